Source: an optimization exercise on an open RTL-to-GDS flow (aim: small area). Production flows keep margins and buffers that such runs may drop. The RTL was checked by simulation tests, not by an equivalence proof against the original design. The runs stand in the order in which they began. Some may have run side by side, so a run need not build on the results above it, and the first need not be the original design. The series may have gaps, and a smaller design here may also do less where the tests do not look. In runs 8 to 16 the design's own scripts or RTL, not TritonCTS, make the clock network. The flow treats the clock pin as an ideal source. Dropping or thinning the clock tree relies on that and would not hold on a real chip.

--- flow/config.mk ---
export PLATFORM = sky130hd
export DESIGN_NAME = top
export DESIGN_NICKNAME = top
export VERILOG_FILES = /design/flow/design.v
export SDC_FILE = /design/flow/constraint.sdc
export NUM_CORES = 4
export LEC_CHECK = 0
export CAP_MARGIN = 20
export CORE_MARGIN = 2
export CORE_UTILIZATION = 40
export SLEW_MARGIN = 20
--- flow/constraint.sdc ---
create_clock -name core_clock -period 10.0 [get_ports {clk}]
set_input_delay 2.0000 -clock core_clock [delete_from_list [all_inputs] [get_ports {clk}]]
set_output_delay 2.0000 -clock core_clock [all_outputs]
set_load 0.01 [all_outputs]
--- flow/design.v ---
`timescale 1ns / 1ps
module top(input clk, rst_raw, up, left, right, down, 
           input [15:0]switches, output dp,a,b,c,d,e,f,g, output [3:0]anode,
           output load_done, output reg fsm_done);
    wire [7:0] A, B;     
    wire [3:0] init_ram_addr, fsm_ram_addr, ram_addr;    
    wire [1:0] rf_w_addr;
    wire rf_w_en;
    wire ram_w_en, init_ram_w_en, fsm_ram_w_en;    
    wire [1:0] reg_r_addr1, reg_r_addr2, reg_r_addr3, reg_r_addr4;
    wire [7:0] init_w_ram_data, fsm_w_ram_data, 
               w_ram_data, r_ram_data;   
    wire acc_en, acc_clear;
    wire done;
    wire [3:0] pp0, pp1;  
    wire [1:0] A1, A2, B1, B2;   
    wire [4:0] acc;  
    wire [4:0] C11, C12, C21, C22;   
    wire up_clean, left_clean, rst, right_clean, down_clean;    
    reg load_en;
    reg load_button;     
    reg start_button;    
    reg C11_button, C12_button, C21_button, C22_button;  
    reg display;     
    debouncer udb(.clk(clk), .raw(up), .clean(up_clean)); 
    debouncer ldb(.clk(clk), .raw(left), .clean(left_clean)); 
    debouncer cdb(.clk(clk), .raw(rst_raw), .clean(rst));  
    debouncer rdb(.clk(clk), .raw(right), .clean(right_clean)); 
    debouncer ddb(.clk(clk), .raw(down), .clean(down_clean)); 
    load_RAM init(.clk(clk), 
                  .rst(rst), 
                  .en(load_en), 
                  .button(load_button), 
                  .matrices(switches), 
                  .write_en(init_ram_w_en), 
                  .done(load_done), 
                  .ram_addr(init_ram_addr),
                  .w_ram_data(init_w_ram_data));   
    controller fsm(.clk(clk),
                   .rst(rst),
                   .start(start_button),
                   .acc(acc),
                   .ram_addr(fsm_ram_addr),
                   .rf_w_addr(rf_w_addr),
                   .ram_w_en(fsm_ram_w_en), 
                   .rf_w_en(rf_w_en), 
                   .w_ram_data(fsm_w_ram_data), 
                   .reg_r_addr1(reg_r_addr1), 
                   .reg_r_addr2(reg_r_addr2), 
                   .reg_r_addr3(reg_r_addr3), 
                   .reg_r_addr4(reg_r_addr4),
                   .acc_en(acc_en),
                   .acc_clear(acc_clear),
                   .done(done),
                   .C11(C11), 
                   .C12(C12), 
                   .C21(C21), 
                   .C22(C22));
    register_file rf(.clk(clk), 
                     .rst(rst), 
                     .write_en(rf_w_en), 
                     .w_addr(rf_w_addr), 
                     .r_addr1(reg_r_addr1), 
                     .r_addr2(reg_r_addr2), 
                     .r_addr3(reg_r_addr3), 
                     .r_addr4(reg_r_addr4), 
                     .w_data(r_ram_data[1:0]),  
                     .data1(A1), 
                     .data2(A2), 
                     .data3(B1), 
                     .data4(B2));               
    RAM8bit ram(.clk(clk), .rst(rst), .write_en(ram_w_en), .address(ram_addr), 
                .w_data(w_ram_data), .r_data(r_ram_data));       
    multiplier multi0(.A(A1), .B(B1), .product(pp0));
    multiplier multi1(.A(A2), .B(B2), .product(pp1));
    accumulator accum(.clk(clk), .rst(rst), .acc_en(acc_en), .clear(acc_clear), 
                      .pp0(pp0), .pp1(pp1), .acc(acc));
    display seg(.clk(clk), 
                .rst(rst),
                .display(display), 
                .C11(C11), 
                .C12(C12), 
                .C21(C21), 
                .C22(C22),
                .C11_button(C11_button), 
                .C12_button(C12_button),
                .C21_button(C21_button),
                .C22_button(C22_button),
                .dp(dp),.a(a),.b(b),.c(c),.d(d),.e(e),.f(f),.g(g), 
                .anode(anode));   
    assign ram_addr = load_en ? init_ram_addr : fsm_ram_addr;
    assign w_ram_data = load_en ? init_w_ram_data : fsm_w_ram_data;
    assign ram_w_en = load_en ? init_ram_w_en : fsm_ram_w_en;    
    always @(posedge clk) begin
        if(rst)
            fsm_done <= 0;
        else if(done)
            fsm_done <= done;
        else
            fsm_done <= fsm_done;
    end
    always @(posedge clk) begin
        if(rst) begin
            load_en <= 1;    
            load_button <= 0;    
            start_button <= 0;   
            C11_button <= 0;     
            C12_button <= 0;
            C21_button <= 0;
            C22_button <= 0;
            display <= 0;    
        end else if(load_en) begin
            if(load_done) begin  
                load_en <= 0;    
                load_button <= 0;    
            end else begin
                load_en <= 1;
                load_button <= left_clean;    
            end
        end else if(!fsm_done) begin
            load_en <= 0;   
            load_button <= 0;   
            start_button <= right_clean & load_done;   
        end else if(fsm_done) begin  
            load_en <= 0;
            load_button <= 0;
            start_button <= 0;   
            C11_button <= up_clean;  
            C12_button <= left_clean;
            C21_button <= right_clean;
            C22_button <= down_clean;
            display <= 1;    
        end
    end
endmodule
module debouncer(input raw, input clk, output reg clean);
    reg [9:0]counter;    
    always @(posedge clk) begin
        if(raw) begin
            if(!(&counter))  
                counter <= counter + 1;  
        end else begin
            if(counter != 0) 
                counter <= counter - 1;  
        end
        if(&counter)
            clean <= 1;
        else if(counter == 0)
            clean <= 0;
    end
endmodule
module load_RAM(input clk, rst, en, button, input [15:0]matrices,
                output reg write_en, done, output reg [3:0]ram_addr,
                output reg [7:0]w_ram_data);
    reg [2:0]count;  
    reg [1:0]current;
    always @(*) begin
        case(count)
            0: current = matrices[15:14];    
            1: current = matrices[13:12];
            2: current = matrices[11:10];
            3: current = matrices[9:8];
            4: current = matrices[7:6];
            5: current = matrices[5:4];
            6: current = matrices[3:2];
            7: current = matrices[1:0];  
        endcase
    end    
    always @(posedge clk) begin
        if(rst) begin
            count <= 0;
            write_en <= 0;
            done <= 0;
            ram_addr <= 0;
            w_ram_data <= 0;
        end else if(en && button) begin    
            write_en <= done ? 0 : 1;    
            if(!done) begin     
                ram_addr <= count;
                w_ram_data <= {6'b000000,current};   
                count <= count + 1;
                if(&count)
                    done <= 1;   
            end 
        end else if(done) begin   
            count <= 0;
            write_en <= 0;
            done <= 1;   
            ram_addr <= 0;
            w_ram_data <= 0;
        end 
    end
endmodule
module controller(input clk,
                  input rst,
                  input start,
                  input [4:0] acc,
                  output reg [3:0] ram_addr,
                  output reg [1:0] rf_w_addr,
                  output reg ram_w_en, rf_w_en, 
                  output reg [7:0] w_ram_data, 
                  output reg [1:0] reg_r_addr1, reg_r_addr2, reg_r_addr3, reg_r_addr4,
                  output reg acc_en,
                  output reg acc_clear,
                  output reg done,
                  output reg [4:0] C11, C12, C21, C22);
    parameter IDLE = 0; 
    parameter READ_A1 = 1;
    parameter LOAD_A1_READ_A2 = 2;
    parameter LOAD_A2_READ_B1 = 3;
    parameter LOAD_B1_READ_B2 = 4;
    parameter LOAD_B2 = 5;
    parameter MULTIPLY = 6;
    parameter ADD = 7;
    parameter WRITE = 8;
    parameter UPDATE = 9;
    parameter DONE = 10;
    reg [3:0] PS, NS;
    reg [2:0] iteration, next_it;     
    reg [2:0] A1_addr, A2_addr, B1_addr, B2_addr; 
    always @(posedge clk) begin
        if(rst) begin
            PS <= IDLE;
            iteration <= 0;
        end else begin
            PS <= NS;
            iteration <= next_it;
        end
    end
    always @(posedge clk) begin
        if(rst)
            {C11,C12,C21,C22} <= 0;
        else if(PS == WRITE) begin
            case(iteration)
                0: C11 <= acc;
                1: C12 <= acc;
                2: C21 <= acc;
                3: C22 <= acc;
            endcase
        end 
    end
    always @(*) begin
        case(PS)
            IDLE: NS = start ? READ_A1 : IDLE;    
            READ_A1: NS = LOAD_A1_READ_A2;
            LOAD_A1_READ_A2: NS = LOAD_A2_READ_B1;
            LOAD_A2_READ_B1: NS = LOAD_B1_READ_B2;
            LOAD_B1_READ_B2: NS = LOAD_B2;
            LOAD_B2: NS = MULTIPLY;
            MULTIPLY: NS = ADD;
            ADD: NS = WRITE;
            WRITE: NS = UPDATE;  
            UPDATE: NS = (iteration == 4) ? DONE : READ_A1;   
            DONE: NS = IDLE;     
            default: NS = IDLE; 
        endcase     
    end
    always @(*) begin
        case(iteration)
            0: {A1_addr,A2_addr,B1_addr,B2_addr} = {3'd0,3'd1,3'd4,3'd6};
            1: {A1_addr,A2_addr,B1_addr,B2_addr} = {3'd0,3'd1,3'd5,3'd7};
            2: {A1_addr,A2_addr,B1_addr,B2_addr} = {3'd2,3'd3,3'd4,3'd6};
            3: {A1_addr,A2_addr,B1_addr,B2_addr} = {3'd2,3'd3,3'd5,3'd7};
            default: {A1_addr,A2_addr,B1_addr,B2_addr} = {3'd2,3'd3,3'd5,3'd7};
        endcase
    end
    always @(*) begin
        case(iteration)
            0: next_it = (PS == WRITE) ? 1 : 0;
            1: next_it = (PS == WRITE) ? 2 : 1;
            2: next_it = (PS == WRITE) ? 3 : 2;
            3: next_it = (PS == WRITE) ? 4 : 3;
            default: next_it = iteration;    
        endcase
    end
    always @(*) begin
        ram_addr = 0;
        rf_w_addr = 0;
        ram_w_en = 0;
        rf_w_en = 0;
        w_ram_data = 0;
        reg_r_addr1 = 0;
        reg_r_addr2 = 1;
        reg_r_addr3 = 2;
        reg_r_addr4 = 3;
        acc_en = 0;
        acc_clear = 0;
        done = 0;
        case(PS)
            READ_A1: begin  
                rf_w_en = 1;
                ram_addr = A1_addr;
            end
            LOAD_A1_READ_A2: begin    
                rf_w_en = 1;
                rf_w_addr = 0;
                ram_addr = A2_addr;
            end
            LOAD_A2_READ_B1: begin
                rf_w_en = 1;
                rf_w_addr = 1;   
                ram_addr = B1_addr;
            end
            LOAD_B1_READ_B2: begin
                rf_w_en = 1;
                rf_w_addr = 2;
                ram_addr = B2_addr;
            end
            LOAD_B2: begin
                rf_w_en = 1;
                rf_w_addr = 3;
                ram_addr = B2_addr;
            end
            MULTIPLY: begin
                rf_w_addr = 3;
                ram_addr = B2_addr;
            end
            ADD: begin
                acc_en = 1;
                rf_w_addr = 3;
                ram_addr = B2_addr;
            end
            WRITE: begin
                rf_w_addr = 3;
                ram_w_en = 1;
                w_ram_data = {3'b000, acc};    
                ram_addr = {2'b10, iteration[1:0]};    
            end   
            UPDATE: begin
                rf_w_addr = 3;
                done = (iteration == 4) ? 1 : 0;     
                acc_clear = 1;   
            end
            DONE: begin
                rf_w_addr = 3;
                acc_clear = 1;
                done = 1;
            end
            default: ;
        endcase
    end
endmodule
module register_file(clk, rst, write_en, w_addr, r_addr1, r_addr2, r_addr3, 
                     r_addr4, w_data, data1, data2, data3, data4);
    parameter DATA_W = 2;     
    parameter ADDR_CNT = 4;     
    parameter ADDR_W = $clog2(ADDR_CNT);    
    input clk, rst, write_en;
    input [ADDR_W-1:0]r_addr1, r_addr2, r_addr3, r_addr4, w_addr;
    input [DATA_W-1:0]w_data;
    output reg [DATA_W-1:0]data1, data2, data3, data4;
    reg[DATA_W-1:0] mem[0:ADDR_CNT-1];  
    integer i;
    always @(posedge clk) begin
        if(rst) begin
            for(i=0; i<ADDR_CNT; i=i+1) begin
                mem[i] <= 0; 
            end
        end else begin
            if(write_en)
                mem[w_addr] <= w_data;
        end
    end
    always @(*) begin
        data1 = mem[r_addr1];
        data2 = mem[r_addr2];
        data3 = mem[r_addr3];
        data4 = mem[r_addr4];
    end
endmodule
module RAM8bit(clk, rst, write_en, address, w_data, r_data);
    parameter DATA_W = 8;    
    parameter ADDR_CNT = 12;    
    parameter ADDR_W = $clog2(ADDR_CNT);  
    input clk,rst,write_en;
    input [ADDR_W-1:0]address;
    input [DATA_W-1:0]w_data;
    output reg [DATA_W-1:0]r_data;
    reg[DATA_W-1:0] mem[0:ADDR_CNT-1];  
    integer i;
    always @(posedge clk) begin     
        if(rst) begin
            for(i=0; i<ADDR_CNT; i=i+1) 
                mem[i] <= 0;
        end else begin
            if(write_en)
                mem[address] <= w_data;
            else
                r_data <= mem[address];   
        end
    end
endmodule
module multiplier(input [1:0] A, B, output [3:0] product);
    assign product = A * B;
endmodule
module accumulator(input clk, rst, acc_en, clear, input [3:0] pp0, pp1, 
                   output reg [4:0] acc);
    always @(posedge clk) begin
        if(rst || clear)
            acc <= 0;    
        else if(acc_en)
            acc <= pp0 + pp1;  
        else
            acc <= acc;
    end
endmodule
module display(input clk, 
               input rst, 
               input display,
               input [4:0]C11, 
               input [4:0]C12, 
               input [4:0]C21, 
               input [4:0]C22, 
               input C11_button,
               input C12_button,
               input C21_button,
               input C22_button,
               output dp,a,b,c,d,e,f,g, 
               output [3:0]anode);
    wire [4:0] Cij;  
    wire [7:0] bcd_Cij;  
    wire conv_en;   
    wire conv_done;
    wire [3:0] value;   
    display_controller ctrl(.clk(clk),
                            .rst(rst),
                            .display(display),
                            .conv_done(conv_done),
                            .C11(C11),
                            .C12(C12),
                            .C21(C21),
                            .C22(C22),
                            .C11_button(C11_button),
                            .C12_button(C12_button),
                            .C21_button(C21_button),
                            .C22_button(C22_button),
                            .Cij(Cij),
                            .conv_en(conv_en));
    BCDconv converter(.clk(clk), .rst(rst), .en(conv_en), .bin_in({7'b0000000,Cij}), 
                      .bcd_out(bcd_Cij), .done(conv_done));
    anodeGen gen(.clk(clk), .rst(rst), .bcd_in({11'd0, bcd_Cij}), 
                 .anode(anode), .val(value));
    segConv seg(.num(value), .dp(dp),.a(a),.b(b),.c(c),.d(d),.e(e),.f(f),.g(g));
endmodule
module display_controller(input clk,
                          input rst,
                          input display,
                          input conv_done,
                          input [4:0]C11,
                          input [4:0]C12,
                          input [4:0]C21,
                          input [4:0]C22,
                          input C11_button,
                          input C12_button,
                          input C21_button,
                          input C22_button,
                          output reg [4:0]Cij,
                          output reg conv_en);
    parameter IDLE = 0;
    parameter READ = 1;
    parameter CONVERT = 2;
    parameter DISPLAY = 3;
    parameter DONE = 4;
    reg [2:0]PS, NS;
    always @(posedge clk) begin
        if(rst)
            PS <= IDLE;
        else
            PS <= NS;
    end
    always @(*) begin
        case(PS)
            IDLE: NS = display ? READ : IDLE;    
            READ: NS = CONVERT;
            CONVERT: NS = conv_done ? DISPLAY : CONVERT;  
            DISPLAY: NS = (|{C11_button,C12_button,C21_button,C22_button}) 
                           ? READ : DISPLAY;    
            default: NS = IDLE;
        endcase
    end
    always @(*) conv_en = (PS == CONVERT) ? 1 : 0;   
    always @(posedge clk) begin
        if(rst)
            Cij <= 0;
        else begin
            if(PS == READ) begin
                if(C11_button)
                    Cij <= C11;
                else if(C12_button)
                    Cij <= C12;
                else if(C21_button)
                    Cij <= C21;
                else if(C22_button)
                    Cij <= C22;
            end
        end
    end
endmodule
module BCDconv(input clk, en, rst, input [11:0]bin_in, 
               output reg [15:0]bcd_out, output reg done);
    parameter IDLE = 2'b00;
    parameter ADD = 2'b01;
    parameter SHIFT = 2'b10;
    parameter DONE = 2'b11;
    reg [27:0]shift_reg;    
    reg [3:0]shift_idx;     
    reg [1:0]state;        
    always @(posedge clk) begin
        if(rst) begin   
            done <= 0;
            bcd_out <= 0;
            shift_reg <= 0;
            shift_idx <= 0;
            state <= IDLE;
        end else begin
            case(state)
                IDLE: begin
                    done <= 0;
                    if(en) begin
                        shift_idx <= 0;
                        shift_reg <= {16'b0, bin_in};    
                        state <= SHIFT;
                    end
                end
                ADD: begin
                    if(shift_reg[27:24] > 4)
                        shift_reg[27:24] <= shift_reg[27:24] + 3;
                    if(shift_reg[23:20] > 4)
                        shift_reg[23:20] <= shift_reg[23:20] + 3;
                    if(shift_reg[19:16] > 4)
                        shift_reg[19:16] <= shift_reg[19:16] + 3;
                    if(shift_reg[15:12] > 4)
                        shift_reg[15:12] <= shift_reg[15:12] + 3;
                    state <= SHIFT;
                end
                SHIFT: begin  
                    shift_reg <= shift_reg << 1;   
                    shift_idx <= shift_idx + 1;    
                    if(shift_idx == 11)
                        state <= DONE;
                    else
                        state <= ADD;
                end
                DONE: begin
                    bcd_out <= shift_reg[27:12];     
                    done <= 1;
                    state <= IDLE;    
                end
            endcase
        end
    end
endmodule
module anodeGen(input clk, rst, input [15:0]bcd_in, 
                output reg [3:0]anode, output reg [3:0] val);
    reg [9:0] count; 
    always @(posedge clk) begin
        if(rst) begin
            anode <= 4'b1110; 
            val <= 0;
            count <= 0;
        end else begin
            count <= count + 1;
            if(count == 1023) begin    
                anode <= {anode[0],anode[3:1]};	 
                count <= 0;   
            end
            case(anode)
                4'b1110: val <= bcd_in[3:0];
                4'b1101: val <= bcd_in[7:4];
                4'b1011: val <= bcd_in[11:8];
                4'b0111: val <= bcd_in[15:12];
            endcase
        end
    end
endmodule
module segConv(input [3:0]num, output reg dp,a,b,c,d,e,f,g);
    always @(*) begin
        dp = 1'b1;    
        case(num)    
            4'b0000: {a,b,c,d,e,f,g} = 7'b0000001;
            4'b0001: {a,b,c,d,e,f,g} = 7'b1001111;
            4'b0010: {a,b,c,d,e,f,g} = 7'b0010010;
            4'b0011: {a,b,c,d,e,f,g} = 7'b0000110;
            4'b0100: {a,b,c,d,e,f,g} = 7'b1001100;
            4'b0101: {a,b,c,d,e,f,g} = 7'b0100100;
            4'b0110: {a,b,c,d,e,f,g} = 7'b0100000;
            4'b0111: {a,b,c,d,e,f,g} = 7'b0001111;
            4'b1000: {a,b,c,d,e,f,g} = 7'b0000000;
            4'b1001: {a,b,c,d,e,f,g} = 7'b0001100;
            default: {a,b,c,d,e,f,g} = 7'b1111111;
        endcase
    end
endmodule
--- flow/run.sh ---
#!/bin/bash
# synth_recipe.tcl (not shown) runs the flow's synth.tcl, then flattens the netlist and writes it again
# the make line also repeats each setting of config.mk as NAME=value (left out here)
make -C /OpenROAD-flow-scripts/flow DESIGN_CONFIG=/design/flow/config.mk WORK_HOME=/design/flow/orfs CLKGATE_MAP_FILE= SYNTH_SCRIPT=/design/flow/synth_recipe.tcl finish
==> results.py, run 1 <==
metrics = {
    "worst_setup_path": {
        "critPathKind": "input pin to register",
        "slowest_stage": "a2111oi_0",
        "max_stage_delay_ns": 0.57,
        "arrival_ns": 4.46,
        "endpoint_kind": "register",
        "start_kind": "input pin",
        "path_cells": "clkdlybuf4s50_1 -> inv_1 -> ha_1 -> a21o_1 -> a21oi_1 -> o21bai_1 -> a2111oi_0 -> nor2_1 -> xor2_1",
        "cp.required_ns": 10.26,
        "crit_path_max_fanout": 9,
    },
    "cells_and_area": {
        "largest_reg_flops": 24,
        "n_antenna_cell": 0,
        "fillers": 2555,
        "fin_nets": 1265,
        "drive_above_1_share_pct": 4.738,
        "syn_to_final_growth_pct": 12.63,
        "final_cells": 1523,
    },
    "worst_hold_path": {
        "min_path_type": "register to register",
    },
    "sta": {
        "finalCriticalPeriod_ns": 4.200,
        "drv_slew": 0,
        "finalClockSkew_ns": 0.007204,
        "postLayoutSetupSlackWorst_ns": 5.800,
        "fmax_ghz": 0.2381,
        "tightest_slew_ns": 1.073,
        "hold_violations": 0,
        "rsz0062_at_grt": "no",
        "max-slew-margin-rel_pct": 28.49,
        "layout_worst_path_cycle_share_pct": 42.00,
        "setup_viol": 0,
        "setup_tns_ns": 0,
    },
    "yosys": {
        "synth-async-reset-ratio_pct": 0,
        "ys_seq_area_share_pct": 45.12,
        "yosysTopAreaCell": "edfxtp_1",
        "syn_inst": 1142,
        "yosysTopAreaCellShare_pct": 22.83,
        "yosys_warnings": 13,
        "synth_top_cells_by_area": "edfxtp_1 23%, dfxtp_1 22%, ha_1 8.0%, nor2_1 6.2%, mux2i_1 5.1%",
        "synth_nets": 1243,
        "syn-cell-area_um2": 11050,
        "synth.distinct_cells": 66,
        "synth_edf_count": 84,
        "syn_avg_cell_area_um2": 9.673,
        "ys.flop_type": "dfxtp_1",
        "synth.ff_latch_count": 207,
    },
    "floorplanning": {
        "io_pins": 36,
        "die_h_um": 170.2,
        "dieArea_um2": 28960,
        "initial_core_util_pct": 40.88,
        "row_count": 60,
        "fp.dieW_um": 170.2,
        "core_area_um2": 27030,
    },
    "global_routing": {
        "grt.total_usage_pct": 14.82,
        "grt_max_degree": 72,
        "grt_pass1_vias": 7598,
        "grt_first_pass_wirelength_um": 36330,
        "grt_overflow": 0,
        "antenna_found_initial": 0,
    },
    "placement": {
        "place_worst_setup_slack_ns": 5.265,
        "port_buffers": 34,
        "gp_congestion": 0.7896,
        "dp_cells": 1479,
        "dp_hpwl_um": 14730,
    },
    "routing": {
        "wl_per_cell_um": 13.78,
        "drc_errors": 0,
        "drt_iter0_drc": 437,
        "vias": 7930,
        "ant_nets": 0,
        "wirelength_um": 20990,
        "viasPerCell": 5.207,
        "wl_met2_um": 9571,
        "wl_met1_um": 10460,
        "met3WireLength_um": 524,
        "dr.max_layer_used": "met4",
        "drtPass1Iterations": 5,
    },
    "cts": {
        "ctsResizeCount": 0,
        "cts_made_buffers": 24,
        "clock_path_buffers": 3,
        "cts.sinks": 207,
        "clk_pin_slew_ns": 0.06,
        "insertion_delay_ns": 0.52,
        "postCtsSetupRepairBufs": 0,
        "cts_hold_buf": 0,
        "tritoncts": "built",
        "root_buffer": "clkbuf_16",
        "cts_max_level": 1,
    },
    "job": {
        "max_cap_viol_count": 0,
    },
    "outcome": {
        "status": "complete, no violations",
    },
}
synth_stat cells, types with 20 or more instances:
master	n
a21o_1	20
a21oi_1	78
clkbuf_1	29
dfxtp_1	123
edfxtp_1	84
ha_1	71
inv_1	53
mux2i_1	56
nand2_1	57
nand2b_1	21
nand3_1	35
nor2_1	181
nor3_1	21
o21ai_0	39
xnor2_1	28
xor2_1	27
cells by family after synthesis:
| kind of cell | after synthesis | share of synthesized area, % |
|---|---|---|
| compound gates | 238 | 14.23 |
| xor+xnor | 55 | 4.361 |
| fa+ha+maj | 79 | 9.491 |
| buf+inv | 93 | 3.375 |
| flops | 207 | 45.12 |
| mux | 64 | 6.094 |
| other cells | 1 | 0.03395 |
| simple gates | 405 | 17.30 |
metrics by stage:
stage	util [%]	hold slack, ns	instance area, um^2
floorplan	-	0.4258	11050
global placement	43.14	0.4413	11660
detailed placement	43.14	0.4477	11660
CTS	46.04	0.4554	12440
global route	46.04	0.4948	12440
finish	46.04	0.4483	12440
final timing paths:
kind	startpoint	end	slack, ns	cells past startpoint
max	right	rdb.counter[7]$_DFFE_PP_	5.80	9
min	display$_SDFFE_PP0P_	display$_SDFFE_PP0P_	0.45	2
max reg2reg	load_en$_SDFF_PP1_	ram.r_data[1]$_DFFE_PP_	6.99	6
min reg2reg	display$_SDFFE_PP0P_	display$_SDFFE_PP0P_	0.45	2
cell type report:
class / count / area (um^2) / share of cell area (%)
sequential: 207 / 4989 / 40.09
clock buffer: 41 / 768.2 / 6.175
tap: 341 / 426.7 / 3.429
timing repair buffer: 36 / 355.3 / 2.856
multi-input combinational: 842 / 5689 / 45.73
inverter: 53 / 198.9 / 1.599
clock inverter: 3 / 15.01 / 0.1207
layout by cell type, fill, tap and decap left out, types with 12 or more instances in the layout:
cell | synthesis | layout
a21o_1 | 20 | 20
a21oi_1 | 78 | 78
a22oi_1 | 16 | 16
and3_1 | 13 | 13
clkbuf_16 | 0 | 27
clkdlybuf4s50_1 | 0 | 34
dfxtp_1 | 123 | 122
edfxtp_1 | 84 | 84
ha_1 | 71 | 71
inv_1 | 53 | 53
mux2i_1 | 56 | 56
nand2_1 | 57 | 57
nand2b_1 | 21 | 21
nand3_1 | 35 | 35
nand4_1 | 12 | 12
nor2_1 | 181 | 181
nor2b_1 | 14 | 14
nor3_1 | 21 | 21
nor4_1 | 15 | 15
o211ai_1 | 13 | 13
o21ai_0 | 39 | 39
o21bai_1 | 16 | 16
xnor2_1 | 28 | 28
xor2_1 | 27 | 27
worst max-delay path, delay by kind of cell:
family                   cells  cell delay (ns)
AO/OA/AOI/OAI                4             1.06
buffers and inverters        2             0.74
XOR/XNOR                     1             0.17
AND/OR/NAND/NOR              1             0.15
adder cells (fa/ha/maj)      1             0.34
metal layers:
metal,up-vias,track usage (%)
li1,4157,-
met5,-,0
met4,0,4.051
met2,67,23.91
met3,33,2.047
met1,3673,20.85
Power of run 1 is not shown: the default activity estimate is doubtful for this run.
==> inputs of run 2 (changes only) <==
==> flow/design.v (replaced) <==
module top(input clk, rst_raw, up, left, right, down,
           input [15:0] switches, output dp, a, b, c, d, e, f, g,
           output [3:0] anode, output load_done, output reg fsm_done);
    wire up_clean, left_clean, rst, right_clean, down_clean;
    debouncer udb(.clk(clk), .raw(up),      .clean(up_clean));
    debouncer ldb(.clk(clk), .raw(left),    .clean(left_clean));
    debouncer cdb(.clk(clk), .raw(rst_raw), .clean(rst));
    debouncer rdb(.clk(clk), .raw(right),   .clean(right_clean));
    debouncer ddb(.clk(clk), .raw(down),    .clean(down_clean));
    reg b_up, b_left, b_right, b_down;
    always @(posedge clk) begin
        b_up    <= up_clean    & ~rst;
        b_left  <= left_clean  & ~rst;
        b_right <= right_clean & ~rst;
        b_down  <= down_clean  & ~rst;
    end
    wire any_btn = b_up | b_left | b_right | b_down;
    reg [5:0] cnt;
    wire ld = |cnt[5:3];
    assign load_done = ld;
    localparam IDLE = 2'd0, READ = 2'd1, CONV = 2'd3, DISP = 2'd2;
    reg [1:0] ps;
    wire conv = (ps == CONV);
    wire c4849 = (cnt[5:1] == 5'b11000);
    always @(posedge clk) begin
        if (rst)
            cnt <= 6'd0;
        else if (!ld)
            cnt <= cnt + {5'd0, b_left};
        else if (!fsm_done) begin
            if (!(cnt == 6'd10 && !b_right))
                cnt <= cnt + 6'd1;
        end else if (c4849)
            cnt <= conv ? 6'd24 : 6'd49;
        else
            cnt <= cnt + 6'd1;
    end
    always @(posedge clk) begin
        if (rst)
            fsm_done <= 1'b0;
        else if (cnt == 6'd46)
            fsm_done <= 1'b1;
    end
    reg [15:0] mat;
    integer k;
    always @(posedge clk) begin
        for (k = 0; k < 8; k = k + 1)
            if (cnt == k)
                mat[15-2*k -: 2] <= switches[15-2*k -: 2];
    end
    always @(posedge clk) begin
        if (rst)
            ps <= IDLE;
        else case (ps)
            IDLE: if (fsm_done && !cnt[0]) ps <= READ;
            READ: ps <= CONV;
            CONV: if (cnt == 6'd48) ps <= DISP;
            DISP: if (any_btn) ps <= READ;
        endcase
    end
    reg [2:0] sel, cap, shown;    
    always @(posedge clk) begin
        if (rst) begin
            sel <= 3'd0;
            cap <= 3'd0;
            shown <= 3'd0;
        end else begin
            if (ps == READ && any_btn)
                sel <= {1'b1, ~(b_up | b_left), ~b_up & (b_left | ~b_right)};
            if (conv && c4849)
                cap <= sel;
            if (cnt == 6'd48)
                shown <= cap;
        end
    end
    reg [11:0] acnt;
    always @(posedge clk) begin
        if (rst)
            acnt <= 12'd0;
        else
            acnt <= acnt + 12'd1;
    end
    assign anode = (acnt[11:10] == 2'd0) ? 4'b1110 :
                   (acnt[11:10] == 2'd1) ? 4'b0111 :
                   (acnt[11:10] == 2'd2) ? 4'b1011 : 4'b1101;
    wire [1:0] pidx = acnt[11:10] - {1'b0, (acnt[9:0] == 10'd0)};
    wire [1:0] a1 = shown[1] ? mat[11:10] : mat[15:14];
    wire [1:0] a2 = shown[1] ? mat[9:8]   : mat[13:12];
    wire [1:0] b1 = shown[0] ? mat[5:4]   : mat[7:6];
    wire [1:0] b2 = shown[0] ? mat[1:0]   : mat[3:2];
    wire [4:0] val = shown[2] ? (a1 * b1 + a2 * b2) : 5'd0;
    wire tens = (val >= 5'd10);
    wire [3:0] ones = tens ? val - 5'd10 : val[3:0];
    wire [3:0] num = (pidx == 2'd0) ? ones : (pidx == 2'd3) ? {3'b000, tens} : 4'd0;
    reg [6:0] seg;
    always @(*) begin
        case (num)
            4'd0: seg = 7'b0000001;
            4'd1: seg = 7'b1001111;
            4'd2: seg = 7'b0010010;
            4'd3: seg = 7'b0000110;
            4'd4: seg = 7'b1001100;
            4'd5: seg = 7'b0100100;
            4'd6: seg = 7'b0100000;
            4'd7: seg = 7'b0001111;
            4'd8: seg = 7'b0000000;
            4'd9: seg = 7'b0001100;
            default: seg = 7'b1111111;
        endcase
    end
    assign {a, b, c, d, e, f, g} = seg;
    assign dp = 1'b1;
endmodule
module debouncer(input raw, input clk, output reg clean);
    reg [9:0] q;
    wire z8 = ~|q[8:1];
    wire a9 = &q[9:1];                        
    wire fu = q[9] ^ q[6] ^ (z8 & ~q[0]);     
    wire fd = q[0] ^ q[7] ^ (z8 & ~q[9]);     
    wire hold0 = a9 & (q[0] ~^ raw);          
    always @(posedge clk) begin
        q[9:1] <= raw ? q[8:0] : {fd, q[9:2]};
        q[0] <= hold0 ? q[0] : (raw ? fu : q[1]);
        if (a9) clean <= q[0];
    end
endmodule
==> run 2 against run 1 <==
Compared with the run above: clock skew up 0.0036 ns; wire length down 57%; sequential share of layout area down 0.20 points; critical path depth up 9; maximum frequency down 40%; setup slack worse by 2.8 ns.
==> results.py, run 2 <==
metrics = {
    "outcome": {
        "status": "complete, no violations",
    },
    "worst_setup_path": {
        "r2r_slack_ns": 7.66,
        "critPathKind": "register to output pin",
        "max_stage_delay_ns": 0.53,
        "crit_path_max_fanout": 5,
        "r2r-start": "cnt[3]$_SDFFE_PP0P_",
        "reg2reg_to": "mat[10]$_DFFE_PN_",
        "arrival_ns": 5.02,
        "r2r_cells": 4,
        "start_kind": "register",
        "cp_common_cell": "ha_1",
        "endpoint_kind": "output pin",
        "cp.required_ns": 8.00,
        "path_cells": "mux2_2 -> nand2_1 -> fa_1 -> inv_1 -> ha_1 -> ha_1 -> fa_1 -> nand2_1 -> ha_1 -> inv_1 -> a221oi_1 -> o22ai_2 -> nand2_1 -> inv_1 -> ha_1 -> nor4_1 -> nor3_1 -> clkdlybuf4s50_1",
        "slowest_stage": "fa_1",
    },
    "cells_and_area": {
        "largest_register": "mat",
        "n_antenna_cell": 0,
        "final_cell_mix": "79 x dfxtp_1, 49 x mux2_2, 47 x nand2_1, 43 x nor2_1, 34 x clkdlybuf4s50_1",
        "largest_reg_flops": 16,
        "mostFrequentLayoutCell": "dfxtp_1",
        "fin_nets": 576,
        "drive_above_1_share_pct": 14.98,
        "syn_to_final_growth_pct": 15.69,
    },
    "yosys": {
        "syn_inst": 499,
        "yosysTopAreaCell": "dfxtp_1",
        "synth.distinct_cells": 61,
        "ys.flop_type": "dfxtp_1",
        "post-synth-top-count-cell": "dfxtp_1",
        "synth.top_cells.by_count": "79 x dfxtp_1, 49 x mux2_2, 47 x nand2_1",
        "synth.ff_latch_count": 105,
        "syn-cell-area_um2": 5119,
        "syn_avg_cell_area_um2": 10.26,
        "ys_seq_area_share_pct": 46.15,
        "synth_nets": 546,
        "synth_top_cells_by_area": "dfxtp_1 31%, edfxtp_1 15%, mux2_2 11%, ha_1 5.4%, nand2_1 3.4%",
        "yosys_warnings": 2,
        "synth-async-reset-ratio_pct": 0,
        "synth_edf_count": 26,
        "yosysTopAreaCellShare_pct": 30.90,
    },
    "sta": {
        "rsz0062_at_grt": "no",
        "setup_viol": 0,
        "hold_violations": 0,
        "tightest_slew_ns": 1.068,
        "fmax_ghz": 0.1424,
        "max-slew-margin-rel_pct": 28.22,
        "setup_tns_ns": 0,
        "finalClockSkew_ns": 0.01082,
        "drv_slew": 0,
        "finalCriticalPeriod_ns": 7.024,
        "layout_worst_path_cycle_share_pct": 70.24,
    },
    "cts": {
        "postCtsSetupRepairBufs": 0,
        "insertion_delay_ns": 0.35,
        "cts_made_buffers": 9,
        "cts.sinks": 105,
        "cts_hold_buf": 0,
        "ctsResizeCount": 0,
        "clk_pin_slew_ns": 0.07,
        "root_buffer": "clkbuf_16",
        "cts_max_level": 3,
        "clock_path_buffers": 2,
        "tritoncts": "built",
    },
    "global_routing": {
        "grt_pass1_vias": 3548,
        "grt_first_pass_wirelength_um": 15790,
        "grt.total_usage_pct": 14.44,
        "grt_max_degree": 33,
        "grt_overflow": 0,
        "antenna_found_initial": 0,
    },
    "placement": {
        "gp_congestion": 0.8614,
        "dp_hpwl_um": 6598,
        "port_buffers": 34,
    },
    "worst_hold_path": {
        "whs_endpoint": "b_right$_DFF_P_",
        "min_path_type": "register to register",
        "min_from": "rdb.clean$_DFFE_PP_",
        "holdPathStages": 1,
    },
    "routing": {
        "viasPerCell": 5.059,
        "drt_iter0_drc": 107,
        "vias": 3572,
        "wl_per_cell_um": 12.67,
        "wirelength_um": 8944,
        "drtPass1Iterations": 4,
        "ant_nets": 0,
        "drc_errors": 0,
    },
    "floorplanning": {
        "core_area_um2": 12570,
        "die_h_um": 117.1,
        "fp.dieW_um": 117.1,
        "initial_core_util_pct": 40.73,
        "io_pins": 36,
        "dieArea_um2": 13720,
        "row_count": 41,
    },
    "job": {
        "max_cap_viol_count": 0,
    },
}
==> run 2: changes by cell type in the layout (fill, tap and decap cells not counted), sizes merged, moves of 43 or more <==
cell    before  now
dfxtp      123   79
mux2         6   49
a21oi       78   14
mux2i       56   10
ha          71   22
edfxtp      84   26
nor2       182   43
==> run 2: cell type report <==
type / instances / area, um^2
sequential: 105 / 2362
clock inverter: 6 / 70.07
inverter: 19 / 71.32
tap: 172 / 215.2
clock buffer: 10 / 239.0
fill: 1216 / 6646
multi-input combinational: 359 / 2616
timing repair buffer: 35 / 347.8
==> run 2: worst max-delay path by stage <==
stage	slack (ns)	from	depth (start not counted)	endpoint
floorplan	4.03	shown[1]$_SDFFE_PP0N_	18	g
global placement	3.50	shown[1]$_SDFFE_PP0N_	18	g
detailed placement	3.37	shown[1]$_SDFFE_PP0N_	18	g
CTS	2.96	shown[1]$_SDFFE_PP0N_	18	g
global route	2.60	shown[1]$_SDFFE_PP0N_	18	f
finish	2.98	shown[1]$_SDFFE_PP0N_	18	g
==> run 2: critical path: cells and delay by family (launching register included) <==
| kind | cells | cell delay (ns) |
|---|---|---|
| adders and majority gates | 6 | 1.82 |
| DFF | 1 | 0.47 |
| muxes | 1 | 0.38 |
| AOI/OAI and AO/OA | 2 | 0.49 |
| buffers and inverters | 4 | 0.74 |
| and+or+nand+nor | 5 | 0.78 |
==> run 2: kinds of logic (layout without fill, tap and decap cells) <==
group                      Yosys count  after routing  share of synthesized area [%]
xor gates and xnor gates            33             33                          5.793
DFF                                105            105                          46.15
other                                1              1                        0.07326
AOI/OAI and AO/OA                   55             55                          7.480
adders and majority gates           25             25                          6.551
muxes                               59             59                          12.74
buffers and inverters               35             70                          2.738
and+or+nand+nor                    186            186                          18.48
==> run 2: per-layer routing <==
layer / GRT usage (%) / vias up / part of all wire (%)
li1: - / 1829 / -
met1: 17.23 / 1695 / 46
met2: 24.59 / 37 / 49
met3: 3.708 / 11 / 3.3
met4: 6.431 / 0 / 1.6
met5: 0 / - / 0
==> run 2: through the flow <==
| stage | std cells | utilization (%) | area (um^2) | setup WS [ns] | hold slack [ns] |
|---|---|---|---|---|---|
| final | 706 | 47.12 | 5922 | 2.976 | 0.4508 |
| after global routing | 706 | 47.12 | 5922 | 2.604 | 0.4726 |
| after CTS | 706 | 47.12 | 5922 | 2.963 | 0.4579 |
| after detailed placement | 690 | 44.66 | 5613 | 3.369 | 0.4423 |
| after global placement | 690 | 44.66 | 5613 | 3.500 | 0.4310 |
| after floorplan | 499 | - | 5119 | 4.034 | 0.4258 |
Power of run 2 is not shown: the default activity estimate is doubtful for this run.
==> inputs of run 3 (changes only) <==
--- a/flow/design.v
+++ b/flow/design.v
@@ -1,6 +1,6 @@
 module top(input clk, rst_raw, up, left, right, down,
            input [15:0] switches, output dp, a, b, c, d, e, f, g,
-           output [3:0] anode, output load_done, output reg fsm_done);
+           output [3:0] anode, output load_done, output fsm_done);
     wire up_clean, left_clean, rst, right_clean, down_clean;
     debouncer udb(.clk(clk), .raw(up),      .clean(up_clean));
     debouncer ldb(.clk(clk), .raw(left),    .clean(left_clean));
@@ -15,31 +15,28 @@
         b_down  <= down_clean  & ~rst;
     end
     wire any_btn = b_up | b_left | b_right | b_down;
-    reg [5:0] cnt;
-    wire ld = |cnt[5:3];
-    assign load_done = ld;
     localparam IDLE = 2'd0, READ = 2'd1, CONV = 2'd3, DISP = 2'd2;
     reg [1:0] ps;
     wire conv = (ps == CONV);
+    reg [5:0] cnt;
+    wire ld = |cnt[5:3];
+    wire c48 = (cnt == 6'd48);
     wire c4849 = (cnt[5:1] == 5'b11000);
+    wire fd = (ps != IDLE) | c48 | (cnt == 6'd47);
+    assign load_done = ld;
+    assign fsm_done = fd;
     always @(posedge clk) begin
         if (rst)
             cnt <= 6'd0;
         else if (!ld)
             cnt <= cnt + {5'd0, b_left};
-        else if (!fsm_done) begin
+        else if (!fd) begin
             if (!(cnt == 6'd10 && !b_right))
                 cnt <= cnt + 6'd1;
         end else if (c4849)
             cnt <= conv ? 6'd24 : 6'd49;
         else
             cnt <= cnt + 6'd1;
-    end
-    always @(posedge clk) begin
-        if (rst)
-            fsm_done <= 1'b0;
-        else if (cnt == 6'd46)
-            fsm_done <= 1'b1;
     end
     reg [15:0] mat;
     integer k;
@@ -52,9 +49,9 @@
         if (rst)
             ps <= IDLE;
         else case (ps)
-            IDLE: if (fsm_done && !cnt[0]) ps <= READ;
+            IDLE: if (c48) ps <= READ;
             READ: ps <= CONV;
-            CONV: if (cnt == 6'd48) ps <= DISP;
+            CONV: if (c48) ps <= DISP;
             DISP: if (any_btn) ps <= READ;
         endcase
     end
@@ -69,21 +66,26 @@
                 sel <= {1'b1, ~(b_up | b_left), ~b_up & (b_left | ~b_right)};
             if (conv && c4849)
                 cap <= sel;
-            if (cnt == 6'd48)
+            if (c48)
                 shown <= cap;
         end
     end
-    reg [11:0] acnt;
+    reg [9:0] lo;
+    reg [1:0] hi;
+    wire lz = ~|lo[8:0];
+    wire lo_first = lz & ~lo[9];
+    wire lo_last = lz & lo[9];
     always @(posedge clk) begin
+        lo <= {lo[8:0], (lo[9] ^ lo[6] ^ lz) & ~rst};
         if (rst)
-            acnt <= 12'd0;
+            hi <= 2'd0;
         else
-            acnt <= acnt + 12'd1;
+            hi <= hi + {1'b0, lo_last};
     end
-    assign anode = (acnt[11:10] == 2'd0) ? 4'b1110 :
-                   (acnt[11:10] == 2'd1) ? 4'b0111 :
-                   (acnt[11:10] == 2'd2) ? 4'b1011 : 4'b1101;
-    wire [1:0] pidx = acnt[11:10] - {1'b0, (acnt[9:0] == 10'd0)};
+    assign anode = (hi == 2'd0) ? 4'b1110 :
+                   (hi == 2'd1) ? 4'b0111 :
+                   (hi == 2'd2) ? 4'b1011 : 4'b1101;
+    wire [1:0] pidx = hi - {1'b0, lo_first};
     wire [1:0] a1 = shown[1] ? mat[11:10] : mat[15:14];
     wire [1:0] a2 = shown[1] ? mat[9:8]   : mat[13:12];
     wire [1:0] b1 = shown[0] ? mat[5:4]   : mat[7:6];
@@ -114,13 +116,13 @@
 module debouncer(input raw, input clk, output reg clean);
     reg [9:0] q;
     wire z8 = ~|q[8:1];
-    wire a9 = &q[9:1];                        
+    wire z9 = z8 & ~q[9];                     
     wire fu = q[9] ^ q[6] ^ (z8 & ~q[0]);     
-    wire fd = q[0] ^ q[7] ^ (z8 & ~q[9]);     
-    wire hold0 = a9 & (q[0] ~^ raw);          
+    wire fd = q[0] ^ q[7] ^ z9;               
+    wire hold0 = z9 & (q[0] ^ raw);           
     always @(posedge clk) begin
         q[9:1] <= raw ? q[8:0] : {fd, q[9:2]};
         q[0] <= hold0 ? q[0] : (raw ? fu : q[1]);
-        if (a9) clean <= q[0];
+        if (z9) clean <= ~q[0];
     end
 endmodule
==> run 3 against run 2 <==
Compared with the run above: still clean; clock skew fell by 0.0041 ns; die area fell by 7.6%; sequential share of layout area rose by 3.0 points; critical endpoint is now b; global-route usage fell by 1.5 points; synthesized cell count fell by 13%; setup slack got worse by 0.78 ns; maximum frequency fell by 10%; wire length fell by 14%; final area fell by 7.7%; hold slack got worse by 0.10 ns.
==> results.py, run 3 <==
metrics = {
    "yosys": {
        "post-synth-top-count-cell": "dfxtp_1",
        "yosys_warnings": 2,
        "syn_inst": 432,
        "yosysTopAreaCellShare_pct": 33.09,
        "synth_edf_count": 26,
        "synth.distinct_cells": 54,
        "ys_seq_area_share_pct": 49.64,
        "synth_top_cells_by_area": "dfxtp_1 33%, edfxtp_1 17%, mux2_2 11%, ha_1 5.0%, nor2_1 3.3%",
        "syn-cell-area_um2": 4718,
        "synth.top_cells.by_count": "78 x dfxtp_1, 46 x mux2_2, 41 x nor2_1",
        "syn_avg_cell_area_um2": 10.92,
        "ys.flop_type": "dfxtp_1",
        "synth.ff_latch_count": 104,
        "synth_nets": 476,
        "synth-async-reset-ratio_pct": 0,
        "yosysTopAreaCell": "dfxtp_1",
    },
    "floorplanning": {
        "dieArea_um2": 12680,
        "die_h_um": 112.6,
        "initial_core_util_pct": 41.15,
        "fp.dieW_um": 112.6,
        "row_count": 39,
        "core_area_um2": 11470,
        "io_pins": 36,
    },
    "worst_hold_path": {
        "holdPathStages": 0,
        "min_from": "lo[4]$_DFF_P_",
        "whs_endpoint": "lo[5]$_DFF_P_",
        "min_path_type": "register to register",
    },
    "routing": {
        "drtPass1Iterations": 4,
        "wirelength_um": 7668,
        "drc_errors": 0,
        "vias": 3025,
        "ant_nets": 0,
        "drt_iter0_drc": 95,
        "viasPerCell": 4.967,
        "wl_per_cell_um": 12.59,
    },
    "sta": {
        "max-slew-margin-rel_pct": 31.85,
        "finalClockSkew_ns": 0.006697,
        "setup_tns_ns": 0,
        "layout_worst_path_cycle_share_pct": 78.07,
        "setup_viol": 0,
        "tightest_slew_ns": 1.014,
        "rsz0062_at_grt": "no",
        "hold_violations": 0,
        "drv_slew": 0,
        "finalCriticalPeriod_ns": 7.807,
        "fmax_ghz": 0.1281,
    },
    "placement": {
        "dp_hpwl_um": 5582,
        "port_buffers": 34,
        "gp_congestion": 0.8199,
    },
    "cells_and_area": {
        "final_cell_mix": "78 x dfxtp_1, 46 x mux2_2, 41 x nor2_1, 34 x clkdlybuf4s50_1, 26 x edfxtp_1",
        "drive_above_1_share_pct": 16.52,
        "post-route-util_pct": 47.65,
        "mostFrequentLayoutCell": "dfxtp_1",
        "multi_input_area_um2": 2207,
        "fillers": 1059,
        "fin_nets": 505,
        "seq_area_um2": 2342,
        "largest_reg_flops": 16,
        "largest_register": "mat",
        "syn_to_final_growth_pct": 15.80,
        "n_antenna_cell": 0,
    },
    "cts": {
        "postCtsSetupRepairBufs": 0,
        "clk_pin_slew_ns": 0.07,
        "clock_path_buffers": 2,
        "cts.sinks": 104,
        "insertion_delay_ns": 0.35,
        "cts_hold_buf": 0,
        "root_buffer": "clkbuf_16",
        "ctsResizeCount": 0,
        "tritoncts": "built",
        "cts_max_level": 3,
        "cts_made_buffers": 9,
    },
    "global_routing": {
        "grt.total_usage_pct": 12.93,
        "grt_pass1_vias": 2933,
        "grt_overflow": 0,
        "grt_max_degree": 25,
        "antenna_found_initial": 0,
        "grt_first_pass_wirelength_um": 13420,
    },
    "job": {
        "max_cap_viol_count": 0,
    },
    "worst_setup_path": {
        "slowest_stage": "clkdlybuf4s50_1",
        "crit_buf_inv": 3,
        "r2r-start": "cnt[0]$_SDFFE_PP0P_",
        "reg2reg_to": "cnt[1]$_SDFFE_PP0P_",
        "r2r_cells": 7,
        "max_stage_delay_ns": 0.55,
        "critPathKind": "register to output pin",
        "cp.required_ns": 8.00,
        "crit_path_max_fanout": 7,
        "path_delay_family": "adder cells",
        "r2r_slack_ns": 7.58,
        "cp_common_cell": "ha_1",
        "path_cells": "mux2_2 -> inv_1 -> or2_2 -> fa_1 -> inv_1 -> ha_1 -> ha_1 -> fa_1 -> nand2_1 -> ha_1 -> a21oi_1 -> or3_1 -> a32oi_2 -> ha_1 -> or3_1 -> or2_2 -> a21oi_1 -> clkdlybuf4s50_1",
        "endpoint_kind": "output pin",
        "arrival_ns": 5.81,
        "start_kind": "register",
        "crit_path_start": "shown[0]$_SDFFE_PP0N_",
        "path_depth": 18,
    },
    "outcome": {
        "status": "complete, no violations",
    },
}
[run 3: cell types whose count changed after synthesis, moves of 4 or more]
cell and change:
or4_1 +5, nor3_1 -6, nor4_1 -6, xor2_1 -5, nand3_1 -9, inv_1 +5, nand2_1 -23, o21bai_1 -4
nand4_1 -10
[run 3: cells by family after synthesis]
group	count (synthesis)	synth area share, %
fa+ha+maj	22	6.311
mux	60	14.05
xor+xnor	26	4.826
other cells	1	0.07948
simple gates	131	14.77
compound gates	47	6.736
flops	104	49.64
buf+inv	41	3.580
[run 3: worst reg2reg max path, cell delays in order (launching register included)]
cell and delay (ns):
dfxtp_1 0.42, inv_1 0.11, ha_1 0.24, nand4_1 0.37, o311ai_2 0.25, nor4_2 0.55
a21oi_1 0.09, a221oi_1 0.30
[run 3: worst max path at each step]
stage | to | slack, ns
2_1_floorplan | b | 3.34
3_3_place_gp | b | 2.72
3_5_place_dp | b | 2.59
4_1_cts | b | 2.18
5_1_grt | b | 1.88
6_report | b | 2.19
[run 3: per-stage QoR]
stage	cell area [um^2]	cells	hold slack [ns]	setup WS, ns
after detailed placement	5162	593	0.3412	2.586
final	5464	609	0.3511	2.193
after floorplan	4718	432	0.3311	3.343
after global routing	5464	609	0.3603	1.882
after CTS	5464	609	0.3542	2.181
after global placement	5162	593	0.3373	2.723
[run 3: layout make-up]
cell class / count / area share [%]
multi-input combinational: 287 / 40.39
clock buffer: 10 / 4.191
tap: 143 / 3.275
inverter: 25 / 1.717
clock inverter: 6 / 1.328
timing repair buffer: 34 / 6.229
sequential: 104 / 42.87
[run 3: per-layer routing]
| layer | GRT usage, % | part of all wire [%] |
|---|---|---|
| met1 | 16.50 | 48 |
| met2 | 20.44 | 46 |
| met3 | 4.752 | 4.6 |
| met4 | 4.146 | 1.4 |
| met5 | 0 | 0 |
Power of run 3 is not shown: the default activity estimate is doubtful for this run.
==> inputs of run 4 (changes only) <==
==> flow/flow/run.sh (new file) <==
#!/bin/bash
# Layout flow: the standard ORFS flow with
#  - synthesis as standard (same yosys synth, flop mapping and register
#    names) but ABC mapping the logic with an area-oriented script
#  - port buffers of the smallest buffer cell
#  - clock tree without dummy loads
# Each tool's output goes to ORFS's own logs under orfs/logs; this script's
# and make's output goes to flow_run.log.
set -euo pipefail
HERE=$(pwd)
export MY_ABC_SCRIPT=$HERE/flow/abc_area.script
{
  bash standard.sh \
    SYNTH_SCRIPT=$HERE/flow/my_synth.tcl \
    "BUFFER_PORTS_ARGS=-buffer_cell sky130_fd_sc_hd__buf_1" \
    "CTS_ARGS=-sink_clustering_enable -repair_clock_nets -dont_use_dummy_load" \
    finish
} > flow_run.log 2>&1
==> flow/flow/abc_area.script (new file) <==
strash
dch -f
amap
topo
==> flow/flow/my_synth.tcl (new file) <==
# synth_recipe.tcl with ABC given an area-oriented script
proc synth {args} { yosys synth -nofsm -noshare {*}$args }
proc abc {args} {
  set i [lsearch -exact $args -script]
  if { $i >= 0 } { lset args [expr {$i + 1}] $::env(MY_ABC_SCRIPT) }
  yosys abc {*}$args
}
source $::env(SCRIPTS_DIR)/synth.tcl
# left out here: clear keep_hierarchy, flatten, clean up, hide names made inside functions, write 1_2_yosys.v
==> flow/standard.sh (new file) <==
#!/bin/bash
# synth_recipe.tcl (not shown) runs the flow's synth.tcl, then flattens the netlist and writes it again
# the make line also repeats each setting of config.mk as NAME=value (left out here)
make -C /OpenROAD-flow-scripts/flow DESIGN_CONFIG=/design/flow/config.mk WORK_HOME=/design/flow/orfs CLKGATE_MAP_FILE= SYNTH_SCRIPT=/design/flow/synth_recipe.tcl "${@:-finish}"
removed: flow/run.sh
==> run 4 against run 3 <==
Compared with the run above: cell count rose by 7.9%; highest routed layer unchanged; maximum frequency increased by 10%; wire length increased by 8.5%; critical path depth increased by 1; still clean; register-to-register slack about the same; via count grew 14%; die area fell by 6.6%; clock-buffer cell count is 1 lower; global-route usage rose by 1.5 points; critical path type unchanged; sequential share of layout area rose by 5.7 points; clock skew rose by 0.017 ns.
==> results.py, run 4 <==
metrics = {
    "cells_and_area": {
        "largest_reg_flops": 16,
        "largest_register": "mat",
        "final_cell_mix": "78 x dfxtp_1, 70 x nor2_1, 69 x clkinv_1, 34 x buf_1, 33 x a21oi_1",
        "post-route-util_pct": 44.67,
        "fillers": 1075,
        "mostFrequentLayoutCell": "dfxtp_1",
        "syn_to_final_growth_pct": 9.647,
        "fin_nets": 563,
        "fin_area_um2": 4821,
        "n_antenna_cell": 0,
        "drive_above_1_share_pct": 1.934,
    },
    "sta": {
        "layout_worst_path_cycle_share_pct": 70.91,
        "fmax_ghz": 0.1410,
        "max-slew-margin-rel_pct": 54.38,
        "finalCriticalPeriod_ns": 7.091,
        "tightest_slew_ns": 0.6791,
        "drv_slew": 0,
        "rsz0062_at_grt": "no",
        "setup_viol": 0,
        "hold_violations": 0,
        "setup_tns_ns": 0,
        "finalClockSkew_ns": 0.02391,
    },
    "routing": {
        "wirelength_um": 8322,
        "ant_nets": 0,
        "drtPass1Iterations": 4,
        "vias": 3459,
        "drt_iter0_drc": 170,
        "drc_errors": 0,
        "wl_per_cell_um": 12.67,
        "viasPerCell": 5.265,
    },
    "global_routing": {
        "grt_overflow": 0,
        "grt.total_usage_pct": 14.45,
        "grt_busiest_layer": "met2",
        "grt_max_degree": 21,
        "grtUsageMet2_pct": 25.09,
        "use_met1_pct": 17.31,
        "use_met3_pct": 4.363,
        "antenna_found_initial": 0,
        "grt_pass1_vias": 3165,
        "grt_first_pass_wirelength_um": 13690,
    },
    "worst_setup_path": {
        "cp.required_ns": 8.00,
        "arrival_ns": 5.09,
        "critPathKind": "register to output pin",
        "start_kind": "register",
        "r2r_slack_ns": 7.58,
        "endpoint_kind": "output pin",
        "r2r-start": "cnt[0]$_SDFFE_PP0P_",
        "reg2reg_to": "cnt[2]$_SDFFE_PP0P_",
        "cp_common_cell": "clkinv_1",
        "crit_path_max_fanout": 6,
        "path_cells": "clkinv_1 -> o22ai_1 -> or2_0 -> fa_1 -> fa_1 -> clkinv_1 -> fa_1 -> nand2_1 -> ha_1 -> clkinv_1 -> a21oi_1 -> o21ai_0 -> clkinv_1 -> a221oi_1 -> clkbuf_2 -> nor2_1 -> a22oi_1 -> o21ai_0 -> buf_1",
        "r2r_cells": 10,
        "slowest_stage": "a221oi_1",
        "crit_path_start": "shown[0]$_SDFFE_PP0N_",
        "max_stage_delay_ns": 0.62,
    },
    "placement": {
        "port_buffers": 34,
        "gp_congestion": 0.8460,
        "dp_hpwl_um": 6247,
        "place_area_um2": 4692,
    },
    "yosys": {
        "syn_avg_cell_area_um2": 9.276,
        "ys.flop_type": "dfxtp_1",
        "yosysTopAreaCell": "dfxtp_1",
        "synth_nets": 518,
        "yosysTopAreaCellShare_pct": 35.52,
        "syn_inst": 474,
        "synth_top_cells_by_area": "dfxtp_1 36%, edfxtp_1 18%, nor2_1 6.0%, clkinv_1 5.9%, ha_1 5.4%",
        "synth.distinct_cells": 32,
        "synth.top_cells.by_count": "78 x dfxtp_1, 70 x nor2_1, 69 x clkinv_1",
        "syn-cell-area_um2": 4397,
        "synth.ff_latch_count": 104,
        "synth_edf_count": 26,
        "yosys_warnings": 2,
        "synth-async-reset-ratio_pct": 0,
        "ys_seq_area_share_pct": 53.27,
        "post-synth-top-count-cell": "dfxtp_1",
    },
    "floorplanning": {
        "io_pins": 36,
        "core_area_um2": 10790,
        "initial_core_util_pct": 40.74,
        "fp.dieW_um": 108.8,
        "die_h_um": 108.8,
        "dieArea_um2": 11850,
        "row_count": 38,
    },
    "worst_hold_path": {
        "whs_endpoint": "lo[3]$_DFF_P_",
        "min_path_type": "register to register",
        "min_from": "lo[2]$_DFF_P_",
        "holdPathStages": 0,
    },
    "cts": {
        "insertion_delay_ns": 0.37,
        "cts_max_level": 3,
        "clk_pin_slew_ns": 0.09,
        "clock_path_buffers": 2,
        "cts.sinks": 104,
        "ctsResizeCount": 0,
        "cts_hold_buf": 0,
        "postCtsSetupRepairBufs": 0,
        "root_buffer": "clkbuf_8",
        "cts_made_buffers": 9,
        "tritoncts": "built",
    },
    "job": {
        "max_cap_viol_count": 0,
    },
    "outcome": {
        "status": "complete, no violations",
    },
}
run 4: area by class of cell:
class	count	area [um^2]	share of cell area, %
Sequential cell	104	2342	48.59
Timing Repair Buffer	35	132.6	2.751
Multi-Input combinational cell	300	1788	37.09
Tap cell	140	175.2	3.634
Inverter	69	259.0	5.372
Clock buffer	9	123.9	2.569
run 4: per-layer routing:
metal,share of wire (%),wire length [um],up-vias
li1,-,-,1785
met1,47,3896,1583
met2,48,3964,82
met3,4.5,372,9
met4,1.1,89,0
met5,0,0,-
run 4: worst max path at each step:
| stage | end | cells past startpoint |
|---|---|---|
| floorplan | a | 16 |
| global placement | c | 17 |
| detailed placement | a | 17 |
| CTS | a | 17 |
| global route | a | 19 |
| finish | a | 19 |
run 4: cells by family after synthesis:
group                      after synthesis  share of synthesized area, %
buffers and inverters                   70                         6.062
DFF                                    104                         53.27
AOI/OAI and AO/OA                      134                         19.44
adders and majority gates               22                         6.773
and+or+nand+nor                        143                         14.37
other                                    1                       0.08529
run 4: stage by stage:
| stage | hold WS (ns) | worst slack, ns | std cells |
|---|---|---|---|
| 6_report | 0.3459 | 2.909 | 657 |
| 5_1_grt | 0.3639 | 2.531 | 657 |
| 4_1_cts | 0.3490 | 2.659 | 656 |
| 3_5_place_dp | 0.3410 | 3.053 | 647 |
| 3_3_place_gp | 0.3395 | 3.330 | 647 |
| 2_1_floorplan | 0.3311 | 3.660 | 474 |
run 4: critical path: cells and delay by family, from the launching register on:
kind | cells | cell delay (ns)
compound gates | 6 | 1.31
fa+ha+maj | 4 | 1.76
buf+inv | 6 | 0.90
flops | 1 | 0.35
simple gates | 3 | 0.42
Power of run 4 is not shown: the default activity estimate is doubtful for this run.
==> inputs of run 5 (changes only) <==
--- a/flow/design.v
+++ b/flow/design.v
@@ -9,10 +9,10 @@
     debouncer ddb(.clk(clk), .raw(down),    .clean(down_clean));
     reg b_up, b_left, b_right, b_down;
     always @(posedge clk) begin
-        b_up    <= up_clean    & ~rst;
+        b_up    <= up_clean;
         b_left  <= left_clean  & ~rst;
-        b_right <= right_clean & ~rst;
-        b_down  <= down_clean  & ~rst;
+        b_right <= right_clean;
+        b_down  <= down_clean;
     end
     wire any_btn = b_up | b_left | b_right | b_down;
     localparam IDLE = 2'd0, READ = 2'd1, CONV = 2'd3, DISP = 2'd2;
@@ -55,20 +55,22 @@
             DISP: if (any_btn) ps <= READ;
         endcase
     end
-    reg [2:0] sel, cap, shown;    
+    reg [2:0] sel, cap, shown;
+    wire pick = (ps == READ) && any_btn;
+    wire start = conv && c4849;
     always @(posedge clk) begin
         if (rst) begin
-            sel <= 3'd0;
-            cap <= 3'd0;
-            shown <= 3'd0;
+            sel[2] <= 1'b0;
+            cap[2] <= 1'b0;
+            shown[2] <= 1'b0;
         end else begin
-            if (ps == READ && any_btn)
-                sel <= {1'b1, ~(b_up | b_left), ~b_up & (b_left | ~b_right)};
-            if (conv && c4849)
-                cap <= sel;
-            if (c48)
-                shown <= cap;
+            if (pick) sel[2] <= 1'b1;
+            if (start) cap[2] <= sel[2];
+            if (c48) shown[2] <= cap[2];
         end
+        if (pick) sel[1:0] <= {~(b_up | b_left), ~b_up & (b_left | ~b_right)};
+        if (start) cap[1:0] <= sel[1:0];
+        if (c48) shown[1:0] <= cap[1:0];
     end
     reg [9:0] lo;
     reg [1:0] hi;
@@ -114,15 +116,18 @@
     assign dp = 1'b1;
 endmodule
 module debouncer(input raw, input clk, output reg clean);
-    reg [9:0] q;
+    localparam [9:0] INV = 10'b1010101010;
+    reg [9:0] s;
+    wire [9:0] q = s ^ INV;
     wire z8 = ~|q[8:1];
     wire z9 = z8 & ~q[9];                     
     wire fu = q[9] ^ q[6] ^ (z8 & ~q[0]);     
     wire fd = q[0] ^ q[7] ^ z9;               
     wire hold0 = z9 & (q[0] ^ raw);           
+    wire [9:0] nq = {raw ? q[8:0] : {fd, q[9:2]},
+                     hold0 ? q[0] : (raw ? fu : q[1])};
     always @(posedge clk) begin
-        q[9:1] <= raw ? q[8:0] : {fd, q[9:2]};
-        q[0] <= hold0 ? q[0] : (raw ? fu : q[1]);
+        s <= nq ^ INV;
         if (z9) clean <= ~q[0];
     end
 endmodule
==> flow/flow/run.sh (replaced) <==
#!/bin/bash
# Layout flow: the standard ORFS flow with
#  - synthesis as standard (same yosys synth, flop mapping and register
#    names), except that ABC maps all the logic, adders included, with an
#    area-oriented script
#  - port buffers of the smallest buffer cell
#  - clock tree without dummy loads
# Each tool's output goes to ORFS's own logs under orfs/logs; this script's
# and make's output goes to flow_run.log.
set -euo pipefail
HERE=$(pwd)
export MY_ABC_SCRIPT=$HERE/flow/abc_area.script
{
  bash standard.sh \
    SYNTH_SCRIPT=$HERE/flow/my_synth.tcl \
    ADDER_MAP_FILE= \
    "BUFFER_PORTS_ARGS=-buffer_cell sky130_fd_sc_hd__buf_1" \
    "CTS_ARGS=-sink_clustering_enable -repair_clock_nets -dont_use_dummy_load" \
    finish
} > flow_run.log 2>&1
==> flow/flow/abc_area.script (replaced) <==
strash
balance
rewrite
refactor
balance
rewrite
rewrite -z
balance
refactor -z
rewrite -z
balance
&get -n
&deepsyn -T 30 -S 1
&put
dch -f
amap
topo
==> run 5 against run 4 <==
Compared with the run above: via count fell by 15%; critical path depth did not move; highest routed layer unchanged; synthesized area fell by 13%; flip-flop and latch count did not move; first-iteration DRC count fell by 34%; global-route usage rose by 0.069 points; utilization rose by 1.1 points; synthesized cell count fell by 18%; non-clock buffer count fell by 1; hold slack got worse by 0.012 ns; sequential share of layout area rose by 8.0 points; wire length fell by 15%.
==> results.py, run 5 <==
metrics = {
    "outcome": {
        "status": "complete, no violations",
    },
    "floorplanning": {
        "initial_core_util_pct": 41.40,
        "core_area_um2": 9284,
        "io_pins": 36,
        "dieArea_um2": 10410,
        "die_h_um": 102.0,
        "fp.dieW_um": 102.0,
        "row_count": 35,
    },
    "yosys": {
        "synth.ff_latch_count": 104,
        "syn-cell-area_um2": 3844,
        "synth_nets": 412,
        "ys_seq_area_share_pct": 62.50,
        "synth_xor_area_share_pct": 0.2279,
        "synthAdderAreaFrac_pct": 0,
        "synth_top_cells_by_area": "dfxtp_1 38%, edfxtp_1 25%, o22ai_1 8.5%, nor2_1 7.3%, clkinv_1 3.8%",
        "yosysTopAreaCellShare_pct": 37.50,
        "syn_inst": 390,
        "synth_top_family_by_area": "simple AND/OR/NAND/NOR gates",
        "synth.area.mux_share_pct": 0,
        "post-synth-top-count-cell": "nor2_1",
        "synth.top_cells.by_count": "75 x nor2_1, 72 x dfxtp_1, 52 x o22ai_1",
        "yosysTopAreaCell": "dfxtp_1",
        "synth_compound_area_share_pct": 16.44,
        "synth-async-reset-ratio_pct": 0,
        "synthSimpleGateAreaFrac_pct": 16.73,
        "synth_edf_count": 32,
        "ys.flop_type": "dfxtp_1",
        "yosys_warnings": 2,
        "synth.distinct_cells": 33,
        "syn_avg_cell_area_um2": 9.856,
    },
    "sta": {
        "setup_viol": 0,
        "finalClockSkew_ns": 0.02879,
        "rsz0062_at_grt": "no",
        "hold_violations": 0,
        "tightest_slew_ns": 0.6772,
        "layout_worst_path_cycle_share_pct": 60.75,
        "setup_tns_ns": 0,
        "holdWs_ns": 0.3342,
        "drv_slew": 0,
        "max-slew-margin-rel_pct": 54.50,
        "finalCriticalPeriod_ns": 6.075,
        "fmax_ghz": 0.1646,
        "postLayoutSetupSlackWorst_ns": 3.925,
    },
    "global_routing": {
        "grt_first_pass_wirelength_um": 11980,
        "grt_pass1_vias": 2765,
        "grt_overflow": 0,
        "grt.total_usage_pct": 14.52,
        "antenna_found_initial": 0,
        "grt_max_degree": 18,
    },
    "worst_setup_path": {
        "crit_buf_inv": 2,
        "cp_common_cell": "nor2_1",
        "crit_path_max_fanout": 5,
        "arrival_ns": 4.07,
        "start_kind": "register",
        "endpoint_kind": "output pin",
        "cp.required_ns": 8.00,
        "path_cells": "clkinv_1 -> o22ai_1 -> nor2_1 -> nand2_1 -> o21a_1 -> nor2_1 -> a21oi_1 -> nor2_1 -> nor2_1 -> nor2_1 -> o21ai_0 -> nor2_1 -> a21oi_1 -> nor2_1 -> a2111oi_0 -> or2_0 -> nor2_1 -> o21ai_0 -> buf_1",
        "path_delay_family": "compound AO/OA/AOI/OAI gates",
        "slowest_stage": "a2111oi_0",
        "critPathKind": "register to output pin",
        "max_stage_delay_ns": 0.48,
    },
    "placement": {
        "gp_congestion": 0.9219,
        "port_buffers": 34,
        "place_worst_setup_slack_ns": 4.429,
        "place_area_um2": 4125,
        "dp_hpwl_um": 5040,
    },
    "cells_and_area": {
        "n_antenna_cell": 0,
        "multi_input_area_um2": 1287,
        "drive_above_1_share_pct": 2.083,
        "final_cell_mix": "75 x nor2_1, 72 x dfxtp_1, 52 x o22ai_1, 39 x clkinv_1, 34 x buf_1",
        "mostFrequentLayoutCell": "nor2_1",
        "fillers": 913,
        "seq_area_um2": 2402,
        "syn_to_final_growth_pct": 10.55,
        "largest_register": "mat",
        "fin_nets": 456,
        "largest_reg_flops": 16,
        "fin_area_um2": 4249,
    },
    "routing": {
        "drt_iter0_drc": 113,
        "drc_errors": 0,
        "wl_per_cell_um": 12.59,
        "drtPass1Iterations": 4,
        "ant_nets": 0,
        "vias": 2932,
        "wirelength_um": 7063,
        "viasPerCell": 5.226,
    },
    "cts": {
        "cts_max_level": 3,
        "cts.sinks": 104,
        "tritoncts": "built",
        "root_buffer": "clkbuf_8",
        "cts_made_buffers": 9,
        "cts_hold_buf": 0,
        "insertion_delay_ns": 0.36,
        "clock_path_buffers": 2,
        "ctsResizeCount": 0,
        "clk_pin_slew_ns": 0.08,
        "postCtsSetupRepairBufs": 0,
    },
    "worst_hold_path": {
        "min_path_type": "register to register",
    },
    "job": {
        "max_cap_viol_count": 0,
    },
}
## run 5: changes by cell type in the layout (fill, tap and decap cells not counted), sizes merged, moves of 6 or more
cell,before,now
dfxtp,78,72
a21oi,33,25
o22a,21,0
nand2,24,15
clkinv,69,39
o22ai,31,52
o21ai,26,9
edfxtp,26,32
ha,19,0
## run 5: per-layer routing
metal	up-vias	GRT usage, %	part of all wire (%)
met3	15	4.446	4.9
met5	-	0	0
met2	77	23.13	45
met4	0	6.359	2.3
li1	1513	-	-
met1	1327	18.30	48
## run 5: cell type report
type | count | area share (%)
Clock buffer | 9 | 2.915
Inverter | 39 | 3.445
Multi-Input combinational cell | 246 | 30.30
Sequential cell | 104 | 56.54
Tap cell | 129 | 3.799
Timing Repair Buffer | 34 | 3.004
## run 5: metrics by stage
| stage | utilization, % | instances |
|---|---|---|
| 2_1_floorplan | - | 390 |
| 3_3_place_gp | 44.43 | 552 |
| 3_5_place_dp | 44.43 | 552 |
| 6_report | 45.77 | 561 |
| 5_1_grt | 45.77 | 561 |
| 4_1_cts | 45.77 | 561 |
## run 5: kinds of logic after synthesis
| logic type | count (synthesis) |
|---|---|
| AO/OA/AOI/OAI | 103 |
| buffers and inverters | 40 |
| flip-flops | 104 |
| other | 1 |
| XOR/XNOR | 1 |
| AND/OR/NAND/NOR | 141 |
## run 5: worst paths after layout
path	startpoint	to	slack, ns	cells past startpoint
setup / recovery	shown[0]$_DFFE_PN_	d	3.93	19
hold / removal	lo[5]$_DFF_P_	lo[6]$_DFF_P_	0.33	0
setup reg to reg	udb.s[4]$_DFF_P_	udb.s[0]$_DFFE_PN_	7.72	8
hold reg to reg	lo[5]$_DFF_P_	lo[6]$_DFF_P_	0.33	0
Power of run 5 is not shown: the default activity estimate is doubtful for this run.
==> inputs of run 6 (changes only) <==
--- a/flow/flow/run.sh
+++ b/flow/flow/run.sh
@@ -15,6 +15,6 @@
     SYNTH_SCRIPT=$HERE/flow/my_synth.tcl \
     ADDER_MAP_FILE= \
     "BUFFER_PORTS_ARGS=-buffer_cell sky130_fd_sc_hd__buf_1" \
-    "CTS_ARGS=-sink_clustering_enable -repair_clock_nets -dont_use_dummy_load" \
+    "CTS_ARGS=-sink_clustering_enable -sink_clustering_size 30 -sink_clustering_max_diameter 60 -buf_list sky130_fd_sc_hd__clkbuf_8 -repair_clock_nets -dont_use_dummy_load" \
     finish
 } > flow_run.log 2>&1
==> flow/flow/abc_area.script (replaced) <==
strash
balance
rewrite
refactor
balance
rewrite
rewrite -z
balance
refactor -z
rewrite -z
balance
dch -f
amap
topo
==> run 6 against run 5 <==
Compared with the run above: clock skew down 0.0061 ns; register-to-register slack worse by 0.58 ns; die area grew 1.8%; via count grew 3.0%; final area up 1.8%; global-route usage is 0.36 points lower; synthesized area increased by 1.9%; critical endpoint is now a.
==> results.py, run 6 <==
metrics = {
    "outcome": {
        "status": "complete, no violations",
    },
    "routing": {
        "vias": 3020,
        "drc_errors": 0,
        "drt_iter0_drc": 107,
        "drtPass1Iterations": 4,
        "wl_per_cell_um": 12.29,
        "wirelength_um": 7106,
        "viasPerCell": 5.225,
        "ant_nets": 0,
    },
    "floorplanning": {
        "die_h_um": 102.9,
        "initial_core_util_pct": 40.62,
        "core_area_um2": 9639,
        "row_count": 36,
        "dieArea_um2": 10590,
        "fp.dieW_um": 102.9,
        "io_pins": 36,
    },
    "global_routing": {
        "grt_busiest_layer": "met2",
        "grt_first_pass_wirelength_um": 11980,
        "grtUsageMet2_pct": 23.98,
        "grt_max_degree": 18,
        "use_met1_pct": 17.53,
        "grt.total_usage_pct": 14.17,
        "grt_overflow": 0,
        "use_met3_pct": 4.203,
        "antenna_found_initial": 0,
        "grt_pass1_vias": 2762,
    },
    "yosys": {
        "yosys_warnings": 2,
        "synth-async-reset-ratio_pct": 0,
        "post-synth-top-count-cell": "dfxtp_1",
        "yosysTopAreaCellShare_pct": 36.82,
        "ys.flop_type": "dfxtp_1",
        "syn_inst": 403,
        "synth_nets": 425,
        "synth.top_cells.by_count": "72 x dfxtp_1, 69 x nor2_1, 57 x o22ai_1",
        "synth_top_cells_by_area": "dfxtp_1 37%, edfxtp_1 25%, o22ai_1 9.1%, nor2_1 6.6%, clkinv_1 3.6%",
        "synth.ff_latch_count": 104,
        "syn-cell-area_um2": 3915,
        "yosysTopAreaCell": "dfxtp_1",
        "syn_avg_cell_area_um2": 9.715,
        "ys_seq_area_share_pct": 61.36,
        "synth.distinct_cells": 31,
        "synth_edf_count": 32,
    },
    "cells_and_area": {
        "final_cell_mix": "72 x dfxtp_1, 69 x nor2_1, 57 x o22ai_1, 38 x clkinv_1, 34 x buf_1",
        "largest_register": "mat",
        "fin_nets": 469,
        "mostFrequentLayoutCell": "dfxtp_1",
        "syn_to_final_growth_pct": 10.48,
        "largest_reg_flops": 16,
        "n_antenna_cell": 0,
        "drive_above_1_share_pct": 2.022,
    },
    "worst_hold_path": {
        "min_path_type": "register to register",
    },
    "sta": {
        "tightest_slew_ns": 0.7487,
        "drv_slew": 0,
        "layout_worst_path_cycle_share_pct": 57.74,
        "finalClockSkew_ns": 0.02273,
        "rsz0062_at_grt": "no",
        "hold_violations": 0,
        "setup_viol": 0,
        "setup_tns_ns": 0,
        "finalCriticalPeriod_ns": 5.774,
        "fmax_ghz": 0.1732,
        "max-slew-margin-rel_pct": 49.70,
    },
    "worst_setup_path": {
        "endpoint_kind": "output pin",
        "start_kind": "register",
        "crit_path_max_fanout": 5,
        "arrival_ns": 3.77,
        "critPathKind": "register to output pin",
        "cp.required_ns": 8.00,
    },
    "cts": {
        "root_buffer": "clkbuf_8",
        "cts_hold_buf": 0,
        "insertion_delay_ns": 0.35,
        "clk_pin_slew_ns": 0.09,
        "ctsResizeCount": 0,
        "cts_made_buffers": 9,
        "clock_path_buffers": 2,
        "postCtsSetupRepairBufs": 0,
        "cts_max_level": 3,
        "tritoncts": "built",
        "cts.sinks": 104,
    },
    "placement": {
        "port_buffers": 34,
        "dp_hpwl_um": 5211,
        "gp_congestion": 0.8044,
    },
    "job": {
        "max_cap_viol_count": 0,
    },
}
## run 6: per-layer routing
layer,share of wire (%),vias to the layer above
li1,-,1560
met1,48,1401
met2,47,55
met3,3.9,4
met4,0.80,0
met5,0,-
## run 6: cells by family after synthesis
logic type	share of synthesized area, %
flops	61.36
other cells	0.09579
compound gates	18.66
buf+inv	3.835
simple gates	16.04
## run 6: worst max-delay path: stages, from the launching register on
cell,delay (ns)
edfxtp_1,0.43
clkinv_1,0.15
o22ai_1,0.25
nor2_1,0.11
nand2_1,0.10
o21a_1,0.14
nand2_1,0.07
o21a_1,0.11
o21ai_0,0.23
nor2_1,0.08
a21oi_1,0.17
nand2_1,0.09
nand2_1,0.09
a21oi_1,0.04
or2_0,0.25
nor2_1,0.13
nor2_1,0.06
nor2_1,0.19
nor2_1,0.11
nor2_1,0.18
clkinv_1,0.11
o22ai_1,0.17
buf_1,0.17
## run 6: cell type report
type | instances | area (um^2)
Clock buffer | 9 | 123.9
Fill cell | 965 | 5314
Inverter | 38 | 142.6
Multi-Input combinational cell | 260 | 1363
Sequential cell | 104 | 2402
Tap cell | 133 | 166.4
Timing Repair Buffer | 34 | 127.6
## run 6: metrics by stage
step	setup slack (ns)	utilization (%)	hold WS, ns	cell area (um^2)	cells
after floorplan	5.106	-	0.3233	3915	403
after global placement	4.836	43.59	0.3236	4202	569
after detailed placement	4.629	43.59	0.3278	4202	569
after CTS	4.226	44.87	0.3422	4325	578
after global routing	3.723	44.87	0.3470	4325	578
final	4.226	44.87	0.3384	4325	578
## run 6: worst paths after layout
| path | slack, ns | endpoint | depth (start not counted) | start |
|---|---|---|---|---|
| setup / recovery | 4.23 | a | 22 | shown[1]$_DFFE_PN_ |
| hold / removal | 0.34 | lo[1]$_DFF_P_ | 0 | lo[0]$_DFF_P_ |
| setup reg to reg | 7.14 | cnt[1]$_SDFFE_PP0P_ | 9 | cnt[4]$_SDFFE_PP0P_ |
| hold reg to reg | 0.34 | lo[1]$_DFF_P_ | 0 | lo[0]$_DFF_P_ |
Power of run 6 is not shown: the default activity estimate is doubtful for this run.
==> inputs of run 7 (changes only) <==
--- a/flow/flow/run.sh
+++ b/flow/flow/run.sh
@@ -15,6 +15,6 @@
     SYNTH_SCRIPT=$HERE/flow/my_synth.tcl \
     ADDER_MAP_FILE= \
     "BUFFER_PORTS_ARGS=-buffer_cell sky130_fd_sc_hd__buf_1" \
-    "CTS_ARGS=-sink_clustering_enable -sink_clustering_size 30 -sink_clustering_max_diameter 60 -buf_list sky130_fd_sc_hd__clkbuf_8 -repair_clock_nets -dont_use_dummy_load" \
+    "CTS_ARGS=-buf_list sky130_fd_sc_hd__clkbuf_16 -repair_clock_nets -dont_use_dummy_load" \
     finish
 } > flow_run.log 2>&1
==> run 7 against run 6 <==
Compared with the run above: flip-flop and latch count unchanged; cell count unchanged; clock-buffer cell count did not move; utilization is 1.1 points higher; register-to-register slack hardly changed; via count rose by 0.13%; hold slack better by 0.0037 ns; non-clock buffer count stayed put; synthesized area did not move; largest cell class unchanged.
==> results.py, run 7 <==
metrics = {
    "placement": {
        "dp_cells": 569,
        "port_buffers": 34,
        "dp_hpwl_um": 5211,
        "gp_congestion": 0.8044,
        "place_worst_setup_slack_ns": 4.629,
    },
    "worst_setup_path": {
        "start_kind": "register",
        "arrival_ns": 3.73,
        "max_stage_delay_ns": 0.42,
        "path_cells": "clkinv_1 -> o22ai_1 -> nor2_1 -> nand2_1 -> o21a_1 -> nand2_1 -> o21a_1 -> o21ai_0 -> nor2_1 -> a21oi_1 -> nand2_1 -> nand2_1 -> a21oi_1 -> or2_0 -> nor2_1 -> nor2_1 -> nor2_1 -> nor2_1 -> nor2_1 -> clkinv_1 -> o22ai_1 -> buf_1",
        "critPathKind": "register to output pin",
        "path_delay_family": "simple AND/OR/NAND/NOR gates",
        "slowest_stage": "edfxtp_1",
        "r2r_slack_ns": 7.14,
        "crit_path_max_fanout": 5,
        "reg2reg_to": "cnt[1]$_SDFFE_PP0P_",
        "r2r-start": "cnt[4]$_SDFFE_PP0P_",
        "r2r_cells": 9,
        "endpoint_kind": "output pin",
        "cp.required_ns": 8.00,
        "crit_buf_inv": 3,
        "cp_common_cell": "nor2_1",
    },
    "yosys": {
        "synth_edf_count": 32,
        "synth_top_cells_by_area": "dfxtp_1 37%, edfxtp_1 25%, o22ai_1 9.1%, nor2_1 6.6%, clkinv_1 3.6%",
        "yosysTopAreaCellShare_pct": 36.82,
        "yosysTopAreaCell": "dfxtp_1",
        "ys_seq_area_share_pct": 61.36,
        "syn_avg_cell_area_um2": 9.715,
        "synth-async-reset-ratio_pct": 0,
        "synth.distinct_cells": 31,
        "yosys_warnings": 2,
        "ys.flop_type": "dfxtp_1",
        "post-synth-top-count-cell": "dfxtp_1",
        "synth_nets": 425,
        "synth.ff_latch_count": 104,
        "syn-cell-area_um2": 3915,
        "synth.top_cells.by_count": "72 x dfxtp_1, 69 x nor2_1, 57 x o22ai_1",
        "syn_inst": 403,
    },
    "sta": {
        "hold_violations": 0,
        "setup_tns_ns": 0,
        "postLayoutSetupSlackWorst_ns": 4.270,
        "rsz0062_at_grt": "no",
        "finalClockSkew_ns": 0.01217,
        "setup_viol": 0,
        "finalCriticalPeriod_ns": 5.730,
        "holdWs_ns": 0.3421,
        "layout_worst_path_cycle_share_pct": 57.30,
        "max-slew-margin-rel_pct": 49.97,
        "fmax_ghz": 0.1745,
        "drv_slew": 0,
        "tightest_slew_ns": 0.7446,
    },
    "global_routing": {
        "antenna_found_initial": 0,
        "grtUsageMet2_pct": 24.18,
        "use_met3_pct": 3.119,
        "grt_first_pass_wirelength_um": 12050,
        "use_met1_pct": 17.68,
        "grt_max_degree": 18,
        "grt_overflow": 0,
        "grt_pass1_vias": 2777,
        "grt.total_usage_pct": 14.28,
        "grt_busiest_layer": "met2",
    },
    "cts": {
        "insertion_delay_ns": 0.33,
        "clock_path_buffers": 2,
        "postCtsSetupRepairBufs": 0,
        "root_buffer": "clkbuf_16",
        "clk_pin_slew_ns": 0.06,
        "cts_made_buffers": 9,
        "cts_max_level": 3,
        "ctsResizeCount": 0,
        "cts.sinks": 104,
        "cts_hold_buf": 0,
        "tritoncts": "built",
    },
    "cells_and_area": {
        "n_antenna_cell": 0,
        "final_cells": 578,
        "fillers": 951,
        "drive_above_1_share_pct": 2.022,
        "final_cell_mix": "72 x dfxtp_1, 69 x nor2_1, 57 x o22ai_1, 38 x clkinv_1, 34 x buf_1",
        "mostFrequentLayoutCell": "dfxtp_1",
        "syn_to_final_growth_pct": 13.07,
        "largest_register": "mat",
        "fin_nets": 469,
        "largest_reg_flops": 16,
    },
    "floorplanning": {
        "io_pins": 36,
        "initial_core_util_pct": 40.62,
        "row_count": 36,
        "fp.dieW_um": 102.9,
        "dieArea_um2": 10590,
        "die_h_um": 102.9,
        "core_area_um2": 9639,
    },
    "routing": {
        "drc_errors": 0,
        "vias": 3024,
        "drtPass1Iterations": 4,
        "drt_iter0_drc": 114,
        "ant_nets": 0,
        "viasPerCell": 5.232,
        "wirelength_um": 7165,
        "wl_per_cell_um": 12.40,
    },
    "worst_hold_path": {
        "whs_endpoint": "lo[1]$_DFF_P_",
        "min_from": "lo[0]$_DFF_P_",
        "holdPathStages": 0,
        "min_path_type": "register to register",
    },
    "outcome": {
        "status": "complete, no violations",
    },
    "job": {
        "max_cap_viol_count": 0,
    },
}
-- run 7: metrics by stage --
step | area [um^2] | util, %
after CTS | 4427 | 45.92
after detailed placement | 4202 | 43.59
final | 4427 | 45.92
after global routing | 4427 | 45.92
after global placement | 4202 | 43.59
after floorplan | 3915 | -
-- run 7: final cells by class --
class                           instances  area, um^2  area share [%]
Clock buffer                            9       225.2           5.088
Inverter                               38       142.6           3.222
Multi-Input combinational cell        260        1363           30.78
Sequential cell                       104        2402           54.27
Tap cell                              133       166.4           3.759
Timing Repair Buffer                   34       127.6           2.883
-- run 7: kinds of logic (layout without fill, tap and decap cells) --
family | count (synthesis) | count (layout) | share of synthesized area [%]
simple gates | 142 | 142 | 16.04
compound gates | 117 | 117 | 18.66
flops | 104 | 104 | 61.36
buf+inv | 39 | 81 | 3.835
other cells | 1 | 1 | 0.09579
-- run 7: worst max path at each step --
stage	startpoint	endpoint	slack, ns	depth (start not counted)
CTS	shown[1]$_DFFE_PN_	a	4.27	22
global route	shown[1]$_DFFE_PN_	a	3.77	22
detailed placement	shown[1]$_DFFE_PN_	a	4.63	22
floorplan	shown[1]$_DFFE_PN_	e	5.11	20
finish	shown[1]$_DFFE_PN_	a	4.27	22
global placement	shown[1]$_DFFE_PN_	a	4.84	22
-- run 7: metal layers --
layer / up-vias / part of all wire [%]
li1: 1564 / -
met1: 1402 / 48
met2: 48 / 47
met3: 10 / 3.3
met4: 0 / 1.7
met5: - / 0
Power of run 7 is not shown: the default activity estimate is doubtful for this run.
==> inputs of run 8 (changes only) <==
==> flow/flow/run.sh (replaced) <==
#!/bin/bash
# Layout flow: the standard ORFS flow with
#  - synthesis as standard (same yosys synth, flop mapping and register
#    names), except that ABC maps all the logic, adders included, with an
#    area-oriented script (my_synth.tcl, abc_area.script)
#  - port buffers of the smallest buffer cell
#  - a one-level clock tree of four buffers (cts_hook.tcl) instead of
#    TritonCTS's H-tree
# Each tool's output goes to ORFS's own logs under orfs/logs; this script's
# and make's output goes to flow_run.log.
set -euo pipefail
HERE=$(pwd)
export MY_ABC_SCRIPT=$HERE/flow/abc_area.script
export PRE_CTS_TCL=$HERE/flow/cts_hook.tcl
export MY_CTS_BUF=sky130_fd_sc_hd__clkbuf_8
export MY_CTS_NX=3
export MY_CTS_NY=2
export MY_CTS_ROOT=sky130_fd_sc_hd__clkbuf_2
{
  bash standard.sh \
    SYNTH_SCRIPT=$HERE/flow/my_synth.tcl \
    ADDER_MAP_FILE= \
    "BUFFER_PORTS_ARGS=-buffer_cell sky130_fd_sc_hd__buf_1" \
    finish
} > flow_run.log 2>&1
==> flow/flow/cts_hook.tcl (new file) <==
# Sourced by ORFS's cts.tcl before clock tree synthesis (PRE_CTS_TCL).
# Replaces TritonCTS's H-tree with a small balanced clock tree: the
# flip-flops are split into MY_CTS_NX columns at x medians, each column
# into MY_CTS_NY groups at y medians; a MY_CTS_BUF buffer placed at each
# group's centre drives the group. The clock port drives these buffers,
# or, if MY_CTS_ROOT names a cell, one such root buffer that drives them.
# All flip-flops see the same buffer depth.
proc clock_tree_synthesis {args} {
  set block [ord::get_db_block]
  set db [ord::get_db]
  set master [$db findMaster $::env(MY_CTS_BUF)]
  set nx $::env(MY_CTS_NX)
  set ny $::env(MY_CTS_NY)
  foreach clk [all_clocks] {
    foreach src [get_property $clk sources] {
      set bterm [$block findBTerm [get_full_name $src]]
      set clknet [$bterm getNet]
      set sinks [$clknet getITerms]
      puts "manual CTS: net [$clknet getName], [llength $sinks] sinks, ${nx}x${ny} [$master getName]"
      set cols [my_cts_chunks [lsort -command my_cts_cmpx $sinks] $nx]
      set groups {}
      foreach col $cols {
        foreach grp [my_cts_chunks [lsort -command my_cts_cmpy $col] $ny] {
          if {[llength $grp] > 0} { lappend groups $grp }
        }
      }
      set drv $clknet
      if {[info exists ::env(MY_CTS_ROOT)] && $::env(MY_CTS_ROOT) ne ""} {
        set rinst [odb::dbInst_create $block [$db findMaster $::env(MY_CTS_ROOT)] "clkbuf_root_[$clknet getName]"]
        set drv [odb::dbNet_create $block "clknet_root_[$clknet getName]"]
        $drv setSigType CLOCK
        [$rinst findITerm A] connect $clknet
        [$rinst findITerm X] connect $drv
        set rx 0
        set ry 0
        foreach it $sinks {
          set rx [expr {$rx + [my_cts_x $it]}]
          set ry [expr {$ry + [my_cts_y $it]}]
        }
        $rinst setLocation [expr {int($rx / [llength $sinks])}] [expr {int($ry / [llength $sinks])}]
        $rinst setPlacementStatus PLACED
      }
      set i 0
      foreach grp $groups {
        set name "clkbuf_q${i}_[$clknet getName]"
        set inst [odb::dbInst_create $block $master $name]
        set net [odb::dbNet_create $block "clknet_q${i}_[$clknet getName]"]
        $net setSigType CLOCK
        set gx 0
        set gy 0
        foreach it $grp {
          $it disconnect
          $it connect $net
          set gx [expr {$gx + [my_cts_x $it]}]
          set gy [expr {$gy + [my_cts_y $it]}]
        }
        [$inst findITerm A] connect $drv
        [$inst findITerm X] connect $net
        $inst setLocation [expr {int($gx / [llength $grp])}] [expr {int($gy / [llength $grp])}]
        $inst setPlacementStatus PLACED
        incr i
      }
    }
  }
}
proc my_cts_x {it} { return [[[$it getInst] getBBox] xMin] }
proc my_cts_y {it} { return [[[$it getInst] getBBox] yMin] }
proc my_cts_cmpx {a b} { expr {[my_cts_x $a] - [my_cts_x $b]} }
proc my_cts_cmpy {a b} { expr {[my_cts_y $a] - [my_cts_y $b]} }
proc my_cts_chunks {lst n} {
  set out {}
  set len [llength $lst]
  for {set i 0} {$i < $n} {incr i} {
    lappend out [lrange $lst [expr {$i * $len / $n}] [expr {($i + 1) * $len / $n - 1}]]
  }
  return $out
}
==> run 8 against run 7 <==
Compared with the run above: critical path depth unchanged; synthesized area unchanged; wire length decreased by 0.85%; setup slack got worse by 0.20 ns; cell count decreased by 0.35%; clock skew decreased by 0.0046 ns; sequential share of layout area increased by 1.7 points; hold slack improved by 0.0072 ns; register-to-register slack about the same; maximum frequency decreased by 3.4%.
==> results.py, run 8 <==
metrics = {
    "cells_and_area": {
        "final_cells": 576,
        "final_cell_mix": "72 x dfxtp_1, 69 x nor2_1, 57 x o22ai_1, 38 x clkinv_1, 34 x buf_1",
        "drive_above_1_share_pct": 1.580,
        "fin_nets": 467,
        "syn_to_final_growth_pct": 9.556,
        "mostFrequentLayoutCell": "dfxtp_1",
        "n_antenna_cell": 0,
        "largest_reg_flops": 16,
        "largest_register": "mat",
        "fillers": 966,
    },
    "sta": {
        "finalCriticalPeriod_ns": 5.930,
        "finalClockSkew_ns": 0.007523,
        "drv_slew": 0,
        "rsz0062_at_grt": "no",
        "fmax_ghz": 0.1686,
        "tightest_slew_ns": 0.7489,
        "layout_worst_path_cycle_share_pct": 59.30,
        "setup_tns_ns": 0,
        "holdWs_ns": 0.3494,
        "max-slew-margin-rel_pct": 49.69,
        "setup_viol": 0,
        "hold_violations": 0,
    },
    "floorplanning": {
        "row_count": 36,
        "fp.dieW_um": 102.9,
        "initial_core_util_pct": 40.62,
        "io_pins": 36,
        "die_h_um": 102.9,
        "core_area_um2": 9639,
        "dieArea_um2": 10590,
    },
    "global_routing": {
        "grt_max_degree": 19,
        "grt.total_usage_pct": 13.30,
        "grt_overflow": 0,
        "grt_first_pass_wirelength_um": 11990,
        "antenna_found_initial": 0,
        "grt_pass1_vias": 2754,
    },
    "worst_setup_path": {
        "cp_common_cell": "nor2_1",
        "max_stage_delay_ns": 0.43,
        "r2r_slack_ns": 7.14,
        "path_cells": "clkinv_1 -> o22ai_1 -> nor2_1 -> nand2_1 -> o21a_1 -> nand2_1 -> o21a_1 -> o21ai_0 -> nor2_1 -> a21oi_1 -> nand2_1 -> nand2_1 -> a21oi_1 -> or2_0 -> nor2_1 -> nor2_1 -> nor2_1 -> nor2_1 -> nor2_1 -> clkinv_1 -> o22ai_1 -> buf_1",
        "cp.required_ns": 8.00,
        "critPathKind": "register to output pin",
        "start_kind": "register",
        "crit_path_max_fanout": 5,
        "arrival_ns": 3.93,
        "slowest_stage": "edfxtp_1",
        "endpoint_kind": "output pin",
    },
    "yosys": {
        "synth.distinct_cells": 31,
        "syn_inst": 403,
        "post-synth-top-count-cell": "dfxtp_1",
        "yosysTopAreaCellShare_pct": 36.82,
        "synth_top_cells_by_area": "dfxtp_1 37%, edfxtp_1 25%, o22ai_1 9.1%, nor2_1 6.6%, clkinv_1 3.6%",
        "syn-cell-area_um2": 3915,
        "ys.flop_type": "dfxtp_1",
        "ys_seq_area_share_pct": 61.36,
        "synth.top_cells.by_count": "72 x dfxtp_1, 69 x nor2_1, 57 x o22ai_1",
        "yosys_warnings": 2,
        "synth-async-reset-ratio_pct": 0,
        "synth_edf_count": 32,
        "syn_avg_cell_area_um2": 9.715,
        "synth.ff_latch_count": 104,
        "synth_nets": 425,
        "yosysTopAreaCell": "dfxtp_1",
    },
    "cts": {
        "clk_pin_slew_ns": 0.11,
        "postCtsSetupRepairBufs": 0,
        "ctsResizeCount": 0,
        "cts_hold_buf": 0,
        "insertion_delay_ns": 0.50,
    },
    "routing": {
        "drc_errors": 0,
        "drtPass1Iterations": 6,
        "viasPerCell": 5.222,
        "wirelength_um": 7104,
        "ant_nets": 0,
        "drt_iter0_drc": 147,
        "vias": 3008,
        "wl_per_cell_um": 12.33,
    },
    "placement": {
        "dp_hpwl_um": 5211,
        "port_buffers": 34,
        "dp_cells": 569,
        "gp_congestion": 0.8044,
    },
    "outcome": {
        "status": "complete, no violations",
    },
    "worst_hold_path": {
        "min_path_type": "register to register",
    },
    "job": {
        "max_cap_viol_count": 0,
    },
}
==> run 8: cell counts after synthesis <==
No cell type changed its count.
==> run 8: worst max-delay path, delay by kind of cell, from the launching register on <==
kind	cells	cell delay (ns)
and+or+nand+nor	12	1.47
AOI/OAI and AO/OA	7	1.12
buffers and inverters	3	0.43
DFF	1	0.43
==> run 8: cells by family (layout without fill, tap and decap cells) <==
| family | Yosys count | after routing | synth area share (%) |
|---|---|---|---|
| other | 1 | 1 | 0.09579 |
| buffers and inverters | 39 | 79 | 3.835 |
| AO/OA/AOI/OAI | 117 | 117 | 18.66 |
| AND/OR/NAND/NOR | 142 | 142 | 16.04 |
| flip-flops | 104 | 104 | 61.36 |
==> run 8: cell type report <==
| class | instances | area, um^2 | share of cell area (%) |
|---|---|---|---|
| Multi-Input combinational cell | 260 | 1363 | 31.77 |
| Tap cell | 133 | 166.4 | 3.880 |
| Sequential cell | 104 | 2402 | 56.01 |
| Timing Repair Buffer | 34 | 127.6 | 2.975 |
| Inverter | 38 | 142.6 | 3.326 |
| Buffer | 7 | 87.58 | 2.042 |
==> run 8: routing by layer <==
| metal | up-vias | GRT usage [%] | share of wire [%] |
|---|---|---|---|
| li1 | 1557 | - | - |
| met1 | 1392 | 18.00 | 48 |
| met2 | 53 | 23.63 | 47 |
| met3 | 6 | 1.627 | 4.5 |
| met4 | 0 | 1.417 | 0.91 |
| met5 | - | 0 | 0 |
==> run 8: path summary, 6_finish.rpt <==
| kind | start | to | cells after the start |
|---|---|---|---|
| min | udb.clean$_DFFE_PP_ | b_up$_DFF_P_ | 0 |
| max reg2reg | cnt[4]$_SDFFE_PP0P_ | cnt[1]$_SDFFE_PP0P_ | 9 |
| max | shown[1]$_DFFE_PN_ | a | 22 |
| min reg2reg | udb.clean$_DFFE_PP_ | b_up$_DFF_P_ | 0 |
==> run 8: through the flow <==
step / util, % / cell area (um^2) / worst slack [ns]
finish: 44.50 / 4289 / 4.070
detailed placement: 43.59 / 4202 / 4.629
global route: 44.50 / 4289 / 3.525
global placement: 43.59 / 4202 / 4.836
CTS: 44.50 / 4289 / 4.624
floorplan: - / 3915 / 5.106
Power of run 8 is not shown: the default activity estimate is doubtful for this run.
==> inputs of run 9 (changes only) <==
--- a/flow/flow/run.sh
+++ b/flow/flow/run.sh
@@ -4,7 +4,8 @@
 #    names), except that ABC maps all the logic, adders included, with an
 #    area-oriented script (my_synth.tcl, abc_area.script)
 #  - port buffers of the smallest buffer cell
-#  - a one-level clock tree of four buffers (cts_hook.tcl) instead of
+#  - a two-level clock tree, a root buffer driving six buffers
+#    (cts_hook.tcl), instead of
 #    TritonCTS's H-tree
 # Each tool's output goes to ORFS's own logs under orfs/logs; this script's
 # and make's output goes to flow_run.log.
==> flow/flow/abc_area.script (replaced) <==
strash
balance
rewrite
refactor
balance
rewrite
rewrite -z
balance
refactor -z
rewrite -z
balance
&get -n
&deepsyn -T 30 -S 1
&put
dch -f
amap
topo
==> run 9 against run 8 <==
Compared with the run above: utilization rose by 0.88 points; first-iteration DRC count decreased by 5.4%; critical endpoint is now d; largest cell class unchanged; synthesized cell count decreased by 3.2%; flip-flop and latch count unchanged; critical path depth shrank 3; cell count down 3.0%; synthesized area decreased by 1.8%; hold slack better by 0.0016 ns; sequential share of layout area rose by 1.0 points; final area decreased by 1.8%; maximum frequency shrank 4.8%.
==> results.py, run 9 <==
metrics = {
    "worst_setup_path": {
        "arrival_ns": 4.23,
        "slowest_stage": "a2111oi_0",
        "critPathKind": "register to output pin",
        "crit_path_max_fanout": 5,
        "r2r_cells": 8,
        "cp_common_cell": "nor2_1",
        "max_stage_delay_ns": 0.48,
        "r2r_slack_ns": 7.71,
        "cp.required_ns": 8.00,
        "reg2reg_to": "udb.s[0]$_DFFE_PN_",
        "path_cells": "clkinv_1 -> o22ai_1 -> nor2_1 -> nand2_1 -> o21a_1 -> nor2_1 -> a21oi_1 -> nor2_1 -> nor2_1 -> nor2_1 -> o21ai_0 -> nor2_1 -> a21oi_1 -> nor2_1 -> a2111oi_0 -> or2_0 -> nor2_1 -> o21ai_0 -> buf_1",
        "endpoint_kind": "output pin",
        "r2r-start": "udb.s[6]$_DFF_P_",
        "start_kind": "register",
    },
    "yosys": {
        "yosysTopAreaCellShare_pct": 37.50,
        "syn_inst": 390,
        "ys_seq_area_share_pct": 62.50,
        "syn-cell-area_um2": 3844,
        "syn_avg_cell_area_um2": 9.856,
        "synth.top_cells.by_count": "75 x nor2_1, 72 x dfxtp_1, 52 x o22ai_1",
        "ys.flop_type": "dfxtp_1",
        "synth_top_cells_by_area": "dfxtp_1 38%, edfxtp_1 25%, o22ai_1 8.5%, nor2_1 7.3%, clkinv_1 3.8%",
        "yosysTopAreaCell": "dfxtp_1",
        "synth_edf_count": 32,
        "post-synth-top-count-cell": "nor2_1",
        "yosys_warnings": 2,
        "synth-async-reset-ratio_pct": 0,
        "synth_nets": 412,
        "synth.distinct_cells": 33,
        "synth.ff_latch_count": 104,
    },
    "floorplanning": {
        "dieArea_um2": 10410,
        "core_area_um2": 9284,
        "die_h_um": 102.0,
        "initial_core_util_pct": 41.40,
        "fp.dieW_um": 102.0,
        "row_count": 35,
        "io_pins": 36,
    },
    "placement": {
        "dp_hpwl_um": 5040,
        "dp_cells": 552,
        "place_worst_setup_slack_ns": 4.429,
        "port_buffers": 34,
        "gp_congestion": 0.9219,
    },
    "routing": {
        "vias": 2916,
        "drtPass1Iterations": 4,
        "drc_errors": 0,
        "wirelength_um": 6952,
        "drt_iter0_drc": 139,
        "viasPerCell": 5.216,
        "wl_per_cell_um": 12.44,
        "ant_nets": 0,
    },
    "sta": {
        "setup_tns_ns": 0,
        "setup_viol": 0,
        "fmax_ghz": 0.1605,
        "drv_slew": 0,
        "finalCriticalPeriod_ns": 6.231,
        "holdWs_ns": 0.3510,
        "max-slew-margin-rel_pct": 55.58,
        "hold_violations": 0,
        "tightest_slew_ns": 0.6612,
        "layout_worst_path_cycle_share_pct": 62.31,
        "rsz0062_at_grt": "no",
        "finalClockSkew_ns": 0.005369,
        "postLayoutSetupSlackWorst_ns": 3.769,
    },
    "cells_and_area": {
        "fin_nets": 454,
        "syn_to_final_growth_pct": 9.603,
        "final_cell_mix": "75 x nor2_1, 72 x dfxtp_1, 52 x o22ai_1, 39 x clkinv_1, 34 x buf_1",
        "mostFrequentLayoutCell": "nor2_1",
        "largest_reg_flops": 16,
        "drive_above_1_share_pct": 1.628,
        "largest_register": "mat",
        "final_cells": 559,
        "n_antenna_cell": 0,
    },
    "worst_hold_path": {
        "min_path_type": "register to register",
        "holdPathStages": 0,
        "whs_endpoint": "b_right$_DFF_P_",
        "min_from": "rdb.clean$_DFFE_PP_",
    },
    "global_routing": {
        "antenna_found_initial": 0,
        "grt_first_pass_wirelength_um": 11860,
        "grt_overflow": 0,
        "grt.total_usage_pct": 13.32,
        "grt_pass1_vias": 2714,
        "grt_max_degree": 19,
    },
    "job": {
        "max_cap_viol_count": 0,
    },
    "outcome": {
        "status": "complete, no violations",
    },
    "cts": {
        "cts_hold_buf": 0,
        "postCtsSetupRepairBufs": 0,
        "insertion_delay_ns": 0.51,
        "ctsResizeCount": 0,
        "clk_pin_slew_ns": 0.11,
    },
}
run 9: cell types whose count changed after synthesis, sizes merged, moves of 3 or more:
cell / before / now
or4: 1 / 5
o22ai: 57 / 52
a21oi: 21 / 25
nor2b: 10 / 2
nor2: 69 / 75
or3: 1 / 4
o311a: 4 / 0
nand2: 28 / 15
o21ai: 18 / 9
run 9: how the worst max path moves through the flow:
stage,start,slack [ns],cells past startpoint,end
finish,shown[0]$_DFFE_PN_,3.77,19,d
global route,shown[0]$_DFFE_PN_,3.03,19,d
CTS,shown[0]$_DFFE_PN_,4.43,19,d
detailed placement,shown[0]$_DFFE_PN_,4.43,19,d
global placement,shown[1]$_DFFE_PN_,4.72,19,d
floorplan,shown[1]$_DFFE_PN_,4.94,18,d
run 9: cells by family after synthesis:
kind of cell           synth area share [%]
buffers and inverters                 4.004
AND/OR/NAND/NOR                       16.73
flip-flops                            62.50
other                               0.09756
XOR/XNOR                             0.2279
AO/OA/AOI/OAI                         16.44
run 9: through the flow:
step                area [um^2]  util, %
floorplan                  3844        -
global placement           4125    44.43
detailed placement         4125    44.43
CTS                        4213    45.38
global route               4213    45.38
finish                     4213    45.38
run 9: per-layer routing:
metal / share of wire (%) / global-route usage (%) / vias up
li1: - / - / 1510
met1: 49 / 18.56 / 1327
met2: 44 / 22.47 / 68
met3: 5.1 / 1.710 / 11
met4: 1.7 / 2.667 / 0
met5: 0 / 0 / -
run 9: critical path: cells and delay by family, from the launching register on:
family / cells / cell delay [ns]
AOI/OAI and AO/OA: 7 / 1.86
DFF: 1 / 0.44
buffers and inverters: 2 / 0.33
and+or+nand+nor: 10 / 1.12
run 9: final cells by class:
type	count	area [um^2]
buffer	7	87.58
fill	906	5071
inverter	39	146.4
multi-input combinational	246	1287
sequential	104	2402
tap	129	161.4
timing repair buffer	34	127.6
Power of run 9 is not shown: the default activity estimate is doubtful for this run.
==> inputs of run 10 (changes only) <==
--- a/flow/design.v
+++ b/flow/design.v
@@ -7,14 +7,14 @@
     debouncer cdb(.clk(clk), .raw(rst_raw), .clean(rst));
     debouncer rdb(.clk(clk), .raw(right),   .clean(right_clean));
     debouncer ddb(.clk(clk), .raw(down),    .clean(down_clean));
-    reg b_up, b_left, b_right, b_down;
+    reg b_left, b_right, b_ud;
     always @(posedge clk) begin
-        b_up    <= up_clean;
-        b_left  <= left_clean  & ~rst;
+        b_left  <= left_clean & ~rst;
         b_right <= right_clean;
-        b_down  <= down_clean;
+        b_ud    <= up_clean | down_clean;
     end
-    wire any_btn = b_up | b_left | b_right | b_down;
+    wire any_btn = b_left | b_right | b_ud;
+    wire any_now = up_clean | left_clean | right_clean | down_clean;
     localparam IDLE = 2'd0, READ = 2'd1, CONV = 2'd3, DISP = 2'd2;
     reg [1:0] ps;
     wire conv = (ps == CONV);
@@ -56,7 +56,8 @@
         endcase
     end
     reg [2:0] sel, cap, shown;
-    wire pick = (ps == READ) && any_btn;
+    wire to_read = (ps == IDLE) ? c48 : (ps == DISP) && any_btn;
+    wire pick = to_read && any_now;
     wire start = conv && c4849;
     always @(posedge clk) begin
         if (rst) begin
@@ -68,7 +69,7 @@
             if (start) cap[2] <= sel[2];
             if (c48) shown[2] <= cap[2];
         end
-        if (pick) sel[1:0] <= {~(b_up | b_left), ~b_up & (b_left | ~b_right)};
+        if (pick) sel[1:0] <= {~(up_clean | left_clean), ~up_clean & (left_clean | ~right_clean)};
         if (start) cap[1:0] <= sel[1:0];
         if (c48) shown[1:0] <= cap[1:0];
     end
@@ -92,26 +93,27 @@
     wire [1:0] a2 = shown[1] ? mat[9:8]   : mat[13:12];
     wire [1:0] b1 = shown[0] ? mat[5:4]   : mat[7:6];
     wire [1:0] b2 = shown[0] ? mat[1:0]   : mat[3:2];
-    wire [4:0] val = shown[2] ? (a1 * b1 + a2 * b2) : 5'd0;
+    wire [4:0] val = a1 * b1 + a2 * b2;
     wire tens = (val >= 5'd10);
     wire [3:0] ones = tens ? val - 5'd10 : val[3:0];
-    wire [3:0] num = (pidx == 2'd0) ? ones : (pidx == 2'd3) ? {3'b000, tens} : 4'd0;
-    reg [6:0] seg;
+    reg [6:0] seg_ones;
     always @(*) begin
-        case (num)
-            4'd0: seg = 7'b0000001;
-            4'd1: seg = 7'b1001111;
-            4'd2: seg = 7'b0010010;
-            4'd3: seg = 7'b0000110;
-            4'd4: seg = 7'b1001100;
-            4'd5: seg = 7'b0100100;
-            4'd6: seg = 7'b0100000;
-            4'd7: seg = 7'b0001111;
-            4'd8: seg = 7'b0000000;
-            4'd9: seg = 7'b0001100;
-            default: seg = 7'b1111111;
+        case (ones)
+            4'd0: seg_ones = 7'b0000001;
+            4'd1: seg_ones = 7'b1001111;
+            4'd2: seg_ones = 7'b0010010;
+            4'd3: seg_ones = 7'b0000110;
+            4'd4: seg_ones = 7'b1001100;
+            4'd5: seg_ones = 7'b0100100;
+            4'd6: seg_ones = 7'b0100000;
+            4'd7: seg_ones = 7'b0001111;
+            4'd8: seg_ones = 7'b0000000;
+            4'd9: seg_ones = 7'b0001100;
+            default: seg_ones = 7'b1111111;    
         endcase
     end
+    wire t1 = shown[2] & (pidx == 2'd3) & tens;
+    wire [6:0] seg = (shown[2] && pidx == 2'd0) ? seg_ones : {t1, 2'b00, t1, t1, t1, 1'b1};
     assign {a, b, c, d, e, f, g} = seg;
     assign dp = 1'b1;
 endmodule
@@ -123,9 +125,8 @@
     wire z9 = z8 & ~q[9];                     
     wire fu = q[9] ^ q[6] ^ (z8 & ~q[0]);     
     wire fd = q[0] ^ q[7] ^ z9;               
-    wire hold0 = z9 & (q[0] ^ raw);           
     wire [9:0] nq = {raw ? q[8:0] : {fd, q[9:2]},
-                     hold0 ? q[0] : (raw ? fu : q[1])};
+                     raw ? (fu & ~(z9 & ~q[0])) : (q[1] | (z9 & q[0]))};
     always @(posedge clk) begin
         s <= nq ^ INV;
         if (z9) clean <= ~q[0];
==> run 10 against run 9 <==
Compared with the run above: hold slack barely moved; sequential share of layout area fell by 0.38 points; still clean on timing, DRC and antenna; cell count fell by 3.8%; maximum frequency rose by 1.9%; first-iteration DRC count fell by 6.5%; highest routed layer unchanged; synthesized area fell by 1.9%.
==> results.py, run 10 <==
metrics = {
    "cells_and_area": {
        "largest_register": "mat",
        "largest_reg_flops": 16,
        "multi_input_area_um2": 1274,
        "n_antenna_cell": 0,
        "fillers": 910,
        "seq_area_um2": 2332,
        "drive_above_1_share_pct": 1.639,
        "final_cell_mix": "76 x dfxtp_1, 60 x o22ai_1, 45 x nor2_1, 42 x clkinv_1, 34 x buf_1",
        "mostFrequentLayoutCell": "dfxtp_1",
        "syn_to_final_growth_pct": 9.190,
        "fin_nets": 451,
    },
    "job": {
        "max_cap_viol_count": 0,
    },
    "routing": {
        "viasPerCell": 5.297,
        "wl_met1_um": 3205,
        "met3WireLength_um": 343,
        "wirelength_um": 6675,
        "drt_iter0_drc": 130,
        "ant_nets": 0,
        "wl_per_cell_um": 12.41,
        "vias": 2850,
        "dr.max_layer_used": "met4",
        "drc_errors": 0,
        "drtPass1Iterations": 4,
        "wl_met2_um": 3041,
    },
    "worst_setup_path": {
        "endpoint_kind": "output pin",
        "critPathKind": "register to output pin",
        "start_kind": "register",
        "crit_path_max_fanout": 5,
        "cp.required_ns": 8.00,
        "arrival_ns": 4.12,
    },
    "floorplanning": {
        "initial_core_util_pct": 41.01,
        "row_count": 35,
        "core_area_um2": 9196,
        "dieArea_um2": 10220,
        "die_h_um": 101.1,
        "io_pins": 36,
        "fp.dieW_um": 101.1,
    },
    "sta": {
        "setup_tns_ns": 0,
        "fmax_ghz": 0.1635,
        "drv_slew": 0,
        "rsz0062_at_grt": "no",
        "finalClockSkew_ns": 0.009580,
        "tightest_slew_ns": 0.7612,
        "setup_viol": 0,
        "layout_worst_path_cycle_share_pct": 61.16,
        "finalCriticalPeriod_ns": 6.116,
        "hold_violations": 0,
        "max-slew-margin-rel_pct": 48.86,
    },
    "yosys": {
        "yosysTopAreaCellShare_pct": 40.35,
        "ys_seq_area_share_pct": 61.84,
        "synth.ff_latch_count": 103,
        "synthAdderAreaFrac_pct": 0,
        "synthSimpleGateAreaFrac_pct": 15.39,
        "synth_xor_area_share_pct": 0,
        "synth_compound_area_share_pct": 18.28,
        "synth.top_cells.by_count": "76 x dfxtp_1, 60 x o22ai_1, 45 x nor2_1",
        "synth-async-reset-ratio_pct": 0,
        "synth_top_cells_by_area": "dfxtp_1 40%, edfxtp_1 21%, o22ai_1 10%, nor2_1 4.5%, clkinv_1 4.2%",
        "syn_avg_cell_area_um2": 9.744,
        "synth_top_family_by_area": "compound AO/OA/AOI/OAI gates",
        "yosysTopAreaCell": "dfxtp_1",
        "post-synth-top-count-cell": "dfxtp_1",
        "synth_nets": 409,
        "ys.flop_type": "dfxtp_1",
        "yosys_warnings": 2,
        "syn_inst": 387,
        "synth.distinct_cells": 30,
        "syn-cell-area_um2": 3771,
        "synth_edf_count": 27,
        "synth.area.mux_share_pct": 0,
    },
    "placement": {
        "gp_congestion": 0.8535,
        "port_buffers": 34,
        "dp_hpwl_um": 5027,
    },
    "cts": {
        "insertion_delay_ns": 0.51,
        "postCtsSetupRepairBufs": 0,
        "cts_hold_buf": 0,
        "clk_pin_slew_ns": 0.10,
        "ctsResizeCount": 0,
    },
    "global_routing": {
        "grt.total_usage_pct": 13.14,
        "grt_first_pass_wirelength_um": 11590,
        "antenna_found_initial": 0,
        "grt_max_degree": 19,
        "grt_overflow": 0,
        "grt_pass1_vias": 2637,
    },
    "outcome": {
        "status": "complete, no violations",
    },
    "worst_hold_path": {
        "min_path_type": "register to register",
    },
}
run 10: area by class of cell:
class / count / area share [%]
buffer: 7 / 2.127
sequential: 103 / 56.64
inverter: 42 / 3.829
tap: 111 / 3.373
timing repair buffer: 34 / 3.099
multi-input combinational: 241 / 30.93
run 10: worst paths after layout:
path	startpoint	end	slack [ns]	cells past startpoint
worst min-delay path	lo[8]$_DFF_P_	lo[9]$_DFF_P_	0.35	0
worst max-delay path	shown[0]$_DFFE_PP_	d	3.88	19
worst min register to register	lo[8]$_DFF_P_	lo[9]$_DFF_P_	0.35	0
worst max register to register	cnt[4]$_SDFFE_PP0P_	sel[0]$_DFFE_PP_	7.60	5
run 10: stage by stage:
step / setup slack [ns] / cell area [um^2] / std cells / hold WS (ns) / utilization, %
floorplan: 4.886 / 3771 / 387 / 0.3227 / -
global placement: 4.687 / 4030 / 531 / 0.3291 / 43.82
detailed placement: 4.476 / 4030 / 531 / 0.3328 / 43.82
CTS: 4.459 / 4118 / 538 / 0.3328 / 44.78
global route: 3.323 / 4118 / 538 / 0.3595 / 44.78
finish: 3.884 / 4118 / 538 / 0.3507 / 44.78
run 10: logic make-up after synthesis:
kind of cell           count (synthesis)
AND/OR/NAND/NOR                      126
AO/OA/AOI/OAI                        114
flip-flops                           103
buffers and inverters                 43
other                                  1
run 10: routing by layer:
layer	track usage [%]	vias to the layer above
met1	18.55	1288
li1	-	1512
met2	22.31	42
met4	1.455	0
met5	0	-
met3	1.734	8
run 10: critical path, stage by stage (launching register included):
cell and delay [ns]:
edfxtp_1 0.43, clkinv_1 0.15, o22ai_1 0.29, nor2_1 0.10, nor2_1 0.10, a21oi_1 0.06
o21ai_0 0.27, nor2_1 0.09, a21oi_1 0.23, nand2_1 0.10, o21ai_0 0.11, nand2_1 0.13
o21ai_0 0.46, o22ai_1 0.20, nor2_1 0.18, o22ai_1 0.13, o22ai_1 0.15, nand3_1 0.14
o311ai_0 0.10, buf_1 0.19
Power of run 10 is not shown: the default activity estimate is doubtful for this run.
==> inputs of run 11 (changes only) <==
--- a/flow/flow/run.sh
+++ b/flow/flow/run.sh
@@ -2,7 +2,8 @@
 # Layout flow: the standard ORFS flow with
 #  - synthesis as standard (same yosys synth, flop mapping and register
 #    names), except that ABC maps all the logic, adders included, with an
-#    area-oriented script (my_synth.tcl, abc_area.script)
+#    area-oriented script (my_synth.tcl, abc_area.script), best of four
+#    seeds
 #  - port buffers of the smallest buffer cell
 #  - a two-level clock tree, a root buffer driving six buffers
 #    (cts_hook.tcl), instead of
@@ -12,6 +13,7 @@
 set -euo pipefail
 HERE=$(pwd)
 export MY_ABC_SCRIPT=$HERE/flow/abc_area.script
+export MY_ABC_TRIES=4
 export PRE_CTS_TCL=$HERE/flow/cts_hook.tcl
 export MY_CTS_BUF=sky130_fd_sc_hd__clkbuf_8
 export MY_CTS_NX=3
==> flow/flow/abc_area.script (replaced) <==
strash
balance
rewrite
refactor
balance
rewrite
rewrite -z
balance
refactor -z
rewrite -z
balance
&get -n
&deepsyn -T 30 -S {SEED}
&put
dch -f
amap
topo
==> flow/flow/my_synth.tcl (replaced) <==
# synth_recipe.tcl with ABC given an area-oriented script (MY_ABC_SCRIPT).
# The script's deep synthesis is randomised and time-limited, so ABC is run
# MY_ABC_TRIES times with different seeds ({SEED} in the script) and the
# smallest mapped result is kept.
proc synth {args} { yosys synth -nofsm -noshare {*}$args }
proc abc {args} {
  set i [lsearch -exact $args -script]
  set tries [expr {[info exists ::env(MY_ABC_TRIES)] ? $::env(MY_ABC_TRIES) : 1}]
  set lib [lindex $::env(LIB_FILES) 0]
  set fh [open $::env(MY_ABC_SCRIPT) r]
  set text [read $fh]
  close $fh
  yosys design -save my_pre_abc
  set best_area -1
  set best 0
  for {set t 1} {$t <= $tries} {incr t} {
    set script "$::env(OBJECTS_DIR)/abc_try$t.script"
    set fh [open $script w]
    puts -nonewline $fh [string map [list "{SEED}" $t] $text]
    close $fh
    set targs $args
    if { $i >= 0 } { lset targs [expr {$i + 1}] $script }
    yosys design -load my_pre_abc
    yosys abc {*}$targs
    yosys tee -q -o $::env(OBJECTS_DIR)/abc_try$t.stat stat -liberty $lib
    set fh [open $::env(OBJECTS_DIR)/abc_try$t.stat r]
    set st [read $fh]
    close $fh
    regexp {Chip area for module[^:]*:\s*([0-9.eE+]+)} $st -> area
    puts "ABC try $t: area $area"
    yosys design -save my_abc_try$t
    if { $best_area < 0 || $area < $best_area } {
      set best_area $area
      set best $t
    }
  }
  puts "ABC keeps try $best: area $best_area"
  yosys design -load my_abc_try$best
}
source $::env(SCRIPTS_DIR)/synth.tcl
# left out here: clear keep_hierarchy, flatten, clean up, hide names made inside functions, write 1_2_yosys.v
==> run 11 against run 10 <==
Compared with the run above: first-iteration DRC count shrank 50%; critical path depth shrank 3; cell count shrank 2.4%; maximum frequency grew 7.0%; critical endpoint is now a; highest routed layer unchanged.
==> results.py, run 11 <==
metrics = {
    "global_routing": {
        "grt_first_pass_wirelength_um": 11500,
        "grt_overflow": 0,
        "grt_max_degree": 19,
        "grt_pass1_vias": 2602,
        "grt.total_usage_pct": 13.23,
        "antenna_found_initial": 0,
    },
    "yosys": {
        "syn-cell-area_um2": 3717,
        "synth.top_cells.by_count": "76 x dfxtp_1, 54 x o22ai_1, 50 x nor2_1",
        "ys.flop_type": "dfxtp_1",
        "yosys_warnings": 2,
        "yosysTopAreaCellShare_pct": 40.93,
        "syn_avg_cell_area_um2": 9.939,
        "ys_seq_area_share_pct": 62.74,
        "post-synth-top-count-cell": "dfxtp_1",
        "synth.ff_latch_count": 103,
        "syn_inst": 374,
        "synth_nets": 396,
        "synth_top_cells_by_area": "dfxtp_1 41%, edfxtp_1 22%, o22ai_1 9.1%, nor2_1 5.0%, clkinv_1 4.0%",
        "yosysTopAreaCell": "dfxtp_1",
        "synth.distinct_cells": 33,
        "synth-async-reset-ratio_pct": 0,
        "synth_edf_count": 27,
    },
    "floorplanning": {
        "dieArea_um2": 10080,
        "row_count": 35,
        "die_h_um": 100.4,
        "io_pins": 36,
        "initial_core_util_pct": 40.81,
        "fp.dieW_um": 100.4,
        "core_area_um2": 9109,
    },
    "sta": {
        "rsz0062_at_grt": "no",
        "finalClockSkew_ns": 0.007329,
        "finalCriticalPeriod_ns": 5.717,
        "hold_violations": 0,
        "setup_tns_ns": 0,
        "tightest_slew_ns": 0.7355,
        "layout_worst_path_cycle_share_pct": 57.17,
        "fmax_ghz": 0.1749,
        "max-slew-margin-rel_pct": 50.59,
        "drv_slew": 0,
        "setup_viol": 0,
        "postLayoutSetupSlackWorst_ns": 4.283,
    },
    "routing": {
        "viasPerCell": 5.377,
        "drt_iter0_drc": 65,
        "ant_nets": 0,
        "wl_per_cell_um": 12.88,
        "wirelength_um": 6764,
        "vias": 2823,
        "drc_errors": 0,
        "drtPass1Iterations": 5,
    },
    "outcome": {
        "status": "complete, no violations",
    },
    "placement": {
        "gp_congestion": 0.8411,
        "port_buffers": 34,
        "dp_hpwl_um": 4990,
        "place_worst_setup_slack_ns": 4.935,
    },
    "cts": {
        "ctsResizeCount": 0,
        "clk_pin_slew_ns": 0.10,
        "postCtsSetupRepairBufs": 0,
        "insertion_delay_ns": 0.51,
        "cts_hold_buf": 0,
    },
    "worst_setup_path": {
        "slowest_stage": "a2111oi_0",
        "crit_path_max_fanout": 5,
        "cp_common_cell": "nor2_1",
        "path_cells": "clkinv_1 -> o22ai_1 -> nor2_1 -> nor2_1 -> a21o_1 -> nor2_1 -> o21ai_0 -> clkinv_1 -> nor2_1 -> a211oi_1 -> a2111oi_0 -> a31oi_1 -> o21ai_0 -> nand2_1 -> o21ai_0 -> buf_1",
        "start_kind": "register",
        "endpoint_kind": "output pin",
        "arrival_ns": 3.72,
        "max_stage_delay_ns": 0.49,
        "critPathKind": "register to output pin",
        "cp.required_ns": 8.00,
    },
    "cells_and_area": {
        "fin_nets": 438,
        "largest_reg_flops": 16,
        "largest_register": "mat",
        "syn_to_final_growth_pct": 9.324,
        "final_cell_mix": "76 x dfxtp_1, 54 x o22ai_1, 50 x nor2_1, 40 x clkinv_1, 34 x buf_1",
        "drive_above_1_share_pct": 1.691,
        "mostFrequentLayoutCell": "dfxtp_1",
        "n_antenna_cell": 0,
    },
    "job": {
        "max_cap_viol_count": 0,
    },
    "worst_hold_path": {
        "min_path_type": "register to register",
    },
}
==> run 11: cell families (layout without fill, tap and decap cells) <==
| logic type | Yosys count | after routing | share of synthesized area [%] |
|---|---|---|---|
| compound gates | 111 | 111 | 18.58 |
| buf+inv | 41 | 81 | 4.241 |
| flops | 103 | 103 | 62.74 |
| other cells | 1 | 1 | 0.1009 |
| simple gates | 118 | 118 | 14.34 |
==> run 11: final cells by class <==
class                           instances  area (um^2)
Inverter                               40        150.1
Sequential cell                       103         2332
Timing Repair Buffer                   34        127.6
Buffer                                  7        87.58
Tap cell                              111        138.9
Multi-Input combinational cell        230         1227
Fill cell                             895         5045
==> run 11: worst paths after layout <==
check                       from                  end  slack [ns]  cells after the start
min reg2reg        lo[3]$_DFF_P_        lo[4]$_DFF_P_        0.35                      0
max reg2reg  cnt[4]$_SDFFE_PP0P_  cap[2]$_SDFFE_PP0P_        7.68                      6
max           shown[1]$_DFFE_PP_                    a        4.28                     16
min                lo[3]$_DFF_P_        lo[4]$_DFF_P_        0.35                      0
==> run 11: metal layers <==
layer | global-route usage, % | vias to the layer above | share of wire, %
met5 | 0 | - | 0
met4 | 1.581 | 0 | 1.0
met3 | 1.741 | 6 | 5.4
met1 | 18.21 | 1299 | 47
li1 | - | 1449 | -
met2 | 23.03 | 69 | 47
==> run 11: metrics by stage <==
step / hold slack [ns] / cell area [um^2] / instances / util [%]
after floorplan: 0.3227 / 3717 / 374 / -
after global placement: 0.3282 / 3976 / 518 / 43.65
after detailed placement: 0.3331 / 3976 / 518 / 43.65
after CTS: 0.3322 / 4064 / 525 / 44.62
after global routing: 0.3594 / 4064 / 525 / 44.62
final: 0.3474 / 4064 / 525 / 44.62
==> run 11: critical path, delay by kind of cell, from the launching register on <==
family                 cells  cell delay [ns]
AOI/OAI and AO/OA          8             1.73
and+or+nand+nor            5             0.55
buffers and inverters      3             0.49
DFF                        1             0.44
Power of run 11 is not shown: the default activity estimate is doubtful for this run.
==> inputs of run 12 (changes only) <==
--- a/flow/flow/run.sh
+++ b/flow/flow/run.sh
@@ -13,12 +13,12 @@
 set -euo pipefail
 HERE=$(pwd)
 export MY_ABC_SCRIPT=$HERE/flow/abc_area.script
-export MY_ABC_TRIES=4
+export MY_ABC_TRIES=1
 export PRE_CTS_TCL=$HERE/flow/cts_hook.tcl
-export MY_CTS_BUF=sky130_fd_sc_hd__clkbuf_8
+export MY_CTS_BUF=sky130_fd_sc_hd__clkbuf_16
 export MY_CTS_NX=3
-export MY_CTS_NY=2
-export MY_CTS_ROOT=sky130_fd_sc_hd__clkbuf_2
+export MY_CTS_NY=1
+export MY_CTS_ROOT=sky130_fd_sc_hd__clkbuf_1
 {
   bash standard.sh \
     SYNTH_SCRIPT=$HERE/flow/my_synth.tcl \
==> run 12 against run 11 <==
Compared with the run above: sequential share of layout area down 0.63 points; flip-flop and latch count did not move; cell count grew 1.9%; wire length shrank 2.9%; synthesized area increased by 1.4%; global-route usage decreased by 0.28 points; maximum frequency shrank 7.9%.
==> results.py, run 12 <==
metrics = {
    "yosys": {
        "syn_avg_cell_area_um2": 9.744,
        "ys_seq_area_share_pct": 61.84,
        "yosys_warnings": 2,
        "syn-cell-area_um2": 3771,
        "post-synth-top-count-cell": "dfxtp_1",
        "syn_inst": 387,
        "synth_edf_count": 27,
        "synth.distinct_cells": 30,
        "synth-async-reset-ratio_pct": 0,
        "synth.ff_latch_count": 103,
        "synth_top_cells_by_area": "dfxtp_1 40%, edfxtp_1 21%, o22ai_1 10%, nor2_1 4.5%, clkinv_1 4.2%",
        "synth.top_cells.by_count": "76 x dfxtp_1, 60 x o22ai_1, 45 x nor2_1",
        "yosysTopAreaCell": "dfxtp_1",
        "yosysTopAreaCellShare_pct": 40.35,
        "ys.flop_type": "dfxtp_1",
        "synth_nets": 409,
    },
    "outcome": {
        "status": "complete, no violations",
    },
    "floorplanning": {
        "dieArea_um2": 10220,
        "initial_core_util_pct": 41.01,
        "die_h_um": 101.1,
        "row_count": 35,
        "io_pins": 36,
        "core_area_um2": 9196,
        "fp.dieW_um": 101.1,
    },
    "sta": {
        "setup_tns_ns": 0,
        "finalCriticalPeriod_ns": 6.209,
        "layout_worst_path_cycle_share_pct": 62.09,
        "tightest_slew_ns": 0.7613,
        "finalClockSkew_ns": 0.007777,
        "fmax_ghz": 0.1611,
        "rsz0062_at_grt": "no",
        "max-slew-margin-rel_pct": 48.85,
        "setup_viol": 0,
        "holdWs_ns": 0.3475,
        "hold_violations": 0,
        "drv_slew": 0,
    },
    "cells_and_area": {
        "largest_reg_flops": 16,
        "fillers": 915,
        "drive_above_1_share_pct": 0.7075,
        "syn_to_final_growth_pct": 8.958,
        "final_cell_mix": "76 x dfxtp_1, 60 x o22ai_1, 45 x nor2_1, 42 x clkinv_1, 34 x buf_1",
        "n_antenna_cell": 0,
        "mostFrequentLayoutCell": "dfxtp_1",
        "largest_register": "mat",
        "fin_nets": 448,
    },
    "placement": {
        "gp_congestion": 0.8535,
        "port_buffers": 34,
        "dp_hpwl_um": 5027,
    },
    "worst_setup_path": {
        "crit_path_max_fanout": 5,
        "start_kind": "register",
        "critPathKind": "register to output pin",
        "r2r_cells": 5,
        "arrival_ns": 4.21,
        "endpoint_kind": "output pin",
        "cp.required_ns": 8.00,
    },
    "global_routing": {
        "grt.total_usage_pct": 12.95,
        "grt_overflow": 0,
        "grt_max_degree": 36,
        "grt_first_pass_wirelength_um": 11460,
        "antenna_found_initial": 0,
        "grt_pass1_vias": 2629,
    },
    "routing": {
        "drt_iter0_drc": 100,
        "wl_per_cell_um": 12.27,
        "drc_errors": 0,
        "wirelength_um": 6566,
        "viasPerCell": 5.282,
        "ant_nets": 0,
        "drtPass1Iterations": 4,
        "vias": 2826,
    },
    "cts": {
        "ctsResizeCount": 0,
        "clk_pin_slew_ns": 0.12,
        "cts_hold_buf": 0,
        "insertion_delay_ns": 0.61,
        "postCtsSetupRepairBufs": 0,
    },
    "worst_hold_path": {
        "holdPathStages": 0,
        "min_path_type": "register to register",
    },
    "job": {
        "max_cap_viol_count": 0,
    },
}
[run 12: changes by cell type in the layout (fill, tap and decap cells not counted), moves of 3 or more]
| cell | before | now |
|---|---|---|
| a211oi_1 | 5 | 2 |
| a21oi_1 | 16 | 13 |
| clkbuf_16 | 0 | 3 |
| clkbuf_8 | 6 | 0 |
| nand2_1 | 28 | 31 |
| nand3b_1 | 3 | 0 |
| nor2_1 | 50 | 45 |
| nor3_1 | 9 | 16 |
| o21ai_0 | 15 | 25 |
| o22ai_1 | 54 | 60 |
| or4_1 | 3 | 7 |
[run 12: worst paths after layout]
| check | from | endpoint | slack (ns) |
|---|---|---|---|
| worst max register to register | cnt[4]$_SDFFE_PP0P_ | sel[1]$_DFFE_PP_ | 7.59 |
| worst max-delay path | shown[0]$_DFFE_PP_ | d | 3.79 |
| worst min-delay path | lo[8]$_DFF_P_ | lo[9]$_DFF_P_ | 0.35 |
| worst min register to register | lo[8]$_DFF_P_ | lo[9]$_DFF_P_ | 0.35 |
[run 12: logic make-up after synthesis]
family / after synthesis / share of synthesized area [%]
flip-flops: 103 / 61.84
buffers and inverters: 43 / 4.380
AND/OR/NAND/NOR: 126 / 15.40
AO/OA/AOI/OAI: 114 / 18.28
other: 1 / 0.09944
[run 12: cell type report]
type | count | area, um^2 | share of cell area (%)
Inverter | 42 | 157.7 | 3.837
Multi-Input combinational cell | 241 | 1274 | 31.00
Timing Repair Buffer | 34 | 127.6 | 3.106
Sequential cell | 103 | 2332 | 56.76
Buffer | 4 | 78.83 | 1.918
Tap cell | 111 | 138.9 | 3.380
[run 12: critical path, stage by stage, from the launching register on]
cell and delay [ns]:
edfxtp_1 0.44, clkinv_1 0.15, o22ai_1 0.28, nor2_1 0.10, nor2_1 0.11, a21oi_1 0.06, o21ai_0 0.28, nor2_1 0.09
a21oi_1 0.22, nand2_1 0.10, o21ai_0 0.11, nand2_1 0.13, o21ai_0 0.46, o22ai_1 0.20, nor2_1 0.18, o22ai_1 0.13
o22ai_1 0.15, nand3_1 0.14, o311ai_0 0.10, buf_1 0.19
[run 12: metrics by stage]
step / instances / setup WS (ns) / area (um^2) / utilization [%]
floorplan: 387 / 4.886 / 3771 / -
finish: 535 / 3.791 / 4109 / 44.68
global route: 535 / 3.199 / 4109 / 44.68
detailed placement: 531 / 4.476 / 4030 / 43.82
global placement: 531 / 4.687 / 4030 / 43.82
CTS: 535 / 4.459 / 4109 / 44.68
[run 12: layer usage]
layer  GRT usage [%]  wire [um]  vias up
met3           1.110        296        5
met4          0.9356         52        0
met5               0          0        -
li1                -          -     1503
met1           18.29       3174     1277
met2           22.67       3043       41
Power of run 12 is not shown: the default activity estimate is doubtful for this run.
==> inputs of run 13 (changes only) <==
--- a/flow/flow/run.sh
+++ b/flow/flow/run.sh
@@ -15,8 +15,8 @@
 export MY_ABC_SCRIPT=$HERE/flow/abc_area.script
 export MY_ABC_TRIES=1
 export PRE_CTS_TCL=$HERE/flow/cts_hook.tcl
-export MY_CTS_BUF=sky130_fd_sc_hd__clkbuf_16
-export MY_CTS_NX=3
+export MY_CTS_BUF=sky130_fd_sc_hd__clkbuf_8
+export MY_CTS_NX=5
 export MY_CTS_NY=1
 export MY_CTS_ROOT=sky130_fd_sc_hd__clkbuf_1
 {
==> run 13 against run 12 <==
Compared with the run above: highest routed layer unchanged; first-iteration DRC count shrank 5.0%; critical endpoint unchanged; largest cell class unchanged; still clean; global-route usage increased by 0.12 points; setup slack got worse by 0.0059 ns.
==> results.py, run 13 <==
metrics = {
    "worst_setup_path": {
        "r2r-start": "cnt[4]$_SDFFE_PP0P_",
        "cp.required_ns": 8.00,
        "r2r_cells": 5,
        "r2r_slack_ns": 7.60,
        "endpoint_kind": "output pin",
        "cp-endpoint": "d",
        "start_kind": "register",
        "reg2reg_to": "sel[0]$_DFFE_PP_",
        "arrival_ns": 4.22,
        "critPathKind": "register to output pin",
        "crit_path_max_fanout": 5,
        "crit_path_start": "shown[0]$_DFFE_PP_",
    },
    "global_routing": {
        "grtUsageMet2_pct": 22.72,
        "use_met3_pct": 1.318,
        "grt.total_usage_pct": 13.07,
        "use_met1_pct": 18.37,
        "antenna_found_initial": 0,
        "grt_max_degree": 22,
        "grt_pass1_vias": 2617,
        "grt_overflow": 0,
        "grt_busiest_layer": "met2",
        "grt_first_pass_wirelength_um": 11530,
    },
    "yosys": {
        "synth.distinct_cells": 30,
        "syn_avg_cell_area_um2": 9.744,
        "yosys_warnings": 2,
        "synth_edf_count": 27,
        "syn_inst": 387,
        "yosysTopAreaCellShare_pct": 40.35,
        "synth_nets": 409,
        "syn-cell-area_um2": 3771,
        "synth_top_cells_by_area": "dfxtp_1 40%, edfxtp_1 21%, o22ai_1 10%, nor2_1 4.5%, clkinv_1 4.2%",
        "synth-async-reset-ratio_pct": 0,
        "synth.ff_latch_count": 103,
        "ys_seq_area_share_pct": 61.84,
        "ys.flop_type": "dfxtp_1",
        "yosysTopAreaCell": "dfxtp_1",
        "synth.top_cells.by_count": "76 x dfxtp_1, 60 x o22ai_1, 45 x nor2_1",
        "post-synth-top-count-cell": "dfxtp_1",
    },
    "floorplanning": {
        "dieArea_um2": 10220,
        "die_h_um": 101.1,
        "initial_core_util_pct": 41.01,
        "core_area_um2": 9196,
        "row_count": 35,
        "io_pins": 36,
        "fp.dieW_um": 101.1,
    },
    "sta": {
        "rsz0062_at_grt": "no",
        "layout_worst_path_cycle_share_pct": 62.15,
        "tightest_slew_ns": 0.7604,
        "setup_viol": 0,
        "drv_slew": 0,
        "max-slew-margin-rel_pct": 48.91,
        "finalCriticalPeriod_ns": 6.215,
        "hold_violations": 0,
        "fmax_ghz": 0.1609,
        "finalClockSkew_ns": 0.006612,
        "setup_tns_ns": 0,
    },
    "routing": {
        "wirelength_um": 6664,
        "wl_per_cell_um": 12.41,
        "drc_errors": 0,
        "vias": 2849,
        "viasPerCell": 5.305,
        "ant_nets": 0,
        "drt_iter0_drc": 95,
        "drtPass1Iterations": 4,
    },
    "placement": {
        "gp_congestion": 0.8535,
        "dp_cells": 531,
        "port_buffers": 34,
        "dp_hpwl_um": 5027,
        "place_area_um2": 4030,
    },
    "cells_and_area": {
        "final_cell_mix": "76 x dfxtp_1, 60 x o22ai_1, 45 x nor2_1, 42 x clkinv_1, 34 x buf_1",
        "post-route-util_pct": 44.61,
        "fin_nets": 450,
        "syn_to_final_growth_pct": 8.792,
        "largest_register": "mat",
        "fin_area_um2": 4103,
        "final_cells": 537,
        "n_antenna_cell": 0,
        "drive_above_1_share_pct": 1.174,
        "mostFrequentLayoutCell": "dfxtp_1",
        "largest_reg_flops": 16,
        "fillers": 916,
    },
    "cts": {
        "ctsResizeCount": 0,
        "postCtsSetupRepairBufs": 0,
        "insertion_delay_ns": 0.62,
        "cts_hold_buf": 0,
        "clk_pin_slew_ns": 0.12,
    },
    "job": {
        "max_cap_viol_count": 0,
    },
    "worst_hold_path": {
        "min_path_type": "register to register",
    },
    "outcome": {
        "status": "complete, no violations",
    },
}
[run 13: cell families after synthesis]
logic type / Yosys count / synth area share, %
AOI/OAI and AO/OA: 114 / 18.28
buffers and inverters: 43 / 4.380
DFF: 103 / 61.84
other: 1 / 0.09944
and+or+nand+nor: 126 / 15.40
[run 13: through the flow]
stage / hold WS [ns] / setup WS (ns)
after floorplan: 0.3227 / 4.886
after global placement: 0.3291 / 4.687
after detailed placement: 0.3328 / 4.476
after CTS: 0.3328 / 4.459
after global routing: 0.3618 / 3.167
final: 0.3489 / 3.785
[run 13: area by class of cell]
type                    instances  area (um^2)  area share, %
flip-flops and latches        103         2332          56.85
multi-input cells             241         1274          31.05
inverters                      42        157.7          3.843
well taps                     111        138.9          3.385
repair buffers                 34        127.6          3.111
plain buffers                   6        72.57          1.769
[run 13: worst min path at each step]
| stage | from | to | slack, ns | cells past startpoint |
|---|---|---|---|---|
| CTS | lo[4]$_DFF_P_ | lo[5]$_DFF_P_ | 0.33 | 0 |
| global route | lo[8]$_DFF_P_ | lo[9]$_DFF_P_ | 0.36 | 0 |
| detailed placement | lo[4]$_DFF_P_ | lo[5]$_DFF_P_ | 0.33 | 0 |
| finish | lo[4]$_DFF_P_ | lo[5]$_DFF_P_ | 0.35 | 0 |
| floorplan | lo[4]$_DFF_P_ | lo[5]$_DFF_P_ | 0.32 | 0 |
| global placement | lo[4]$_DFF_P_ | lo[5]$_DFF_P_ | 0.33 | 0 |
[run 13: layer usage]
metal | share of wire, % | vias to the layer above | routed length, um
li1 | - | 1505 | -
met1 | 48 | 1293 | 3187
met2 | 47 | 47 | 3108
met3 | 4.7 | 4 | 316
met4 | 0.78 | 0 | 52
met5 | 0 | - | 0
[run 13: worst max-delay path, stage by stage (launching register included)]
cell and delay, ns:
edfxtp_1 0.44, clkinv_1 0.15, o22ai_1 0.28, nor2_1 0.10, nor2_1 0.11, a21oi_1 0.06
o21ai_0 0.28, nor2_1 0.09, a21oi_1 0.22, nand2_1 0.10, o21ai_0 0.11, nand2_1 0.13
o21ai_0 0.46, o22ai_1 0.20, nor2_1 0.18, o22ai_1 0.13, o22ai_1 0.15, nand3_1 0.14
o311ai_0 0.10, buf_1 0.19
Power of run 13 is not shown: the default activity estimate is doubtful for this run.
==> inputs of run 14 (changes only) <==
--- a/flow/design.v
+++ b/flow/design.v
@@ -7,13 +7,7 @@
     debouncer cdb(.clk(clk), .raw(rst_raw), .clean(rst));
     debouncer rdb(.clk(clk), .raw(right),   .clean(right_clean));
     debouncer ddb(.clk(clk), .raw(down),    .clean(down_clean));
-    reg b_left, b_right, b_ud;
-    always @(posedge clk) begin
-        b_left  <= left_clean & ~rst;
-        b_right <= right_clean;
-        b_ud    <= up_clean | down_clean;
-    end
-    wire any_btn = b_left | b_right | b_ud;
+    reg btn;
     wire any_now = up_clean | left_clean | right_clean | down_clean;
     localparam IDLE = 2'd0, READ = 2'd1, CONV = 2'd3, DISP = 2'd2;
     reg [1:0] ps;
@@ -25,13 +19,15 @@
     wire fd = (ps != IDLE) | c48 | (cnt == 6'd47);
     assign load_done = ld;
     assign fsm_done = fd;
+    always @(posedge clk)
+        btn <= ~rst & (!ld ? left_clean : !fd ? right_clean : any_now);
     always @(posedge clk) begin
         if (rst)
             cnt <= 6'd0;
         else if (!ld)
-            cnt <= cnt + {5'd0, b_left};
+            cnt <= cnt + {5'd0, btn};
         else if (!fd) begin
-            if (!(cnt == 6'd10 && !b_right))
+            if (!(cnt == 6'd10 && !btn))
                 cnt <= cnt + 6'd1;
         end else if (c4849)
             cnt <= conv ? 6'd24 : 6'd49;
@@ -52,11 +48,11 @@
             IDLE: if (c48) ps <= READ;
             READ: ps <= CONV;
             CONV: if (c48) ps <= DISP;
-            DISP: if (any_btn) ps <= READ;
+            DISP: if (btn) ps <= READ;
         endcase
     end
     reg [2:0] sel, cap, shown;
-    wire to_read = (ps == IDLE) ? c48 : (ps == DISP) && any_btn;
+    wire to_read = (ps == IDLE) ? c48 : (ps == DISP) && btn;
     wire pick = to_read && any_now;
     wire start = conv && c4849;
     always @(posedge clk) begin
==> flow/flow/run.sh (replaced) <==
#!/bin/bash
# Layout flow: the standard ORFS flow with
#  - synthesis as standard (same yosys synth, flop mapping and register
#    names), except that ABC maps all the logic, adders included, with an
#    area-oriented script (my_synth.tcl, abc_area.script), best of six
#    seeds
#  - port buffers of the smallest buffer cell
#  - a two-level clock tree, a root buffer driving six buffers
#    (cts_hook.tcl), instead of TritonCTS's H-tree
# Each tool's output goes to ORFS's own logs under orfs/logs; this script's
# and make's output goes to flow_run.log.
set -euo pipefail
HERE=$(pwd)
export MY_ABC_SCRIPT=$HERE/flow/abc_area.script
export MY_ABC_TRIES=6
export PRE_CTS_TCL=$HERE/flow/cts_hook.tcl
export MY_CTS_BUF=sky130_fd_sc_hd__clkbuf_8
export MY_CTS_NX=3
export MY_CTS_NY=2
export MY_CTS_ROOT=sky130_fd_sc_hd__clkbuf_2
{
  bash standard.sh \
    SYNTH_SCRIPT=$HERE/flow/my_synth.tcl \
    ADDER_MAP_FILE= \
    "BUFFER_PORTS_ARGS=-buffer_cell sky130_fd_sc_hd__buf_1" \
    finish
} > flow_run.log 2>&1
==> run 14 against run 13 <==
Compared with the run above: setup slack worse by 0.026 ns; die area down 1.5%; wire length down 1.5%; synthesized area down 1.6%; sequential share of layout area down 0.36 points; utilization down 0.066 points; highest routed layer unchanged; still clean on timing, DRC and antenna.
==> results.py, run 14 <==
metrics = {
    "global_routing": {
        "grt_overflow": 0,
        "grt_pass1_vias": 2557,
        "grt_first_pass_wirelength_um": 11010,
        "grt.total_usage_pct": 12.67,
        "antenna_found_initial": 0,
        "grt_max_degree": 18,
    },
    "sta": {
        "setup_tns_ns": 0,
        "fmax_ghz": 0.1602,
        "hold_violations": 0,
        "rsz0062_at_grt": "no",
        "finalCriticalPeriod_ns": 6.241,
        "tightest_slew_ns": 0.8060,
        "layout_worst_path_cycle_share_pct": 62.41,
        "drv_slew": 0,
        "max-slew-margin-rel_pct": 45.85,
        "setup_viol": 0,
        "finalClockSkew_ns": 0.007561,
    },
    "floorplanning": {
        "core_area_um2": 9109,
        "initial_core_util_pct": 40.74,
        "io_pins": 36,
        "die_h_um": 100.3,
        "fp.dieW_um": 100.3,
        "dieArea_um2": 10060,
        "row_count": 35,
    },
    "worst_hold_path": {
        "holdPathStages": 0,
        "min_path_type": "register to register",
    },
    "yosys": {
        "synth_edf_count": 27,
        "synth.top_cells.by_count": "74 x dfxtp_1, 57 x o22ai_1, 51 x nor2_1",
        "synth_top_cells_by_area": "dfxtp_1 40%, edfxtp_1 22%, o22ai_1 9.6%, nor2_1 5.2%, clkinv_1 4.8%",
        "ys_seq_area_share_pct": 61.77,
        "synth.area.mux_share_pct": 0,
        "ys.flop_type": "dfxtp_1",
        "synthAdderAreaFrac_pct": 0,
        "synth_nets": 403,
        "yosysTopAreaCellShare_pct": 39.92,
        "synth_xor_area_share_pct": 0,
        "synth.ff_latch_count": 101,
        "yosysTopAreaCell": "dfxtp_1",
        "syn-cell-area_um2": 3711,
        "yosys_warnings": 2,
        "synth_top_family_by_area": "compound AO/OA/AOI/OAI gates",
        "syn_avg_cell_area_um2": 9.740,
        "synthSimpleGateAreaFrac_pct": 15.17,
        "synth-async-reset-ratio_pct": 0,
        "synth_compound_area_share_pct": 18.00,
        "synth.distinct_cells": 31,
        "post-synth-top-count-cell": "dfxtp_1",
        "syn_inst": 381,
    },
    "routing": {
        "drtPass1Iterations": 4,
        "wl_per_cell_um": 12.34,
        "drt_iter0_drc": 117,
        "drc_errors": 0,
        "viasPerCell": 5.229,
        "wirelength_um": 6564,
        "vias": 2782,
        "ant_nets": 0,
    },
    "cells_and_area": {
        "drive_above_1_share_pct": 1.663,
        "fillers": 893,
        "mostFrequentLayoutCell": "dfxtp_1",
        "n_antenna_cell": 0,
        "syn_to_final_growth_pct": 9.339,
        "fin_area_um2": 4058,
        "largest_register": "mat",
        "final_cell_mix": "74 x dfxtp_1, 57 x o22ai_1, 51 x nor2_1, 47 x clkinv_1, 34 x buf_1",
        "fin_nets": 445,
        "largest_reg_flops": 16,
    },
    "job": {
        "max_cap_viol_count": 0,
    },
    "cts": {
        "clk_pin_slew_ns": 0.10,
        "insertion_delay_ns": 0.50,
        "postCtsSetupRepairBufs": 0,
        "ctsResizeCount": 0,
        "cts_hold_buf": 0,
    },
    "outcome": {
        "status": "complete, no violations",
    },
    "placement": {
        "place_area_um2": 3970,
        "dp_hpwl_um": 4930,
        "gp_congestion": 0.9235,
        "port_buffers": 34,
    },
    "worst_setup_path": {
        "crit_path_max_fanout": 5,
        "cp.required_ns": 8.00,
        "r2r_cells": 6,
        "start_kind": "register",
        "endpoint_kind": "output pin",
        "critPathKind": "register to output pin",
        "arrival_ns": 4.24,
    },
}
run 14: changes by cell type after synthesis, sizes merged, moves of 3 or more:
| cell | delta |
|---|---|
| or4 | -4 |
| o22ai | -3 |
| clkinv | +5 |
| nand4 | -5 |
| o21ai | -7 |
| a21oi | -7 |
| a31oi | +3 |
| nor2 | +6 |
run 14: area by class of cell:
cell class / count / area (um^2) / area share [%]
multi-input combinational: 232 / 1235 / 30.43
inverter: 47 / 176.4 / 4.348
tap: 111 / 138.9 / 3.423
buffer: 7 / 87.58 / 2.158
sequential: 101 / 2292 / 56.49
timing repair buffer: 34 / 127.6 / 3.145
run 14: worst paths after layout:
path / from / endpoint / slack, ns
setup / recovery: shown[1]$_DFFE_PP_ / c / 3.76
hold / removal: lo[4]$_DFF_P_ / lo[5]$_DFF_P_ / 0.35
setup reg to reg: cnt[1]$_SDFFE_PP0P_ / cap[2]$_SDFFE_PP0P_ / 7.62
hold reg to reg: lo[4]$_DFF_P_ / lo[5]$_DFF_P_ / 0.35
run 14: cell families (layout without fill, tap and decap cells):
kind of cell           count (synthesis)  count (layout)
and+or+nand+nor                      125             125
AOI/OAI and AO/OA                    106             106
DFF                                  101             101
buffers and inverters                 48              88
other                                  1               1
run 14: through the flow:
stage | utilization [%] | setup slack, ns | instances | hold WS, ns
after floorplan | - | 4.360 | 381 | 0.3227
after global placement | 43.59 | 4.593 | 525 | 0.3262
after detailed placement | 43.59 | 4.320 | 525 | 0.3383
after CTS | 44.55 | 4.307 | 532 | 0.3338
after global routing | 44.55 | 3.138 | 532 | 0.3570
final | 44.55 | 3.759 | 532 | 0.3548
run 14: per-layer routing:
layer,global-route usage (%),part of all wire [%]
met4,2.002,1.7
met2,21.63,45
met3,1.950,4.4
met1,17.40,49
met5,0,0
run 14: critical path, stage by stage, from the launching register on:
cell and delay (ns):
edfxtp_1 0.44, clkinv_1 0.15, o22ai_1 0.21, nor2_1 0.08
o21ai_0 0.23, nor2_1 0.08, a21oi_1 0.27, clkinv_1 0.14
o22ai_1 0.24, a21oi_1 0.11, a41oi_1 0.25, clkinv_1 0.13
nand2_1 0.14, o22ai_1 0.10, o21bai_1 0.19, o21a_1 0.14
a2111oi_0 0.59, nor3_1 0.11, buf_1 0.16
Power of run 14 is not shown: the default activity estimate is doubtful for this run.
==> inputs of run 15 (changes only) <==
--- a/flow/design.v
+++ b/flow/design.v
@@ -51,24 +51,21 @@
             DISP: if (btn) ps <= READ;
         endcase
     end
-    reg [2:0] sel, cap, shown;
+    reg [1:0] sel, cap, shown;
+    reg [1:0] vs;
     wire to_read = (ps == IDLE) ? c48 : (ps == DISP) && btn;
     wire pick = to_read && any_now;
     wire start = conv && c4849;
     always @(posedge clk) begin
-        if (rst) begin
-            sel[2] <= 1'b0;
-            cap[2] <= 1'b0;
-            shown[2] <= 1'b0;
-        end else begin
-            if (pick) sel[2] <= 1'b1;
-            if (start) cap[2] <= sel[2];
-            if (c48) shown[2] <= cap[2];
-        end
-        if (pick) sel[1:0] <= {~(up_clean | left_clean), ~up_clean & (left_clean | ~right_clean)};
-        if (start) cap[1:0] <= sel[1:0];
-        if (c48) shown[1:0] <= cap[1:0];
+        if (rst)
+            vs <= 2'd0;
+        else if ((vs == 2'd0 && pick) || (vs == 2'd1 && start) || (vs == 2'd2 && c48))
+            vs <= vs + 2'd1;
+        if (pick) sel <= {~(up_clean | left_clean), ~up_clean & (left_clean | ~right_clean)};
+        if (start) cap <= sel;
+        if (c48) shown <= cap;
     end
+    wire shown_valid = (vs == 2'd3);
     reg [9:0] lo;
     reg [1:0] hi;
     wire lz = ~|lo[8:0];
@@ -108,8 +105,8 @@
             default: seg_ones = 7'b1111111;    
         endcase
     end
-    wire t1 = shown[2] & (pidx == 2'd3) & tens;
-    wire [6:0] seg = (shown[2] && pidx == 2'd0) ? seg_ones : {t1, 2'b00, t1, t1, t1, 1'b1};
+    wire t1 = shown_valid & (pidx == 2'd3) & tens;
+    wire [6:0] seg = (shown_valid && pidx == 2'd0) ? seg_ones : {t1, 2'b00, t1, t1, t1, 1'b1};
     assign {a, b, c, d, e, f, g} = seg;
     assign dp = 1'b1;
 endmodule
==> run 15 against run 14 <==
Compared with the run above: hold slack got worse by 0.0033 ns; wire length rose by 2.1%; register-to-register slack worse by 0.02 ns; sequential share of layout area down 0.11 points; global-route usage increased by 0.40 points; die area decreased by 0.72%; cell count down 0.56%; maximum frequency shrank 3.8%; via count is 0.93% higher; critical path depth grew 2; final area decreased by 0.68%; highest routed layer unchanged.
==> results.py, run 15 <==
metrics = {
    "outcome": {
        "status": "complete, no violations",
    },
    "global_routing": {
        "grt_max_degree": 18,
        "grt.total_usage_pct": 13.07,
        "grt_overflow": 0,
        "grt_pass1_vias": 2585,
        "grt_first_pass_wirelength_um": 11390,
        "antenna_found_initial": 0,
    },
    "routing": {
        "ant_nets": 0,
        "wl_per_cell_um": 12.67,
        "vias": 2808,
        "drt_iter0_drc": 92,
        "viasPerCell": 5.308,
        "wirelength_um": 6703,
        "drc_errors": 0,
        "drtPass1Iterations": 4,
    },
    "sta": {
        "drv_slew": 0,
        "tightest_slew_ns": 0.8138,
        "holdWs_ns": 0.3515,
        "layout_worst_path_cycle_share_pct": 64.85,
        "max-slew-margin-rel_pct": 45.33,
        "setup_viol": 0,
        "hold_violations": 0,
        "finalCriticalPeriod_ns": 6.485,
        "setup_tns_ns": 0,
        "finalClockSkew_ns": 0.008687,
        "fmax_ghz": 0.1542,
        "rsz0062_at_grt": "no",
    },
    "yosys": {
        "synth.ff_latch_count": 100,
        "synth_edf_count": 27,
        "synth_top_family_by_area": "compound AO/OA/AOI/OAI gates",
        "synth-async-reset-ratio_pct": 0,
        "synth_xor_area_share_pct": 0,
        "synth_top_cells_by_area": "dfxtp_1 40%, edfxtp_1 22%, o22ai_1 9.2%, nor2_1 5.7%, clkinv_1 4.8%",
        "synth.top_cells.by_count": "73 x dfxtp_1, 56 x nor2_1, 54 x o22ai_1",
        "syn_inst": 378,
        "yosysTopAreaCellShare_pct": 39.67,
        "post-synth-top-count-cell": "dfxtp_1",
        "synth_compound_area_share_pct": 17.83,
        "yosysTopAreaCell": "dfxtp_1",
        "synthAdderAreaFrac_pct": 0,
        "ys.flop_type": "dfxtp_1",
        "yosys_warnings": 2,
        "synth.area.mux_share_pct": 0,
        "synth_nets": 400,
        "synth.distinct_cells": 35,
        "ys_seq_area_share_pct": 61.68,
        "syn_avg_cell_area_um2": 9.745,
        "synthSimpleGateAreaFrac_pct": 15.39,
        "syn-cell-area_um2": 3684,
    },
    "placement": {
        "port_buffers": 34,
        "gp_congestion": 0.8853,
        "dp_hpwl_um": 5006,
        "place_area_um2": 3943,
    },
    "worst_setup_path": {
        "endpoint_kind": "output pin",
        "cp.required_ns": 8.00,
        "start_kind": "register",
        "r2r_slack_ns": 7.60,
        "path_delay_family": "compound AO/OA/AOI/OAI gates",
        "cp_common_cell": "nor2_1",
        "critPathKind": "register to output pin",
        "r2r_cells": 16,
        "slowest_stage": "edfxtp_1",
        "crit_path_max_fanout": 5,
        "arrival_ns": 4.49,
        "path_cells": "clkinv_1 -> o22ai_1 -> nor2_1 -> nor2_1 -> a21oi_1 -> and2_0 -> or2_0 -> o21ai_0 -> or2_0 -> a21boi_0 -> nor2_1 -> o21ai_0 -> nand2_1 -> clkinv_1 -> nor2_1 -> o221ai_1 -> o2111ai_1 -> o31ai_1 -> o21bai_1 -> buf_1",
        "crit_buf_inv": 3,
        "r2r-start": "cnt[5]$_SDFFE_PP0P_",
        "reg2reg_to": "cnt[1]$_SDFFE_PP0P_",
        "max_stage_delay_ns": 0.43,
    },
    "floorplanning": {
        "initial_core_util_pct": 40.63,
        "fp.dieW_um": 99.96,
        "core_area_um2": 9065,
        "io_pins": 36,
        "dieArea_um2": 9992,
        "die_h_um": 99.96,
        "row_count": 35,
    },
    "cells_and_area": {
        "n_antenna_cell": 0,
        "syn_to_final_growth_pct": 9.409,
        "fin_area_um2": 4030,
        "drive_above_1_share_pct": 1.675,
        "fin_nets": 442,
        "final_cell_mix": "73 x dfxtp_1, 56 x nor2_1, 54 x o22ai_1, 47 x clkinv_1, 34 x buf_1",
        "largest_reg_flops": 16,
        "mostFrequentLayoutCell": "dfxtp_1",
        "largest_register": "mat",
        "post-route-util_pct": 44.46,
    },
    "worst_hold_path": {
        "min_path_type": "register to register",
        "whs_endpoint": "lo[6]$_DFF_P_",
        "min_from": "lo[5]$_DFF_P_",
        "holdPathStages": 0,
    },
    "cts": {
        "ctsResizeCount": 0,
        "postCtsSetupRepairBufs": 0,
        "clk_pin_slew_ns": 0.10,
        "cts_hold_buf": 0,
        "insertion_delay_ns": 0.52,
    },
    "job": {
        "max_cap_viol_count": 0,
    },
}
-- run 15: cell count changes in the layout (fill, tap and decap cells not counted), moves of 2 or more --
| cell | delta |
|---|---|
| a21oi_1 | +8 |
| o21ai_0 | -6 |
| nand3_1 | -5 |
| nor2_1 | +5 |
| nor4_1 | +3 |
| o22ai_1 | -3 |
| nand2_1 | -2 |
| o32ai_1 | +2 |
| or4_1 | -2 |
-- run 15: kinds of logic (layout without fill, tap and decap cells) --
family / after synthesis / after routing
flip-flops: 100 / 100
AND/OR/NAND/NOR: 125 / 125
buffers and inverters: 48 / 88
AO/OA/AOI/OAI: 104 / 104
other: 1 / 1
-- run 15: worst max path at each step --
| stage | from | to | depth (start not counted) |
|---|---|---|---|
| final | shown[0]$_DFFE_PP_ | d | 20 |
| after global routing | shown[0]$_DFFE_PP_ | d | 20 |
| after CTS | shown[1]$_DFFE_PP_ | d | 20 |
| after detailed placement | shown[1]$_DFFE_PP_ | d | 20 |
| after global placement | shown[0]$_DFFE_PP_ | d | 20 |
| after floorplan | shown[0]$_DFFE_PP_ | e | 19 |
-- run 15: area by class of cell --
type,instances,area (um^2)
Buffer,7,87.58
Inverter,47,176.4
Sequential cell,100,2272
Timing Repair Buffer,34,127.6
Multi-Input combinational cell,230,1227
Tap cell,111,138.9
Fill cell,883,5035
-- run 15: worst reg2reg max path: cells and delay by family, from the launching register on --
kind                   cells  cell delay [ns]
AO/OA/AOI/OAI              2             0.34
buffers and inverters      3             0.32
flip-flops                 1             0.33
AND/OR/NAND/NOR           11             1.34
-- run 15: metrics by stage --
stage | cells | setup slack [ns]
6_report | 529 | 3.515
5_1_grt | 529 | 3.047
4_1_cts | 529 | 4.136
3_5_place_dp | 522 | 4.159
3_3_place_gp | 522 | 4.437
2_1_floorplan | 378 | 4.586
-- run 15: layer usage --
| metal | global-route usage [%] | vias to the layer above | routed length, um |
|---|---|---|---|
| li1 | - | 1463 | - |
| met1 | 17.57 | 1281 | 3165 |
| met2 | 23.39 | 55 | 3188 |
| met5 | 0 | - | 0 |
| met4 | 1.475 | 0 | 95 |
| met3 | 1.671 | 9 | 253 |
Power of run 15 is not shown: the default activity estimate is doubtful for this run.
==> inputs of run 16 (changes only) <==
==> flow/flow/run.sh (replaced) <==
#!/bin/bash
# Layout flow: the standard ORFS flow with
#  - synthesis as standard (same yosys synth, flop mapping and register
#    names), except that ABC maps all the logic, adders included, with an
#    area-oriented script (my_synth.tcl, abc_area.script), best of eight
#    seeds
#  - port buffers of the smallest buffer cell
#  - a two-level clock tree, a root buffer driving five buffers
#    (cts_hook.tcl), instead of TritonCTS's H-tree
# Each tool's output goes to ORFS's own logs under orfs/logs; this script's
# and make's output goes to flow_run.log.
set -euo pipefail
HERE=$(pwd)
export MY_ABC_SCRIPT=$HERE/flow/abc_area.script
export MY_ABC_TRIES=8
export PRE_CTS_TCL=$HERE/flow/cts_hook.tcl
export MY_CTS_BUF=sky130_fd_sc_hd__clkbuf_8
export MY_CTS_NX=5
export MY_CTS_NY=1
export MY_CTS_ROOT=sky130_fd_sc_hd__clkbuf_1
{
  bash standard.sh \
    SYNTH_SCRIPT=$HERE/flow/my_synth.tcl \
    ADDER_MAP_FILE= \
    "BUFFER_PORTS_ARGS=-buffer_cell sky130_fd_sc_hd__buf_1" \
    finish
} > flow_run.log 2>&1
==> run 16 against run 15 <==
Compared with the run above: hold slack better by 0.0051 ns; flip-flop and latch count unchanged; cell count is 1.3% lower; critical path depth shrank 11; wire length decreased by 4.0%; global-route usage shrank 0.69 points; final area down 0.78%; still clean on timing, DRC and antenna; via count is 0.50% lower; sequential share of layout area grew 0.44 points; first-iteration DRC count up 28%.
==> results.py, run 16 <==
metrics = {
    "floorplanning": {
        "io_pins": 36,
        "fp.dieW_um": 99.80,
        "row_count": 34,
        "initial_core_util_pct": 41.69,
        "core_area_um2": 8806,
        "dieArea_um2": 9960,
        "die_h_um": 99.80,
    },
    "yosys": {
        "yosys_warnings": 2,
        "syn_inst": 375,
        "yosysTopAreaCellShare_pct": 39.81,
        "synth_edf_count": 27,
        "syn-cell-area_um2": 3671,
        "synth.ff_latch_count": 100,
        "synth-async-reset-ratio_pct": 0,
        "synth_top_cells_by_area": "dfxtp_1 40%, edfxtp_1 22%, o22ai_1 8.9%, nor2_1 4.6%, clkinv_1 4.0%",
        "synth.distinct_cells": 34,
        "syn_avg_cell_area_um2": 9.789,
        "ys_seq_area_share_pct": 61.90,
        "ys.flop_type": "dfxtp_1",
        "post-synth-top-count-cell": "dfxtp_1",
        "yosysTopAreaCell": "dfxtp_1",
        "synth_nets": 397,
        "synth.top_cells.by_count": "73 x dfxtp_1, 52 x o22ai_1, 45 x nor2_1",
    },
    "routing": {
        "ant_nets": 0,
        "vias": 2794,
        "wl_per_cell_um": 12.32,
        "drt_iter0_drc": 118,
        "viasPerCell": 5.352,
        "drtPass1Iterations": 4,
        "wirelength_um": 6433,
        "drc_errors": 0,
    },
    "worst_hold_path": {
        "whs_endpoint": "lo[5]$_DFF_P_",
        "min_path_type": "register to register",
        "min_from": "lo[4]$_DFF_P_",
        "holdPathStages": 0,
    },
    "worst_setup_path": {
        "cp.required_ns": 8.00,
        "critPathKind": "register to output pin",
        "r2r_slack_ns": 7.48,
        "reg2reg_to": "btn$_DFF_P_",
        "crit_path_max_fanout": 4,
        "r2r-start": "cnt[2]$_SDFFE_PP0P_",
        "endpoint_kind": "output pin",
        "arrival_ns": 3.69,
        "start_kind": "register",
        "r2r_cells": 15,
    },
    "outcome": {
        "status": "complete, no violations",
    },
    "cells_and_area": {
        "fin_area_um2": 3999,
        "n_antenna_cell": 0,
        "largest_reg_flops": 16,
        "fillers": 847,
        "mostFrequentLayoutCell": "dfxtp_1",
        "drive_above_1_share_pct": 1.208,
        "syn_to_final_growth_pct": 8.930,
        "post-route-util_pct": 45.41,
        "final_cells": 522,
        "final_cell_mix": "73 x dfxtp_1, 52 x o22ai_1, 45 x nor2_1, 39 x clkinv_1, 39 x nand2_1",
        "largest_register": "mat",
        "fin_nets": 438,
    },
    "sta": {
        "hold_violations": 0,
        "setup_tns_ns": 0,
        "layout_worst_path_cycle_share_pct": 56.85,
        "finalCriticalPeriod_ns": 5.685,
        "fmax_ghz": 0.1759,
        "rsz0062_at_grt": "no",
        "finalClockSkew_ns": 0.006857,
        "tightest_slew_ns": 0.8656,
        "drv_slew": 0,
        "setup_viol": 0,
        "max-slew-margin-rel_pct": 40.80,
    },
    "cts": {
        "insertion_delay_ns": 0.62,
        "clk_pin_slew_ns": 0.12,
        "ctsResizeCount": 0,
        "cts_hold_buf": 0,
        "postCtsSetupRepairBufs": 0,
    },
    "placement": {
        "dp_hpwl_um": 4753,
        "gp_congestion": 0.8939,
        "place_area_um2": 3926,
        "dp_cells": 516,
        "port_buffers": 34,
    },
    "global_routing": {
        "grt_max_degree": 21,
        "grt_first_pass_wirelength_um": 10760,
        "grt_overflow": 0,
        "grt.total_usage_pct": 12.39,
        "antenna_found_initial": 0,
        "grt_pass1_vias": 2471,
    },
    "job": {
        "max_cap_viol_count": 0,
    },
}
[run 16: cell count changes after synthesis, sizes merged, moves of 2 or more]
cell    change
o32ai       -3
nor4        -3
nand2      +10
nor2       -11
o22ai       -2
nand3       +3
a21o        +2
a21oi       +2
clkinv      -8
o21ai       +8
nor3        -5
or4         +2
[run 16: layout make-up]
class / count / area (um^2) / area share [%]
repair buffers: 34 / 127.6 / 3.191
multi-input cells: 235 / 1245 / 31.13
plain buffers: 6 / 72.57 / 1.815
well taps: 108 / 135.1 / 3.379
inverters: 39 / 146.4 / 3.661
flip-flops and latches: 100 / 2272 / 56.82
[run 16: per-stage QoR]
step	worst slack [ns]	hold WS [ns]
global placement	5.145	0.3276
finish	4.315	0.3566
CTS	5.030	0.3358
global route	3.960	0.3652
detailed placement	5.004	0.3346
floorplan	5.421	0.3227
[run 16: worst max path at each step]
stage / startpoint / endpoint / slack, ns / depth (start not counted)
6_report: lo[3]$_DFF_P_ / a / 4.31 / 9
2_1_floorplan: lo[3]$_DFF_P_ / c / 5.42 / 8
4_1_cts: lo[3]$_DFF_P_ / a / 5.03 / 9
3_3_place_gp: lo[3]$_DFF_P_ / a / 5.14 / 9
5_1_grt: lo[3]$_DFF_P_ / a / 3.96 / 9
3_5_place_dp: lo[3]$_DFF_P_ / a / 5.00 / 9
[run 16: cell families after synthesis]
| logic type | count (synthesis) | share of synthesized area [%] |
|---|---|---|
| compound gates | 114 | 19.16 |
| other cells | 1 | 0.1022 |
| flops | 100 | 61.90 |
| buf+inv | 40 | 4.192 |
| simple gates | 120 | 14.66 |
[run 16: layer usage]
layer  global-route usage, %  routed length [um]
met2                   21.05                2901
met5                       0                   0
met3                   1.532                 275
met1                   17.38                3188
met4                   2.002                  68
[run 16: critical path: stages (launching register included)]
cell and delay, ns:
dfxtp_1 0.33, or4_1 0.51, nor4_1 0.43, a21oi_1 0.16, a2111oi_0 0.69, o221ai_1 0.26, o21ai_0 0.28, a31oi_1 0.10
a21oi_1 0.15, buf_1 0.16
Power of run 16 is not shown: the default activity estimate is doubtful for this run.

re-timing with driven ports:
In the flow no input, the clock included, has a driving cell. The finished layouts below were timed again as built, in two steps. Step 1 assumes that a clkbuf_16 drives the clock port and a buf_2 every other input. Step 2 moves the port delays by t, midway between the first and last clock arrival at a register: inputs arrive t later, outputs are due t later. That takes back most of the time a late clock gives input paths. Slacks: no drivers / after step 1 / after step 2; pairs: no drivers / after step 1.
run | t (ns) | setup WS [ns] | worst register clock-pin slew, ns | cell pins on the clock port's net
run 1 | 0.557 | 5.800 / 5.823 / 5.265 | 0.06 / 0.06 | 1
run 2 | 0.385 | 2.976 / 2.936 / 3.320 | 0.08 / 0.08 | 1
run 3 | 0.383 | 2.193 / 2.156 / 2.538 | 0.07 / 0.07 | 1
run 4 | 0.384 | 2.909 / 2.878 / 3.261 | 0.10 / 0.10 | 1
run 5 | 0.382 | 3.925 / 3.894 / 4.276 | 0.10 / 0.10 | 1
run 6 | 0.374 | 4.226 / 4.193 / 4.567 | 0.10 / 0.10 | 1
run 7 | 0.362 | 4.270 / 4.233 / 4.595 | 0.07 / 0.07 | 1
run 8 | 0.515 | 4.070 / 4.045 / 4.560 | 0.11 / 0.11 | 1
run 9 | 0.526 | 3.769 / 3.745 / 4.271 | 0.11 / 0.11 | 1
run 10 | 0.526 | 3.884 / 3.859 / 4.386 | 0.10 / 0.10 | 1
run 11 | 0.529 | 4.283 / 4.257 / 4.786 | 0.10 / 0.10 | 1
run 12 | 0.631 | 3.791 / 3.766 / 4.397 | 0.12 / 0.12 | 1
run 13 | 0.639 | 3.785 / 3.760 / 4.400 | 0.12 / 0.12 | 1
run 14 | 0.517 | 3.759 / 3.733 / 4.250 | 0.10 / 0.10 | 1
run 15 | 0.542 | 3.515 / 3.489 / 4.031 | 0.10 / 0.10 | 1
run 16 | 0.638 | 4.315 / 4.288 / 4.926 | 0.12 / 0.12 | 1
After both steps every run listed still meets setup and hold. The setup slack of run 1, which loses most, moves by +0.023 ns with the drivers and by -0.535 ns with both steps.
